Background: an optimization exercise with open tools, aiming at small area. Do not read the settings as production practice. At most, simulation tests tie the RTL to the original design; equivalence was not proved. Order is by start time. A run may have started before the one above it ended, and the first run may already hold edits. Not every run is shown, and edits may drop behaviour that the tests do not exercise. No functional check of the RTL was part of run 3. In runs 7 to 12 the design's own scripts or RTL, not TritonCTS, make the clock network. The clock port is modelled as an ideal driver, which makes a skipped or thinned clock tree look cheaper than it is; a real chip needs a root buffer or a tree. Power figures rest on the tool's default switching activity, not on a simulated workload.

**flow/design.v**
```verilog
module reel
(
    input [5:0] v_reel,
    output reg [3:0] symbol
);
localparam BLANK     = 4'd0;
localparam LIME      = 4'd1;
localparam ORANGE    = 4'd2;
localparam GRAPE     = 4'd3;
localparam BANANA    = 4'd4;
localparam BLUEBERRY = 4'd5;
localparam CHERRY    = 4'd6;
    always @(*)
    begin
        if (v_reel >= 3 && v_reel < 10)   
        begin
            symbol = LIME;
        end
        else if (v_reel >= 13 && v_reel < 18)   
        begin
            symbol = BANANA;
        end
        else if (v_reel >= 21 && v_reel < 26)   
        begin
            symbol = ORANGE;
        end
        else if (v_reel >= 29 && v_reel < 36)   
        begin
            symbol = GRAPE;
        end
        else if (v_reel >= 39 && v_reel < 45)   
        begin
            symbol = LIME;
        end
        else if (v_reel >= 48 && v_reel < 51)   
        begin
            symbol = BLUEBERRY;
        end
        else if (v_reel >= 54 && v_reel < 59)   
        begin
            symbol = ORANGE;
        end
        else if (v_reel == 63)   
        begin
            symbol = CHERRY;
        end
        else
        begin
            symbol = BLANK;
        end
    end
endmodule
module debouncer
(
    input clk,
    input rst_n,
    input signal_in,
    output reg deb_pulse_out
);
    reg sig_q;
    reg sig_qq;
    reg [12:0] clk_cnt;
    reg        busy;
    always @(posedge clk)
    begin
        if (!rst_n)
            {sig_qq, sig_q} <= 2'b00;
        else
            {sig_qq, sig_q} <= {sig_q, signal_in};
    end
    always @(posedge clk)
    begin
        deb_pulse_out <= 1'b0;
        if (!rst_n)
        begin
            clk_cnt <= 'b0;
            busy    <= 1'b0;
        end
        else
        if (!busy)
        begin
            if (!sig_qq & sig_q)   
            begin
                deb_pulse_out <= 1'b1;   
                busy <= 1'b1;   
            end
        end
        else 
        begin
            if (&clk_cnt)
            begin
                busy <= 1'b0;
            end
            clk_cnt <= clk_cnt + 1;
        end
    end
endmodule
`timescale 1ns / 1ps
module seven_seg_disp
(
    input        clk,
    input        rst_n,
    input [11:0] x,
    output reg [6:0] seg,
    output reg [2:0] an
);
    wire [2:0]  s;   
    reg  [2:0]  digit;
    wire [2:0]  aen;
    reg  [6:0]  clkdiv;
    assign s = clkdiv[6:4];
    assign aen = 3'b111;  
    always @(posedge clk)
    begin   
        case (s)
            0: digit = x[3:0];    
            1: digit = x[7:4];    
            2: digit = x[11:8];   
            default: digit = x[3:0];
        endcase
    end    
    always @(*)
    begin
        case (digit)
            0:   seg = 7'b1000000;
            1:   seg = 7'b1111001;
            2:   seg = 7'b0100100;
            3:   seg = 7'b0110000;
            4:   seg = 7'b0011001;
            5:   seg = 7'b0010010;
            6:   seg = 7'b0000010;
            7:   seg = 7'b1111000;
            8:   seg = 7'b0000000;
            9:   seg = 7'b0010000;
            default: seg = 7'b0000000; 
        endcase
    end
    always @(*)
    begin
        an = 3'b111;
        if (s < 3'd3 && aen[s[1:0]] == 1)
        begin
            an[s[1:0]] = 0;
        end
    end
    always @(posedge clk) 
    begin
        if (!rst_n)
            clkdiv <= 'b0;
        else
            clkdiv <= clkdiv + 1;
    end
endmodule
module sm_engine
(
    input clk,
    input rst_n,
    input lever,
    output reg        win,
    output reg        win_blink,
    output     [11:0] symbols
);
localparam BLANK     = 4'd0;
localparam LIME      = 4'd1;
localparam ORANGE    = 4'd2;
localparam GRAPE     = 4'd3;
localparam BANANA    = 4'd4;
localparam BLUEBERRY = 4'd5;
localparam CHERRY    = 4'd6;
    localparam  IDLE_st           = 8'b00000001;
    localparam  GET_SYMBOLS_st    = 8'b00000010;
    localparam  CALC_PAYOUT_st    = 8'b00000100;
    localparam  ANIMATION_st      = 8'b00001000;
    reg  [11:0] clk_cnt;
    reg         clk_cnt_rst;
    reg  [17:0] v_reel_rng;
    reg  [5:0]  v_reel [2:0];
    wire [3:0]  p_reel [2:0];
    wire [3:0]  symbol [2:0];
    reg  [15:0] balance;
    reg         update_bcd;
    wire [15:0] dat_bcd_o;
    wire        bcd_done;
    reg  [7:0]  state;
    always @(posedge clk)
    begin
        if (clk_cnt_rst)
        begin
            clk_cnt <= 'b0;
        end
        else
        begin
            clk_cnt <= clk_cnt + 1;
        end
    end
    always @(posedge clk)
    begin
        if (!rst_n)
            v_reel_rng <= 'b0;
        else
            v_reel_rng <= v_reel_rng + 1;
    end
    always @(posedge clk)
    begin
        if (!rst_n)
        begin
            {v_reel[2], v_reel[1], v_reel[0]} <= 'b0;
            clk_cnt_rst <= 1'b1;
            win         <= 1'b0;
            win_blink   <= 1'b0;
            state <= IDLE_st;
        end
        else
        begin
            clk_cnt_rst <= 1'b1;
            case (state)
                IDLE_st:
                begin
                    if (lever)
                    begin
                        win_blink <= 1'b0;
                        {v_reel[2], v_reel[1], v_reel[0]} <= v_reel_rng;
                        state <= GET_SYMBOLS_st;
                    end
                    else if (win)
                    begin
                        clk_cnt_rst <= 1'b0;
                        if (&clk_cnt)
                        begin
                            win_blink <= ~win_blink;
                        end
                    end
                end
                GET_SYMBOLS_st:   
                begin
                    state <= CALC_PAYOUT_st;
                end
                CALC_PAYOUT_st:
                begin
                    win <= ((symbol[0] == symbol[1]) && (symbol[0] == symbol[2]) && (symbol[0] != BLANK));
                    state <= ANIMATION_st;
                end
                ANIMATION_st:
                begin
                    clk_cnt_rst <= 1'b0;
                    if (&clk_cnt)
                    begin
                        state <= IDLE_st;
                    end
                end
                default:
                begin
                    state <= IDLE_st;
                end
            endcase
        end
    end
    reel reel0
    (
        .v_reel (v_reel[0]),
        .symbol (symbol[0])
    );
    reel reel1
    (
        .v_reel (v_reel[1]),
        .symbol (symbol[1])
    );
    reel reel2
    (
        .v_reel (v_reel[2]),
        .symbol (symbol[2])
    );
    assign symbols = {symbol[2], symbol[1], symbol[0]};
endmodule
`timescale 1ns / 1ps
module top
(
    input SYSCLK,
    input RST_N,
    input LEVER,
    output [6:0]  SEG, 
    output [2:0]  AN 
);
    wire clk;
    reg  rst_n;
    reg  rst_n_q1;
    wire lever_pulse;
    wire [15:0] balance;
    wire [11:0] symbols;
    reg         disp_bal_sym;
    wire [15:0] bal_bcd;
    wire [11:0] disp_data;
    wire        win;
    wire        win_blink;
    wire [2:0]  an_out;
    assign clk = SYSCLK;
    always @(posedge clk or negedge RST_N)
    begin
        if (!RST_N)
        begin
            {rst_n, rst_n_q1} <= 2'b0;
        end
        else
        begin
            {rst_n, rst_n_q1} <= {rst_n_q1, 1'b1};
        end
    end
    debouncer lever_debounce
    (
        .clk           (clk),
        .rst_n         (rst_n),
        .signal_in     (LEVER),
        .deb_pulse_out (lever_pulse)
    );
    sm_engine sm_engine
    (
        .clk        (clk),
        .rst_n      (rst_n),
        .lever      (lever_pulse),
        .win        (win),
        .win_blink  (win_blink),
        .symbols    (symbols)
    );
    seven_seg_disp seven_seg_disp
    (
        .clk (clk),
        .rst_n (rst_n),
        .x   (symbols),
        .seg (SEG),
        .an  (an_out)
    );
    assign AN = win_blink ? 3'b111 : an_out;
endmodule
localparam BLANK     = 4'd0;
localparam LIME      = 4'd1;
localparam ORANGE    = 4'd2;
localparam GRAPE     = 4'd3;
localparam BANANA    = 4'd4;
localparam BLUEBERRY = 4'd5;
localparam CHERRY    = 4'd6;
```
**flow/config.mk**
```make
export PLATFORM = sky130hd
export DESIGN_NAME = top
export DESIGN_NICKNAME = top
export VERILOG_FILES = /design/flow/design.v
export SDC_FILE = /design/flow/constraint.sdc
export NUM_CORES = 4
export LEC_CHECK = 0
export CAP_MARGIN = 20
export CORE_MARGIN = 2
export CORE_UTILIZATION = 40
export SLEW_MARGIN = 20
```
**flow/constraint.sdc**
```tcl
create_clock -name core_clock -period 10.0 [get_ports {SYSCLK}]
set_input_delay 2.0000 -clock core_clock [delete_from_list [all_inputs] [get_ports {SYSCLK}]]
set_output_delay 2.0000 -clock core_clock [all_outputs]
set_load 0.01 [all_outputs]
```
**flow/run.sh**
```bash
#!/bin/bash
# synth_recipe.tcl (not shown) runs the flow's synth.tcl, then flattens the netlist and writes it again
# the make line also repeats each setting of config.mk as NAME=value (left out here)
make -C /OpenROAD-flow-scripts/flow DESIGN_CONFIG=/design/flow/config.mk WORK_HOME=/design/flow/orfs CLKGATE_MAP_FILE= SYNTH_SCRIPT=/design/flow/synth_recipe.tcl finish
```
==> report_table.html, run 1 <==
<table>
<tr><th>Metric</th><th>Value</th></tr>
<tr><th colspan="2">Run status</th></tr>
<tr><td>Status</td><td>no timing/DRC/antenna violations</td></tr>
<tr><th colspan="2">Worst setup path</th></tr>
<tr><td>Chain of cells forming the critical path</td><td>or4_1 -&gt; clkdlybuf4s50_1</td></tr>
<tr><td>Required arrival time at the worst endpoint</td><td>8.00 ns</td></tr>
<tr><td>Crit Path Category</td><td>reg -&gt; out</td></tr>
<tr><td>Number of buffers and inverters on the critical path</td><td>1</td></tr>
<tr><td>Delay-heaviest family, CP</td><td>simple AND/OR/NAND/NOR gates</td></tr>
<tr><td>Element type at the critical path end</td><td>output pin</td></tr>
<tr><td>CP Data Arrival Time</td><td>1.79 ns</td></tr>
<tr><td>Source of the critical timing path</td><td>seven_seg_disp.clkdiv[4]</td></tr>
<tr><td>Worst setup slack for register-to-register paths</td><td>7.28 ns</td></tr>
<tr><td>Start of the worst register-to-register path</td><td>sm_engine.v_reel[1][2]</td></tr>
<tr><td>Highest-delay cell along the critical path</td><td>or4_1</td></tr>
<tr><td>Highest fanout seen on the critical path</td><td>12</td></tr>
<tr><td>Stage delay of the slowest cell on the critical path</td><td>0.53 ns</td></tr>
<tr><td>Nature of the critical path startpoint</td><td>flip-flop</td></tr>
<tr><th colspan="2">GRT</th></tr>
<tr><td>First-pass GRT wire length</td><td>14.51 mm</td></tr>
<tr><td>Number of antenna violations at the first check in global routing</td><td>0</td></tr>
<tr><td>GRT overflow</td><td>0</td></tr>
<tr><td>Vias in the first global route</td><td>3117</td></tr>
<tr><td>Global router's overall resource usage</td><td>15.51%</td></tr>
<tr><td>Maximum number of pins on one net before global-route repair</td><td>39</td></tr>
<tr><th colspan="2">Timing</th></tr>
<tr><td>Maximum clock frequency</td><td>263.7 MHz</td></tr>
<tr><td>Setup-failing EPs final</td><td>0</td></tr>
<tr><td>Portion of the clock cycle consumed by the worst path in the final layout</td><td>37.92%</td></tr>
<tr><td>Worst-case clock skew</td><td>0.01022 ns</td></tr>
<tr><td>Max-slew violations</td><td>0</td></tr>
<tr><td>Relative slew margins</td><td>56.75%</td></tr>
<tr><td>Final-report hold violation count</td><td>0</td></tr>
<tr><td>Smallest hold slack</td><td>0.3663 ns</td></tr>
<tr><td>Minimum clock period after layout</td><td>3.792 ns</td></tr>
<tr><td>Unrepaired setup endpoints after global routing</td><td>no</td></tr>
<tr><td>Minimum setup slack in the final design</td><td>6.208 ns</td></tr>
<tr><td>Setup tns final</td><td>0 ns</td></tr>
<tr><td>Worst slew pin tran</td><td>0.6397 ns</td></tr>
<tr><th colspan="2">Layout</th></tr>
<tr><td>Growth of design area from synthesis to finish</td><td>7.931%</td></tr>
<tr><td>Post-layout nets</td><td>501</td></tr>
<tr><td>Fraction of final layout cells sized beyond drive strength 1</td><td>6.288%</td></tr>
<tr><td>Final standard cell count with taps included and fillers excluded</td><td>633</td></tr>
<tr><td>Fin area</td><td>4700 µm²</td></tr>
<tr><td>End-of-flow core utilization</td><td>43.74%</td></tr>
<tr><td>Final antenna diode count</td><td>0</td></tr>
<tr><td>Fill cell count</td><td>1057</td></tr>
<tr><th colspan="2">Floorplanning</th></tr>
<tr><td>Placeable core area</td><td>10750 µm²</td></tr>
<tr><td>Area of the die</td><td>11740 µm²</td></tr>
<tr><td>Number of placement rows</td><td>38</td></tr>
<tr><td>I/O pin cnt</td><td>13</td></tr>
<tr><td>Height of the die</td><td>108.3 µm</td></tr>
<tr><td>Starting utilization of the core area</td><td>40.52%</td></tr>
<tr><td>Die Span X</td><td>108.3 µm</td></tr>
<tr><th colspan="2">Clocking</th></tr>
<tr><td>Maximum number of buffers from clock root to sink</td><td>2</td></tr>
<tr><td>Buffer type at the clock tree root</td><td>clkbuf_8</td></tr>
<tr><td>Total number of clock tree sinks</td><td>88</td></tr>
<tr><td>Inserted Clock Buffers</td><td>9</td></tr>
<tr><td>Clock tree from TritonCTS</td><td>yes</td></tr>
<tr><td>Number of H-tree levels</td><td>3</td></tr>
<tr><td>Clock input transition at the sequential cells of the worst setup and hold paths</td><td>0.08 ns</td></tr>
<tr><td>Hold-fix buffer count after cts</td><td>0</td></tr>
<tr><td>Skew-Pair Late Insertion Delay</td><td>0.36 ns</td></tr>
<tr><td>Number of setup buffers added after CTS</td><td>0</td></tr>
<tr><td>Cells resized by post-CTS repair</td><td>0</td></tr>
<tr><th colspan="2">Yosys</th></tr>
<tr><td>Post-synthesis share of cell area spent on full adders, half adders and majority gates</td><td>2.586%</td></tr>
<tr><td>Synthesized area per cell</td><td>8.814 µm²</td></tr>
<tr><td>Seq cells post-synth</td><td>88</td></tr>
<tr><td>Number of distinct library cell variants in the gate-level netlist after synthesis</td><td>75</td></tr>
<tr><td>Fraction of synthesized area in multiplexers</td><td>0.9483%</td></tr>
<tr><td>Async set-or-reset flop fraction in the synthesized netlist</td><td>2.273%</td></tr>
<tr><td>Cell count after synthesis</td><td>494</td></tr>
<tr><td>Xor and xnor fraction of the mapped netlist area</td><td>7.040%</td></tr>
<tr><td>Number of enable flip-flop cells after synthesis</td><td>0</td></tr>
<tr><td>Synthesis Warnings</td><td>7</td></tr>
<tr><td>Sequential cell area fraction in the yosys report</td><td>40.69%</td></tr>
<tr><td>Top_reg_cell synth</td><td>dfxtp_1</td></tr>
<tr><td>Compound-gate portion of the synthesized area</td><td>17.82%</td></tr>
<tr><td>Area fraction in and, or, nand and nor cells after synthesis</td><td>26.75%</td></tr>
<tr><td>Summed instance area of the synthesized netlist</td><td>4354 µm²</td></tr>
<tr><td>Mapped Nets</td><td>506</td></tr>
<tr><td>Main combinational cell family by area after synthesis</td><td>simple AND/OR/NAND/NOR gates</td></tr>
<tr><th colspan="2">Route</th></tr>
<tr><td>Detailed-router iteration count before antenna repair</td><td>4</td></tr>
<tr><td>Post-DR wirelength/cell</td><td>13.23 µm</td></tr>
<tr><td>Total routed wirelength</td><td>8.375 mm</td></tr>
<tr><td>Via count normalized by instance count</td><td>5.458</td></tr>
<tr><td>Number of antenna-violating nets in the routed design</td><td>0</td></tr>
<tr><td>Vias</td><td>3455</td></tr>
<tr><td>Initial drt markers</td><td>312</td></tr>
<tr><td>Drc violations</td><td>0</td></tr>
<tr><th colspan="2">Place</th></tr>
<tr><td>Final HPWL from detailed placement</td><td>5.800 mm</td></tr>
<tr><td>Number of buffer cells added on primary ports</td><td>12</td></tr>
<tr><td>Area of placed instances</td><td>4521 µm²</td></tr>
<tr><td>Final GP Congestion</td><td>0.7933</td></tr>
<tr><td>Number of placed instances with taps included</td><td>618</td></tr>
<tr><td>Worst setup slack after placement</td><td>6.596 ns</td></tr>
<tr><th colspan="2">Hold path</th></tr>
<tr><td>Start point of the worst min-delay path</td><td>rst_n_q1</td></tr>
<tr><td>Tightest Hold Check Type</td><td>reg -&gt; reg</td></tr>
<tr><th colspan="2">Pwr</th></tr>
<tr><td>Power, Total</td><td>0.6071 mW</td></tr>
<tr><td>Leakage power of the design</td><td>1.599 nW</td></tr>
<tr><td>Worst ir drop on vdd</td><td>0.00005050 V</td></tr>
<tr><td>Power density cells</td><td>129.2 nW/µm²</td></tr>
<tr><th colspan="2">Job</th></tr>
<tr><td>Max-cap violations</td><td>0</td></tr>
</table>
[where the power goes]
| part | total, mW | switching, mW | internal (mW) |
|---|---|---|---|
| clock network | 0.231 | 0.127 | 0.103 |
| logic | 0.0159 | 0.00910 | 0.00679 |
| registers | 0.361 | 0.00582 | 0.355 |
[cells in the mapped netlist (3+ instances only)]
| cell | n | share of area [%] |
|---|---|---|
| nor4b_1 | 7 | 1.4 |
| ha_1 | 9 | 2.6 |
| clkbuf_1 | 13 | 1.1 |
| nand3b_1 | 4 | 0.69 |
| a21oi_1 | 22 | 2.5 |
| and4b_1 | 3 | 0.69 |
| xor2_1 | 22 | 4.4 |
| nand2b_1 | 11 | 1.6 |
| nor2b_1 | 6 | 0.86 |
| and2_1 | 8 | 1.1 |
| or3_1 | 10 | 1.4 |
| and3_1 | 11 | 1.6 |
| nand2_1 | 30 | 2.6 |
| nand3_1 | 19 | 2.2 |
| mux2i_1 | 3 | 0.69 |
| nand4_1 | 19 | 2.7 |
| xnor2_1 | 13 | 2.6 |
| buf_2 | 13 | 1.5 |
| nor2_1 | 56 | 4.8 |
| nor3_1 | 11 | 1.3 |
| a22o_1 | 18 | 3.6 |
| o21ai_0 | 16 | 1.8 |
| or2_1 | 4 | 0.57 |
| o21a_1 | 3 | 0.52 |
| dfxtp_1 | 86 | 40 |
| and4_1 | 3 | 0.60 |
| o31ai_1 | 4 | 0.69 |
| inv_1 | 8 | 0.69 |
[layout make-up]
class                           count  area, µm²  area share, %
Timing Repair Buffer               14      135.1          2.875
Sequential cell                    88       1772          37.70
Clock inverter                      4      27.53         0.5857
Tap cell                          140      175.2          3.727
Clock buffer                       11      151.4          3.222
Multi-Input combinational cell    367       2405          51.17
Inverter                            9      33.78         0.7188
[layout by cell type (no fill, tap or decap), types with 12 or more instances in the layout]
| cell type | n |
|---|---|
| xnor2_1 | 13 |
| nand2_1 | 30 |
| a22o_1 | 18 |
| clkdlybuf4s50_1 | 12 |
| o21ai_0 | 16 |
| nand4_1 | 19 |
| xor2_1 | 22 |
| nor2_1 | 56 |
| dfxtp_1 | 86 |
| nand3_1 | 19 |
| a21oi_1 | 22 |
[final timing paths]
path                       cells past startpoint       end
hold / removal                                 0     rst_n
max in group asynchronous                      1  rst_n_q1
setup reg to reg                               8    SEG[1]
min in group asynchronous                      1     rst_n
setup / recovery                               2     AN[0]
hold reg to reg                                0     rst_n
[state kept, by name, indices dropped and copies added, names as in the netlist]
signal,cells
sm_engine.clk_cnt,12
sm_engine.v_reel_rng,18
sm_engine.win_blink,1
lever_debounce.sig_q,1
lever_debounce.sig_qq,1
rst_n_q1,1
sm_engine.v_reel,18
lever_debounce.deb_pulse_out,1
sm_engine.clk_cnt_rst,1
seven_seg_disp.clkdiv,7
rst_n,1
lever_debounce.clk_cnt,13
SEG,7
sm_engine.win,1
sm_engine.state,4
lever_debounce.busy,1
[per-layer routing]
| layer | GRT usage (%) | vias up | wire length [µm] |
|---|---|---|---|
| met5 | 0 | - | 0 |
| met4 | 7.875 | 0 | 211 |
| met3 | 2.532 | 13 | 205 |
| met2 | 24.98 | 46 | 3827 |
| met1 | 20.06 | 1608 | 4130 |
| li1 | - | 1788 | - |
[cells by family (layout without fill, tap and decap cells)]
family,Yosys count,after routing
flip-flops,88,88
buffers and inverters,39,38
adder cells (fa/ha/maj),9,9
multiplexers,4,4
AND/OR/NAND/NOR,215,215
AO/OA/AOI/OAI,103,103
XOR/XNOR,35,35
other,1,1
==> run 2: changes to the inputs <==
==> flow/design.v (replaced) <==
module reel
(
    input      [5:0] v_reel,
    output reg [2:0] symbol
);
    always @(*)
    begin
        if      (v_reel >=  3 && v_reel <= 9)  symbol = 3'd1;   
        else if (v_reel >= 13 && v_reel <= 17) symbol = 3'd4;   
        else if (v_reel >= 21 && v_reel <= 25) symbol = 3'd2;   
        else if (v_reel >= 29 && v_reel <= 35) symbol = 3'd3;   
        else if (v_reel >= 39 && v_reel <= 44) symbol = 3'd1;   
        else if (v_reel >= 48 && v_reel <= 50) symbol = 3'd5;   
        else if (v_reel >= 54 && v_reel <= 58) symbol = 3'd2;   
        else if (v_reel == 63)                 symbol = 3'd6;   
        else                                   symbol = 3'd0;   
    end
endmodule
module top
(
    input        SYSCLK,
    input        RST_N,
    input        LEVER,
    output [6:0] SEG,
    output [2:0] AN
);
    reg  rst_n, rst_n_q1;
    always @(posedge SYSCLK or negedge RST_N)
        if (!RST_N) {rst_n, rst_n_q1} <= 2'b00;
        else        {rst_n, rst_n_q1} <= {rst_n_q1, 1'b1};
    reg  sig_q, sig_qq;
    reg  pulse;
    reg  busy;
    reg  [17:0] rng;
    wire [17:0] rng_inc = rng + 18'd1;
    reg  [12:0] v;           
    reg  [2:0]  sym2_q;      
    reg         blink;
    reg         prev_match;  
    reg  [2:0]  digit;
    wire [2:0] sym0, sym1, sym2_new;
    reel reel0 (.v_reel(v[5:0]),        .symbol(sym0));
    reel reel1 (.v_reel(v[11:6]),       .symbol(sym1));
    reel reel2 (.v_reel(rng[17:12]),    .symbol(sym2_new));
    wire win = (sym0 == sym1) && (sym0 == sym2_q) && (sym0 != 3'd0);
    wire low_eq  = (rng_inc[1:0] == v[1:0]);
    wire mid_eq  = (rng_inc[11:2] == v[11:2]);
    wire lock_end = low_eq & mid_eq & (rng_inc[12] == v[12]) & !pulse;
    wire blink_ev = low_eq & prev_match;
    wire edge_in = sig_q & !sig_qq;
    always @(posedge SYSCLK)
    begin
        sig_q  <= rst_n & LEVER;
        sig_qq <= sig_q;
        pulse  <= !busy & edge_in;
        if (!rst_n)
            busy <= 1'b0;
        else if (!busy)
            busy <= edge_in;
        else if (lock_end)
            busy <= 1'b0;
        if (!rst_n) rng <= 18'd0;
        else        rng <= rng_inc;
        if (rng_inc[1:0] == 2'd3)
            prev_match <= mid_eq;
        if (!rst_n)
        begin
            v      <= 13'd0;
            sym2_q <= 3'd0;
            blink  <= 1'b0;
        end
        else if (pulse)
        begin
            v      <= rng[12:0];
            sym2_q <= sym2_new;
            blink  <= 1'b0;
        end
        else if (!busy && win && blink_ev)
            blink <= !blink;
        case (rng[6:4])
            3'd1:    digit <= sym1;
            3'd2:    digit <= sym2_q;
            default: digit <= sym0;
        endcase
    end
    reg [6:0] seg;
    always @(*)
        case (digit)
            3'd0:    seg = 7'b1000000;
            3'd1:    seg = 7'b1111001;
            3'd2:    seg = 7'b0100100;
            3'd3:    seg = 7'b0110000;
            3'd4:    seg = 7'b0011001;
            3'd5:    seg = 7'b0010010;
            default: seg = 7'b0000010;
        endcase
    assign SEG = seg;
    assign AN  = blink           ? 3'b111 :
                 rng[6:4] == 3'd0 ? 3'b110 :
                 rng[6:4] == 3'd1 ? 3'b101 :
                 rng[6:4] == 3'd2 ? 3'b011 : 3'b111;
endmodule
localparam BLANK     = 4'd0;
localparam LIME      = 4'd1;
localparam ORANGE    = 4'd2;
localparam GRAPE     = 4'd3;
localparam BANANA    = 4'd4;
localparam BLUEBERRY = 4'd5;
localparam CHERRY    = 4'd6;
==> report_table.html, run 2 <==
<table>
<tr><th>Metric</th><th>Value</th></tr>
<tr><th colspan="2">Worst setup path</th></tr>
<tr><td>Highest fanout seen on the critical path</td><td>10 (-2)</td></tr>
<tr><td>Crit Path Category</td><td>reg -&gt; out</td></tr>
<tr><td>Required arrival time at the worst endpoint</td><td>8.00 ns (about the same)</td></tr>
<tr><td>Element type at the critical path end</td><td>output pin</td></tr>
<tr><td>CP Data Arrival Time</td><td>1.81 ns (+0.02 ns)</td></tr>
<tr><td>Source of the critical timing path</td><td>rng[5]</td></tr>
<tr><td>Start of the worst register-to-register path</td><td>v[5]</td></tr>
<tr><td>Nature of the critical path startpoint</td><td>flip-flop</td></tr>
<tr><th colspan="2">Clocking</th></tr>
<tr><td>Number of setup buffers added after CTS</td><td>0 (unchanged)</td></tr>
<tr><td>Hold-fix buffer count after cts</td><td>0 (unchanged)</td></tr>
<tr><td>Clock tree from TritonCTS</td><td>yes</td></tr>
<tr><td>Total number of clock tree sinks</td><td>45 (-49%)</td></tr>
<tr><td>Number of H-tree levels</td><td>2 (-1)</td></tr>
<tr><td>Inserted Clock Buffers</td><td>5 (-4)</td></tr>
<tr><td>Clock input transition at the sequential cells of the worst setup and hold paths</td><td>0.09 ns (about the same)</td></tr>
<tr><td>Buffer type at the clock tree root</td><td>clkbuf_8</td></tr>
<tr><td>Skew-Pair Late Insertion Delay</td><td>0.30 ns (-0.06 ns)</td></tr>
<tr><td>Cells resized by post-CTS repair</td><td>0 (unchanged)</td></tr>
<tr><td>Maximum number of buffers from clock root to sink</td><td>2 (unchanged)</td></tr>
<tr><th colspan="2">Yosys</th></tr>
<tr><td>Number of enable flip-flop cells after synthesis</td><td>1 (+1)</td></tr>
<tr><td>Leading post-synthesis cells by instance count</td><td>42 x dfxtp_1, 29 x nor2b_1, 27 x nor2_1</td></tr>
<tr><td>Sequential cell area fraction in the yosys report</td><td>33.09% (-7.6 points)</td></tr>
<tr><td>Cell type with the highest aggregate area in the netlist</td><td>dfxtp_1</td></tr>
<tr><td>Cell count after synthesis</td><td>342 (-31%)</td></tr>
<tr><td>Top_reg_cell synth</td><td>dfxtp_1</td></tr>
<tr><td>Top cell type's share of synthesized area</td><td>30.22% (-9.3 points)</td></tr>
<tr><td>Number of distinct library cell variants in the gate-level netlist after synthesis</td><td>61 (-19%)</td></tr>
<tr><td>Mapped Nets</td><td>347 (-31%)</td></tr>
<tr><td>Cells taking the most area after synthesis</td><td>dfxtp_1 30%, nor2b_1 6.5%, xnor2_1 5.4%, mux2i_1 5.0%, nor2_1 3.6%</td></tr>
<tr><td>Most used standard cell by instance count after synthesis</td><td>dfxtp_1</td></tr>
<tr><td>Synthesized area per cell</td><td>8.136 µm² (-7.7%)</td></tr>
<tr><td>Synthesis Warnings</td><td>2 (-5)</td></tr>
<tr><td>Summed instance area of the synthesized netlist</td><td>2783 µm² (-36%)</td></tr>
<tr><td>Async set-or-reset flop fraction in the synthesized netlist</td><td>4.444% (+2.2 points)</td></tr>
<tr><td>Seq cells post-synth</td><td>45 (-49%)</td></tr>
<tr><th colspan="2">Layout</th></tr>
<tr><td>Fill cell count</td><td>671 (-37%)</td></tr>
<tr><td>Flip-flop count of the largest register, all copies and words added</td><td>18</td></tr>
<tr><td>Growth of design area from synthesis to finish</td><td>6.385%</td></tr>
<tr><td>Final antenna diode count</td><td>0 (unchanged)</td></tr>
<tr><td>Commonest non-fill, non-tap cells in the layout</td><td>42 x dfxtp_1, 29 x nor2b_1, 27 x nor2_1</td></tr>
<tr><td>Most frequent standard cell in the layout excluding fill and tap cells</td><td>dfxtp_1</td></tr>
<tr><td>Fraction of final layout cells sized beyond drive strength 1</td><td>5.136% (-1.2 points)</td></tr>
<tr><td>Biggest register</td><td>rng</td></tr>
<tr><td>Post-layout nets</td><td>335 (-33%)</td></tr>
<tr><th colspan="2">Timing</th></tr>
<tr><td>Portion of the clock cycle consumed by the worst path in the final layout</td><td>38.09% (+0.17 points)</td></tr>
<tr><td>Setup-failing EPs final</td><td>0 (unchanged)</td></tr>
<tr><td>Minimum clock period after layout</td><td>3.809 ns (+0.01680 ns)</td></tr>
<tr><td>Max-slew violations</td><td>0 (unchanged)</td></tr>
<tr><td>Worst-case clock skew</td><td>0.008914 ns (-0.001304 ns)</td></tr>
<tr><td>Relative slew margins</td><td>36.46% (-20 points)</td></tr>
<tr><td>Maximum clock frequency</td><td>262.5 MHz (-0.44%)</td></tr>
<tr><td>Smallest hold slack</td><td>0.3581 ns (-0.008167 ns)</td></tr>
<tr><td>Final-report hold violation count</td><td>0 (unchanged)</td></tr>
<tr><td>Worst slew pin tran</td><td>0.9531 ns (+0.3134 ns)</td></tr>
<tr><td>Setup tns final</td><td>0 ns (unchanged)</td></tr>
<tr><td>Unrepaired setup endpoints after global routing</td><td>no</td></tr>
<tr><th colspan="2">GRT</th></tr>
<tr><td>Vias in the first global route</td><td>2031 (-35%)</td></tr>
<tr><td>Global router's overall resource usage</td><td>15.68% (+0.18 points)</td></tr>
<tr><td>Maximum number of pins on one net before global-route repair</td><td>39 (unchanged)</td></tr>
<tr><td>Number of antenna violations at the first check in global routing</td><td>0 (unchanged)</td></tr>
<tr><td>First-pass GRT wire length</td><td>9.653 mm (-33%)</td></tr>
<tr><td>GRT overflow</td><td>0 (unchanged)</td></tr>
<tr><th colspan="2">Route</th></tr>
<tr><td>Detailed-router iteration count before antenna repair</td><td>4 (unchanged)</td></tr>
<tr><td>Initial drt markers</td><td>171 (-45%)</td></tr>
<tr><td>Via count normalized by instance count</td><td>5.467 (+0.17%)</td></tr>
<tr><td>Met3 Wirelength</td><td>190 µm (-7.3%)</td></tr>
<tr><td>Met1 wire length</td><td>2.739 mm (-34%)</td></tr>
<tr><td>Vias</td><td>2247 (-35%)</td></tr>
<tr><td>Drc violations</td><td>0 (unchanged)</td></tr>
<tr><td>Total routed wirelength</td><td>5.471 mm (-35%)</td></tr>
<tr><td>Top layer in use</td><td>met4</td></tr>
<tr><td>Number of antenna-violating nets in the routed design</td><td>0 (unchanged)</td></tr>
<tr><td>Met2 layer wire length in the routed design</td><td>2.479 mm (-35%)</td></tr>
<tr><td>Post-DR wirelength/cell</td><td>13.31 µm (+0.61%)</td></tr>
<tr><th colspan="2">Floorplanning</th></tr>
<tr><td>Area of the die</td><td>7640 µm² (-35%)</td></tr>
<tr><td>Placeable core area</td><td>6756 µm² (-37%)</td></tr>
<tr><td>I/O pin cnt</td><td>13 (unchanged)</td></tr>
<tr><td>Die Span X</td><td>87.41 µm (-19%)</td></tr>
<tr><td>Number of placement rows</td><td>30 (-21%)</td></tr>
<tr><td>Starting utilization of the core area</td><td>41.19% (+0.66 points)</td></tr>
<tr><td>Height of the die</td><td>87.41 µm (-19%)</td></tr>
<tr><th colspan="2">Job</th></tr>
<tr><td>Max-cap violations</td><td>0 (unchanged)</td></tr>
<tr><th colspan="2">Pwr</th></tr>
<tr><td>Power density cells</td><td>109.9 nW/µm² (-15%)</td></tr>
<tr><td>Leakage power of the design</td><td>0.9824 nW (-39%)</td></tr>
<tr><td>Worst ir drop on vdd</td><td>0.00009464 V (+87%)</td></tr>
<tr><th colspan="2">Run status</th></tr>
<tr><td>Status</td><td>no timing/DRC/antenna violations</td></tr>
<tr><th colspan="2">Place</th></tr>
<tr><td>Final GP Congestion</td><td>0.7977 (+0.55%)</td></tr>
<tr><td>Final HPWL from detailed placement</td><td>3.814 mm (-34%)</td></tr>
<tr><td>Number of buffer cells added on primary ports</td><td>12 (unchanged)</td></tr>
<tr><th colspan="2">Hold path</th></tr>
<tr><td>Start point of the worst min-delay path</td><td>sig_q</td></tr>
<tr><td>Tightest Hold Check Type</td><td>reg -&gt; reg</td></tr>
</table>
## run 2: cell types whose count changed after synthesis, sizes merged, moves of 8 or more
cell | before | now
nor2 | 57 | 27
clkbuf | 13 | 21
nor2b | 6 | 29
nand2 | 30 | 19
nand2b | 11 | 3
xor2 | 22 | 10
nand4 | 19 | 5
mux2i | 3 | 14
a22o | 18 | 0
dfxtp | 86 | 42
## run 2: cells by family (layout without fill, tap and decap cells)
family / Yosys count / count (layout) / synth area share, %
XOR/XNOR: 28 / 28 / 9.307
adder cells (fa/ha/maj): 2 / 2 / 0.8991
flip-flops: 45 / 45 / 33.09
other: 1 / 1 / 0.1348
AND/OR/NAND/NOR: 145 / 145 / 29.36
multiplexers: 14 / 14 / 5.036
buffers and inverters: 43 / 32 / 6.609
AO/OA/AOI/OAI: 64 / 64 / 15.56
## run 2: layout make-up
| class | instances | area [µm²] | share of cell area [%] |
|---|---|---|---|
| sequential | 45 | 920.9 | 31.11 |
| tap | 80 | 100.1 | 3.381 |
| timing repair buffer | 12 | 120.1 | 4.057 |
| inverter | 12 | 45.04 | 1.522 |
| clock inverter | 2 | 13.76 | 0.4649 |
| clock buffer | 6 | 82.58 | 2.790 |
| multi-input combinational | 254 | 1678 | 56.68 |
## run 2: stage by stage
stage | area [µm²] | cells | power, mW | utilization (%) | setup slack [ns]
6_report | 2960 | 411 | 0.3253 | 43.81 | 6.191
5_1_grt | 2960 | 411 | 0.3379 | 43.81 | 6.051
4_1_cts | 2960 | 411 | 0.3286 | 43.81 | 6.209
3_5_place_dp | 2864 | 403 | 0.2099 | 42.39 | 6.542
3_3_place_gp | 2864 | 403 | 0.2096 | 42.39 | 6.579
2_1_floorplan | 2783 | 342 | 0.2054 | - | 6.991
## run 2: worst paths after layout
kind	depth (start not counted)	to	slack (ns)
max in group asynchronous	1	rst_n	8.03
worst max register to register	7	blink	7.44
worst min register to register	0	sig_qq	0.36
min in group asynchronous	1	rst_n_q1	1.86
worst max-delay path	4	AN[2]	6.19
worst min-delay path	0	sig_qq	0.36
## run 2: power by group
part           internal, mW  switching [mW]  total, mW
logic               0.00928         0.00562     0.0149
clock network        0.0561          0.0638      0.120
registers             0.183         0.00719      0.190
total                 0.249          0.0766      0.325
## run 2: layer usage
layer  vias to the layer above  track usage [%]
met1                      1042            22.13
met4                         0            3.776
met2                        33            24.66
met5                         -                0
met3                         7            3.033
li1                       1165                -
## run 2: critical path, cell delays in order, from the launching register on
cell and delay [ns]:
dfxtp_1 0.50, inv_1 0.17, nor2_1 0.26, nand2_1 0.09, clkdlybuf4s50_1 0.49
==> run 3: changes to the inputs <==
--- a/flow/design.v
+++ b/flow/design.v
@@ -35,4 +35,3 @@
     wire [17:0] rng_inc = rng + 18'd1;
-    reg  [12:0] v;           
-    reg  [2:0]  sym2_q;      
+    reg  [17:0] v;
     reg         blink;
@@ -40,7 +39,10 @@
     reg  [2:0]  digit;
-    wire [2:0] sym0, sym1, sym2_new;
-    reel reel0 (.v_reel(v[5:0]),        .symbol(sym0));
-    reel reel1 (.v_reel(v[11:6]),       .symbol(sym1));
-    reel reel2 (.v_reel(rng[17:12]),    .symbol(sym2_new));
-    wire win = (sym0 == sym1) && (sym0 == sym2_q) && (sym0 != 3'd0);
+    reg         eq01;        
+    reg         win;
+    wire [2:0] s = rng[6:4];
+    wire [5:0] sel = (s == 3'd1) ? v[11:6] :
+                     (s == 3'd2) ? v[17:12] : v[5:0];
+    wire [2:0] sym;
+    reel reel_dec (.v_reel(sel), .symbol(sym));
+    wire same = (digit == sym);
     wire low_eq  = (rng_inc[1:0] == v[1:0]);
@@ -65,21 +67,15 @@
             prev_match <= mid_eq;
-        if (!rst_n)
-        begin
-            v      <= 13'd0;
-            sym2_q <= 3'd0;
-            blink  <= 1'b0;
-        end
-        else if (pulse)
-        begin
-            v      <= rng[12:0];
-            sym2_q <= sym2_new;
-            blink  <= 1'b0;
-        end
+        if (pulse || !rst_n)
+            v <= rng;
+        if (pulse || !rst_n)
+            blink <= 1'b0;
         else if (!busy && win && blink_ev)
             blink <= !blink;
-        case (rng[6:4])
-            3'd1:    digit <= sym1;
-            3'd2:    digit <= sym2_q;
-            default: digit <= sym0;
-        endcase
+        digit <= sym;
+        if (rng[6:0] == 7'd16)
+            eq01 <= same;
+        if (!rst_n)
+            win <= 1'b0;
+        else if (rng[6:0] == 7'd32)
+            win <= eq01 & same & (sym != 3'd0);
     end
@@ -97,3 +93,3 @@
     assign SEG = seg;
-    assign AN  = blink           ? 3'b111 :
+    assign AN  = blink            ? 3'b111 :
                  rng[6:4] == 3'd0 ? 3'b110 :
==> report_table.html, run 3 <==
<table>
<tr><th>Metric</th><th>Value</th></tr>
<tr><th colspan="2">Run status</th></tr>
<tr><td>Status</td><td>no timing/DRC/antenna violations</td></tr>
<tr><th colspan="2">Yosys</th></tr>
<tr><td>Xor and xnor fraction of the mapped netlist area</td><td>11.31% (+2.0 points)</td></tr>
<tr><td>Synthesis Warnings</td><td>2 (unchanged)</td></tr>
<tr><td>Sequential cell area fraction in the yosys report</td><td>48.28% (+15 points)</td></tr>
<tr><td>Area fraction in and, or, nand and nor cells after synthesis</td><td>22.97% (-6.4 points)</td></tr>
<tr><td>Summed instance area of the synthesized netlist</td><td>2467 µm² (-11%)</td></tr>
<tr><td>Fraction of synthesized area in multiplexers</td><td>0% (-5.0 points)</td></tr>
<tr><td>Most used standard cell by instance count after synthesis</td><td>nor2_1</td></tr>
<tr><td>Async set-or-reset flop fraction in the synthesized netlist</td><td>4.082% (-0.36 points)</td></tr>
<tr><td>Leading post-synthesis cells by instance count</td><td>35 x nor2_1, 27 x dfxtp_1, 20 x edfxtp_1</td></tr>
<tr><td>Top cell type's share of synthesized area</td><td>24.34% (-5.9 points)</td></tr>
<tr><td>Main combinational cell family by area after synthesis</td><td>simple AND/OR/NAND/NOR gates</td></tr>
<tr><td>Seq cells post-synth</td><td>49 (+8.9%)</td></tr>
<tr><td>Cells taking the most area after synthesis</td><td>edfxtp_1 24%, dfxtp_1 22%, xnor2_1 5.7%, nor2_1 5.3%, xor2_1 5.0%</td></tr>
<tr><td>Compound-gate portion of the synthesized area</td><td>12.37% (-3.2 points)</td></tr>
<tr><td>Number of enable flip-flop cells after synthesis</td><td>20 (+19)</td></tr>
<tr><td>Mapped Nets</td><td>256 (-26%)</td></tr>
<tr><td>Synthesized area per cell</td><td>9.869 µm² (+21%)</td></tr>
<tr><td>Top_reg_cell synth</td><td>dfxtp_1</td></tr>
<tr><td>Cell count after synthesis</td><td>250 (-27%)</td></tr>
<tr><td>Post-synthesis share of cell area spent on full adders, half adders and majority gates</td><td>1.521% (+0.62 points)</td></tr>
<tr><td>Number of distinct library cell variants in the gate-level netlist after synthesis</td><td>57 (-6.6%)</td></tr>
<tr><td>Cell type with the highest aggregate area in the netlist</td><td>edfxtp_1</td></tr>
<tr><th colspan="2">Timing</th></tr>
<tr><td>Minimum clock period after layout</td><td>4.091 ns (+0.2818 ns)</td></tr>
<tr><td>Worst-case clock skew</td><td>0.002071 ns (-0.006843 ns)</td></tr>
<tr><td>Final-report hold violation count</td><td>0 (unchanged)</td></tr>
<tr><td>Setup-failing EPs final</td><td>0 (unchanged)</td></tr>
<tr><td>Portion of the clock cycle consumed by the worst path in the final layout</td><td>40.91% (+2.8 points)</td></tr>
<tr><td>Minimum setup slack in the final design</td><td>5.909 ns (-0.2818 ns)</td></tr>
<tr><td>Max-slew violations</td><td>0 (unchanged)</td></tr>
<tr><td>Relative slew margins</td><td>36.66% (+0.20 points)</td></tr>
<tr><td>Smallest hold slack</td><td>0.3547 ns (-0.003447 ns)</td></tr>
<tr><td>Unrepaired setup endpoints after global routing</td><td>no</td></tr>
<tr><td>Worst slew pin tran</td><td>0.9501 ns (-0.002954 ns)</td></tr>
<tr><td>Setup tns final</td><td>0 ns (unchanged)</td></tr>
<tr><td>Maximum clock frequency</td><td>244.4 MHz (-6.9%)</td></tr>
<tr><th colspan="2">Worst setup path</th></tr>
<tr><td>Required arrival time at the worst endpoint</td><td>8.00 ns (about the same)</td></tr>
<tr><td>Source of the critical timing path</td><td>rng[4]</td></tr>
<tr><td>Highest fanout seen on the critical path</td><td>17 (+7)</td></tr>
<tr><td>Nature of the critical path startpoint</td><td>flip-flop</td></tr>
<tr><td>CP Data Arrival Time</td><td>2.09 ns (+0.28 ns)</td></tr>
<tr><td>Start of the worst register-to-register path</td><td>rng[4]</td></tr>
<tr><td>Element type at the critical path end</td><td>output pin</td></tr>
<tr><td>Crit Path Category</td><td>reg -&gt; out</td></tr>
<tr><th colspan="2">Pwr</th></tr>
<tr><td>Leakage power of the design</td><td>0.9537 nW (-2.9%)</td></tr>
<tr><td>Clock network fraction of design power</td><td>33.3% (-3.6 points)</td></tr>
<tr><td>Worst ir drop on vdd</td><td>0.00006392 V (-32%)</td></tr>
<tr><td>Switching share of power</td><td>24.41% (+0.84 points)</td></tr>
<tr><td>Combinational share of power</td><td>12.1% (+7.5 points)</td></tr>
<tr><td>Sw Pwr</td><td>0.1010 mW (+32%)</td></tr>
<tr><td>Internal Dissipation</td><td>0.3129 mW (+26%)</td></tr>
<tr><td>Power, Total</td><td>0.4139 mW (+27%)</td></tr>
<tr><td>Power density cells</td><td>150.8 nW/µm² (+37%)</td></tr>
<tr><td>Sequential fraction of design power</td><td>54.6% (-3.9 points)</td></tr>
<tr><th colspan="2">Clocking</th></tr>
<tr><td>Cells resized by post-CTS repair</td><td>0 (unchanged)</td></tr>
<tr><td>Clock input transition at the sequential cells of the worst setup and hold paths</td><td>0.09 ns (about the same)</td></tr>
<tr><td>Hold-fix buffer count after cts</td><td>0 (unchanged)</td></tr>
<tr><td>Inserted Clock Buffers</td><td>5 (unchanged)</td></tr>
<tr><td>Total number of clock tree sinks</td><td>49 (+8.9%)</td></tr>
<tr><td>Clock tree from TritonCTS</td><td>yes</td></tr>
<tr><td>Skew-Pair Late Insertion Delay</td><td>0.30 ns (about the same)</td></tr>
<tr><td>Number of H-tree levels</td><td>2 (unchanged)</td></tr>
<tr><td>Maximum number of buffers from clock root to sink</td><td>2 (unchanged)</td></tr>
<tr><td>Number of setup buffers added after CTS</td><td>0 (unchanged)</td></tr>
<tr><td>Buffer type at the clock tree root</td><td>clkbuf_8</td></tr>
<tr><th colspan="2">Layout</th></tr>
<tr><td>Fraction of final layout cells sized beyond drive strength 1</td><td>7.692% (+2.6 points)</td></tr>
<tr><td>Final standard cell count with taps included and fillers excluded</td><td>335 (-18%)</td></tr>
<tr><td>Most frequent standard cell in the layout excluding fill and tap cells</td><td>nor2_1</td></tr>
<tr><td>Growth of design area from synthesis to finish</td><td>11.26%</td></tr>
<tr><td>Area used by multi-input combinational logic</td><td>1192 µm² (-29%)</td></tr>
<tr><td>End-of-flow core utilization</td><td>46.09% (+2.3 points)</td></tr>
<tr><td>Post-layout nets</td><td>265 (-21%)</td></tr>
<tr><td>Fill cell count</td><td>589 (-12%)</td></tr>
<tr><td>Fin area</td><td>2745 µm² (-7.3%)</td></tr>
<tr><td>Commonest non-fill, non-tap cells in the layout</td><td>35 x nor2_1, 27 x dfxtp_1, 20 x edfxtp_1</td></tr>
<tr><td>Register area</td><td>1191 µm² (+29%)</td></tr>
<tr><td>Final antenna diode count</td><td>0 (unchanged)</td></tr>
<tr><th colspan="2">GRT</th></tr>
<tr><td>GRT overflow</td><td>0 (unchanged)</td></tr>
<tr><td>Vias in the first global route</td><td>1701 (-16%)</td></tr>
<tr><td>First-pass GRT wire length</td><td>8.052 mm (-17%)</td></tr>
<tr><td>Number of antenna violations at the first check in global routing</td><td>0 (unchanged)</td></tr>
<tr><td>Global router's overall resource usage</td><td>15.60% (-0.086 points)</td></tr>
<tr><td>Maximum number of pins on one net before global-route repair</td><td>20 (-49%)</td></tr>
<tr><th colspan="2">Floorplanning</th></tr>
<tr><td>I/O pin cnt</td><td>13 (unchanged)</td></tr>
<tr><td>Starting utilization of the core area</td><td>41.43% (+0.24 points)</td></tr>
<tr><td>Height of the die</td><td>82.54 µm (-5.6%)</td></tr>
<tr><td>Die Span X</td><td>82.54 µm (-5.6%)</td></tr>
<tr><td>Number of placement rows</td><td>28 (-6.7%)</td></tr>
<tr><td>Area of the die</td><td>6813 µm² (-11%)</td></tr>
<tr><td>Placeable core area</td><td>5956 µm² (-12%)</td></tr>
<tr><th colspan="2">Hold path</th></tr>
<tr><td>Start point of the worst min-delay path</td><td>sig_q</td></tr>
<tr><td>Tightest Hold Check Type</td><td>reg -&gt; reg</td></tr>
<tr><th colspan="2">Route</th></tr>
<tr><td>Drc violations</td><td>0 (unchanged)</td></tr>
<tr><td>Post-DR wirelength/cell</td><td>14.22 µm (+6.8%)</td></tr>
<tr><td>Detailed-router iteration count before antenna repair</td><td>4 (unchanged)</td></tr>
<tr><td>Number of antenna-violating nets in the routed design</td><td>0 (unchanged)</td></tr>
<tr><td>Initial drt markers</td><td>89 (-48%)</td></tr>
<tr><td>Via count normalized by instance count</td><td>5.358 (-2.0%)</td></tr>
<tr><td>Vias</td><td>1795 (-20%)</td></tr>
<tr><td>Total routed wirelength</td><td>4.763 mm (-13%)</td></tr>
<tr><th colspan="2">Place</th></tr>
<tr><td>Number of placed instances with taps included</td><td>327 (-19%)</td></tr>
<tr><td>Worst setup slack after placement</td><td>6.264 ns (-0.2778 ns)</td></tr>
<tr><td>Area of placed instances</td><td>2631 µm² (-8.1%)</td></tr>
<tr><td>Final GP Congestion</td><td>0.8007 (+0.38%)</td></tr>
<tr><td>Number of buffer cells added on primary ports</td><td>12 (unchanged)</td></tr>
<tr><td>Final HPWL from detailed placement</td><td>3.462 mm (-9.2%)</td></tr>
<tr><th colspan="2">Job</th></tr>
<tr><td>Max-cap violations</td><td>0 (unchanged)</td></tr>
</table>
-- run 3: changes by cell type in the layout (fill, tap and decap cells not counted), moves of 6 or more --
cell      change
a21oi_1       -9
nand3_1       -6
edfxtp_1     +19
nor2_1        +8
o22a_1        +6
and3_1        -7
dfxtp_1      -15
nor2b_1      -28
o21ai_0       -7
mux2i_1      -14
nand2_1       -6
-- run 3: logic make-up after synthesis --
group / count (synthesis)
flops: 49
buf+inv: 19
compound gates: 40
other cells: 1
fa+ha+maj: 3
simple gates: 107
xor+xnor: 31
-- run 3: final cells by class --
class                           count  share of cell area [%]
Clock buffer                        7                   3.920
Inverter                            9                   1.231
Timing Repair Buffer               12                   4.376
Tap cell                           75                   3.418
Clock inverter                      1                  0.2279
Multi-Input combinational cell    182                   43.44
Sequential cell                    49                   43.39
-- run 3: power by group through the flow --
| stage | Sequential, mW | Clock [mW] | Combinational, mW |
|---|---|---|---|
| floorplan | 0.227 | 0 | 0.0359 |
| global placement | 0.231 | 0 | 0.0500 |
| detailed placement | 0.231 | 0 | 0.0503 |
| CTS | 0.226 | 0.140 | 0.0506 |
| global route | 0.228 | 0.150 | 0.0564 |
| finish | 0.226 | 0.138 | 0.0502 |
-- run 3: worst paths after layout --
path	end	slack, ns	cells past startpoint
min in group asynchronous	rst_n_q1	1.85	1
worst max-delay path	AN[1]	5.91	3
max in group asynchronous	rst_n	8.03	1
worst min-delay path	sig_qq	0.35	0
worst min register to register	sig_qq	0.35	0
worst max register to register	eq01	7.06	8
-- run 3: per-layer routing --
layer | share of wire, % | GRT usage, %
met3 | 4.4 | 2.609
met5 | 0 | 0
met4 | 1.4 | 4.918
met1 | 49 | 21.43
met2 | 45 | 25.08
-- run 3: critical path, stage by stage, from the launching register on --
cell             delay [ns]
dfxtp_1                0.71
nand2b_1               0.22
or3_1                  0.37
clkdlybuf4s50_1        0.49
==> run 4: changes to the inputs <==
--- a/flow/design.v
+++ b/flow/design.v
@@ -39,4 +39,3 @@
     reg  [2:0]  digit;
-    reg         eq01;        
-    reg         win;
+    reg         win;         
     wire [2:0] s = rng[6:4];
@@ -74,8 +73,10 @@
         digit <= sym;
-        if (rng[6:0] == 7'd16)
-            eq01 <= same;
         if (!rst_n)
             win <= 1'b0;
+        else if (pulse)
+            win <= 1'b1;
+        else if (rng[6:0] == 7'd16)
+            win <= win & same;
         else if (rng[6:0] == 7'd32)
-            win <= eq01 & same & (sym != 3'd0);
+            win <= win & same & (sym != 3'd0);
     end
--- a/flow/config.mk
+++ b/flow/config.mk
@@ -9,3 +9,3 @@
 export CORE_MARGIN = 2
-export CORE_UTILIZATION = 40
+export CORE_UTILIZATION = 65
 export SLEW_MARGIN = 20
==> report_table.html, run 4 <==
<table>
<tr><th>Metric</th><th>Value</th></tr>
<tr><th colspan="2">Yosys</th></tr>
<tr><td>Seq cells post-synth</td><td>48 (-2.0%)</td></tr>
<tr><td>Most used standard cell by instance count after synthesis</td><td>dfxtp_1</td></tr>
<tr><td>Summed instance area of the synthesized netlist</td><td>2386 µm² (-3.3%)</td></tr>
<tr><td>Leading post-synthesis cells by instance count</td><td>27 x dfxtp_1, 20 x xnor2_1, 19 x edfxtp_1</td></tr>
<tr><td>Number of enable flip-flop cells after synthesis</td><td>19 (-5.0%)</td></tr>
<tr><td>Sequential cell area fraction in the yosys report</td><td>48.66% (+0.39 points)</td></tr>
<tr><td>Number of distinct library cell variants in the gate-level netlist after synthesis</td><td>43 (-25%)</td></tr>
<tr><td>Async set-or-reset flop fraction in the synthesized netlist</td><td>4.167% (+0.085 points)</td></tr>
<tr><td>Top cell type's share of synthesized area</td><td>23.91% (-0.43 points)</td></tr>
<tr><td>Cell count after synthesis</td><td>223 (-11%)</td></tr>
<tr><td>Synthesized area per cell</td><td>10.70 µm² (+8.4%)</td></tr>
<tr><td>Cell type with the highest aggregate area in the netlist</td><td>edfxtp_1</td></tr>
<tr><td>Cells taking the most area after synthesis</td><td>edfxtp_1 24%, dfxtp_1 23%, xnor2_1 7.3%, xor2_1 5.5%, o22a_1 3.3%</td></tr>
<tr><td>Mapped Nets</td><td>229 (-11%)</td></tr>
<tr><td>Synthesis Warnings</td><td>2 (unchanged)</td></tr>
<tr><td>Top_reg_cell synth</td><td>dfxtp_1</td></tr>
<tr><th colspan="2">Clocking</th></tr>
<tr><td>Clock tree from TritonCTS</td><td>yes</td></tr>
<tr><td>Maximum number of buffers from clock root to sink</td><td>2 (unchanged)</td></tr>
<tr><td>Total number of clock tree sinks</td><td>48 (-2.0%)</td></tr>
<tr><td>Buffer type at the clock tree root</td><td>clkbuf_8</td></tr>
<tr><td>Hold-fix buffer count after cts</td><td>0 (unchanged)</td></tr>
<tr><td>Clock input transition at the sequential cells of the worst setup and hold paths</td><td>0.08 ns (about the same)</td></tr>
<tr><td>Skew-Pair Late Insertion Delay</td><td>0.30 ns (about the same)</td></tr>
<tr><td>Inserted Clock Buffers</td><td>5 (unchanged)</td></tr>
<tr><td>Number of H-tree levels</td><td>2 (unchanged)</td></tr>
<tr><td>Cells resized by post-CTS repair</td><td>0 (unchanged)</td></tr>
<tr><td>Number of setup buffers added after CTS</td><td>0 (unchanged)</td></tr>
<tr><th colspan="2">Route</th></tr>
<tr><td>Number of antenna-violating nets in the routed design</td><td>0 (unchanged)</td></tr>
<tr><td>Vias</td><td>1676 (-6.6%)</td></tr>
<tr><td>Total routed wirelength</td><td>4.532 mm (-4.8%)</td></tr>
<tr><td>Via count normalized by instance count</td><td>5.922 (+11%)</td></tr>
<tr><td>Drc violations</td><td>0 (unchanged)</td></tr>
<tr><td>Initial drt markers</td><td>164 (+84%)</td></tr>
<tr><td>Post-DR wirelength/cell</td><td>16.01 µm (+13%)</td></tr>
<tr><td>Detailed-router iteration count before antenna repair</td><td>5 (+1)</td></tr>
<tr><th colspan="2">Job</th></tr>
<tr><td>Max-cap violations</td><td>0 (unchanged)</td></tr>
<tr><th colspan="2">Floorplanning</th></tr>
<tr><td>Starting utilization of the core area</td><td>66.17% (+25 points)</td></tr>
<tr><td>Die Span X</td><td>64.59 µm (-22%)</td></tr>
<tr><td>Height of the die</td><td>64.59 µm (-22%)</td></tr>
<tr><td>Area of the die</td><td>4171 µm² (-39%)</td></tr>
<tr><td>Placeable core area</td><td>3606 µm² (-39%)</td></tr>
<tr><td>I/O pin cnt</td><td>13 (unchanged)</td></tr>
<tr><td>Number of placement rows</td><td>22 (-21%)</td></tr>
<tr><th colspan="2">Place</th></tr>
<tr><td>Final HPWL from detailed placement</td><td>3.248 mm (-6.2%)</td></tr>
<tr><td>Area of placed instances</td><td>2510 µm² (-4.6%)</td></tr>
<tr><td>Number of buffer cells added on primary ports</td><td>12 (unchanged)</td></tr>
<tr><td>Final GP Congestion</td><td>0.8475 (+5.8%)</td></tr>
<tr><th colspan="2">Worst setup path</th></tr>
<tr><td>CP Data Arrival Time</td><td>1.84 ns (-0.25 ns)</td></tr>
<tr><td>Highest-delay cell along the critical path</td><td>dfxtp_1</td></tr>
<tr><td>Chain of cells forming the critical path</td><td>nor3_1 -&gt; nand2_1 -&gt; clkdlybuf4s50_1</td></tr>
<tr><td>Element type at the critical path end</td><td>output pin</td></tr>
<tr><td>Crit Path Category</td><td>reg -&gt; out</td></tr>
<tr><td>Required arrival time at the worst endpoint</td><td>8.00 ns (about the same)</td></tr>
<tr><td>Stage delay of the slowest cell on the critical path</td><td>0.76 ns (+0.05 ns)</td></tr>
<tr><td>Nature of the critical path startpoint</td><td>flip-flop</td></tr>
<tr><td>Delay-heaviest family, CP</td><td>flip-flops</td></tr>
<tr><td>Highest fanout seen on the critical path</td><td>16 (-1)</td></tr>
<tr><td>Number of buffers and inverters on the critical path</td><td>1 (unchanged)</td></tr>
<tr><th colspan="2">Pwr</th></tr>
<tr><td>Switching share of power</td><td>24.33% (-0.070 points)</td></tr>
<tr><td>Combinational share of power</td><td>11.8% (-0.3 points)</td></tr>
<tr><td>Power density cells</td><td>148.1 nW/µm² (-1.8%)</td></tr>
<tr><td>Clock network fraction of design power</td><td>30.6% (-2.7 points)</td></tr>
<tr><td>Leakage power of the design</td><td>0.9123 nW (-4.3%)</td></tr>
<tr><td>Sequential fraction of design power</td><td>57.6% (+3.0 points)</td></tr>
<tr><td>Internal Dissipation</td><td>0.2917 mW (-6.8%)</td></tr>
<tr><td>Worst ir drop on vdd</td><td>0.0001165 V (+82%)</td></tr>
<tr><td>Sw Pwr</td><td>0.09383 mW (-7.1%)</td></tr>
<tr><th colspan="2">Layout</th></tr>
<tr><td>Growth of design area from synthesis to finish</td><td>9.124%</td></tr>
<tr><td>Final antenna diode count</td><td>0 (unchanged)</td></tr>
<tr><td>Most frequent standard cell in the layout excluding fill and tap cells</td><td>dfxtp_1</td></tr>
<tr><td>Fraction of final layout cells sized beyond drive strength 1</td><td>8.085% (+0.39 points)</td></tr>
<tr><td>Post-layout nets</td><td>240 (-9.4%)</td></tr>
<tr><td>Fin area</td><td>2604 µm² (-5.2%)</td></tr>
<tr><td>Commonest non-fill, non-tap cells in the layout</td><td>27 x dfxtp_1, 20 x xnor2_1, 19 x edfxtp_1</td></tr>
<tr><th colspan="2">Timing</th></tr>
<tr><td>Max-slew violations</td><td>0 (unchanged)</td></tr>
<tr><td>Worst-case clock skew</td><td>0.007904 ns (+0.005833 ns)</td></tr>
<tr><td>Final-report hold violation count</td><td>0 (unchanged)</td></tr>
<tr><td>Worst slew pin tran</td><td>0.9373 ns (-0.01282 ns)</td></tr>
<tr><td>Relative slew margins</td><td>37.51% (+0.85 points)</td></tr>
<tr><td>Portion of the clock cycle consumed by the worst path in the final layout</td><td>38.42% (-2.5 points)</td></tr>
<tr><td>Unrepaired setup endpoints after global routing</td><td>no</td></tr>
<tr><td>Setup tns final</td><td>0 ns (unchanged)</td></tr>
<tr><td>Setup-failing EPs final</td><td>0 (unchanged)</td></tr>
<tr><td>Maximum clock frequency</td><td>260.3 MHz (+6.5%)</td></tr>
<tr><td>Minimum clock period after layout</td><td>3.842 ns (-0.2487 ns)</td></tr>
<tr><th colspan="2">GRT</th></tr>
<tr><td>Maximum number of pins on one net before global-route repair</td><td>23 (+15%)</td></tr>
<tr><td>Fraction of met2 tracks used by global routing</td><td>34.38% (+9.3 points)</td></tr>
<tr><td>Met1 routing resource usage after global routing</td><td>33.60% (+12 points)</td></tr>
<tr><td>Global router's overall resource usage</td><td>23.80% (+8.2 points)</td></tr>
<tr><td>Global-route track usage on met3</td><td>5.208% (+2.6 points)</td></tr>
<tr><td>GRT overflow</td><td>0 (unchanged)</td></tr>
<tr><td>Vias in the first global route</td><td>1558 (-8.4%)</td></tr>
<tr><td>Number of antenna violations at the first check in global routing</td><td>0 (unchanged)</td></tr>
<tr><td>First-pass GRT wire length</td><td>7.362 mm (-8.6%)</td></tr>
<tr><td>Global-route layer with the greatest usage</td><td>met2</td></tr>
<tr><th colspan="2">Run status</th></tr>
<tr><td>Status</td><td>no timing/DRC/antenna violations</td></tr>
<tr><th colspan="2">Hold path</th></tr>
<tr><td>Tightest Hold Check Type</td><td>reg -&gt; reg</td></tr>
</table>
==> run 4: layer usage <==
| layer | share of wire, % | up-vias | wire length (µm) |
|---|---|---|---|
| met4 | 2.6 | 0 | 117 |
| li1 | - | 811 | - |
| met3 | 3.9 | 10 | 179 |
| met1 | 48 | 810 | 2183 |
| met2 | 45 | 45 | 2051 |
| met5 | 0 | - | 0 |
==> run 4: per-stage QoR <==
step	std cells	hold WS (ns)	setup WS (ns)	power, mW	utilization, %
floorplan	223	0.3232	6.967	0.2549	-
global placement	275	0.3332	6.527	0.2695	69.60
detailed placement	275	0.3355	6.472	0.2717	69.60
CTS	283	0.3550	6.137	0.3891	72.21
global route	283	0.3634	6.035	0.4022	72.21
finish	283	0.3516	6.158	0.3856	72.21
==> run 4: worst register-to-register path, stage by stage (launching register included) <==
cell and delay [ns]:
dfxtp_1 0.55, nand2b_1 0.32, a21oi_4 0.37, o22ai_2 0.23, nor4b_2 0.37, o21ai_1 0.12
nand4_2 0.11, mux2_1 0.32, nand4_1 0.09, a21boi_1 0.06
==> run 4: final timing paths <==
check	end	from	cells past startpoint	slack, ns
setup / recovery	AN[0]	rng[6]	3	6.16
hold / removal	sig_qq	sig_q	0	0.35
setup reg to reg	win	rng[4]	9	7.34
hold reg to reg	sig_qq	sig_q	0	0.35
max in group asynchronous	rst_n	RST_N	1	8.03
min in group asynchronous	rst_n_q1	RST_N	1	1.86
==> run 4: area by class of cell <==
type / instances / area [µm²]
clock buffer: 7 / 86.33
clock inverter: 1 / 7.507
fill: 266 / 1002
inverter: 3 / 11.26
multi-input combinational: 164 / 1157
sequential: 48 / 1161
tap: 48 / 60.06
timing repair buffer: 12 / 120.1
==> run 4: cells by family after synthesis <==
| group | count (synthesis) | synth area share, % |
|---|---|---|
| flip-flops | 48 | 48.66 |
| AND/OR/NAND/NOR | 88 | 21.50 |
| other | 1 | 0.1572 |
| AO/OA/AOI/OAI | 36 | 11.96 |
| adder cells (fa/ha/maj) | 3 | 1.573 |
| multiplexers | 1 | 0.4719 |
| buffers and inverters | 11 | 2.831 |
| XOR/XNOR | 35 | 12.85 |
==> run 4: power groups by stage <==
stage	clock, mW	sequential (mW)	combinational (mW)
after floorplan	0	0.223	0.0323
after global placement	0	0.226	0.0433
after detailed placement	0	0.227	0.0450
after CTS	0.122	0.222	0.0453
after global routing	0.129	0.224	0.0500
final	0.118	0.222	0.0454
==> run 5: changes to the inputs <==
--- a/flow/config.mk
+++ b/flow/config.mk
@@ -9,3 +9,3 @@
 export CORE_MARGIN = 2
-export CORE_UTILIZATION = 65
+export CORE_UTILIZATION = 40
 export SLEW_MARGIN = 20
==> report_table.html, run 5 <==
<table>
<tr><th>Metric</th><th>Value</th></tr>
<tr><th colspan="2">Route</th></tr>
<tr><td>Vias</td><td>1585 (-5.4%)</td></tr>
<tr><td>Initial drt markers</td><td>100 (-39%)</td></tr>
<tr><td>Via count normalized by instance count</td><td>5.113 (-14%)</td></tr>
<tr><td>Drc violations</td><td>0 (unchanged)</td></tr>
<tr><td>Total routed wirelength</td><td>4.461 mm (-1.6%)</td></tr>
<tr><td>Number of antenna-violating nets in the routed design</td><td>0 (unchanged)</td></tr>
<tr><td>Post-DR wirelength/cell</td><td>14.39 µm (-10%)</td></tr>
<tr><td>Detailed-router iteration count before antenna repair</td><td>4 (-1)</td></tr>
<tr><th colspan="2">Clocking</th></tr>
<tr><td>Clock tree from TritonCTS</td><td>yes</td></tr>
<tr><td>Maximum number of buffers from clock root to sink</td><td>2 (unchanged)</td></tr>
<tr><td>Clock input transition at the sequential cells of the worst setup and hold paths</td><td>0.08 ns (about the same)</td></tr>
<tr><td>Cells resized by post-CTS repair</td><td>0 (unchanged)</td></tr>
<tr><td>Inserted Clock Buffers</td><td>5 (unchanged)</td></tr>
<tr><td>Total number of clock tree sinks</td><td>48 (unchanged)</td></tr>
<tr><td>Number of H-tree levels</td><td>2 (unchanged)</td></tr>
<tr><td>Buffer type at the clock tree root</td><td>clkbuf_8</td></tr>
<tr><td>Skew-Pair Late Insertion Delay</td><td>0.30 ns (about the same)</td></tr>
<tr><td>Number of setup buffers added after CTS</td><td>0 (unchanged)</td></tr>
<tr><td>Hold-fix buffer count after cts</td><td>0 (unchanged)</td></tr>
<tr><th colspan="2">Pwr</th></tr>
<tr><td>Power density cells</td><td>143.8 nW/µm² (-2.9%)</td></tr>
<tr><td>Worst ir drop on vdd</td><td>0.00008884 V (-24%)</td></tr>
<tr><td>Power, Total</td><td>0.3777 mW (-2.0%)</td></tr>
<tr><td>Leakage power of the design</td><td>0.9067 nW (-0.62%)</td></tr>
<tr><th colspan="2">Timing</th></tr>
<tr><td>Max-slew violations</td><td>0 (unchanged)</td></tr>
<tr><td>Minimum setup slack in the final design</td><td>6.187 ns (+0.02892 ns)</td></tr>
<tr><td>Relative slew margins</td><td>37.79% (+0.28 points)</td></tr>
<tr><td>Portion of the clock cycle consumed by the worst path in the final layout</td><td>38.13% (-0.29 points)</td></tr>
<tr><td>Unrepaired setup endpoints after global routing</td><td>no</td></tr>
<tr><td>Worst slew pin tran</td><td>0.9332 ns (-0.004163 ns)</td></tr>
<tr><td>Setup-failing EPs final</td><td>0 (unchanged)</td></tr>
<tr><td>Smallest hold slack</td><td>0.3495 ns (-0.002041 ns)</td></tr>
<tr><td>Setup tns final</td><td>0 ns (unchanged)</td></tr>
<tr><td>Minimum clock period after layout</td><td>3.813 ns (-0.02892 ns)</td></tr>
<tr><td>Worst-case clock skew</td><td>0.008032 ns (+0.0001277 ns)</td></tr>
<tr><td>Maximum clock frequency</td><td>262.2 MHz (+0.76%)</td></tr>
<tr><td>Final-report hold violation count</td><td>0 (unchanged)</td></tr>
<tr><th colspan="2">Worst setup path</th></tr>
<tr><td>Highest-delay cell along the critical path</td><td>dfxtp_1</td></tr>
<tr><td>Start of the worst register-to-register path</td><td>rng[0]</td></tr>
<tr><td>Source of the critical timing path</td><td>rng[6]</td></tr>
<tr><td>Worst setup slack for register-to-register paths</td><td>7.37 ns (+0.03 ns)</td></tr>
<tr><td>Chain of cells forming the critical path</td><td>nor3_1 -&gt; nand2_1 -&gt; clkdlybuf4s50_1</td></tr>
<tr><td>Crit Path Category</td><td>reg -&gt; out</td></tr>
<tr><td>Stage delay of the slowest cell on the critical path</td><td>0.75 ns (about the same)</td></tr>
<tr><td>Element type at the critical path end</td><td>output pin</td></tr>
<tr><td>Nature of the critical path startpoint</td><td>flip-flop</td></tr>
<tr><td>Required arrival time at the worst endpoint</td><td>8.00 ns (about the same)</td></tr>
<tr><td>Highest fanout seen on the critical path</td><td>16 (unchanged)</td></tr>
<tr><td>CP Data Arrival Time</td><td>1.81 ns (-0.03 ns)</td></tr>
<tr><th colspan="2">Yosys</th></tr>
<tr><td>Number of distinct library cell variants in the gate-level netlist after synthesis</td><td>43 (unchanged)</td></tr>
<tr><td>Synthesized area per cell</td><td>10.70 µm² (unchanged)</td></tr>
<tr><td>Mapped Nets</td><td>229 (unchanged)</td></tr>
<tr><td>Cell count after synthesis</td><td>223 (unchanged)</td></tr>
<tr><td>Top_reg_cell synth</td><td>dfxtp_1</td></tr>
<tr><td>Summed instance area of the synthesized netlist</td><td>2386 µm² (unchanged)</td></tr>
<tr><td>Sequential cell area fraction in the yosys report</td><td>48.66% (unchanged)</td></tr>
<tr><td>Leading post-synthesis cells by instance count</td><td>27 x dfxtp_1, 20 x xnor2_1, 19 x edfxtp_1</td></tr>
<tr><td>Number of enable flip-flop cells after synthesis</td><td>19 (unchanged)</td></tr>
<tr><td>Cell type with the highest aggregate area in the netlist</td><td>edfxtp_1</td></tr>
<tr><td>Cells taking the most area after synthesis</td><td>edfxtp_1 24%, dfxtp_1 23%, xnor2_1 7.3%, xor2_1 5.5%, o22a_1 3.3%</td></tr>
<tr><td>Most used standard cell by instance count after synthesis</td><td>dfxtp_1</td></tr>
<tr><td>Synthesis Warnings</td><td>2 (unchanged)</td></tr>
<tr><td>Seq cells post-synth</td><td>48 (unchanged)</td></tr>
<tr><td>Top cell type's share of synthesized area</td><td>23.91% (unchanged)</td></tr>
<tr><td>Async set-or-reset flop fraction in the synthesized netlist</td><td>4.167% (unchanged)</td></tr>
<tr><th colspan="2">Floorplanning</th></tr>
<tr><td>Starting utilization of the core area</td><td>40.78% (-25 points)</td></tr>
<tr><td>Die Span X</td><td>81.24 µm (+26%)</td></tr>
<tr><td>Area of the die</td><td>6599 µm² (+58%)</td></tr>
<tr><td>Height of the die</td><td>81.24 µm (+26%)</td></tr>
<tr><td>I/O pin cnt</td><td>13 (unchanged)</td></tr>
<tr><td>Number of placement rows</td><td>28 (+27%)</td></tr>
<tr><td>Placeable core area</td><td>5851 µm² (+62%)</td></tr>
<tr><th colspan="2">GRT</th></tr>
<tr><td>GRT overflow</td><td>0 (unchanged)</td></tr>
<tr><td>First-pass GRT wire length</td><td>7.189 mm (-2.3%)</td></tr>
<tr><td>Vias in the first global route</td><td>1458 (-6.4%)</td></tr>
<tr><td>Number of antenna violations at the first check in global routing</td><td>0 (unchanged)</td></tr>
<tr><td>Global router's overall resource usage</td><td>14.71% (-9.1 points)</td></tr>
<tr><td>Maximum number of pins on one net before global-route repair</td><td>23 (unchanged)</td></tr>
<tr><th colspan="2">Layout</th></tr>
<tr><td>Fill cell count</td><td>567 (+110%)</td></tr>
<tr><td>Final antenna diode count</td><td>0 (unchanged)</td></tr>
<tr><td>Fraction of final layout cells sized beyond drive strength 1</td><td>7.660% (-0.43 points)</td></tr>
<tr><td>Most frequent standard cell in the layout excluding fill and tap cells</td><td>dfxtp_1</td></tr>
<tr><td>Growth of design area from synthesis to finish</td><td>10.12%</td></tr>
<tr><td>Commonest non-fill, non-tap cells in the layout</td><td>27 x dfxtp_1, 20 x xnor2_1, 19 x edfxtp_1</td></tr>
<tr><td>Post-layout nets</td><td>240 (unchanged)</td></tr>
<tr><td>End-of-flow core utilization</td><td>44.91% (-27 points)</td></tr>
<tr><th colspan="2">Place</th></tr>
<tr><td>Final HPWL from detailed placement</td><td>3.163 mm (-2.6%)</td></tr>
<tr><td>Number of buffer cells added on primary ports</td><td>12 (unchanged)</td></tr>
<tr><td>Final GP Congestion</td><td>0.7703 (-9.1%)</td></tr>
<tr><td>Worst setup slack after placement</td><td>6.502 ns (+0.02993 ns)</td></tr>
<tr><th colspan="2">Hold path</th></tr>
<tr><td>Tightest Hold Check Type</td><td>reg -&gt; reg</td></tr>
<tr><td>Start point of the worst min-delay path</td><td>sig_q</td></tr>
<tr><th colspan="2">Run status</th></tr>
<tr><td>Status</td><td>no timing/DRC/antenna violations</td></tr>
<tr><th colspan="2">Job</th></tr>
<tr><td>Max-cap violations</td><td>0 (unchanged)</td></tr>
</table>
[run 5: cell counts after synthesis]
Identical to the previous run, type by type.
[run 5: final timing paths]
kind,to,cells past startpoint
max,AN[1],3
min,sig_qq,0
max reg2reg,busy,10
min reg2reg,sig_qq,0
max in group asynchronous,rst_n,1
min in group asynchronous,rst_n_q1,1
[run 5: critical path, delay by kind of cell, from the launching register on]
family,cells,cell delay [ns]
buf+inv,1,0.53
simple gates,2,0.24
flops,1,0.75
[run 5: cell type report]
| cell class | instances | area [µm²] | area share, % |
|---|---|---|---|
| flip-flops and latches | 48 | 1161 | 44.19 |
| multi-input cells | 164 | 1157 | 44.05 |
| repair buffers | 12 | 120.1 | 4.571 |
| well taps | 75 | 93.84 | 3.571 |
| clock buffers | 6 | 72.57 | 2.762 |
| clock inverters | 2 | 11.26 | 0.4286 |
| inverters | 3 | 11.26 | 0.4286 |
[run 5: logic make-up (layout without fill, tap and decap cells)]
group                    after synthesis  in the layout  share of synthesized area, %
AND/OR/NAND/NOR                       88             88                         21.50
flip-flops                            48             48                         48.66
AO/OA/AOI/OAI                         36             36                         11.96
XOR/XNOR                              35             35                         12.85
buffers and inverters                 11             23                         2.831
adder cells (fa/ha/maj)                3              3                         1.573
other                                  1              1                        0.1572
multiplexers                           1              1                        0.4719
[run 5: routing by layer]
| layer | up-vias | GRT usage (%) | share of wire, % |
|---|---|---|---|
| met3 | 5 | 3.333 | 2.9 |
| met2 | 24 | 23.97 | 46 |
| met1 | 744 | 19.47 | 50 |
| li1 | 812 | - | - |
| met5 | - | 0 | 0 |
| met4 | 0 | 4.576 | 1.0 |
[run 5: metrics by stage]
stage,instance area (µm²),cells
2_1_floorplan,2386,223
3_3_place_gp,2544,302
3_5_place_dp,2544,302
4_1_cts,2628,310
5_1_grt,2628,310
6_report,2628,310
[run 5: where the power goes]
group          leakage (nW)  internal, mW  switching, mW
Clock                0.0388        0.0486         0.0626
Sequential            0.442         0.212        0.00973
Combinational         0.425        0.0231         0.0213
==> run 6: changes to the inputs <==
==> flow/flow/run.sh (new file) <==
#!/bin/bash
# Own layout flow: the standard synthesis, then the combinational logic
# between the registers is mapped again by ABC for area (the registers, their
# names and cell types are left exactly as the standard synthesis made them),
# then the standard layout steps with single-drive port buffers.
set -euo pipefail
W=$PWD
R=$W/orfs/results/$FLOW_PLATFORM/top/base
LIB=$FLOW_HOME/platforms/$FLOW_PLATFORM/lib/sky130_fd_sc_hd__tt_025C_1v80.lib

# 1. standard synthesis
bash standard.sh synth > $W/std_synth.log 2>&1
cp $R/1_2_yosys.v $W/std_netlist.v

# 2. area re-mapping of the combinational logic
sed -e "s#@LIB@#$LIB#g" -e "s#@ABC@#$W/flow/area.abc#g" \
    -e "s#@IN@#$W/std_netlist.v#g" -e "s#@OUT@#$W/remapped.v#g" \
    $W/flow/remap.ys > $W/remap_run.ys
yosys -q -s $W/remap_run.ys -l $W/remap.log > /dev/null
cp $W/remapped.v $R/1_2_yosys.v
bash standard.sh do-1_synth > $W/remap_synth_odb.log 2>&1

# 3. the rest of the standard layout
bash standard.sh "BUFFER_PORTS_ARGS=-buffer_cell sky130_fd_sc_hd__buf_1" \
    "CTS_ARGS=-sink_clustering_enable -repair_clock_nets -dont_use_dummy_load" finish > $W/layout.log 2>&1
==> flow/flow/area.abc (new file) <==
strash
&get -n
&st
&dch
&nf -R 1000
&st
&dch
&nf -R 1000
&st
&dch
&nf -R 1000
&put
topo
==> flow/flow/remap.ys (new file) <==
# Cell functions for the combinational cells; registers and tie cells stay
# black boxes, so their instances, names and cell types pass through untouched.
read_liberty -ignore_miss_func @LIB@
blackbox sky130_fd_sc_hd__df* sky130_fd_sc_hd__edf* sky130_fd_sc_hd__sdf* sky130_fd_sc_hd__dl* sky130_fd_sc_hd__conb_1
read_verilog @IN@
hierarchy -top top
flatten
hierarchy -top top
techmap
opt -purge
abc -liberty @LIB@ -dont_use sky130_fd_sc_hd__probe_p_8 -dont_use sky130_fd_sc_hd__probec_p_8 -dont_use sky130_fd_sc_hd__lpflow_* -script @ABC@
opt_clean -purge
insbuf -buf sky130_fd_sc_hd__buf_1 A X
rename -hide w:*.*
opt_clean -purge
stat -liberty @LIB@
write_verilog -noattr -noexpr -nohex -nodec @OUT@
==> flow/standard.sh (new file) <==
#!/bin/bash
# synth_recipe.tcl (not shown) runs the flow's synth.tcl, then flattens the netlist and writes it again
# the make line also repeats each setting of config.mk as NAME=value (left out here)
make -C /OpenROAD-flow-scripts/flow DESIGN_CONFIG=/design/flow/config.mk WORK_HOME=/design/flow/orfs CLKGATE_MAP_FILE= SYNTH_SCRIPT=/design/flow/synth_recipe.tcl "${@:-finish}"
removed: flow/run.sh
==> report_table.html, run 6 <==
<table>
<tr><th>Metric</th><th>Value</th></tr>
<tr><th colspan="2">Pwr</th></tr>
<tr><td>Power, Total</td><td>0.3572 mW (-5.4%)</td></tr>
<tr><td>Sw Pwr</td><td>0.08627 mW (-7.9%)</td></tr>
<tr><td>Combinational share of power</td><td>9.4% (-2.4 points)</td></tr>
<tr><td>Clock network fraction of design power</td><td>28.7% (-0.7 points)</td></tr>
<tr><td>Internal Dissipation</td><td>0.2709 mW (-4.6%)</td></tr>
<tr><td>Switching share of power</td><td>24.15% (-0.63 points)</td></tr>
<tr><td>Worst ir drop on vdd</td><td>0.00006838 V (-23%)</td></tr>
<tr><td>Leakage power of the design</td><td>0.7747 nW (-15%)</td></tr>
<tr><td>Sequential fraction of design power</td><td>61.8% (+3.0 points)</td></tr>
<tr><td>Power density cells</td><td>157.7 nW/µm² (+9.7%)</td></tr>
<tr><th colspan="2">Place</th></tr>
<tr><td>Final HPWL from detailed placement</td><td>2.881 mm (-8.9%)</td></tr>
<tr><td>Final GP Congestion</td><td>0.7765 (+0.80%)</td></tr>
<tr><td>Number of placed instances with taps included</td><td>282 (-6.6%)</td></tr>
<tr><td>Number of buffer cells added on primary ports</td><td>12 (unchanged)</td></tr>
<tr><td>Area of placed instances</td><td>2196 µm² (-14%)</td></tr>
<tr><th colspan="2">Clocking</th></tr>
<tr><td>Clock input transition at the sequential cells of the worst setup and hold paths</td><td>0.09 ns (about the same)</td></tr>
<tr><td>Hold-fix buffer count after cts</td><td>0 (unchanged)</td></tr>
<tr><td>Number of H-tree levels</td><td>2 (unchanged)</td></tr>
<tr><td>Total number of clock tree sinks</td><td>48 (unchanged)</td></tr>
<tr><td>Maximum number of buffers from clock root to sink</td><td>2 (unchanged)</td></tr>
<tr><td>Skew-Pair Late Insertion Delay</td><td>0.30 ns (about the same)</td></tr>
<tr><td>Buffer type at the clock tree root</td><td>clkbuf_8</td></tr>
<tr><td>Number of setup buffers added after CTS</td><td>0 (unchanged)</td></tr>
<tr><td>Cells resized by post-CTS repair</td><td>0 (unchanged)</td></tr>
<tr><td>Clock tree from TritonCTS</td><td>yes</td></tr>
<tr><td>Inserted Clock Buffers</td><td>5 (unchanged)</td></tr>
<tr><th colspan="2">Timing</th></tr>
<tr><td>Setup-failing EPs final</td><td>0 (unchanged)</td></tr>
<tr><td>Minimum clock period after layout</td><td>3.543 ns (-0.2706 ns)</td></tr>
<tr><td>Portion of the clock cycle consumed by the worst path in the final layout</td><td>35.43% (-2.7 points)</td></tr>
<tr><td>Maximum clock frequency</td><td>282.3 MHz (+7.6%)</td></tr>
<tr><td>Worst-case clock skew</td><td>0.02026 ns (+0.01222 ns)</td></tr>
<tr><td>Setup tns final</td><td>0 ns (unchanged)</td></tr>
<tr><td>Worst slew pin tran</td><td>0.9732 ns (+0.04006 ns)</td></tr>
<tr><td>Max-slew violations</td><td>0 (unchanged)</td></tr>
<tr><td>Unrepaired setup endpoints after global routing</td><td>no</td></tr>
<tr><td>Relative slew margins</td><td>35.12% (-2.7 points)</td></tr>
<tr><td>Smallest hold slack</td><td>0.3580 ns (+0.008414 ns)</td></tr>
<tr><td>Final-report hold violation count</td><td>0 (unchanged)</td></tr>
<tr><th colspan="2">Route</th></tr>
<tr><td>Number of antenna-violating nets in the routed design</td><td>0 (unchanged)</td></tr>
<tr><td>Vias</td><td>1509 (-4.8%)</td></tr>
<tr><td>Total routed wirelength</td><td>3.982 mm (-11%)</td></tr>
<tr><td>Detailed-router iteration count before antenna repair</td><td>4 (unchanged)</td></tr>
<tr><td>Drc violations</td><td>0 (unchanged)</td></tr>
<tr><td>Via count normalized by instance count</td><td>5.258 (+2.8%)</td></tr>
<tr><td>Initial drt markers</td><td>82 (-18%)</td></tr>
<tr><td>Post-DR wirelength/cell</td><td>13.87 µm (-3.6%)</td></tr>
<tr><th colspan="2">Worst setup path</th></tr>
<tr><td>Crit Path Category</td><td>reg -&gt; out</td></tr>
<tr><td>Worst setup slack for register-to-register paths</td><td>6.90 ns (-0.47 ns)</td></tr>
<tr><td>Number of buffers and inverters on the critical path</td><td>1 (unchanged)</td></tr>
<tr><td>Chain of cells forming the critical path</td><td>nand2b_1 -&gt; or3_1 -&gt; buf_1</td></tr>
<tr><td>Nature of the critical path startpoint</td><td>flip-flop</td></tr>
<tr><td>Delay-heaviest family, CP</td><td>simple AND/OR/NAND/NOR gates</td></tr>
<tr><td>Stage delay of the slowest cell on the critical path</td><td>0.48 ns (-0.27 ns)</td></tr>
<tr><td>Start of the worst register-to-register path</td><td>rng[4]</td></tr>
<tr><td>Highest-delay cell along the critical path</td><td>dfxtp_1</td></tr>
<tr><td>Required arrival time at the worst endpoint</td><td>8.00 ns (about the same)</td></tr>
<tr><td>Element type at the critical path end</td><td>output pin</td></tr>
<tr><td>Source of the critical timing path</td><td>rng[4]</td></tr>
<tr><td>CP Data Arrival Time</td><td>1.54 ns (-0.27 ns)</td></tr>
<tr><td>Highest fanout seen on the critical path</td><td>10 (-6)</td></tr>
<tr><th colspan="2">Floorplanning</th></tr>
<tr><td>Height of the die</td><td>75.89 µm (-6.6%)</td></tr>
<tr><td>Placeable core area</td><td>5042 µm² (-14%)</td></tr>
<tr><td>I/O pin cnt</td><td>13 (unchanged)</td></tr>
<tr><td>Die Span X</td><td>75.89 µm (-6.6%)</td></tr>
<tr><td>Area of the die</td><td>5759 µm² (-13%)</td></tr>
<tr><td>Number of placement rows</td><td>26 (-7.1%)</td></tr>
<tr><td>Starting utilization of the core area</td><td>40.99% (+0.21 points)</td></tr>
<tr><th colspan="2">GRT</th></tr>
<tr><td>First-pass GRT wire length</td><td>6.582 mm (-8.4%)</td></tr>
<tr><td>Vias in the first global route</td><td>1356 (-7.0%)</td></tr>
<tr><td>GRT overflow</td><td>0 (unchanged)</td></tr>
<tr><td>Number of antenna violations at the first check in global routing</td><td>0 (unchanged)</td></tr>
<tr><td>Maximum number of pins on one net before global-route repair</td><td>20 (-13%)</td></tr>
<tr><td>Global router's overall resource usage</td><td>15.83% (+1.1 points)</td></tr>
<tr><th colspan="2">Layout</th></tr>
<tr><td>Final antenna diode count</td><td>0 (unchanged)</td></tr>
<tr><td>Growth of design area from synthesis to finish</td><td>9.564%</td></tr>
<tr><td>Post-layout nets</td><td>222 (-7.5%)</td></tr>
<tr><td>Fraction of final layout cells sized beyond drive strength 1</td><td>2.304% (-5.4 points)</td></tr>
<tr><td>Fin area</td><td>2265 µm² (-14%)</td></tr>
<tr><td>Final standard cell count with taps included and fillers excluded</td><td>287 (-7.4%)</td></tr>
<tr><td>Most frequent standard cell in the layout excluding fill and tap cells</td><td>nor2_1</td></tr>
<tr><td>Fill cell count</td><td>511 (-9.9%)</td></tr>
<tr><td>Area used by multi-input combinational logic</td><td>883.3 µm² (-24%)</td></tr>
<tr><td>Register area</td><td>1161 µm² (unchanged)</td></tr>
<tr><td>Commonest non-fill, non-tap cells in the layout</td><td>28 x nor2_1, 27 x dfxtp_1, 19 x edfxtp_1</td></tr>
<tr><th colspan="2">Hold path</th></tr>
<tr><td>Tightest Hold Check Type</td><td>reg -&gt; reg</td></tr>
<tr><td>Start point of the worst min-delay path</td><td>rst_n_q1</td></tr>
<tr><th colspan="2">Yosys</th></tr>
<tr><td>Synthesis Warnings</td><td>2 (unchanged)</td></tr>
<tr><td>Cell count after synthesis</td><td>201 (-9.9%)</td></tr>
<tr><td>Summed instance area of the synthesized netlist</td><td>2067 µm² (-13%)</td></tr>
<tr><td>Synthesized area per cell</td><td>10.28 µm² (-3.9%)</td></tr>
<tr><td>Mapped Nets</td><td>204 (-11%)</td></tr>
<tr><th colspan="2">Job</th></tr>
<tr><td>Max-cap violations</td><td>0 (unchanged)</td></tr>
<tr><th colspan="2">Run status</th></tr>
<tr><td>Status</td><td>no timing/DRC/antenna violations</td></tr>
</table>
==> run 6: metrics by stage <==
| stage | util (%) | setup slack [ns] |
|---|---|---|
| global route | 44.91 | 6.345 |
| global placement | 43.55 | 6.804 |
| finish | 44.91 | 6.457 |
| CTS | 44.91 | 6.452 |
| detailed placement | 43.55 | 6.776 |
| floorplan | - | 6.978 |
==> run 6: worst paths after layout <==
kind,to,depth (start not counted)
setup / recovery,AN[1],3
hold / removal,rst_n,0
setup reg to reg,win,10
hold reg to reg,rst_n,0
max in group asynchronous,rst_n,1
min in group asynchronous,rst_n_q1,1
==> run 6: power by group through the flow <==
stage / registers (mW) / logic [mW] / clock network, mW
CTS: 0.221 / 0.0343 / 0.106
detailed placement: 0.225 / 0.0341 / 0
global route: 0.222 / 0.0386 / 0.112
finish: 0.221 / 0.0337 / 0.103
global placement: 0.225 / 0.0337 / 0
floorplan: 0.222 / 0.0260 / 0
==> run 6: area by class of cell <==
cell class | count | share of cell area (%)
Inverter | 5 | 0.8287
Tap cell | 70 | 3.867
Timing Repair Buffer | 12 | 1.989
Sequential cell | 48 | 51.27
Clock buffer | 5 | 3.039
Multi-Input combinational cell | 147 | 39.01
==> run 6: per-layer routing <==
layer	global-route usage, %	share of wire [%]
met1	21.02	49
met5	0	0
met2	23.95	44
met4	7.797	3.2
met3	4.101	3.5
==> run 7: changes to the inputs <==
--- a/flow/flow/run.sh
+++ b/flow/flow/run.sh
@@ -22,4 +22,8 @@
 
-# 3. the rest of the standard layout
+# 3. the rest of the standard layout, with single-drive port buffers and,
+#    after CTS, the clock tree replaced by a few leaf buffers (post_cts.tcl)
 bash standard.sh "BUFFER_PORTS_ARGS=-buffer_cell sky130_fd_sc_hd__buf_1" \
-    "CTS_ARGS=-sink_clustering_enable -repair_clock_nets -dont_use_dummy_load" finish > $W/layout.log 2>&1
+    "CTS_ARGS=-sink_clustering_enable -repair_clock_nets -dont_use_dummy_load" \
+    "POST_CTS_TCL=$W/flow/post_cts.tcl" \
+    "CLK_LEAF_BUF=sky130_fd_sc_hd__clkbuf_8" "CLK_LEAF_COUNT=3" \
+    finish > $W/layout.log 2>&1
==> flow/flow/area.abc (replaced) <==
strash
&get -n
&deepsyn -T 60
&st
&dch -f
&nf -R 1000
&st
&dch -f
&nf -R 1000
&put
topo
==> flow/flow/post_cts.tcl (new file) <==
# Replace the clock tree that CTS built by a few clock buffers, each driven
# straight from the clock port and driving one cluster of nearby flip-flops
# (the design has fewer than 50 flip-flops). All sinks see one buffer stage.
set master [[ord::get_db] findMaster $::env(CLK_LEAF_BUF)]
set nclus $::env(CLK_LEAF_COUNT)
set block [ord::get_db_block]
set port_net [[$block findBTerm SYSCLK] getNet]

set ::sinks {}
set ::tree {}
proc walk {net} {
  foreach it [$net getITerms] {
    if {[$it isOutputSignal]} { continue }
    set inst [$it getInst]
    set mname [[$inst getMaster] getName]
    if {[regexp {__(clkbuf|clkinv|bufinv)} $mname]} {
      lappend ::tree $inst
      foreach o [$inst getITerms] {
        if {[$o isOutputSignal] && [$o getNet] ne "NULL"} { walk [$o getNet] }
      }
    } else {
      lappend ::sinks $it
    }
  }
}
walk $port_net
set sinks $::sinks
set tree $::tree
puts "clock leaves: [llength $sinks] sinks, [llength $tree] tree cells removed, $nclus leaf buffers"

# sink coordinates
set pts {}
foreach it $sinks {
  set b [[$it getInst] getBBox]
  lappend pts [list [expr {([$b xMin] + [$b xMax]) / 2.0}] [expr {([$b yMin] + [$b yMax]) / 2.0}]]
}
# k-means, started from sinks spread along x
set order [lsort -real -index 0 $pts]
set cents {}
for {set k 0} {$k < $nclus} {incr k} {
  lappend cents [lindex $order [expr {int(($k + 0.5) * [llength $order] / $nclus)}]]
}
for {set iter 0} {$iter < 50} {incr iter} {
  set assign {}
  foreach p $pts {
    set best 0; set bd 1e30
    for {set k 0} {$k < $nclus} {incr k} {
      set c [lindex $cents $k]
      set d [expr {abs([lindex $p 0] - [lindex $c 0]) + abs([lindex $p 1] - [lindex $c 1])}]
      if {$d < $bd} { set bd $d; set best $k }
    }
    lappend assign $best
  }
  set new {}
  for {set k 0} {$k < $nclus} {incr k} {
    set sx 0; set sy 0; set n 0
    foreach p $pts a $assign { if {$a == $k} { set sx [expr {$sx + [lindex $p 0]}]; set sy [expr {$sy + [lindex $p 1]}]; incr n } }
    if {$n > 0} { lappend new [list [expr {$sx / $n}] [expr {$sy / $n}]] } else { lappend new [lindex $cents $k] }
  }
  set cents $new
}

set old_nets {}
foreach inst $tree {
  foreach o [$inst getITerms] {
    if {[$o isOutputSignal] && [$o getNet] ne "NULL"} { lappend old_nets [$o getNet] }
  }
}
foreach it $sinks { $it disconnect }
foreach inst $tree { odb::dbInst_destroy $inst }
foreach n [lsort -unique $old_nets] { odb::dbNet_destroy $n }

for {set k 0} {$k < $nclus} {incr k} {
  set net [odb::dbNet_create $block clknet_leaf_$k]
  $net setSigType CLOCK
  set buf [odb::dbInst_create $block $master clkbuf_leaf_$k]
  [$buf findITerm A] connect $port_net
  [$buf findITerm X] connect $net
  foreach it $sinks a $assign { if {$a == $k} { $it connect $net } }
  set c [lindex $cents $k]
  $buf setLocation [expr {int([lindex $c 0])}] [expr {int([lindex $c 1])}]
  $buf setPlacementStatus PLACED
}

detailed_placement
check_placement -verbose
estimate_parasitics -placement
report_clock_skew
==> report_table.html, run 7 <==
<table>
<tr><th>Metric</th><th>Value</th></tr>
<tr><th colspan="2">Floorplanning</th></tr>
<tr><td>Number of placement rows</td><td>25 (-3.8%)</td></tr>
<tr><td>Area of the die</td><td>5633 µm² (-2.2%)</td></tr>
<tr><td>Starting utilization of the core area</td><td>42.20% (+1.2 points)</td></tr>
<tr><td>Height of the die</td><td>75.06 µm (-1.1%)</td></tr>
<tr><td>I/O pin cnt</td><td>13 (unchanged)</td></tr>
<tr><td>Placeable core area</td><td>4786 µm² (-5.1%)</td></tr>
<tr><td>Die Span X</td><td>75.06 µm (-1.1%)</td></tr>
<tr><th colspan="2">Worst setup path</th></tr>
<tr><td>Highest fanout seen on the critical path</td><td>9 (-1)</td></tr>
<tr><td>Element type at the critical path end</td><td>output pin</td></tr>
<tr><td>CP Data Arrival Time</td><td>1.71 ns (+0.17 ns)</td></tr>
<tr><td>Nature of the critical path startpoint</td><td>flip-flop</td></tr>
<tr><td>Required arrival time at the worst endpoint</td><td>8.00 ns (about the same)</td></tr>
<tr><td>Crit Path Category</td><td>reg -&gt; out</td></tr>
<tr><th colspan="2">Pwr</th></tr>
<tr><td>Power density cells</td><td>149.2 nW/µm² (-5.4%)</td></tr>
<tr><td>Leakage power of the design</td><td>0.8042 nW (+3.8%)</td></tr>
<tr><td>Worst ir drop on vdd</td><td>0.00007307 V (+6.9%)</td></tr>
<tr><td>Power, Total</td><td>0.3261 mW (-8.7%)</td></tr>
<tr><th colspan="2">Job</th></tr>
<tr><td>Max-cap violations</td><td>0 (unchanged)</td></tr>
<tr><th colspan="2">GRT</th></tr>
<tr><td>Global router's overall resource usage</td><td>15.02% (-0.81 points)</td></tr>
<tr><td>Maximum number of pins on one net before global-route repair</td><td>21 (+5.0%)</td></tr>
<tr><td>Number of antenna violations at the first check in global routing</td><td>0 (unchanged)</td></tr>
<tr><td>GRT overflow</td><td>0 (unchanged)</td></tr>
<tr><td>Vias in the first global route</td><td>1360 (+0.29%)</td></tr>
<tr><td>First-pass GRT wire length</td><td>6.403 mm (-2.7%)</td></tr>
<tr><th colspan="2">Clocking</th></tr>
<tr><td>Skew-Pair Late Insertion Delay</td><td>0.17 ns (-0.13 ns)</td></tr>
<tr><td>Total number of clock tree sinks</td><td>48 (unchanged)</td></tr>
<tr><td>Clock input transition at the sequential cells of the worst setup and hold paths</td><td>0.12 ns (+0.03 ns)</td></tr>
<tr><th colspan="2">Layout</th></tr>
<tr><td>Growth of design area from synthesis to finish</td><td>8.241%</td></tr>
<tr><td>Post-layout nets</td><td>221 (-0.45%)</td></tr>
<tr><td>Fraction of final layout cells sized beyond drive strength 1</td><td>1.389% (-0.92 points)</td></tr>
<tr><td>Final standard cell count with taps included and fillers excluded</td><td>283 (-1.4%)</td></tr>
<tr><td>Commonest non-fill, non-tap cells in the layout</td><td>38 x nor2_1, 27 x dfxtp_1, 19 x edfxtp_1</td></tr>
<tr><td>End-of-flow core utilization</td><td>45.67% (+0.76 points)</td></tr>
<tr><td>Most frequent standard cell in the layout excluding fill and tap cells</td><td>nor2_1</td></tr>
<tr><td>Final antenna diode count</td><td>0 (unchanged)</td></tr>
<tr><th colspan="2">Place</th></tr>
<tr><td>Final GP Congestion</td><td>0.8278 (+6.6%)</td></tr>
<tr><td>Final HPWL from detailed placement</td><td>2.851 mm (-1.0%)</td></tr>
<tr><td>Number of placed instances with taps included</td><td>280 (-0.71%)</td></tr>
<tr><td>Number of buffer cells added on primary ports</td><td>12 (unchanged)</td></tr>
<tr><th colspan="2">Timing</th></tr>
<tr><td>Setup-failing EPs final</td><td>0 (unchanged)</td></tr>
<tr><td>Max-slew violations</td><td>0 (unchanged)</td></tr>
<tr><td>Minimum clock period after layout</td><td>3.705 ns (+0.1624 ns)</td></tr>
<tr><td>Relative slew margins</td><td>36.04% (+0.92 points)</td></tr>
<tr><td>Portion of the clock cycle consumed by the worst path in the final layout</td><td>37.05% (+1.6 points)</td></tr>
<tr><td>Smallest hold slack</td><td>0.3626 ns (+0.004690 ns)</td></tr>
<tr><td>Maximum clock frequency</td><td>269.9 MHz (-4.4%)</td></tr>
<tr><td>Unrepaired setup endpoints after global routing</td><td>no</td></tr>
<tr><td>Setup tns final</td><td>0 ns (unchanged)</td></tr>
<tr><td>Final-report hold violation count</td><td>0 (unchanged)</td></tr>
<tr><td>Worst slew pin tran</td><td>0.9594 ns (-0.01380 ns)</td></tr>
<tr><td>Worst-case clock skew</td><td>0.03504 ns (+0.01478 ns)</td></tr>
<tr><th colspan="2">Route</th></tr>
<tr><td>Drc violations</td><td>0 (unchanged)</td></tr>
<tr><td>Post-DR wirelength/cell</td><td>13.52 µm (-2.6%)</td></tr>
<tr><td>Vias</td><td>1441 (-4.5%)</td></tr>
<tr><td>Initial drt markers</td><td>62 (-24%)</td></tr>
<tr><td>Number of antenna-violating nets in the routed design</td><td>0 (unchanged)</td></tr>
<tr><td>Total routed wirelength</td><td>3.825 mm (-3.9%)</td></tr>
<tr><td>Via count normalized by instance count</td><td>5.092 (-3.2%)</td></tr>
<tr><td>Detailed-router iteration count before antenna repair</td><td>4 (unchanged)</td></tr>
<tr><th colspan="2">Run status</th></tr>
<tr><td>Status</td><td>no timing/DRC/antenna violations</td></tr>
<tr><th colspan="2">Yosys</th></tr>
<tr><td>Synthesized area per cell</td><td>9.997 µm² (-2.8%)</td></tr>
<tr><td>Synthesis Warnings</td><td>2 (unchanged)</td></tr>
<tr><td>Summed instance area of the synthesized netlist</td><td>2019 µm² (-2.3%)</td></tr>
<tr><td>Cell count after synthesis</td><td>202 (+0.50%)</td></tr>
<tr><td>Mapped Nets</td><td>205 (+0.49%)</td></tr>
<tr><th colspan="2">Hold path</th></tr>
<tr><td>Tightest Hold Check Type</td><td>reg -&gt; reg</td></tr>
</table>
==> run 7: cell types whose count changed in the layout (fill, tap and decap cells not counted), moves of 3 or more <==
cell / change
or3_1: -4
xnor2_1: -3
nor3_1: -6
o22a_1: -9
nor2_1: +10
o21ai_0: +3
==> run 7: area by class of cell <==
cell class	count	area [µm²]
plain buffers	3	41.29
fillers	480	2600
inverters	6	22.52
multi-input cells	147	832.0
flip-flops and latches	48	1161
well taps	67	83.83
repair buffers	12	45.04
==> run 7: final timing paths <==
kind,from,to,slack [ns],cells past startpoint
max,rng[4],AN[1],6.29,4
min,sig_q,sig_qq,0.36,0
max reg2reg,rng[4],win,6.29,15
min reg2reg,sig_q,sig_qq,0.36,0
max in group asynchronous,RST_N,rst_n,8.29,1
min in group asynchronous,RST_N,rst_n_q1,1.59,1
==> run 7: routing by layer <==
layer	vias up	global-route usage (%)	share of wire, %
li1	748	-	-
met1	665	20.73	49
met2	28	24.27	46
met3	0	3.614	4.3
met4	0	2.976	0
met5	-	0	0
==> run 7: per-stage QoR <==
step	cell area, µm²	setup WS (ns)
finish	2186	6.295
global route	2186	5.752
detailed placement	2145	6.314
global placement	2145	6.471
floorplan	2019	6.784
==> run 7: critical path, stage by stage (launching register included) <==
cell and delay (ns):
dfxtp_1 0.40, clkinv_1 0.15, nor3_1 0.77, nand2b_1 0.10, buf_1 0.16
==> run 7: report_power, final <==
group	total [mW]	internal [mW]	switching, mW
registers	0.220	0.212	0.00801
clock network	0.0745	0.0278	0.0467
logic	0.0317	0.0119	0.0198
==> run 8: changes to the inputs <==
--- a/flow/flow/run.sh
+++ b/flow/flow/run.sh
@@ -27,3 +27,3 @@
     "POST_CTS_TCL=$W/flow/post_cts.tcl" \
-    "CLK_LEAF_BUF=sky130_fd_sc_hd__clkbuf_8" "CLK_LEAF_COUNT=3" \
+    "CLK_LEAF_BUF=sky130_fd_sc_hd__clkbuf_8" "CLK_LEAF_COUNT=3" "CLK_LEAF_SLEW_PS=110" \
     finish > $W/layout.log 2>&1
==> flow/flow/post_cts.tcl (replaced) <==
# Replace the clock tree that CTS built by a few clock buffers, each driven
# straight from the clock port and driving one cluster of nearby flip-flops
# (the design has fewer than 50 flip-flops). All sinks see one buffer stage.
# Starts from CLK_LEAF_COUNT clusters and adds one while the estimated slew
# at any flip-flop clock pin is above CLK_LEAF_SLEW_PS.
set ::clk_master [[ord::get_db] findMaster $::env(CLK_LEAF_BUF)]
set ::clk_block [ord::get_db_block]
set ::clk_port_net [[$::clk_block findBTerm SYSCLK] getNet]

set ::sinks {}
set ::tree {}
proc clk_walk {net} {
  foreach it [$net getITerms] {
    if {[$it isOutputSignal]} { continue }
    set inst [$it getInst]
    set mname [[$inst getMaster] getName]
    if {[regexp {__(clkbuf|clkinv|bufinv)} $mname]} {
      lappend ::tree $inst
      foreach o [$inst getITerms] {
        if {[$o isOutputSignal] && [$o getNet] ne "NULL"} { clk_walk [$o getNet] }
      }
    } else {
      lappend ::sinks $it
    }
  }
}
clk_walk $::clk_port_net

# remove the tree CTS built
set old_nets {}
foreach inst $::tree {
  foreach o [$inst getITerms] {
    if {[$o isOutputSignal] && [$o getNet] ne "NULL"} { lappend old_nets [$o getNet] }
  }
}
foreach it $::sinks { $it disconnect }
foreach inst $::tree { odb::dbInst_destroy $inst }
foreach n [lsort -unique $old_nets] { odb::dbNet_destroy $n }
puts "clock leaves: [llength $::sinks] sinks, [llength $::tree] tree cells removed"

set ::pts {}
foreach it $::sinks {
  set b [[$it getInst] getBBox]
  lappend ::pts [list [expr {([$b xMin] + [$b xMax]) / 2.0}] [expr {([$b yMin] + [$b yMax]) / 2.0}]]
}

# k-means on the sink locations, started from sinks spread along x
proc clk_clusters {nclus} {
  set order [lsort -real -index 0 $::pts]
  set cents {}
  for {set k 0} {$k < $nclus} {incr k} {
    lappend cents [lindex $order [expr {int(($k + 0.5) * [llength $order] / $nclus)}]]
  }
  for {set iter 0} {$iter < 50} {incr iter} {
    set assign {}
    foreach p $::pts {
      set best 0; set bd 1e30
      for {set k 0} {$k < $nclus} {incr k} {
        set c [lindex $cents $k]
        set d [expr {abs([lindex $p 0] - [lindex $c 0]) + abs([lindex $p 1] - [lindex $c 1])}]
        if {$d < $bd} { set bd $d; set best $k }
      }
      lappend assign $best
    }
    set new {}
    for {set k 0} {$k < $nclus} {incr k} {
      set sx 0; set sy 0; set n 0
      foreach p $::pts a $assign { if {$a == $k} { set sx [expr {$sx + [lindex $p 0]}]; set sy [expr {$sy + [lindex $p 1]}]; incr n } }
      if {$n > 0} { lappend new [list [expr {$sx / $n}] [expr {$sy / $n}]] } else { lappend new [lindex $cents $k] }
    }
    set cents $new
  }
  return [list $cents $assign]
}

proc clk_build {nclus} {
  lassign [clk_clusters $nclus] cents assign
  set made {}
  for {set k 0} {$k < $nclus} {incr k} {
    set net [odb::dbNet_create $::clk_block clknet_leaf_$k]
    $net setSigType CLOCK
    set buf [odb::dbInst_create $::clk_block $::clk_master clkbuf_leaf_$k]
    [$buf findITerm A] connect $::clk_port_net
    [$buf findITerm X] connect $net
    foreach it $::sinks a $assign { if {$a == $k} { $it connect $net } }
    set c [lindex $cents $k]
    $buf setLocation [expr {int([lindex $c 0])}] [expr {int([lindex $c 1])}]
    $buf setPlacementStatus PLACED
    lappend made $buf $net
  }
  return $made
}

proc clk_teardown {made} {
  foreach it $::sinks { $it disconnect }
  foreach {buf net} $made { odb::dbInst_destroy $buf; odb::dbNet_destroy $net }
}

proc clk_slew_ps {} {
  estimate_parasitics -placement
  set m 0
  foreach pin [all_registers -clock_pins -edge_triggered] {
    foreach e {rise fall} {
      foreach a {min max} {
        set s [sta::time_ui_sta [get_property $pin slew_${a}_$e]]
        if {$s > $m} { set m $s }
      }
    }
  }
  return [expr {$m * 1e12}]
}

set_propagated_clock [all_clocks]
set nclus $::env(CLK_LEAF_COUNT)
while 1 {
  set made [clk_build $nclus]
  detailed_placement
  set slew [clk_slew_ps]
  puts "clock leaves: $nclus x $::env(CLK_LEAF_BUF), estimated clock pin slew $slew ps"
  if {$slew <= $::env(CLK_LEAF_SLEW_PS) || $nclus >= 4} { break }
  clk_teardown $made
  incr nclus
}
check_placement -verbose
report_clock_skew
==> report_table.html, run 8 <==
<table>
<tr><th>Metric</th><th>Value</th></tr>
<tr><th colspan="2">Timing</th></tr>
<tr><td>Max-slew violations</td><td>0 (unchanged)</td></tr>
<tr><td>Setup-failing EPs final</td><td>0 (unchanged)</td></tr>
<tr><td>Minimum clock period after layout</td><td>3.700 ns (-0.004930 ns)</td></tr>
<tr><td>Portion of the clock cycle consumed by the worst path in the final layout</td><td>37.00% (-0.049 points)</td></tr>
<tr><td>Final-report hold violation count</td><td>0 (unchanged)</td></tr>
<tr><td>Worst slew pin tran</td><td>0.9867 ns (+0.02725 ns)</td></tr>
<tr><td>Smallest hold slack</td><td>0.3559 ns (-0.006730 ns)</td></tr>
<tr><td>Worst-case clock skew</td><td>0.01834 ns (-0.01670 ns)</td></tr>
<tr><td>Unrepaired setup endpoints after global routing</td><td>no</td></tr>
<tr><td>Relative slew margins</td><td>34.22% (-1.8 points)</td></tr>
<tr><td>Maximum clock frequency</td><td>270.3 MHz (+0.13%)</td></tr>
<tr><td>Setup tns final</td><td>0 ns (unchanged)</td></tr>
<tr><th colspan="2">Layout</th></tr>
<tr><td>Fill cell count</td><td>480 (unchanged)</td></tr>
<tr><td>Post-layout nets</td><td>222 (+0.45%)</td></tr>
<tr><td>Most frequent standard cell in the layout excluding fill and tap cells</td><td>nor2_1</td></tr>
<tr><td>Final standard cell count with taps included and fillers excluded</td><td>284 (+0.35%)</td></tr>
<tr><td>Fraction of final layout cells sized beyond drive strength 1</td><td>1.843% (+0.45 points)</td></tr>
<tr><td>Commonest non-fill, non-tap cells in the layout</td><td>38 x nor2_1, 27 x dfxtp_1, 19 x edfxtp_1</td></tr>
<tr><td>Final antenna diode count</td><td>0 (unchanged)</td></tr>
<tr><td>Growth of design area from synthesis to finish</td><td>8.922%</td></tr>
<tr><th colspan="2">Route</th></tr>
<tr><td>Post-DR wirelength/cell</td><td>13.54 µm (+0.19%)</td></tr>
<tr><td>Initial drt markers</td><td>54 (-13%)</td></tr>
<tr><td>Drc violations</td><td>0 (unchanged)</td></tr>
<tr><td>Detailed-router iteration count before antenna repair</td><td>4 (unchanged)</td></tr>
<tr><td>Number of antenna-violating nets in the routed design</td><td>0 (unchanged)</td></tr>
<tr><td>Vias</td><td>1440 (-0.069%)</td></tr>
<tr><td>Total routed wirelength</td><td>3.846 mm (+0.55%)</td></tr>
<tr><td>Via count normalized by instance count</td><td>5.070 (-0.42%)</td></tr>
<tr><th colspan="2">Place</th></tr>
<tr><td>Number of buffer cells added on primary ports</td><td>12 (unchanged)</td></tr>
<tr><td>Final HPWL from detailed placement</td><td>2.851 mm (unchanged)</td></tr>
<tr><td>Number of placed instances with taps included</td><td>280 (unchanged)</td></tr>
<tr><td>Final GP Congestion</td><td>0.8278 (unchanged)</td></tr>
<tr><th colspan="2">GRT</th></tr>
<tr><td>First-pass GRT wire length</td><td>6.486 mm (+1.3%)</td></tr>
<tr><td>Vias in the first global route</td><td>1381 (+1.5%)</td></tr>
<tr><td>Number of antenna violations at the first check in global routing</td><td>0 (unchanged)</td></tr>
<tr><td>Maximum number of pins on one net before global-route repair</td><td>20 (-4.8%)</td></tr>
<tr><td>Global router's overall resource usage</td><td>15.50% (+0.48 points)</td></tr>
<tr><td>GRT overflow</td><td>0 (unchanged)</td></tr>
<tr><th colspan="2">Worst setup path</th></tr>
<tr><td>Start of the worst register-to-register path</td><td>rng[4]</td></tr>
<tr><td>Worst setup slack for register-to-register paths</td><td>6.30 ns (about the same)</td></tr>
<tr><td>Element type at the critical path end</td><td>flip-flop</td></tr>
<tr><td>Dominant cell type by count on the critical path</td><td>nor2_1</td></tr>
<tr><td>CP Data Arrival Time</td><td>3.78 ns (+2.07 ns)</td></tr>
<tr><td>Highest-delay cell along the critical path</td><td>nor3_1</td></tr>
<tr><td>Number of buffers and inverters on the critical path</td><td>1 (-1)</td></tr>
<tr><td>Required arrival time at the worst endpoint</td><td>10.08 ns (+2.08 ns)</td></tr>
<tr><td>Nature of the critical path startpoint</td><td>flip-flop</td></tr>
<tr><td>Chain of cells forming the critical path</td><td>clkinv_1 -&gt; nor3_1 -&gt; nand2b_1 -&gt; nor2_1 -&gt; a211oi_1 -&gt; nand2_1 -&gt; nor3_1 -&gt; nor2_1 -&gt; o21ai_0 -&gt; nand2_1 -&gt; a211oi_1 -&gt; a21oi_1 -&gt; o311ai_0 -&gt; a21oi_1 -&gt; nor2_1</td></tr>
<tr><td>Reg2Reg Depth</td><td>15 (unchanged)</td></tr>
<tr><td>Worst reg2reg endpoint</td><td>win</td></tr>
<tr><td>Stage delay of the slowest cell on the critical path</td><td>0.77 ns (about the same)</td></tr>
<tr><td>Highest fanout seen on the critical path</td><td>9 (unchanged)</td></tr>
<tr><td>Delay-heaviest family, CP</td><td>simple AND/OR/NAND/NOR gates</td></tr>
<tr><td>Crit Path Category</td><td>reg -&gt; reg</td></tr>
<tr><td>Source of the critical timing path</td><td>rng[4]</td></tr>
<tr><th colspan="2">Floorplanning</th></tr>
<tr><td>I/O pin cnt</td><td>13 (unchanged)</td></tr>
<tr><td>Number of placement rows</td><td>25 (unchanged)</td></tr>
<tr><td>Starting utilization of the core area</td><td>42.20% (unchanged)</td></tr>
<tr><td>Area of the die</td><td>5633 µm² (unchanged)</td></tr>
<tr><td>Placeable core area</td><td>4786 µm² (unchanged)</td></tr>
<tr><td>Height of the die</td><td>75.06 µm (unchanged)</td></tr>
<tr><td>Die Span X</td><td>75.06 µm (unchanged)</td></tr>
<tr><th colspan="2">Pwr</th></tr>
<tr><td>Worst ir drop on vdd</td><td>0.00008217 V (+12%)</td></tr>
<tr><td>Power density cells</td><td>151.7 nW/µm² (+1.7%)</td></tr>
<tr><td>Leakage power of the design</td><td>0.8114 nW (+0.89%)</td></tr>
<tr><th colspan="2">Hold path</th></tr>
<tr><td>Tightest Hold Check Type</td><td>reg -&gt; reg</td></tr>
<tr><td>Worst hold endpoint</td><td>rst_n</td></tr>
<tr><td>Cells on Worst Hold Path</td><td>0 (unchanged)</td></tr>
<tr><td>Start point of the worst min-delay path</td><td>rst_n_q1</td></tr>
<tr><th colspan="2">Yosys</th></tr>
<tr><td>Summed instance area of the synthesized netlist</td><td>2019 µm² (unchanged)</td></tr>
<tr><td>Synthesis Warnings</td><td>2 (unchanged)</td></tr>
<tr><td>Mapped Nets</td><td>205 (unchanged)</td></tr>
<tr><td>Cell count after synthesis</td><td>202 (unchanged)</td></tr>
<tr><td>Synthesized area per cell</td><td>9.997 µm² (unchanged)</td></tr>
<tr><th colspan="2">Clocking</th></tr>
<tr><td>Total number of clock tree sinks</td><td>48 (unchanged)</td></tr>
<tr><td>Clock input transition at the sequential cells of the worst setup and hold paths</td><td>0.09 ns (-0.03 ns)</td></tr>
<tr><td>Skew-Pair Late Insertion Delay</td><td>0.15 ns (-0.02 ns)</td></tr>
<tr><th colspan="2">Run status</th></tr>
<tr><td>Status</td><td>no timing/DRC/antenna violations</td></tr>
<tr><th colspan="2">Job</th></tr>
<tr><td>Max-cap violations</td><td>0 (unchanged)</td></tr>
</table>
==> run 8: cell type report <==
cell class                      count  area (µm²)  share of cell area [%]
Sequential cell                    48        1161                   52.79
Buffer                              4       55.05                   2.503
Timing Repair Buffer               12       45.04                   2.048
Inverter                            6       22.52                   1.024
Multi-Input combinational cell    147       832.0                   37.83
Tap cell                           67       83.83                   3.811
==> run 8: worst max path at each step <==
stage / to / depth (start not counted) / slack (ns)
6_report: win / 15 / 6.30
5_1_grt: win / 15 / 5.74
3_5_place_dp: win / 15 / 6.31
3_3_place_gp: win / 15 / 6.47
2_1_floorplan: AN[1] / 3 / 6.78
==> run 8: metal layers <==
layer  global-route usage (%)  share of wire [%]  up-vias
met5                        0                  0        -
met4                    4.762               0.31        0
met3                    4.418                3.9        2
met2                    24.17                 46       24
met1                    20.99                 50      662
li1                         -                  -      752
==> run 8: stage by stage <==
| step | power, mW | util, % | worst slack, ns | instance area, µm² |
|---|---|---|---|---|
| after global routing | 0.3497 | 45.96 | 5.737 | 2200 |
| final | 0.3336 | 45.96 | 6.300 | 2200 |
| after floorplan | 0.2458 | - | 6.784 | 2019 |
| after detailed placement | 0.2563 | 44.81 | 6.314 | 2145 |
| after global placement | 0.2564 | 44.81 | 6.471 | 2145 |
==> run 8: where the power goes <==
group	internal, mW	switching (mW)	leakage (nW)
Sequential	0.212	0.00807	0.444
Clock	0.0366	0.0453	0.0288
Combinational	0.0119	0.0199	0.339
==> run 9: changes to the inputs <==
--- a/flow/design.v
+++ b/flow/design.v
@@ -7,10 +7,10 @@
     begin
-        if      (v_reel >=  3 && v_reel <= 9)  symbol = 3'd1;   
+        if      (v_reel >=  3 && v_reel <= 9)  symbol = 3'd3;   
         else if (v_reel >= 13 && v_reel <= 17) symbol = 3'd4;   
-        else if (v_reel >= 21 && v_reel <= 25) symbol = 3'd2;   
-        else if (v_reel >= 29 && v_reel <= 35) symbol = 3'd3;   
-        else if (v_reel >= 39 && v_reel <= 44) symbol = 3'd1;   
+        else if (v_reel >= 21 && v_reel <= 25) symbol = 3'd1;   
+        else if (v_reel >= 29 && v_reel <= 35) symbol = 3'd7;   
+        else if (v_reel >= 39 && v_reel <= 44) symbol = 3'd3;   
         else if (v_reel >= 48 && v_reel <= 50) symbol = 3'd5;   
-        else if (v_reel >= 54 && v_reel <= 58) symbol = 3'd2;   
-        else if (v_reel == 63)                 symbol = 3'd6;   
+        else if (v_reel >= 54 && v_reel <= 58) symbol = 3'd1;   
+        else if (v_reel == 63)                 symbol = 3'd2;   
         else                                   symbol = 3'd0;   
@@ -29,3 +29,3 @@
         if (!RST_N) {rst_n, rst_n_q1} <= 2'b00;
-        else        {rst_n, rst_n_q1} <= {rst_n_q1, 1'b1};
+        else        {rst_n, rst_n_q1} <= {rst_n_q1, RST_N};   
     reg  sig_q, sig_qq;
@@ -84,10 +84,11 @@
     always @(*)
-        case (digit)
-            3'd0:    seg = 7'b1000000;
-            3'd1:    seg = 7'b1111001;
-            3'd2:    seg = 7'b0100100;
-            3'd3:    seg = 7'b0110000;
-            3'd4:    seg = 7'b0011001;
-            3'd5:    seg = 7'b0010010;
-            default: seg = 7'b0000010;
+        case (digit)                     
+            3'd0:    seg = 7'b1000000;       
+            3'd3:    seg = 7'b1111001;       
+            3'd1:    seg = 7'b0100100;       
+            3'd7:    seg = 7'b0110000;       
+            3'd4:    seg = 7'b0011001;       
+            3'd5:    seg = 7'b0010010;       
+            3'd2:    seg = 7'b0000010;       
+            default: seg = 7'b0000010;       
         endcase
--- a/flow/flow/run.sh
+++ b/flow/flow/run.sh
@@ -4,3 +4,4 @@
 # names and cell types are left exactly as the standard synthesis made them),
-# then the standard layout steps with single-drive port buffers.
+# then the standard layout steps with single-drive port buffers and a
+# one-level clock tree (post_cts.tcl).
 set -euo pipefail
@@ -14,8 +15,19 @@
 
-# 2. area re-mapping of the combinational logic
-sed -e "s#@LIB@#$LIB#g" -e "s#@ABC@#$W/flow/area.abc#g" \
-    -e "s#@IN@#$W/std_netlist.v#g" -e "s#@OUT@#$W/remapped.v#g" \
-    $W/flow/remap.ys > $W/remap_run.ys
-yosys -q -s $W/remap_run.ys -l $W/remap.log > /dev/null
-cp $W/remapped.v $R/1_2_yosys.v
+# 2. area re-mapping of the combinational logic, with a few ABC scripts in
+#    parallel; the smallest netlist is kept
+for S in abc_deep abc_deep_amap abc_nf; do
+  sed -e "s#@LIB@#$LIB#g" -e "s#@ABC@#$W/flow/$S.abc#g" \
+      -e "s#@IN@#$W/std_netlist.v#g" -e "s#@OUT@#$W/remapped_$S.v#g" \
+      $W/flow/remap.ys > $W/remap_$S.ys
+  yosys -q -s $W/remap_$S.ys -l $W/remap_$S.log > /dev/null &
+done
+wait
+best=""; best_area=""
+for S in abc_deep abc_deep_amap abc_nf; do
+  a=$(awk '/Chip area for module/ {print $NF}' $W/remap_$S.log)
+  echo "remap $S: $a"
+  if [[ -z "$best" ]] || awk "BEGIN {exit !($a < $best_area)}"; then best=$S; best_area=$a; fi
+done
+echo "remap chosen: $best ($best_area)"
+cp $W/remapped_$best.v $R/1_2_yosys.v
 bash standard.sh do-1_synth > $W/remap_synth_odb.log 2>&1
@@ -27,3 +39,3 @@
     "POST_CTS_TCL=$W/flow/post_cts.tcl" \
-    "CLK_LEAF_BUF=sky130_fd_sc_hd__clkbuf_8" "CLK_LEAF_COUNT=3" "CLK_LEAF_SLEW_PS=110" \
+    "CLK_LEAF_BUF=sky130_fd_sc_hd__clkbuf_8" "CLK_LEAF_COUNT=3" "CLK_LEAF_SLEW_PS=122" \
     finish > $W/layout.log 2>&1
==> flow/flow/abc_deep.abc (new file) <==
strash
&get -n
&deepsyn -T 60
&st
&dch -f
&nf -R 1000
&st
&dch -f
&nf -R 1000
&put
topo
==> flow/flow/abc_deep_amap.abc (new file) <==
strash
&get -n
&deepsyn -T 60
&put
dch -f
amap
topo
==> flow/flow/abc_nf.abc (new file) <==
strash
&get -n
&st
&dch
&nf -R 1000
&st
&dch
&nf -R 1000
&st
&dch
&nf -R 1000
&put
topo
--- a/flow/flow/post_cts.tcl
+++ b/flow/flow/post_cts.tcl
@@ -46,5 +46,12 @@
 
-# k-means on the sink locations, started from sinks spread along x
-proc clk_clusters {nclus} {
-  set order [lsort -real -index 0 $::pts]
+# k-means on the sink locations, started from sinks spread along one of
+# four directions (dir 0: x, 1: y, 2: x+y, 3: x-y)
+proc clk_clusters {nclus dir} {
+  set keyed {}
+  foreach p $::pts {
+    lassign $p x y
+    lappend keyed [list [lindex [list $x $y [expr {$x + $y}] [expr {$x - $y}]] $dir] $p]
+  }
+  set order {}
+  foreach kp [lsort -real -index 0 $keyed] { lappend order [lindex $kp 1] }
   set cents {}
@@ -75,4 +82,4 @@
 
-proc clk_build {nclus} {
-  lassign [clk_clusters $nclus] cents assign
+proc clk_build {nclus dir} {
+  lassign [clk_clusters $nclus $dir] cents assign
   set made {}
@@ -115,10 +122,16 @@
 while 1 {
-  set made [clk_build $nclus]
-  detailed_placement
-  set slew [clk_slew_ps]
-  puts "clock leaves: $nclus x $::env(CLK_LEAF_BUF), estimated clock pin slew $slew ps"
-  if {$slew <= $::env(CLK_LEAF_SLEW_PS) || $nclus >= 4} { break }
-  clk_teardown $made
+  set best_dir 0; set best_slew 1e9
+  foreach dir {0 1 2 3} {
+    set made [clk_build $nclus $dir]
+    set slew [clk_slew_ps]
+    puts "clock leaves: $nclus x $::env(CLK_LEAF_BUF), start $dir, estimated clock pin slew $slew ps"
+    clk_teardown $made
+    if {$slew < $best_slew} { set best_slew $slew; set best_dir $dir }
+  }
+  if {$best_slew <= $::env(CLK_LEAF_SLEW_PS) || $nclus >= 4} { break }
   incr nclus
 }
+clk_build $nclus $best_dir
+detailed_placement
+puts "clock leaves: chose $nclus x $::env(CLK_LEAF_BUF), start $best_dir, estimated clock pin slew [clk_slew_ps] ps"
 check_placement -verbose
removed: flow/flow/area.abc
==> report_table.html, run 9 <==
<table>
<tr><th>Metric</th><th>Value</th></tr>
<tr><th colspan="2">Timing</th></tr>
<tr><td>Setup tns final</td><td>0 ns (unchanged)</td></tr>
<tr><td>Final-report hold violation count</td><td>0 (unchanged)</td></tr>
<tr><td>Maximum clock frequency</td><td>291.2 MHz (+7.8%)</td></tr>
<tr><td>Minimum clock period after layout</td><td>3.434 ns (-0.2666 ns)</td></tr>
<tr><td>Portion of the clock cycle consumed by the worst path in the final layout</td><td>34.34% (-2.7 points)</td></tr>
<tr><td>Minimum setup slack in the final design</td><td>6.566 ns (+0.2666 ns)</td></tr>
<tr><td>Worst slew pin tran</td><td>0.8896 ns (-0.09709 ns)</td></tr>
<tr><td>Worst-case clock skew</td><td>0.01017 ns (-0.008169 ns)</td></tr>
<tr><td>Relative slew margins</td><td>40.70% (+6.5 points)</td></tr>
<tr><td>Smallest hold slack</td><td>0.3536 ns (-0.002320 ns)</td></tr>
<tr><td>Max-slew violations</td><td>0 (unchanged)</td></tr>
<tr><td>Setup-failing EPs final</td><td>0 (unchanged)</td></tr>
<tr><td>Unrepaired setup endpoints after global routing</td><td>no</td></tr>
<tr><th colspan="2">Worst setup path</th></tr>
<tr><td>Crit Path Category</td><td>reg -&gt; out</td></tr>
<tr><td>Critical path capture point</td><td>AN[2]</td></tr>
<tr><td>CP Data Arrival Time</td><td>1.43 ns (-2.35 ns)</td></tr>
<tr><td>Element type at the critical path end</td><td>output pin</td></tr>
<tr><td>Nature of the critical path startpoint</td><td>flip-flop</td></tr>
<tr><td>Highest fanout seen on the critical path</td><td>8 (-1)</td></tr>
<tr><td>Start of the worst register-to-register path</td><td>rng[6]</td></tr>
<tr><td>Reg2Reg Depth</td><td>13 (-2)</td></tr>
<tr><td>Required arrival time at the worst endpoint</td><td>8.00 ns (-2.08 ns)</td></tr>
<tr><td>Worst reg2reg endpoint</td><td>win</td></tr>
<tr><td>Source of the critical timing path</td><td>rng[4]</td></tr>
<tr><td>Worst setup slack for register-to-register paths</td><td>6.76 ns (+0.46 ns)</td></tr>
<tr><th colspan="2">GRT</th></tr>
<tr><td>Vias in the first global route</td><td>1266 (-8.3%)</td></tr>
<tr><td>Maximum number of pins on one net before global-route repair</td><td>20 (unchanged)</td></tr>
<tr><td>GRT overflow</td><td>0 (unchanged)</td></tr>
<tr><td>Number of antenna violations at the first check in global routing</td><td>0 (unchanged)</td></tr>
<tr><td>Global router's overall resource usage</td><td>14.79% (-0.70 points)</td></tr>
<tr><td>First-pass GRT wire length</td><td>6.147 mm (-5.2%)</td></tr>
<tr><th colspan="2">Layout</th></tr>
<tr><td>Commonest non-fill, non-tap cells in the layout</td><td>27 x dfxtp_1, 22 x nor2_1, 22 x o21ai_0</td></tr>
<tr><td>Most frequent standard cell in the layout excluding fill and tap cells</td><td>dfxtp_1</td></tr>
<tr><td>Growth of design area from synthesis to finish</td><td>8.328%</td></tr>
<tr><td>Final antenna diode count</td><td>0 (unchanged)</td></tr>
<tr><td>Fraction of final layout cells sized beyond drive strength 1</td><td>1.442% (-0.40 points)</td></tr>
<tr><td>Register area</td><td>1161 µm² (unchanged)</td></tr>
<tr><td>Fill cell count</td><td>470 (-2.1%)</td></tr>
<tr><td>Post-layout nets</td><td>213 (-4.1%)</td></tr>
<tr><td>Area used by multi-input combinational logic</td><td>822.0 µm² (-1.2%)</td></tr>
<tr><td>End-of-flow core utilization</td><td>45.23% (-0.73 points)</td></tr>
<tr><th colspan="2">Route</th></tr>
<tr><td>Number of antenna-violating nets in the routed design</td><td>0 (unchanged)</td></tr>
<tr><td>Drc violations</td><td>0 (unchanged)</td></tr>
<tr><td>Post-DR wirelength/cell</td><td>13.46 µm (-0.62%)</td></tr>
<tr><td>Initial drt markers</td><td>94 (+74%)</td></tr>
<tr><td>Via count normalized by instance count</td><td>5.058 (-0.24%)</td></tr>
<tr><td>Vias</td><td>1391 (-3.4%)</td></tr>
<tr><td>Detailed-router iteration count before antenna repair</td><td>4 (unchanged)</td></tr>
<tr><td>Total routed wirelength</td><td>3.701 mm (-3.8%)</td></tr>
<tr><th colspan="2">Floorplanning</th></tr>
<tr><td>Starting utilization of the core area</td><td>41.75% (-0.44 points)</td></tr>
<tr><td>Die Span X</td><td>74.68 µm (-0.50%)</td></tr>
<tr><td>Number of placement rows</td><td>25 (unchanged)</td></tr>
<tr><td>Area of the die</td><td>5577 µm² (-1.0%)</td></tr>
<tr><td>Placeable core area</td><td>4786 µm² (unchanged)</td></tr>
<tr><td>I/O pin cnt</td><td>13 (unchanged)</td></tr>
<tr><td>Height of the die</td><td>74.68 µm (-0.50%)</td></tr>
<tr><th colspan="2">Pwr</th></tr>
<tr><td>Worst ir drop on vdd</td><td>0.0001010 V (+23%)</td></tr>
<tr><td>Power density cells</td><td>152.7 nW/µm² (+0.66%)</td></tr>
<tr><td>Power, Total</td><td>0.3305 mW (-0.94%)</td></tr>
<tr><td>Leakage power of the design</td><td>0.7862 nW (-3.1%)</td></tr>
<tr><th colspan="2">Yosys</th></tr>
<tr><td>Cell count after synthesis</td><td>194 (-4.0%)</td></tr>
<tr><td>Mapped Nets</td><td>197 (-3.9%)</td></tr>
<tr><td>Summed instance area of the synthesized netlist</td><td>1998 µm² (-1.1%)</td></tr>
<tr><td>Synthesis Warnings</td><td>2 (unchanged)</td></tr>
<tr><td>Synthesized area per cell</td><td>10.30 µm² (+3.0%)</td></tr>
<tr><th colspan="2">Clocking</th></tr>
<tr><td>Skew-Pair Late Insertion Delay</td><td>0.16 ns (about the same)</td></tr>
<tr><td>Clock input transition at the sequential cells of the worst setup and hold paths</td><td>0.10 ns (about the same)</td></tr>
<tr><td>Total number of clock tree sinks</td><td>48 (unchanged)</td></tr>
<tr><th colspan="2">Place</th></tr>
<tr><td>Final HPWL from detailed placement</td><td>2.776 mm (-2.6%)</td></tr>
<tr><td>Final GP Congestion</td><td>0.8506 (+2.8%)</td></tr>
<tr><td>Worst setup slack after placement</td><td>6.761 ns (+0.4477 ns)</td></tr>
<tr><td>Number of buffer cells added on primary ports</td><td>12 (unchanged)</td></tr>
<tr><th colspan="2">Hold path</th></tr>
<tr><td>Tightest Hold Check Type</td><td>reg -&gt; reg</td></tr>
<tr><th colspan="2">Job</th></tr>
<tr><td>Max-cap violations</td><td>0 (unchanged)</td></tr>
<tr><th colspan="2">Run status</th></tr>
<tr><td>Status</td><td>no timing/DRC/antenna violations</td></tr>
</table>
run 9: cell count changes in the layout (fill, tap and decap cells not counted), moves of 3 or more:
cell,delta
o311ai_0,+3
o21ai_0,+11
xnor2_1,-5
nor2_1,-16
clkinv_1,-3
o22a_1,+6
or2_0,+4
nor3_1,+3
and3_1,+5
a211oi_1,-4
run 9: routing by layer:
metal	up-vias	global-route usage (%)	wire (µm)
met5	-	0	0
met4	0	4.762	51
met3	5	2.410	120
met2	20	20.94	1586
met1	632	23.07	1943
li1	734	-	-
run 9: worst min-delay path by stage:
stage	startpoint	endpoint	depth (start not counted)	slack, ns
floorplan	sig_q	sig_qq	0	0.32
global placement	rst_n_q1	rst_n	0	0.33
detailed placement	sig_q	sig_qq	0	0.33
global route	sig_q	sig_qq	0	0.36
finish	sig_q	sig_qq	0	0.35
run 9: stage by stage:
step	cell area, µm²	cells
2_1_floorplan	1998	194
3_3_place_gp	2123	272
3_5_place_dp	2123	272
5_1_grt	2165	275
6_report	2165	275
run 9: cell type report:
class,instances,share of cell area [%]
multi-input cells,142,37.98
well taps,67,3.873
plain buffers,3,1.908
inverters,3,0.5202
flip-flops and latches,48,53.64
repair buffers,12,2.081
run 9: worst max-delay path, cell delays in order (launching register included):
cell	delay, ns
dfxtp_1	0.39
or3b_1	0.53
or2_0	0.24
buf_1	0.13
run 9: power breakdown:
group	leakage [nW]	internal [mW]	total [mW]	switching (mW)
Combinational	0.322	0.0140	0.0355	0.0215
Sequential	0.443	0.213	0.221	0.00872
Clock	0.0216	0.0278	0.0736	0.0458
==> run 10: changes to the inputs <==
--- a/flow/design.v
+++ b/flow/design.v
@@ -39,3 +39,4 @@
     reg  [2:0]  digit;
-    reg         win;         
+    reg         eq01;        
+    reg         win;
     wire [2:0] s = rng[6:4];
@@ -73,10 +74,8 @@
         digit <= sym;
+        if (rng[6:0] == 7'd16)
+            eq01 <= same;
         if (!rst_n)
             win <= 1'b0;
-        else if (pulse)
-            win <= 1'b1;
-        else if (rng[6:0] == 7'd16)
-            win <= win & same;
         else if (rng[6:0] == 7'd32)
-            win <= win & same & (sym != 3'd0);
+            win <= eq01 & same & (sym != 3'd0);
     end
==> report_table.html, run 10 <==
<table>
<tr><th>Metric</th><th>Value</th></tr>
<tr><th colspan="2">Worst setup path</th></tr>
<tr><td>Crit Path Category</td><td>reg -&gt; reg</td></tr>
<tr><td>CP Data Arrival Time</td><td>4.32 ns (+2.89 ns)</td></tr>
<tr><td>Highest fanout seen on the critical path</td><td>8 (unchanged)</td></tr>
<tr><td>Nature of the critical path startpoint</td><td>flip-flop</td></tr>
<tr><td>Worst reg2reg endpoint</td><td>win</td></tr>
<tr><td>Element type at the critical path end</td><td>flip-flop</td></tr>
<tr><td>Reg2Reg Depth</td><td>15 (+2)</td></tr>
<tr><td>Required arrival time at the worst endpoint</td><td>10.10 ns (+2.10 ns)</td></tr>
<tr><td>Worst setup slack for register-to-register paths</td><td>5.77 ns (-0.99 ns)</td></tr>
<tr><td>Start of the worst register-to-register path</td><td>rng[4]</td></tr>
<tr><th colspan="2">Timing</th></tr>
<tr><td>Relative slew margins</td><td>45.64% (+4.9 points)</td></tr>
<tr><td>Unrepaired setup endpoints after global routing</td><td>no</td></tr>
<tr><td>Setup tns final</td><td>0 ns (unchanged)</td></tr>
<tr><td>Setup-failing EPs final</td><td>0 (unchanged)</td></tr>
<tr><td>Minimum setup slack in the final design</td><td>5.772 ns (-0.7948 ns)</td></tr>
<tr><td>Worst-case clock skew</td><td>0.01484 ns (+0.004673 ns)</td></tr>
<tr><td>Final-report hold violation count</td><td>0 (unchanged)</td></tr>
<tr><td>Minimum clock period after layout</td><td>4.228 ns (+0.7948 ns)</td></tr>
<tr><td>Worst slew pin tran</td><td>0.8092 ns (-0.08033 ns)</td></tr>
<tr><td>Portion of the clock cycle consumed by the worst path in the final layout</td><td>42.28% (+7.9 points)</td></tr>
<tr><td>Max-slew violations</td><td>0 (unchanged)</td></tr>
<tr><td>Maximum clock frequency</td><td>236.5 MHz (-19%)</td></tr>
<tr><th colspan="2">Layout</th></tr>
<tr><td>Post-layout nets</td><td>241 (+13%)</td></tr>
<tr><td>Fill cell count</td><td>511 (+8.7%)</td></tr>
<tr><td>Most frequent standard cell in the layout excluding fill and tap cells</td><td>nor2_1</td></tr>
<tr><td>Fin area</td><td>2228 µm² (+2.9%)</td></tr>
<tr><td>Growth of design area from synthesis to finish</td><td>9.063%</td></tr>
<tr><td>Final antenna diode count</td><td>0 (unchanged)</td></tr>
<tr><td>Commonest non-fill, non-tap cells in the layout</td><td>47 x nor2_1, 27 x dfxtp_1, 24 x clkinv_1</td></tr>
<tr><td>Fraction of final layout cells sized beyond drive strength 1</td><td>2.119% (+0.68 points)</td></tr>
<tr><th colspan="2">Hold path</th></tr>
<tr><td>Worst hold endpoint</td><td>sig_qq</td></tr>
<tr><td>Cells on Worst Hold Path</td><td>0 (unchanged)</td></tr>
<tr><td>Start point of the worst min-delay path</td><td>sig_q</td></tr>
<tr><td>Tightest Hold Check Type</td><td>reg -&gt; reg</td></tr>
<tr><th colspan="2">Run status</th></tr>
<tr><td>Status</td><td>no timing/DRC/antenna violations</td></tr>
<tr><th colspan="2">GRT</th></tr>
<tr><td>Number of antenna violations at the first check in global routing</td><td>0 (unchanged)</td></tr>
<tr><td>Vias in the first global route</td><td>1367 (+8.0%)</td></tr>
<tr><td>Global router's overall resource usage</td><td>15.12% (+0.33 points)</td></tr>
<tr><td>GRT overflow</td><td>0 (unchanged)</td></tr>
<tr><td>First-pass GRT wire length</td><td>6.299 mm (+2.5%)</td></tr>
<tr><td>Maximum number of pins on one net before global-route repair</td><td>22 (+10%)</td></tr>
<tr><th colspan="2">Clocking</th></tr>
<tr><td>Total number of clock tree sinks</td><td>49 (+2.1%)</td></tr>
<tr><td>Clock input transition at the sequential cells of the worst setup and hold paths</td><td>0.11 ns (about the same)</td></tr>
<tr><td>Skew-Pair Late Insertion Delay</td><td>0.16 ns (about the same)</td></tr>
<tr><th colspan="2">Route</th></tr>
<tr><td>Total routed wirelength</td><td>3.938 mm (+6.4%)</td></tr>
<tr><td>Vias</td><td>1556 (+12%)</td></tr>
<tr><td>Top layer in use</td><td>met4</td></tr>
<tr><td>Detailed-router iteration count before antenna repair</td><td>4 (unchanged)</td></tr>
<tr><td>Post-DR wirelength/cell</td><td>12.87 µm (-4.4%)</td></tr>
<tr><td>Met2 layer wire length in the routed design</td><td>1.729 mm (+9.0%)</td></tr>
<tr><td>Met1 wire length</td><td>1.983 mm (+2.1%)</td></tr>
<tr><td>Number of antenna-violating nets in the routed design</td><td>0 (unchanged)</td></tr>
<tr><td>Met3 Wirelength</td><td>162 µm (+35%)</td></tr>
<tr><td>Initial drt markers</td><td>148 (+57%)</td></tr>
<tr><td>Via count normalized by instance count</td><td>5.085 (+0.53%)</td></tr>
<tr><td>Drc violations</td><td>0 (unchanged)</td></tr>
<tr><th colspan="2">Pwr</th></tr>
<tr><td>Power density cells</td><td>151.2 nW/µm² (-0.95%)</td></tr>
<tr><td>Worst ir drop on vdd</td><td>0.00006893 V (-32%)</td></tr>
<tr><td>Leakage power of the design</td><td>0.7635 nW (-2.9%)</td></tr>
<tr><th colspan="2">Yosys</th></tr>
<tr><td>Mapped Nets</td><td>223 (+13%)</td></tr>
<tr><td>Synthesis Warnings</td><td>2 (unchanged)</td></tr>
<tr><td>Synthesized area per cell</td><td>9.287 µm² (-9.8%)</td></tr>
<tr><td>Summed instance area of the synthesized netlist</td><td>2043 µm² (+2.3%)</td></tr>
<tr><td>Cell count after synthesis</td><td>220 (+13%)</td></tr>
<tr><th colspan="2">Floorplanning</th></tr>
<tr><td>I/O pin cnt</td><td>13 (unchanged)</td></tr>
<tr><td>Height of the die</td><td>75.47 µm (+1.1%)</td></tr>
<tr><td>Die Span X</td><td>75.47 µm (+1.1%)</td></tr>
<tr><td>Starting utilization of the core area</td><td>40.78% (-0.97 points)</td></tr>
<tr><td>Area of the die</td><td>5696 µm² (+2.1%)</td></tr>
<tr><td>Placeable core area</td><td>5010 µm² (+4.7%)</td></tr>
<tr><td>Number of placement rows</td><td>26 (+4.0%)</td></tr>
<tr><th colspan="2">Place</th></tr>
<tr><td>Area of placed instances</td><td>2187 µm² (+3.0%)</td></tr>
<tr><td>Worst setup slack after placement</td><td>5.872 ns (-0.8890 ns)</td></tr>
<tr><td>Number of buffer cells added on primary ports</td><td>12 (unchanged)</td></tr>
<tr><td>Final HPWL from detailed placement</td><td>2.898 mm (+4.4%)</td></tr>
<tr><td>Final GP Congestion</td><td>0.8351 (-1.8%)</td></tr>
<tr><th colspan="2">Job</th></tr>
<tr><td>Max-cap violations</td><td>0 (unchanged)</td></tr>
</table>
## run 10: worst max-delay path, stage by stage, from the launching register on
cell and delay, ns:
dfxtp_1 0.39, clkinv_1 0.10, nor3_1 0.68, nor2_1 0.26, a222oi_1 0.53, clkinv_1 0.25, nor3_1 0.23, a21oi_1 0.07
o221ai_1 0.32, nor2_1 0.09, a31oi_1 0.28, nor2_1 0.06, a2111oi_0 0.50, o2111ai_1 0.19, o21a_1 0.14, nor2_1 0.07
## run 10: worst max-delay path by stage
stage	from	end
after floorplan	rng[4]	win
after global placement	rng[4]	win
after detailed placement	rng[4]	win
after global routing	rng[4]	win
final	rng[4]	win
## run 10: metal layers
layer  vias up  global-route usage [%]
met4         0                   4.873
met5         -                       0
met3         7                   4.233
met2        28                   25.22
li1        822                       -
met1       699                   19.04
## run 10: cell type report
type	instances	area, µm²	area share (%)
plain buffers	3	41.29	1.853
multi-input cells	146	758.2	34.03
inverters	24	90.09	4.043
flip-flops and latches	49	1191	53.45
repair buffers	14	60.06	2.695
well taps	70	87.58	3.930
## run 10: stage by stage
stage | std cells | utilization (%) | hold WS (ns) | power, mW
detailed placement | 303 | 43.66 | 0.3378 | 0.2645
global route | 306 | 44.48 | 0.3715 | 0.3497
global placement | 303 | 43.66 | 0.3342 | 0.2642
finish | 306 | 44.48 | 0.3606 | 0.3370
floorplan | 220 | - | 0.3232 | 0.2524
## run 10: power breakdown
part / total (mW) / internal, mW / switching, mW
Sequential: 0.224 / 0.217 / 0.00728
Combinational: 0.0360 / 0.0122 / 0.0239
Clock: 0.0770 / 0.0279 / 0.0491
Total: 0.337 / 0.257 / 0.0803
==> run 11: changes to the inputs <==
--- a/flow/design.v
+++ b/flow/design.v
@@ -39,4 +39,4 @@
     reg  [2:0]  digit;
-    reg         eq01;        
-    reg         win;
+    reg         loaded;      
+    reg         win;         
     wire [2:0] s = rng[6:4];
@@ -74,8 +74,11 @@
         digit <= sym;
-        if (rng[6:0] == 7'd16)
-            eq01 <= same;
+        loaded <= pulse;
         if (!rst_n)
             win <= 1'b0;
+        else if (pulse || loaded)
+            win <= 1'b1;
+        else if (rng[6:0] == 7'd16)
+            win <= win & same;
         else if (rng[6:0] == 7'd32)
-            win <= eq01 & same & (sym != 3'd0);
+            win <= win & same & (sym != 3'd0);
     end
==> report_table.html, run 11 <==
<table>
<tr><th>Metric</th><th>Value</th></tr>
<tr><th colspan="2">Pwr</th></tr>
<tr><td>Power density cells</td><td>154.2 nW/µm² (+2.0%)</td></tr>
<tr><td>Power, Total</td><td>0.3353 mW (-0.50%)</td></tr>
<tr><td>Worst ir drop on vdd</td><td>0.00008446 V (+23%)</td></tr>
<tr><td>Leakage power of the design</td><td>0.7373 nW (-3.4%)</td></tr>
<tr><th colspan="2">Hold path</th></tr>
<tr><td>Start point of the worst min-delay path</td><td>sig_q</td></tr>
<tr><td>Worst hold endpoint</td><td>sig_qq</td></tr>
<tr><td>Cells on Worst Hold Path</td><td>0 (unchanged)</td></tr>
<tr><td>Tightest Hold Check Type</td><td>reg -&gt; reg</td></tr>
<tr><th colspan="2">Place</th></tr>
<tr><td>Worst setup slack after placement</td><td>6.168 ns (+0.2954 ns)</td></tr>
<tr><td>Number of buffer cells added on primary ports</td><td>12 (unchanged)</td></tr>
<tr><td>Final GP Congestion</td><td>0.8466 (+1.4%)</td></tr>
<tr><td>Final HPWL from detailed placement</td><td>2.757 mm (-4.9%)</td></tr>
<tr><td>Area of placed instances</td><td>2133 µm² (-2.5%)</td></tr>
<tr><td>Number of placed instances with taps included</td><td>288 (-5.0%)</td></tr>
<tr><th colspan="2">GRT</th></tr>
<tr><td>Global router's overall resource usage</td><td>14.68% (-0.44 points)</td></tr>
<tr><td>Global-route layer with the greatest usage</td><td>met2</td></tr>
<tr><td>First-pass GRT wire length</td><td>6.099 mm (-3.2%)</td></tr>
<tr><td>Maximum number of pins on one net before global-route repair</td><td>23 (+4.5%)</td></tr>
<tr><td>Global-route track usage on met3</td><td>3.882% (-0.35 points)</td></tr>
<tr><td>Met1 routing resource usage after global routing</td><td>20.15% (+1.1 points)</td></tr>
<tr><td>Number of antenna violations at the first check in global routing</td><td>0 (unchanged)</td></tr>
<tr><td>Fraction of met2 tracks used by global routing</td><td>22.71% (-2.5 points)</td></tr>
<tr><td>GRT overflow</td><td>0 (unchanged)</td></tr>
<tr><td>Vias in the first global route</td><td>1281 (-6.3%)</td></tr>
<tr><th colspan="2">Layout</th></tr>
<tr><td>Fin area</td><td>2175 µm² (-2.4%)</td></tr>
<tr><td>Final antenna diode count</td><td>0 (unchanged)</td></tr>
<tr><td>Most frequent standard cell in the layout excluding fill and tap cells</td><td>nor2_1</td></tr>
<tr><td>Growth of design area from synthesis to finish</td><td>8.287%</td></tr>
<tr><td>Fill cell count</td><td>460 (-10%)</td></tr>
<tr><td>Final standard cell count with taps included and fillers excluded</td><td>291 (-4.9%)</td></tr>
<tr><td>Commonest non-fill, non-tap cells in the layout</td><td>41 x nor2_1, 28 x dfxtp_1, 22 x clkinv_1</td></tr>
<tr><td>End-of-flow core utilization</td><td>45.44% (+0.96 points)</td></tr>
<tr><td>Post-layout nets</td><td>229 (-5.0%)</td></tr>
<tr><td>Fraction of final layout cells sized beyond drive strength 1</td><td>1.339% (-0.78 points)</td></tr>
<tr><th colspan="2">Timing</th></tr>
<tr><td>Unrepaired setup endpoints after global routing</td><td>no</td></tr>
<tr><td>Minimum clock period after layout</td><td>3.943 ns (-0.2854 ns)</td></tr>
<tr><td>Setup-failing EPs final</td><td>0 (unchanged)</td></tr>
<tr><td>Worst slew pin tran</td><td>0.8524 ns (+0.04320 ns)</td></tr>
<tr><td>Smallest hold slack</td><td>0.3560 ns (-0.004511 ns)</td></tr>
<tr><td>Setup tns final</td><td>0 ns (unchanged)</td></tr>
<tr><td>Minimum setup slack in the final design</td><td>6.057 ns (+0.2854 ns)</td></tr>
<tr><td>Maximum clock frequency</td><td>253.6 MHz (+7.2%)</td></tr>
<tr><td>Relative slew margins</td><td>43.17% (-2.5 points)</td></tr>
<tr><td>Final-report hold violation count</td><td>0 (unchanged)</td></tr>
<tr><td>Max-slew violations</td><td>0 (unchanged)</td></tr>
<tr><td>Worst-case clock skew</td><td>0.01274 ns (-0.002107 ns)</td></tr>
<tr><td>Portion of the clock cycle consumed by the worst path in the final layout</td><td>39.43% (-2.9 points)</td></tr>
<tr><th colspan="2">Floorplanning</th></tr>
<tr><td>Number of placement rows</td><td>25 (-3.8%)</td></tr>
<tr><td>Die Span X</td><td>74.86 µm (-0.81%)</td></tr>
<tr><td>Placeable core area</td><td>4786 µm² (-4.5%)</td></tr>
<tr><td>Starting utilization of the core area</td><td>41.96% (+1.2 points)</td></tr>
<tr><td>Height of the die</td><td>74.86 µm (-0.81%)</td></tr>
<tr><td>I/O pin cnt</td><td>13 (unchanged)</td></tr>
<tr><td>Area of the die</td><td>5603 µm² (-1.6%)</td></tr>
<tr><th colspan="2">Yosys</th></tr>
<tr><td>Synthesis Warnings</td><td>2 (unchanged)</td></tr>
<tr><td>Mapped Nets</td><td>213 (-4.5%)</td></tr>
<tr><td>Cell count after synthesis</td><td>210 (-4.5%)</td></tr>
<tr><td>Summed instance area of the synthesized netlist</td><td>2008 µm² (-1.7%)</td></tr>
<tr><td>Synthesized area per cell</td><td>9.563 µm² (+3.0%)</td></tr>
<tr><th colspan="2">Worst setup path</th></tr>
<tr><td>Start of the worst register-to-register path</td><td>rng[5]</td></tr>
<tr><td>Crit Path Category</td><td>reg -&gt; reg</td></tr>
<tr><td>Highest fanout seen on the critical path</td><td>8 (unchanged)</td></tr>
<tr><td>Nature of the critical path startpoint</td><td>flip-flop</td></tr>
<tr><td>CP Data Arrival Time</td><td>4.01 ns (-0.31 ns)</td></tr>
<tr><td>Reg2Reg Depth</td><td>14 (-1)</td></tr>
<tr><td>Element type at the critical path end</td><td>flip-flop</td></tr>
<tr><td>Worst setup slack for register-to-register paths</td><td>6.06 ns (+0.29 ns)</td></tr>
<tr><td>Required arrival time at the worst endpoint</td><td>10.07 ns (-0.03 ns)</td></tr>
<tr><td>Worst reg2reg endpoint</td><td>win</td></tr>
<tr><th colspan="2">Route</th></tr>
<tr><td>Vias</td><td>1492 (-4.1%)</td></tr>
<tr><td>Number of antenna-violating nets in the routed design</td><td>0 (unchanged)</td></tr>
<tr><td>Detailed-router iteration count before antenna repair</td><td>4 (unchanged)</td></tr>
<tr><td>Drc violations</td><td>0 (unchanged)</td></tr>
<tr><td>Post-DR wirelength/cell</td><td>12.65 µm (-1.7%)</td></tr>
<tr><td>Via count normalized by instance count</td><td>5.127 (+0.83%)</td></tr>
<tr><td>Total routed wirelength</td><td>3.680 mm (-6.6%)</td></tr>
<tr><td>Initial drt markers</td><td>141 (-4.7%)</td></tr>
<tr><th colspan="2">Job</th></tr>
<tr><td>Max-cap violations</td><td>0 (unchanged)</td></tr>
<tr><th colspan="2">Clocking</th></tr>
<tr><td>Skew-Pair Late Insertion Delay</td><td>0.16 ns (about the same)</td></tr>
<tr><td>Total number of clock tree sinks</td><td>49 (unchanged)</td></tr>
<tr><td>Clock input transition at the sequential cells of the worst setup and hold paths</td><td>0.10 ns (about the same)</td></tr>
<tr><th colspan="2">Run status</th></tr>
<tr><td>Status</td><td>no timing/DRC/antenna violations</td></tr>
</table>
run 11: area by class of cell:
cell class	instances	area, µm²	area share [%]
inverter	22	82.58	3.797
sequential	49	1181	54.32
buffer	3	41.29	1.899
multi-input combinational	138	740.7	34.06
tap	67	83.83	3.855
timing repair buffer	12	45.04	2.071
run 11: routing by layer:
layer | vias to the layer above | part of all wire (%) | wire length [µm]
li1 | 782 | - | -
met1 | 675 | 48 | 1778
met2 | 31 | 46 | 1686
met3 | 4 | 4.7 | 172
met4 | 0 | 1.2 | 43
met5 | - | 0 | 0
run 11: report_power, final:
group	internal (mW)	total [mW]	switching, mW
clock network	0.0278	0.0749	0.0471
registers	0.217	0.224	0.00766
logic	0.0130	0.0361	0.0232
total	0.257	0.335	0.0779
run 11: worst max-delay path, cell delays in order, from the launching register on:
cell and delay, ns:
dfxtp_1 0.40, clkinv_1 0.10, nor3_1 0.68, nor2_1 0.25, a222oi_1 0.64, clkinv_1 0.29
o22ai_1 0.24, nor2_1 0.06, nor3_1 0.24, o21ai_0 0.19, nor2_1 0.14, a21oi_1 0.05
a2111oi_0 0.31, o21ai_0 0.14, a21oi_1 0.14
run 11: worst max path at each step:
stage / from / endpoint / cells after the start
global placement: rng[5] / win / 14
global route: rng[5] / win / 14
detailed placement: rng[5] / win / 13
finish: rng[5] / win / 14
floorplan: rng[5] / win / 13
==> run 12: changes to the inputs <==
--- a/flow/design.v
+++ b/flow/design.v
@@ -77,3 +77,3 @@
             win <= 1'b0;
-        else if (pulse || loaded)
+        else if (loaded)
             win <= 1'b1;
==> report_table.html, run 12 <==
<table>
<tr><th>Metric</th><th>Value</th></tr>
<tr><th colspan="2">Run status</th></tr>
<tr><td>Status</td><td>no timing/DRC/antenna violations</td></tr>
<tr><th colspan="2">Worst setup path</th></tr>
<tr><td>Element type at the critical path end</td><td>flip-flop</td></tr>
<tr><td>Nature of the critical path startpoint</td><td>flip-flop</td></tr>
<tr><td>Highest fanout seen on the critical path</td><td>8 (unchanged)</td></tr>
<tr><td>Required arrival time at the worst endpoint</td><td>10.08 ns (about the same)</td></tr>
<tr><td>Crit Path Category</td><td>reg -&gt; reg</td></tr>
<tr><td>CP Data Arrival Time</td><td>4.12 ns (+0.11 ns)</td></tr>
<tr><th colspan="2">Timing</th></tr>
<tr><td>Setup tns final</td><td>0 ns (unchanged)</td></tr>
<tr><td>Setup-failing EPs final</td><td>0 (unchanged)</td></tr>
<tr><td>Unrepaired setup endpoints after global routing</td><td>no</td></tr>
<tr><td>Portion of the clock cycle consumed by the worst path in the final layout</td><td>40.41% (+0.98 points)</td></tr>
<tr><td>Maximum clock frequency</td><td>247.5 MHz (-2.4%)</td></tr>
<tr><td>Final-report hold violation count</td><td>0 (unchanged)</td></tr>
<tr><td>Max-slew violations</td><td>0 (unchanged)</td></tr>
<tr><td>Minimum clock period after layout</td><td>4.041 ns (+0.09806 ns)</td></tr>
<tr><td>Worst-case clock skew</td><td>0.01702 ns (+0.004286 ns)</td></tr>
<tr><td>Smallest hold slack</td><td>0.3542 ns (-0.001876 ns)</td></tr>
<tr><td>Worst slew pin tran</td><td>0.8331 ns (-0.01928 ns)</td></tr>
<tr><td>Relative slew margins</td><td>44.46% (+1.3 points)</td></tr>
<tr><th colspan="2">Layout</th></tr>
<tr><td>Growth of design area from synthesis to finish</td><td>8.380% (about the same)</td></tr>
<tr><td>Fraction of final layout cells sized beyond drive strength 1</td><td>1.382% (+0.043 points)</td></tr>
<tr><td>Most frequent standard cell in the layout excluding fill and tap cells</td><td>nor2_1</td></tr>
<tr><td>Final antenna diode count</td><td>0 (unchanged)</td></tr>
<tr><td>Register area</td><td>1181 µm² (unchanged)</td></tr>
<tr><td>Commonest non-fill, non-tap cells in the layout</td><td>37 x nor2_1, 28 x dfxtp_1, 21 x nand2_1</td></tr>
<tr><td>Post-layout nets</td><td>222 (-3.1%)</td></tr>
<tr><td>Fill cell count</td><td>476 (+3.5%)</td></tr>
<tr><td>Area used by multi-input combinational logic</td><td>729.5 µm² (-1.5%)</td></tr>
<tr><th colspan="2">Pwr</th></tr>
<tr><td>Worst ir drop on vdd</td><td>0.00007142 V (-15%)</td></tr>
<tr><td>Power density cells</td><td>155.5 nW/µm² (+0.83%)</td></tr>
<tr><td>Leakage power of the design</td><td>0.7499 nW (+1.7%)</td></tr>
<tr><th colspan="2">Yosys</th></tr>
<tr><td>Mapped Nets</td><td>206 (-3.3%)</td></tr>
<tr><td>Synthesized area per cell</td><td>9.782 µm² (+2.3%)</td></tr>
<tr><td>Summed instance area of the synthesized netlist</td><td>1986 µm² (-1.1%)</td></tr>
<tr><td>Cell count after synthesis</td><td>203 (-3.3%)</td></tr>
<tr><td>Synthesis Warnings</td><td>2 (unchanged)</td></tr>
<tr><th colspan="2">Clocking</th></tr>
<tr><td>Clock input transition at the sequential cells of the worst setup and hold paths</td><td>0.09 ns (about the same)</td></tr>
<tr><td>Skew-Pair Late Insertion Delay</td><td>0.16 ns (about the same)</td></tr>
<tr><td>Total number of clock tree sinks</td><td>49 (unchanged)</td></tr>
<tr><th colspan="2">GRT</th></tr>
<tr><td>GRT overflow</td><td>0 (unchanged)</td></tr>
<tr><td>Maximum number of pins on one net before global-route repair</td><td>23 (unchanged)</td></tr>
<tr><td>Vias in the first global route</td><td>1265 (-1.2%)</td></tr>
<tr><td>Global router's overall resource usage</td><td>14.19% (-0.49 points)</td></tr>
<tr><td>First-pass GRT wire length</td><td>5.996 mm (-1.7%)</td></tr>
<tr><td>Number of antenna violations at the first check in global routing</td><td>0 (unchanged)</td></tr>
<tr><th colspan="2">Place</th></tr>
<tr><td>Final GP Congestion</td><td>0.7953 (-6.1%)</td></tr>
<tr><td>Number of buffer cells added on primary ports</td><td>12 (unchanged)</td></tr>
<tr><td>Final HPWL from detailed placement</td><td>2.702 mm (-2.0%)</td></tr>
<tr><th colspan="2">Floorplanning</th></tr>
<tr><td>Placeable core area</td><td>4755 µm² (-0.65%)</td></tr>
<tr><td>Height of the die</td><td>74.46 µm (-0.53%)</td></tr>
<tr><td>Starting utilization of the core area</td><td>41.76% (-0.20 points)</td></tr>
<tr><td>I/O pin cnt</td><td>13 (unchanged)</td></tr>
<tr><td>Number of placement rows</td><td>25 (unchanged)</td></tr>
<tr><td>Die Span X</td><td>74.46 µm (-0.53%)</td></tr>
<tr><td>Area of the die</td><td>5544 µm² (-1.1%)</td></tr>
<tr><th colspan="2">Route</th></tr>
<tr><td>Drc violations</td><td>0 (unchanged)</td></tr>
<tr><td>Detailed-router iteration count before antenna repair</td><td>5 (+1)</td></tr>
<tr><td>Initial drt markers</td><td>108 (-23%)</td></tr>
<tr><td>Via count normalized by instance count</td><td>5.123 (about the same)</td></tr>
<tr><td>Number of antenna-violating nets in the routed design</td><td>0 (unchanged)</td></tr>
<tr><td>Total routed wirelength</td><td>3.615 mm (-1.8%)</td></tr>
<tr><td>Vias</td><td>1455 (-2.5%)</td></tr>
<tr><td>Post-DR wirelength/cell</td><td>12.73 µm (+0.65%)</td></tr>
<tr><th colspan="2">Hold path</th></tr>
<tr><td>Tightest Hold Check Type</td><td>reg -&gt; reg</td></tr>
<tr><th colspan="2">Job</th></tr>
<tr><td>Max-cap violations</td><td>0 (unchanged)</td></tr>
</table>
## run 12: area by class of cell
class                      count  area share [%]
timing repair buffer          12           2.093
inverter                      19           3.314
buffer                         3           1.919
multi-input combinational    134           33.90
tap                           67           3.895
sequential                    49           54.88
## run 12: layer usage
| metal | up-vias | track usage [%] | part of all wire (%) |
|---|---|---|---|
| met5 | - | 0 | 0 |
| met4 | 0 | 2.976 | 0.66 |
| li1 | 767 | - | - |
| met2 | 39 | 22.03 | 43 |
| met1 | 647 | 19.91 | 51 |
| met3 | 2 | 4.065 | 5.3 |
## run 12: through the flow
step	std cells	util, %	setup WS, ns	total power, mW	instance area (µm²)
finish	284	45.26	5.959	0.3346	2152
global route	284	45.26	5.405	0.3507	2152
detailed placement	281	44.39	6.018	0.2641	2111
global placement	281	44.39	6.222	0.2642	2111
floorplan	203	-	6.571	0.2531	1986
## run 12: final timing paths
path                        start       end  slack, ns  cells after the start
max in group asynchronous   RST_N  rst_n_q1       8.26                      1
min reg2reg                 sig_q    sig_qq       0.35                      0
max reg2reg                rng[5]       win       5.96                     15
max                        rng[5]       win       5.96                     15
min in group asynchronous   RST_N     rst_n       1.60                      1
min                         sig_q    sig_qq       0.35                      0
## run 12: where the power goes
group / leakage, nW / internal, mW / switching (mW)
registers: 0.451 / 0.216 / 0.00707
clock network: 0.0216 / 0.0278 / 0.0473
logic: 0.278 / 0.0131 / 0.0229
total: 0.750 / 0.257 / 0.0773
## run 12: critical path, stage by stage, from the launching register on
cell	delay [ns]
dfxtp_1	0.39
clkinv_1	0.10
nor3_1	0.68
nor2_1	0.25
a222oi_1	0.55
clkinv_1	0.25
o21a_1	0.25
o32a_1	0.14
o21ai_0	0.28
clkinv_1	0.14
o32ai_1	0.20
nor2_1	0.07
a2111oi_0	0.37
o21a_1	0.18
nor2_1	0.04
nor2_1	0.08

## re-timing with driven ports
The flow's constraints put no driver on any port. The routed layouts listed below were extracted and timed again, unchanged, in two steps. Step 1 assumes that a clkbuf_16 drives the clock port and a buf_2 every other input. Step 2 times the ports against the registers' clock, not the clock port: input delays grow and output delays shrink by t, the midpoint of the rising clock arrivals with the driver on. a / b / c = ideal / step 1 / step 2; a / b = the first two.
run | t (ns) | setup slack, ns | worst setup path after step 2 | cell pins on the clock port's net
run 1 | 0.391 | 6.208 / 6.174 / 6.565 | register to output | 1
run 2 | 0.320 | 6.191 / 6.165 / 6.484 | register to output | 1
run 3 | 0.327 | 5.909 / 5.884 / 6.211 | register to output | 1
run 4 | 0.327 | 6.158 / 6.127 / 6.454 | register to output | 1
run 5 | 0.319 | 6.187 / 6.160 / 6.479 | register to output | 1
run 6 | 0.321 | 6.457 / 6.431 / 6.752 | register to output | 1
run 7 | 0.199 | 6.295 / 6.249 / 6.305 | register to register | 3
run 8 | 0.192 | 6.300 / 6.259 / 6.300 | register to register | 4
run 9 | 0.198 | 6.566 / 6.520 / 6.718 | register to output | 3
run 10 | 0.202 | 5.772 / 5.772 / 5.772 | register to register | 3
run 11 | 0.202 | 6.057 / 6.057 / 6.057 | register to register | 3
run 12 | 0.203 | 5.959 / 5.959 / 5.959 | register to register | 3
After both steps every run listed still meets setup and hold.
